What follows belongs to an exercise in optimizing a design on an open flow for small area, a short achievable clock period and few clock cycles per item; a production flow would make more cautious choices. In this exercise RTL edits were held to simulation tests only and were not proved equivalent to the original. The runs stand in the order in which they began. Some may have run side by side, so a run need not build on the results above it, and the first need not be the original design. Some runs may be left out. An edit can pass the tests and still lose a function that they never use. The clock cells of runs 4 to 24 come from the design's own scripts or RTL, not from TritonCTS. The flow treats the clock pin as an ideal source. Dropping or thinning the clock tree relies on that and would not hold on a real chip. Power figures rest on the tool's default switching activity, not on a simulated workload.

==> flow/design.v <==
module fib_good #(
    parameter int INPUT_WIDTH = 6,
    parameter int OUTPUT_WIDTH = 32
) (
    input  logic                    clk,
    input  logic                    rst,
    input  logic                    go,
    input  logic [ INPUT_WIDTH-1:0] n,
    output logic [OUTPUT_WIDTH-1:0] result,
    output logic                    overflow,
    output logic                    done
);
  logic busy_r, done_r;
  logic [5:0] n_r;
  logic start;
  logic [32:0] rom;
  assign start = go & ~busy_r;
  always_ff @(posedge clk or posedge rst) begin
    if (rst) begin
      busy_r <= 1'b0;
      done_r <= 1'b0;
    end else begin
      busy_r <= start;
      done_r <= busy_r | (done_r & ~go);
    end
  end
  always_ff @(posedge clk) begin
    if (start) n_r <= n;
  end
  always_comb begin
    case (n_r)
      6'd0: rom = {1'b0, 32'h00000000};
      6'd1: rom = {1'b0, 32'h00000000};
      6'd2: rom = {1'b0, 32'h00000001};
      6'd3: rom = {1'b0, 32'h00000001};
      6'd4: rom = {1'b0, 32'h00000002};
      6'd5: rom = {1'b0, 32'h00000003};
      6'd6: rom = {1'b0, 32'h00000005};
      6'd7: rom = {1'b0, 32'h00000008};
      6'd8: rom = {1'b0, 32'h0000000d};
      6'd9: rom = {1'b0, 32'h00000015};
      6'd10: rom = {1'b0, 32'h00000022};
      6'd11: rom = {1'b0, 32'h00000037};
      6'd12: rom = {1'b0, 32'h00000059};
      6'd13: rom = {1'b0, 32'h00000090};
      6'd14: rom = {1'b0, 32'h000000e9};
      6'd15: rom = {1'b0, 32'h00000179};
      6'd16: rom = {1'b0, 32'h00000262};
      6'd17: rom = {1'b0, 32'h000003db};
      6'd18: rom = {1'b0, 32'h0000063d};
      6'd19: rom = {1'b0, 32'h00000a18};
      6'd20: rom = {1'b0, 32'h00001055};
      6'd21: rom = {1'b0, 32'h00001a6d};
      6'd22: rom = {1'b0, 32'h00002ac2};
      6'd23: rom = {1'b0, 32'h0000452f};
      6'd24: rom = {1'b0, 32'h00006ff1};
      6'd25: rom = {1'b0, 32'h0000b520};
      6'd26: rom = {1'b0, 32'h00012511};
      6'd27: rom = {1'b0, 32'h0001da31};
      6'd28: rom = {1'b0, 32'h0002ff42};
      6'd29: rom = {1'b0, 32'h0004d973};
      6'd30: rom = {1'b0, 32'h0007d8b5};
      6'd31: rom = {1'b0, 32'h000cb228};
      6'd32: rom = {1'b0, 32'h00148add};
      6'd33: rom = {1'b0, 32'h00213d05};
      6'd34: rom = {1'b0, 32'h0035c7e2};
      6'd35: rom = {1'b0, 32'h005704e7};
      6'd36: rom = {1'b0, 32'h008cccc9};
      6'd37: rom = {1'b0, 32'h00e3d1b0};
      6'd38: rom = {1'b0, 32'h01709e79};
      6'd39: rom = {1'b0, 32'h02547029};
      6'd40: rom = {1'b0, 32'h03c50ea2};
      6'd41: rom = {1'b0, 32'h06197ecb};
      6'd42: rom = {1'b0, 32'h09de8d6d};
      6'd43: rom = {1'b0, 32'h0ff80c38};
      6'd44: rom = {1'b0, 32'h19d699a5};
      6'd45: rom = {1'b0, 32'h29cea5dd};
      6'd46: rom = {1'b0, 32'h43a53f82};
      6'd47: rom = {1'b0, 32'h6d73e55f};
      6'd48: rom = {1'b0, 32'hb11924e1};
      6'd49: rom = {1'b1, 32'h1e8d0a40};
      6'd50: rom = {1'b1, 32'hcfa62f21};
      6'd51: rom = {1'b1, 32'hee333961};
      6'd52: rom = {1'b1, 32'hbdd96882};
      6'd53: rom = {1'b1, 32'hac0ca1e3};
      6'd54: rom = {1'b1, 32'h69e60a65};
      6'd55: rom = {1'b1, 32'h15f2ac48};
      6'd56: rom = {1'b1, 32'h7fd8b6ad};
      6'd57: rom = {1'b1, 32'h95cb62f5};
      6'd58: rom = {1'b1, 32'h15a419a2};
      6'd59: rom = {1'b1, 32'hab6f7c97};
      6'd60: rom = {1'b1, 32'hc1139639};
      6'd61: rom = {1'b1, 32'h6c8312d0};
      6'd62: rom = {1'b1, 32'h2d96a909};
      6'd63: rom = {1'b1, 32'h9a19bbd9};
      default: rom = '0;
    endcase
  end
  assign done = done_r;
  assign {overflow, result} = rom;
endmodule
==> flow/run.sh <==
#!/bin/bash
# synth_recipe.tcl (not shown) runs the flow's synth.tcl, then flattens the netlist and writes it again
# the make line also repeats each setting of config.mk as NAME=value (left out here)
make -C /OpenROAD-flow-scripts/flow DESIGN_CONFIG=/design/flow/config.mk WORK_HOME=/design/flow/orfs CLKGATE_MAP_FILE= SYNTH_SCRIPT=/design/flow/synth_recipe.tcl finish
==> flow/config.mk <==
export PLATFORM = sky130hd
export DESIGN_NAME = fib_good
export DESIGN_NICKNAME = fib_good
export VERILOG_FILES = /design/flow/design.v
export SDC_FILE = /design/flow/constraint.sdc
export NUM_CORES = 4
export LEC_CHECK = 0
export CAP_MARGIN = 20
export CORE_MARGIN = 2
export CORE_UTILIZATION = 30
export SLEW_MARGIN = 20
==> flow/constraint.sdc <==
create_clock -name core_clock -period 5.0 [get_ports {clk}]
set_input_delay 1.0000 -clock core_clock [delete_from_list [all_inputs] [get_ports {clk}]]
set_output_delay 1.0000 -clock core_clock [all_outputs]
set_load 0.01 [all_outputs]
==> results_dict.tcl, run 1 <==
set metrics [dict create \
    intPower_uw 842 \
    ant_nets 0 \
    hold_viol_final 0 \
    p_clk_frac 0.294 \
    antenna_found_initial 0 \
    vias 3826 \
    cts_setup_buffers 0 \
    grt.total_usage 0.223 \
    vias_per_cell 6.43 \
    area_delta_synth_final_pct 20.7 \
    final_cell_area_mm2 0.00410 \
    setup_viol 0 \
    wl_per_cell_um 23.9 \
    yosysTopAreaCellShare 0.194 \
    h-tree-depth 2 \
    async_flop_share 0.0488 \
    initial_utilization 0.311 \
    numPortBuffers 42 \
    die-area_mm2 0.0122 \
    dp_hpwl_um 9780 \
    cp-end-kind "flip-flop" \
    arrival_ns 4.03 \
    power_switching_uw 470 \
    overflow 0 \
    avgSynthCellArea_um2 7.94 \
    synth.most_common_cell "a21oi_1" \
    grt_pass1_wl_um 21500 \
    whs_ns 0.486 \
    status "complete, no violations" \
    final_core_util 0.375 \
    netlist_top_cells_count "a21oi_1 (35), dfxtp_1 (33), nor2_1 (33)" \
    ys.flop_type "dfxtp_1" \
    die_w_um 110 \
    finalCritPeriodShare 0.770 \
    yosysWarnings 1 \
    critPathKind "input port to flip-flop" \
    pwr-share-comb 0.398 \
    drt_iter0_markers 376 \
    r2r_slack_ns 1.92 \
    r2r-end "rom[4]$_DFF_P_" \
    worstMarginPinSlew_ns 0.977 \
    fin_crit_ns 3.85 \
    synth_top_area_cell "dfxtp_1" \
    fp.dieH_um 110 \
    min_to "done_r$_DFF_PP0_" \
    fill_cells 1169 \
    slew_headroom 0.346 \
    cp_max_fo 16 \
    route.final.wire_length_um 14200 \
    cts-buffers-inserted 5 \
    clockBufferDepth 2 \
    power_density_mw_per_mm2 320 \
    drcViolationCount 0 \
    root_buffer "clkbuf_16" \
    yosysSeqAreaShare 0.262 \
    drtPass1Iterations 5 \
    clk_pin_slew_worst_paths_ns 0.06 \
    hold_path.class "flip-flop to flip-flop" \
    gp_congestion 1.01 \
    num_antenna_cells 0 \
    grt_max_degree 35 \
    fp-row-count 38 \
    r2r-start "busy_r$_DFF_PP0_" \
    p_leak_uw 0.00153 \
    core_area_mm2 0.0109 \
    cp.required_ns 5.18 \
    post_cts_resized 0 \
    syn_area_mm2 0.00340 \
    layout-drive-gt1-share 0.105 \
    critPathLaunchType "input port" \
    insertion_delay_ns 0.29 \
    max_freq_ghz 0.260 \
    syn_inst 428 \
    seq_power_share 0.308 \
    synth-edff-count 6 \
    finalNetCount 475 \
    syn-num-nets 449 \
    hold_buffers 0 \
    skew_ns 0.00574 \
    synth.distinct_cells 73 \
    cap_viol_max_count 0 \
    io_pins 43 \
    grt_pass1_vias 3622 \
    hp-start "done_r$_DFF_PP0_" \
    peakVddDrop_uv 139 \
    dpl-instance-area_mm2 0.00393 \
    synthTopCellsByArea "dfxtp_1 (19%), edfxtp_1 (5.3%), a21oi_1 (5.2%), ha_1 (4.4%), mux2i_1 (4.1%)" \
    tns_ns 0 \
    cts_tree "yes" \
    holdPathStages 1 \
    maxSlewViolCount 0 \
    yosys_register_bits 41 \
    reg2regPathDepth 9 \
    power_switching_share 0.358 \
    rsz0062_at_grt "no" \
    cts_sinks 41 \
]
[layout make-up]
cell class | count | area [um2] | share of cell area
Multi-Input combinational cell | 326 | 2230 | 0.543
Inverter | 19 | 72.6 | 0.0177
Clock inverter | 1 | 30.0 | 0.00732
Clock buffer | 7 | 143 | 0.0348
Tap cell | 140 | 175 | 0.0427
Sequential cell | 41 | 891 | 0.217
Timing Repair Buffer | 61 | 563 | 0.137
[cells by family (layout without fill, tap and decap cells)]
group                      after synthesis  in the layout  synth area share
muxes                                   24             24            0.0769
and+or+nand+nor                        122            122             0.184
adders and majority gates               12             12            0.0442
xor gates and xnor gates                 4              4            0.0103
DFF                                     41             41             0.262
AOI/OAI and AO/OA                      164            164             0.339
buffers and inverters                   61             88            0.0835
[worst max path at each step]
stage	slack, ns	startpoint	end	cells after the start
after floorplan	1.85	go	rom[3]$_DFF_P_	10
after global placement	0.97	go	rom[3]$_DFF_P_	8
after detailed placement	0.97	go	rom[4]$_DFF_P_	10
after CTS	1.24	go	rom[4]$_DFF_P_	10
after global routing	0.94	go	rom[4]$_DFF_P_	10
final	1.15	go	rom[4]$_DFF_P_	10
[routing by layer]
layer	global-route usage	share of wire
met1	0.298	0.41
met2	0.337	0.44
met3	0.0401	0.098
met4	0.125	0.052
met5	0	0
[placed cells by master, fill, tap and decap left out, types with 3 or more instances in the layout]
master and n:
nor4b_1 3, xor2_1 3, o22ai_1 6, nor4_1 5
a211o_1 3, a32oi_1 4, clkbuf_16 5, nor2b_1 4
nor3_1 9, buf_4 19, ha_1 12, nand3_1 12
nor2_1 33, dfxtp_1 33, mux2i_1 14, nor4bb_1 5
o21ai_0 25, o211ai_1 8, a211oi_1 12, edfxtp_1 6
a221oi_1 10, clkdlybuf4s50_1 42, inv_1 16, mux2_2 7
a21oi_1 34, o221ai_1 6, a31oi_1 12, and2_1 4
nand2_1 32, o31ai_1 11
[worst max-delay path, cell delays in order]
cell and delay, ns:
clkdlybuf4s50_1 0.64, nand2b_1 0.25, mux2_2 0.49, inv_2 0.24, ha_1 0.31, inv_1 0.18
a211oi_1 0.36, a2111oi_0 0.13, a211o_1 0.31, o32ai_1 0.12
[flip-flops by register name (all words and copies together) (netlist names)]
| register | cells |
|---|---|
| n_r | 6 |
| done_r | 1 |
| busy_r | 1 |
| rom | 33 |
[power groups by stage]
stage	logic, uW	registers, uW	clock network (uW)
after floorplan	274	430	0
after global placement	513	411	0
after detailed placement	507	412	0
after CTS	510	405	396
after global routing	549	410	409
final	522	404	385
[through the flow]
step / cells / power, uW / setup slack, ns
after floorplan: 428 / 703 / 1.85
after global placement: 587 / 925 / 0.970
after detailed placement: 587 / 919 / 0.967
after CTS: 595 / 1310 / 1.24
after global routing: 595 / 1370 / 0.943
final: 595 / 1310 / 1.15
Testbench counts, summed over its fixed seeds: cycles 4,800, items 2,400.
==> run 2: changes to the inputs <==
==> flow/design.v (replaced) <==
module fib_good #(
    parameter int INPUT_WIDTH = 6,
    parameter int OUTPUT_WIDTH = 32
) (
    input  logic                    clk,
    input  logic                    rst,
    input  logic                    go,
    input  logic [ INPUT_WIDTH-1:0] n,
    output logic [OUTPUT_WIDTH-1:0] result,
    output logic                    overflow,
    output logic                    done
);
  localparam logic [63:0] COL0 = 64'hdb6db6db6db6db6c;
  localparam logic [63:0] COL1 = 64'h0c30c30c30c30c30;
  localparam logic [63:0] COL2 = 64'h0b40b40b40b40b40;
  localparam logic [63:0] COL3 = 64'hd180aed180aed180;
  localparam logic [63:0] COL4 = 64'hba00a8616d1eba00;
  localparam logic [63:0] COL5 = 64'h176d1deceba5cc00;
  localparam logic [63:0] COL6 = 64'ha2eba65d3173d000;
  localparam logic [63:0] COL7 = 64'haf31733d41426000;
  localparam logic [63:0] COL8 = 64'hc42cf42637828000;
  localparam logic [63:0] COL9 = 64'hb3464345996f0000;
  localparam logic [63:0] COL10 = 64'h1985ef5e17840000;
  localparam logic [63:0] COL11 = 64'hccde5f5379680000;
  localparam logic [63:0] COL12 = 64'hbd0852e2fa300000;
  localparam logic [63:0] COL13 = 64'hcbbde28297400000;
  localparam logic [63:0] COL14 = 64'h0a1082b479800000;
  localparam logic [63:0] COL15 = 64'hd1a0b475fa000000;
  localparam logic [63:0] COL16 = 64'hba1bc32e4c000000;
  localparam logic [63:0] COL17 = 64'h7accb42850000000;
  localparam logic [63:0] COL18 = 64'h4c66759de0000000;
  localparam logic [63:0] COL19 = 64'h8b332e1080000000;
  localparam logic [63:0] COL20 = 64'hd1999ecd00000000;
  localparam logic [63:0] COL21 = 64'h0cccc86600000000;
  localparam logic [63:0] COL22 = 64'h0bd0bde800000000;
  localparam logic [63:0] COL23 = 64'h67d67d3000000000;
  localparam logic [63:0] COL24 = 64'h5fd5fd4000000000;
  localparam logic [63:0] COL25 = 64'h890e4b8000000000;
  localparam logic [63:0] COL26 = 64'h67be8a0000000000;
  localparam logic [63:0] COL27 = 64'he97ebc0000000000;
  localparam logic [63:0] COL28 = 64'h8793100000000000;
  localparam logic [63:0] COL29 = 64'h6979a00000000000;
  localparam logic [63:0] COL30 = 64'h314cc00000000000;
  localparam logic [63:0] COL31 = 64'h9a3d000000000000;
  localparam logic [63:0] COL32 = 64'hfffe000000000000;
  logic busy_r, done_r;
  logic [5:0] n_r;
  logic start;
  logic [32:0] rom;
  logic [32:0] res_r;
  assign start = go & ~busy_r;
  always_ff @(posedge clk or posedge rst) begin
    if (rst) begin
      busy_r <= 1'b0;
      done_r <= 1'b0;
    end else begin
      busy_r <= start;
      done_r <= busy_r | (done_r & ~go);
    end
  end
  always_ff @(posedge clk) begin
    if (start) n_r <= n;
  end
  always_ff @(posedge clk) begin
    res_r <= rom;
  end
  assign rom[0] = COL0[n_r];
  assign rom[1] = COL1[n_r];
  assign rom[2] = COL2[n_r];
  assign rom[3] = COL3[n_r];
  assign rom[4] = COL4[n_r];
  assign rom[5] = COL5[n_r];
  assign rom[6] = COL6[n_r];
  assign rom[7] = COL7[n_r];
  assign rom[8] = COL8[n_r];
  assign rom[9] = COL9[n_r];
  assign rom[10] = COL10[n_r];
  assign rom[11] = COL11[n_r];
  assign rom[12] = COL12[n_r];
  assign rom[13] = COL13[n_r];
  assign rom[14] = COL14[n_r];
  assign rom[15] = COL15[n_r];
  assign rom[16] = COL16[n_r];
  assign rom[17] = COL17[n_r];
  assign rom[18] = COL18[n_r];
  assign rom[19] = COL19[n_r];
  assign rom[20] = COL20[n_r];
  assign rom[21] = COL21[n_r];
  assign rom[22] = COL22[n_r];
  assign rom[23] = COL23[n_r];
  assign rom[24] = COL24[n_r];
  assign rom[25] = COL25[n_r];
  assign rom[26] = COL26[n_r];
  assign rom[27] = COL27[n_r];
  assign rom[28] = COL28[n_r];
  assign rom[29] = COL29[n_r];
  assign rom[30] = COL30[n_r];
  assign rom[31] = COL31[n_r];
  assign rom[32] = COL32[n_r];
  assign done = done_r;
  assign {overflow, result} = res_r;
endmodule
==> results_dict.tcl, run 2 <==
set metrics [dict create \
    synth_top_area_cell "dfxtp_1" \
    fin_crit_ns 3.07 \
    async_flop_share 0.0488 \
    fp.dieH_um 108 \
    die_w_um 108 \
    hold_viol_final 0 \
    antenna_found_initial 0 \
    synth.distinct_cells 62 \
    maxSlewViolCount 0 \
    ys.flop_type "dfxtp_1" \
    max_freq_ghz 0.325 \
    drtPass1Iterations 6 \
    num_antenna_cells 0 \
    final_core_util 0.360 \
    cp_max_fo 21 \
    synth_top_family_by_area "compound AO/OA/AOI/OAI gates" \
    p_leak_uw 0.00139 \
    layout_commonest_cell "clkdlybuf4s50_1" \
    netlist_top_cells_count "dfxtp_1 (33), a21oi_1 (32), nand2_1 (29)" \
    route.final.wire_length_um 10700 \
    skew_ns 0.00432 \
    layout-drive-gt1-share 0.0431 \
    slew_headroom 0.386 \
    syn_inst 405 \
    path_cells "inv_1, ha_1, inv_1, ha_1, a211oi_1, a311oi_1, or3b_1" \
    cp_slowest_cell "edfxtp_1" \
    synthMuxAreaShare 0.0293 \
    yosysWarnings 1 \
    r2r-start "n_r[1]$_DFFE_PP_" \
    worstMarginPinSlew_ns 0.918 \
    cp-end-kind "flip-flop" \
    setup.worst_path.start "n_r[1]$_DFFE_PP_" \
    fill_cells 1078 \
    vias_per_cell 6.09 \
    h-tree-depth 2 \
    wl_per_cell_um 19.2 \
    io_pins 43 \
    syn-num-nets 436 \
    post_cts_resized 0 \
    avgSynthCellArea_um2 8.00 \
    clk_pin_slew_worst_paths_ns 0.09 \
    power_density_mw_per_mm2 254 \
    ant_nets 0 \
    hp-start "busy_r$_DFF_PP0_" \
    yosys.area_share.simple 0.212 \
    vias 3373 \
    grt_max_degree 81 \
    cts_sinks 41 \
    hold_path.class "flip-flop to flip-flop" \
    r2r_slack_ns 1.93 \
    root_buffer "clkbuf_8" \
    cts_setup_buffers 0 \
    synth-edff-count 6 \
    core_area_mm2 0.0104 \
    final_cell_mix "clkdlybuf4s50_1 (42), dfxtp_1 (33), a21oi_1 (32)" \
    dp_hpwl_um 6990 \
    max_stage_delay_ns 0.80 \
    critPathBufInv 2 \
    grt.total_usage 0.181 \
    initial_utilization 0.311 \
    yosysSeqAreaShare 0.275 \
    synth_xor_area_frac 0.00540 \
    synth.most_common_cell "dfxtp_1" \
    cts-buffers-inserted 5 \
    insertion_delay_ns 0.31 \
    grt_pass1_wl_um 16300 \
    peakVddDrop_uv 108 \
    yosysTopAreaCellShare 0.204 \
    finalNetCount 448 \
    setup_viol 0 \
    cts_tree "yes" \
    cap_viol_max_count 0 \
    largest_reg_flops 33 \
    status "complete, no violations" \
    synth_compound_area_frac 0.308 \
    area_delta_synth_final_pct 15.8 \
    drcViolationCount 0 \
    critPathKind "flip-flop to flip-flop" \
    drt_iter0_markers 505 \
    rsz0062_at_grt "no" \
    numPortBuffers 42 \
    fp-row-count 37 \
    tns_ns 0 \
    cp.required_ns 5.20 \
    overflow 0 \
    hold_buffers 0 \
    grt_pass1_vias 3026 \
    yosys_register_bits 41 \
    clockBufferDepth 2 \
    finalCritPeriodShare 0.615 \
    die-area_mm2 0.0117 \
    synthAdderAreaFrac 0.0849 \
    register_area_um2 891 \
    syn_area_mm2 0.00324 \
    synthTopCellsByArea "dfxtp_1 (20%), ha_1 (8.5%), edfxtp_1 (5.6%), a21oi_1 (4.9%), o21ai_0 (3.9%)" \
    critPathLaunchType "flip-flop" \
    critical_path.top_delay_family "adder cells" \
    multiInputGateArea_mm2 0.00207 \
    arrival_ns 3.27 \
    gp_congestion 0.949 \
]
run 2: stage by stage:
step	cells	worst slack (ns)	hold WS, ns	instance area [um2]	total power [uW]
finish	554	1.93	0.470	3750	952
global route	554	1.78	0.506	3750	993
CTS	554	2.03	0.477	3750	950
detailed placement	546	2.08	0.457	3640	668
global placement	546	2.18	0.439	3640	669
floorplan	405	2.66	0.429	3240	563
run 2: worst register-to-register path, cell delays in order, from the launching register on:
cell	delay, ns
edfxtp_1	0.80
inv_1	0.35
ha_1	0.70
inv_1	0.17
ha_1	0.25
a211oi_1	0.22
a311oi_1	0.08
or3b_1	0.39
run 2: cell families (layout without fill, tap and decap cells):
group | count (synthesis) | count (layout)
AOI/OAI and AO/OA | 146 | 146
and+or+nand+nor | 132 | 132
buffers and inverters | 55 | 68
DFF | 41 | 41
adders and majority gates | 22 | 22
muxes | 7 | 7
xor gates and xnor gates | 2 | 2
run 2: layout make-up:
| cell class | count | area share |
|---|---|---|
| clock buffer | 6 | 0.0193 |
| clock inverter | 2 | 0.0103 |
| inverter | 12 | 0.0120 |
| multi-input combinational | 309 | 0.552 |
| sequential | 41 | 0.237 |
| tap | 136 | 0.0453 |
| timing repair buffer | 48 | 0.124 |
run 2: per-layer routing:
metal / up-vias / wire length [um] / part of all wire / global-route usage
met5: - / 0 / 0 / 0
met4: 0 / 413 / 0.039 / 0.0769
met3: 36 / 1060 / 0.099 / 0.0440
met2: 230 / 4650 / 0.44 / 0.266
met1: 1576 / 4540 / 0.43 / 0.252
li1: 1531 / - / - / -
run 2: path summary, 6_finish.rpt:
| path | end | depth (start not counted) |
|---|---|---|
| max | res_r[10]$_DFF_P_ | 7 |
| min | done_r$_DFF_PP0_ | 1 |
| max reg2reg | res_r[10]$_DFF_P_ | 7 |
| min reg2reg | done_r$_DFF_PP0_ | 1 |
| max in group asynchronous | busy_r$_DFF_PP0_ | 2 |
| min in group asynchronous | done_r$_DFF_PP0_ | 2 |
run 2: where the power goes:
group | internal [uW] | total (uW) | leakage (uW) | switching [uW]
logic | 124 | 286 | 0.000979 | 162
registers | 366 | 382 | 0.000357 | 16.1
clock network | 150 | 285 | 0.0000554 | 135
total | 639 | 952 | 0.00139 | 313
Testbench counts for the RTL of run 2, summed over its fixed seeds: cycles 4,800, items 2,400.
==> run 3: changes to the inputs <==
--- a/flow/config.mk
+++ b/flow/config.mk
@@ -9,3 +9,4 @@
 export CORE_MARGIN = 2
 export CORE_UTILIZATION = 30
+export SETUP_SLACK_MARGIN = 3.2
 export SLEW_MARGIN = 20
==> results_dict.tcl, run 3 <==
set metrics [dict create \
    status "complete, no violations" \
    numPortBuffers 42 \
    final_cell_mix "a21oi_1 (31), buf_2 (31), buf_4 (27)" \
    synth_top_area_cell "dfxtp_1" \
    synthTopCellsByArea "dfxtp_1 (20%), ha_1 (8.5%), edfxtp_1 (5.6%), a21oi_1 (4.9%), o21ai_0 (3.9%)" \
    synth_top_family_by_area "compound AO/OA/AOI/OAI gates" \
    cts-buffers-inserted 5 \
    maxSlewViolCount 0 \
    cp-end-kind "flip-flop" \
    async_flop_share 0.0488 \
    tns_ns 0 \
    syn_area_mm2 0.00324 \
    hold_buffers 0 \
    syn-num-nets 436 \
    grt_pass1_vias 3291 \
    ant_nets 0 \
    wl_per_cell_um 21.1 \
    initial_utilization 0.311 \
    hold_path.class "flip-flop to flip-flop" \
    critPathKind "flip-flop to flip-flop" \
    route.final.wire_length_um 12300 \
    largest_reg_flops 33 \
    synth_xor_area_frac 0.00540 \
    root_buffer "clkbuf_8" \
    worstMarginPinSlew_ns 0.459 \
    reg2regPathDepth 7 \
    cts_tree "yes" \
    wl_met3_um 1500 \
    hp-start "done_r$_DFF_PP0_" \
    dp_hpwl_um 7190 \
    yosysSeqAreaShare 0.275 \
    drt_iter0_markers 746 \
    crit_path_end "res_r[6]$_DFF_P_" \
    wl_met1_um 4760 \
    power_switching_uw 337 \
    grt_pass1_wl_um 17700 \
    power_density_mw_per_mm2 235 \
    p_clk_frac 0.274 \
    finalNetCount 476 \
    yosysTopAreaCellShare 0.204 \
    fp-row-count 37 \
    cp.required_ns 5.22 \
    synth_compound_area_frac 0.308 \
    top_layer "met4" \
    synthMuxAreaShare 0.0293 \
    synth.most_common_cell "dfxtp_1" \
    num_antenna_cells 0 \
    finalCritPeriodShare 0.385 \
    antenna_found_initial 0 \
    r2r_slack_ns 3.08 \
    drtPass1Iterations 6 \
    max_freq_ghz 0.520 \
    synth-edff-count 6 \
    gp_congestion 0.957 \
    core_area_mm2 0.0104 \
    fp.dieH_um 108 \
    vias_per_cell 6.25 \
    insertion_delay_ns 0.31 \
    io_pins 43 \
    seq_power_share 0.383 \
    grt.total_usage 0.195 \
    rsz0062_at_grt "yes" \
    power_switching_share 0.341 \
    r2r-start "n_r[0]$_DFFE_PP_" \
    intPower_uw 650 \
    dpl-instance-area_mm2 0.00371 \
    avgSynthCellArea_um2 8.00 \
    netlist_top_cells_count "dfxtp_1 (33), a21oi_1 (32), nand2_1 (29)" \
    synth.distinct_cells 62 \
    drcViolationCount 0 \
    vias 3638 \
    ys.flop_type "dfxtp_1" \
    overflow 0 \
    whs_ns 0.494 \
    pwr-share-comb 0.343 \
    layout-drive-gt1-share 0.303 \
    fin_crit_ns 1.92 \
    skew_ns 0.00824 \
    area_delta_synth_final_pct 29.2 \
    cts_sinks 41 \
    slew_headroom 0.693 \
    p_leak_uw 0.00162 \
    clockBufferDepth 2 \
    die-area_mm2 0.0117 \
    setup.worst_path.start "n_r[0]$_DFFE_PP_" \
    yosys.area_share.simple 0.212 \
    syn_inst 405 \
    synthAdderAreaFrac 0.0849 \
    critPathLaunchType "flip-flop" \
    final_cell_area_mm2 0.00419 \
    grt_max_degree 98 \
    cp_max_fo 11 \
    peakVddDrop_uv 108 \
    cap_viol_max_count 0 \
    setup_viol 0 \
    yosys_register_bits 41 \
    clk_pin_slew_worst_paths_ns 0.08 \
    arrival_ns 2.15 \
    r2r-end "res_r[6]$_DFF_P_" \
    route.met2.wl_um 5340 \
    hold_viol_final 0 \
    die_w_um 108 \
    yosysWarnings 1 \
    h-tree-depth 2 \
]
## run 3: cell types whose count changed in the layout (fill, tap and decap cells not counted), moves of 11 or more
cell | previous run | this run
clkdlybuf4s50_1 | 42 | 8
buf_2 | 0 | 31
buf_4 | 6 | 27
ha_1 | 22 | 8
ha_4 | 0 | 11
## run 3: cell families after synthesis
logic type,Yosys count
XOR/XNOR,2
flip-flops,41
buffers and inverters,55
adder cells (fa/ha/maj),22
AND/OR/NAND/NOR,132
multiplexers,7
AO/OA/AOI/OAI,146
## run 3: timing repair
| action | in CTS | in global routing |
|---|---|---|
| gates resized for setup | 186 | 31 |
| cloned | 0 | 3 |
| endpoints found under the setup margin | 74 | 33 |
| buffers inserted | 20 | 6 |
| pin swaps | 5 | 8 |
## run 3: worst min path at each step
stage / end / slack, ns / cells after the start
floorplan: done_r$_DFF_PP0_ / 0.43 / 1
global placement: done_r$_DFF_PP0_ / 0.44 / 1
detailed placement: done_r$_DFF_PP0_ / 0.45 / 1
CTS: done_r$_DFF_PP0_ / 0.50 / 1
global route: done_r$_DFF_PP0_ / 0.53 / 1
finish: done_r$_DFF_PP0_ / 0.49 / 1
## run 3: cell type report
class,count,area [um2]
tap,136,170
inverter,12,65.1
sequential,41,901
timing repair buffer,76,596
multi-input combinational,309,2350
clock buffer,8,111
fill,1035,6230
## run 3: power groups by stage
stage,registers [uW],logic (uW),clock network [uW]
finish,378,339,270
global route,382,357,290
CTS,378,303,277
detailed placement,390,291,0
global placement,390,292,0
floorplan,399,177,0
## run 3: layer usage
| metal | vias up | track usage |
|---|---|---|
| met5 | - | 0 |
| met2 | 293 | 0.299 |
| met3 | 75 | 0.0404 |
| li1 | 1577 | - |
| met4 | 0 | 0.0998 |
| met1 | 1693 | 0.258 |
## run 3: worst max-delay path, cell delays in order (launching register included)
cell and delay [ns]:
edfxtp_1 0.40, clkinvlp_4 0.19, buf_4 0.19, ha_4 0.21
mux4_2 0.48, nand2_1 0.08, o21ai_0 0.09, a31oi_1 0.19
## run 3: per-stage QoR
| stage | setup WS, ns | instances | util | power, uW |
|---|---|---|---|---|
| global route | 3.04 | 582 | 0.402 | 1030 |
| finish | 3.08 | 582 | 0.402 | 986 |
| CTS | 3.10 | 573 | 0.382 | 958 |
| floorplan | 2.88 | 405 | - | 576 |
| global placement | 2.52 | 545 | 0.356 | 682 |
| detailed placement | 2.38 | 545 | 0.356 | 681 |
==> run 4: changes to the inputs <==
==> flow/flow/run.sh (new file) <==
#!/bin/bash
# Own layout flow:
#  1. the standard synthesis (standard.sh synth), unchanged;
#  2. its combinational logic re-mapped by ABC (flow/remap.tcl, flow/remap.abc),
#     every flip-flop kept as synthesized, with its name and cell;
#  3. the standard floorplan and placement, with the delay cells
#     (dlymetal*, dlygate*, clkdlybuf*) added to the don't-use list;
#  4. a clock tree of one level, two clock buffers each driving half the flip-flops (flow/cts1.tcl)
#     in place of the standard clock tree synthesis, then timing repair;
#  5. the standard global and detailed routing and finishing.
# Each tool's output goes to a log file of its own in this folder.
set -euo pipefail
W=$PWD
R=$W/orfs/results/$FLOW_PLATFORM/fib_good/base
P=$FLOW_HOME/platforms/$FLOW_PLATFORM
LIB=$P/lib/sky130_fd_sc_hd__tt_025C_1v80.lib
DU="$(cat $W/flow/dont_use.txt)"

bash standard.sh synth > $W/1_standard_synth.log 2>&1
cp $R/1_2_yosys.v $W/standard_synth.v
IN=$W/standard_synth.v OUT=$R/1_2_yosys.v LIB=$LIB TOP=$FLOW_TOP \
  ABCSCRIPT=$W/flow/remap.abc yosys -c $W/flow/remap.tcl > $W/2_remap.log 2>&1
rm -f $R/1_synth.odb $R/1_synth.sdc

bash standard.sh "DONT_USE_CELLS=$DU" place > $W/3_place.log 2>&1

RESULTS_DIR=$R PLATFORM_DIR=$P LIB_FILE=$LIB DONT_USE="$DU" \
  CLKBUF=sky130_fd_sc_hd__clkbuf_16 NBUF=2 SETUP_SLACK_MARGIN=3.35 \
  openroad -no_init -exit $W/flow/cts1.tcl > $W/4_cts.log 2>&1

bash standard.sh "DONT_USE_CELLS=$DU" finish > $W/5_route_finish.log 2>&1
==> flow/flow/cts1.tcl (new file) <==
# Clock tree of one level: the clock port drives NBUF clock buffers, each
# placed at the centre of its cluster of flip-flops and driving their clock
# pins; the clusters come from a k-means split of the flip-flop positions.
# env: RESULTS_DIR, PLATFORM_DIR, LIB_FILE, DONT_USE, CLKBUF, NBUF, SETUP_SLACK_MARGIN
read_db $::env(RESULTS_DIR)/3_place.odb
read_liberty $::env(LIB_FILE)
read_sdc $::env(RESULTS_DIR)/3_place.sdc
source $::env(PLATFORM_DIR)/setRC.tcl
set_dont_use $::env(DONT_USE)

set block [ord::get_db_block]
set clk [$block findNet clk]
set master [[ord::get_db] findMaster $::env(CLKBUF)]
set k $::env(NBUF)

# clock pins and their positions
set pins {}
foreach it [$clk getITerms] {
  set bb [[$it getInst] getBBox]
  lappend pins [list $it [expr {([$bb xMin] + [$bb xMax]) / 2.0}] [expr {([$bb yMin] + [$bb yMax]) / 2.0}]]
}
set pins [lsort -real -index 1 $pins]
set n [llength $pins]
# initial centres: spread along x
set cx {}; set cy {}
for {set j 0} {$j < $k} {incr j} {
  set p [lindex $pins [expr {int(($j + 0.5) * $n / $k)}]]
  lappend cx [lindex $p 1]; lappend cy [lindex $p 2]
}
for {set iter 0} {$iter < 20} {incr iter} {
  set assign {}
  foreach p $pins {
    set best 0; set bd 1e30
    for {set j 0} {$j < $k} {incr j} {
      set d [expr {abs([lindex $p 1] - [lindex $cx $j]) + abs([lindex $p 2] - [lindex $cy $j])}]
      if {$d < $bd} { set bd $d; set best $j }
    }
    lappend assign $best
  }
  set sx [lrepeat $k 0.0]; set sy [lrepeat $k 0.0]; set sc [lrepeat $k 0]
  foreach p $pins a $assign {
    lset sx $a [expr {[lindex $sx $a] + [lindex $p 1]}]
    lset sy $a [expr {[lindex $sy $a] + [lindex $p 2]}]
    lset sc $a [expr {[lindex $sc $a] + 1}]
  }
  for {set j 0} {$j < $k} {incr j} {
    if {[lindex $sc $j] > 0} {
      lset cx $j [expr {[lindex $sx $j] / [lindex $sc $j]}]
      lset cy $j [expr {[lindex $sy $j] / [lindex $sc $j]}]
    }
  }
}
for {set j 0} {$j < $k} {incr j} {
  set buf [odb::dbInst_create $block $master clkbuf_root_$j]
  set net [odb::dbNet_create $block clknet_root_$j]
  $net setSigType CLOCK
  [$buf findITerm A] connect $clk
  [$buf findITerm X] connect $net
  $buf setLocation [expr {int([lindex $cx $j])}] [expr {int([lindex $cy $j])}]
  $buf setPlacementStatus PLACED
  lappend nets $net
}
foreach p $pins a $assign {
  set it [lindex $p 0]
  $it disconnect
  $it connect [lindex $nets $a]
}
puts "clock buffers: $k, pins per buffer: $sc"
detailed_placement
set_propagated_clock [all_clocks]
estimate_parasitics -placement
report_clock_latency
report_worst_slack -max
if {[info exists ::env(SETUP_SLACK_MARGIN)]} {
  repair_timing -setup_margin $::env(SETUP_SLACK_MARGIN) -repair_tns 100 -verbose
  detailed_placement
  estimate_parasitics -placement
}
report_worst_slack -max
report_worst_slack -min
report_checks -group_path_count 5 -format end
report_design_area
check_placement
write_db $::env(RESULTS_DIR)/4_1_cts.odb
write_sdc -no_timestamp $::env(RESULTS_DIR)/4_cts.sdc
==> flow/flow/dont_use.txt (new file) <==
sky130_fd_sc_hd__probe_p_8 sky130_fd_sc_hd__probec_p_8 sky130_fd_sc_hd__lpflow_bleeder_1 sky130_fd_sc_hd__lpflow_clkbufkapwr_1 sky130_fd_sc_hd__lpflow_clkbufkapwr_16 sky130_fd_sc_hd__lpflow_clkbufkapwr_2 sky130_fd_sc_hd__lpflow_clkbufkapwr_4 sky130_fd_sc_hd__lpflow_clkbufkapwr_8 sky130_fd_sc_hd__lpflow_clkinvkapwr_1 sky130_fd_sc_hd__lpflow_clkinvkapwr_16 sky130_fd_sc_hd__lpflow_clkinvkapwr_2 sky130_fd_sc_hd__lpflow_clkinvkapwr_4 sky130_fd_sc_hd__lpflow_clkinvkapwr_8 sky130_fd_sc_hd__lpflow_decapkapwr_12 sky130_fd_sc_hd__lpflow_decapkapwr_3 sky130_fd_sc_hd__lpflow_decapkapwr_4 sky130_fd_sc_hd__lpflow_decapkapwr_6 sky130_fd_sc_hd__lpflow_decapkapwr_8 sky130_fd_sc_hd__lpflow_inputiso0n_1 sky130_fd_sc_hd__lpflow_inputiso0p_1 sky130_fd_sc_hd__lpflow_inputiso1n_1 sky130_fd_sc_hd__lpflow_inputiso1p_1 sky130_fd_sc_hd__lpflow_inputisolatch_1 sky130_fd_sc_hd__lpflow_isobufsrc_1 sky130_fd_sc_hd__lpflow_isobufsrc_16 sky130_fd_sc_hd__lpflow_isobufsrc_2 sky130_fd_sc_hd__lpflow_isobufsrc_4 sky130_fd_sc_hd__lpflow_isobufsrc_8 sky130_fd_sc_hd__lpflow_isobufsrckapwr_16 sky130_fd_sc_hd__lpflow_lsbuf_lh_hl_isowell_tap_1 sky130_fd_sc_hd__lpflow_lsbuf_lh_hl_isowell_tap_2 sky130_fd_sc_hd__lpflow_lsbuf_lh_hl_isowell_tap_4 sky130_fd_sc_hd__lpflow_lsbuf_lh_isowell_4 sky130_fd_sc_hd__lpflow_lsbuf_lh_isowell_tap_1 sky130_fd_sc_hd__lpflow_lsbuf_lh_isowell_tap_2 sky130_fd_sc_hd__lpflow_lsbuf_lh_isowell_tap_4 sky130_fd_sc_hd__dlymetal6s2s_1 sky130_fd_sc_hd__dlymetal6s4s_1 sky130_fd_sc_hd__dlymetal6s6s_1 sky130_fd_sc_hd__dlygate4sd1_1 sky130_fd_sc_hd__dlygate4sd2_1 sky130_fd_sc_hd__dlygate4sd3_1 sky130_fd_sc_hd__clkdlybuf4s15_1 sky130_fd_sc_hd__clkdlybuf4s15_2 sky130_fd_sc_hd__clkdlybuf4s18_1 sky130_fd_sc_hd__clkdlybuf4s18_2 sky130_fd_sc_hd__clkdlybuf4s25_1 sky130_fd_sc_hd__clkdlybuf4s25_2 sky130_fd_sc_hd__clkdlybuf4s50_1 sky130_fd_sc_hd__clkdlybuf4s50_2 
==> flow/flow/remap.abc (new file) <==
strash
dch
map -a
strash
dch
map -a
strash
dch
map -B 0.9 -D 900
topo
stime -c
buffer -c
upsize -c -D 900
dnsize -c -D 900
stime -c
==> flow/flow/remap.tcl (new file) <==
# yosys -c: re-map the combinational logic of a mapped netlist,
# keeping every flip-flop instance (and its name) as it is.
# env: IN, OUT, LIB, TOP, ABCSCRIPT, ABCD (delay target in ps, optional)
yosys read_liberty -ignore_miss_func $::env(LIB)
yosys read_verilog $::env(IN)
yosys hierarchy -top $::env(TOP)
yosys setattr -mod -set keep_hierarchy 1 sky130_fd_sc_hd__df* sky130_fd_sc_hd__edf* sky130_fd_sc_hd__conb*
yosys flatten
yosys opt_clean -purge
set constr [file rootname $::env(OUT)].constr
set f [open $constr w]
puts $f "set_driving_cell sky130_fd_sc_hd__buf_1"
puts $f "set_load 0.005"
close $f
set dargs {}
if {[info exists ::env(ABCD)]} { set dargs [list -D $::env(ABCD)] }
yosys abc -liberty $::env(LIB) -constr $constr -script $::env(ABCSCRIPT) {*}$dargs -dont_use sky130_fd_sc_hd__probe_p_8 -dont_use sky130_fd_sc_hd__probec_p_8 -dont_use sky130_fd_sc_hd__lpflow_* $::env(TOP)
yosys opt_clean -purge
yosys rename -hide w:*.*
yosys tee -o [file rootname $::env(OUT)].stat stat -liberty $::env(LIB)
yosys "select -module $::env(TOP)"
yosys write_verilog -noattr -noexpr -nohex -nodec -selected $::env(OUT)
==> flow/standard.sh (new file) <==
#!/bin/bash
# synth_recipe.tcl (not shown) runs the flow's synth.tcl, then flattens the netlist and writes it again
# the make line also repeats each setting of config.mk as NAME=value (left out here)
make -C /OpenROAD-flow-scripts/flow DESIGN_CONFIG=/design/flow/config.mk WORK_HOME=/design/flow/orfs CLKGATE_MAP_FILE= SYNTH_SCRIPT=/design/flow/synth_recipe.tcl "${@:-finish}"
--- a/flow/config.mk
+++ b/flow/config.mk
@@ -6,7 +6,8 @@
 export NUM_CORES = 4
 export LEC_CHECK = 0
+export ABC_AREA = 1
 export CAP_MARGIN = 20
 export CORE_MARGIN = 2
 export CORE_UTILIZATION = 30
-export SETUP_SLACK_MARGIN = 3.2
+export SETUP_SLACK_MARGIN = 3.3
 export SLEW_MARGIN = 20
removed: flow/run.sh
==> results_dict.tcl, run 4 <==
set metrics [dict create \
    clk_pin_slew_worst_paths_ns 0.08 \
    io_pins 43 \
    critPathLaunchType "flip-flop" \
    hold_path.class "flip-flop to flip-flop" \
    syn_inst 376 \
    ant_nets 0 \
    power_density_mw_per_mm2 258 \
    placed_cells 504 \
    grt_max_degree 35 \
    whs_ns 0.504 \
    wl_per_cell_um 17.7 \
    max_freq_ghz 0.585 \
    cp.required_ns 5.04 \
    fill_cells 860 \
    initial_utilization 0.311 \
    die-area_mm2 0.00874 \
    insertion_delay_ns 0.15 \
    yosysWarnings 1 \
    cp_max_fo 8 \
    peakVddDrop_uv 182 \
    syn-num-nets 385 \
    fp.dieH_um 93.5 \
    rsz0062_at_grt "yes" \
    vias 3086 \
    grt_pass1_wl_um 14800 \
    fp-row-count 32 \
    drcViolationCount 0 \
    critPathKind "flip-flop to flip-flop" \
    tns_ns 0 \
    arrival_ns 1.74 \
    dp_hpwl_um 6420 \
    drt_iter0_markers 597 \
    finalNetCount 446 \
    numPortBuffers 42 \
    die_w_um 93.5 \
    skew_ns 0.00413 \
    grt.total_usage 0.212 \
    slew_headroom 0.586 \
    layout-drive-gt1-share 0.126 \
    num_antenna_cells 0 \
    gp_congestion 1.02 \
    syn_area_mm2 0.00240 \
    final_cells 537 \
    path_cells "buf_4, buf_1, nand2_1, nand2_1, nand2_1, nand3_1, o21ai_0, nand2_1, nand2_1" \
    largest_reg_flops 33 \
    core_area_mm2 0.00773 \
    max_stage_delay_ns 0.38 \
    hold_viol_final 0 \
    status "complete, no violations" \
    finalCritPeriodShare 0.342 \
    worstMarginPinSlew_ns 0.619 \
    cap_viol_max_count 0 \
    maxSlewViolCount 0 \
    layout_commonest_cell "nand2_1" \
    cp-end-kind "flip-flop" \
    timing.critical_path.mode_cell "nand2_1" \
    cp_slowest_cell "edfxtp_1" \
    setup_viol 0 \
    drtPass1Iterations 7 \
    final_cell_mix "nand2_1 (100), nand3_1 (55), buf_1 (53)" \
    avgSynthCellArea_um2 6.39 \
    antenna_found_initial 0 \
    vias_per_cell 5.75 \
    area_delta_synth_final_pct 21.6 \
    grt_pass1_vias 2896 \
    route.final.wire_length_um 9480 \
    overflow 0 \
    p_leak_uw 0.00137 \
    fin_crit_ns 1.71 \
]
-- run 4: cell types whose count changed in the layout (fill, tap and decap cells not counted), moves of 9 or more --
| cell | delta |
|---|---|
| nand2_1 | +75 |
| buf_1 | +53 |
| nand3_1 | +47 |
| buf_4 | -26 |
| buf_2 | -21 |
| inv_1 | +20 |
| nand2b_1 | -17 |
| nor2_1 | +17 |
| a21oi_1 | -13 |
| nor2b_1 | -13 |
| ha_4 | -11 |
| nand2_2 | +10 |
| a211oi_1 | -9 |
-- run 4: area by class of cell --
cell class | count | area [um2] | share of cell area
buffer | 2 | 50.0 | 0.0171
inverter | 32 | 138 | 0.0471
multi-input combinational | 287 | 1370 | 0.470
sequential | 41 | 891 | 0.305
tap | 102 | 128 | 0.0437
timing repair buffer | 72 | 337 | 0.115
timing repair inverter | 1 | 5.00 | 0.00171
-- run 4: power breakdown --
group,internal [uW],switching (uW),total [uW]
combinational,65.0,157,222
sequential,367,10.3,377
clock,72.8,81.2,154
total,504,248,752
-- run 4: metal layers --
layer  global-route usage  share of wire
met1                0.281           0.38
met2                0.329           0.42
met3               0.0443           0.14
met4                0.103          0.058
met5                    0              0
-- run 4: worst max-delay path: cells and delay by family, from the launching register on --
kind	cells	cell delay, ns
compound gates	1	0.12
simple gates	6	0.65
flops	1	0.38
buf+inv	2	0.44
-- run 4: final timing paths --
kind / start / endpoint / slack, ns / depth (start not counted)
worst max register to register: n_r[1]$_DFFE_PP_ / res_r[9]$_DFF_P_ / 3.29 / 9
min in group asynchronous: rst / done_r$_DFF_PP0_ / 0.66 / 2
worst min-delay path: busy_r$_DFF_PP0_ / busy_r$_DFF_PP0_ / 0.50 / 1
worst min register to register: busy_r$_DFF_PP0_ / busy_r$_DFF_PP0_ / 0.50 / 1
worst max-delay path: n_r[1]$_DFFE_PP_ / res_r[9]$_DFF_P_ / 3.29 / 9
max in group asynchronous: rst / busy_r$_DFF_PP0_ / 4.24 / 2
-- run 4: metrics by stage --
step / setup WS, ns / power [uW] / instance area, um2 / util
detailed placement: 2.78 / 573 / 2600 / 0.336
floorplan: 3.41 / 512 / 2410 / -
global placement: 2.75 / 580 / 2600 / 0.336
finish: 3.29 / 752 / 2920 / 0.378
global route: 3.25 / 792 / 2920 / 0.378
==> run 5: changes to the inputs <==
--- a/flow/config.mk
+++ b/flow/config.mk
@@ -10,4 +10,4 @@
 export CORE_MARGIN = 2
 export CORE_UTILIZATION = 30
-export SETUP_SLACK_MARGIN = 3.3
+export SETUP_SLACK_MARGIN = 3.2
 export SLEW_MARGIN = 20
==> results_dict.tcl, run 5 <==
set metrics [dict create \
    path_cells "inv_2, nand2_1, o21ai_0, nor2_1, nor2_1, nand3_1" \
    rsz0062_at_grt "no" \
    drcViolationCount 0 \
    layout-drive-gt1-share 0.0993 \
    syn_area_mm2 0.00240 \
    timing.critical_path.mode_cell "nor2_1" \
    insertion_delay_ns 0.16 \
    vias_per_cell 5.71 \
    finalCritPeriodShare 0.345 \
    hold_viol_final 0 \
    cap_viol_max_count 0 \
    area_delta_synth_final_pct 16.0 \
    largest_reg_flops 33 \
    max_stage_delay_ns 0.46 \
    grt_max_degree 35 \
    core_area_mm2 0.00773 \
    tns_ns 0 \
    antenna_found_initial 0 \
    grt_pass1_vias 2808 \
    vias 2997 \
    peakVddDrop_uv 233 \
    cp_max_fo 34 \
    power.total_uw 745 \
    grt_pass1_wl_um 15100 \
    syn-num-nets 385 \
    maxSlewViolCount 0 \
    cp_slowest_cell "inv_2" \
    skew_ns 0.0195 \
    wl_per_cell_um 18.1 \
    status "complete, no violations" \
    die_w_um 93.5 \
    cp-end-kind "flip-flop" \
    critPathKind "flip-flop to flip-flop" \
    hold_path.class "flip-flop to flip-flop" \
    yosysWarnings 1 \
    register_area_um2 892 \
    overflow 0 \
    fp.dieH_um 93.5 \
    arrival_ns 1.78 \
    die-area_mm2 0.00874 \
    cp.required_ns 5.06 \
    p_leak_uw 0.00133 \
    power_density_mw_per_mm2 267 \
    grt.total_usage 0.220 \
    max_freq_ghz 0.579 \
    gp_congestion 1.04 \
    worstMarginPinSlew_ns 0.600 \
    critPathLaunchType "flip-flop" \
    placed_cells 504 \
    route.final.wire_length_um 9530 \
    drt_iter0_markers 490 \
    avgSynthCellArea_um2 6.39 \
    drtPass1Iterations 6 \
    finalNetCount 434 \
    clk_pin_slew_worst_paths_ns 0.09 \
    setup_viol 0 \
    dp_hpwl_um 6770 \
    numPortBuffers 42 \
    final_cells 525 \
    syn_inst 376 \
    final_cell_mix "nand2_1 (108), nand3_1 (57), buf_1 (44)" \
    multiInputGateArea_mm2 0.00133 \
    layout_commonest_cell "nand2_1" \
    ant_nets 0 \
    fp-row-count 32 \
    num_antenna_cells 0 \
    slew_headroom 0.599 \
    fill_cells 891 \
    fin_crit_ns 1.73 \
    initial_utilization 0.311 \
    io_pins 43 \
]
run 5: cell types whose count changed in the layout (fill, tap and decap cells not counted), sizes merged:
cell	previous run	this run
clkbuf	4	7
inv	30	31
clkinvlp	3	1
buf	70	56
run 5: layer usage:
metal / vias to the layer above / global-route usage / wire [um]
li1: 1347 / - / -
met1: 1328 / 0.292 / 3770
met2: 266 / 0.338 / 4030
met3: 56 / 0.0306 / 1060
met4: 0 / 0.131 / 665
met5: - / 0 / 0
run 5: per-stage QoR:
| step | area [um2] | hold slack (ns) | util | worst slack, ns |
|---|---|---|---|---|
| 2_1_floorplan | 2400 | 0.475 | - | 3.28 |
| 6_report | 2790 | 0.514 | 0.361 | 3.27 |
| 3_3_place_gp | 2600 | 0.490 | 0.336 | 2.68 |
| 3_5_place_dp | 2600 | 0.504 | 0.336 | 2.68 |
| 5_1_grt | 2790 | 0.569 | 0.361 | 3.25 |
run 5: final timing paths:
path / from / to / slack [ns] / cells past startpoint
max reg2reg: n_r[3]$_DFFE_PP_ / res_r[5]$_DFF_P_ / 3.27 / 6
max: n_r[3]$_DFFE_PP_ / res_r[5]$_DFF_P_ / 3.27 / 6
min reg2reg: done_r$_DFF_PP0_ / done_r$_DFF_PP0_ / 0.51 / 2
max in group asynchronous: rst / busy_r$_DFF_PP0_ / 4.23 / 2
min in group asynchronous: rst / done_r$_DFF_PP0_ / 0.67 / 2
min: done_r$_DFF_PP0_ / done_r$_DFF_PP0_ / 0.51 / 2
run 5: power breakdown:
group / total, uW / switching, uW / leakage, uW / internal (uW)
registers: 378 / 10.8 / 0.000358 / 367
clock network: 158 / 84.6 / 0.0000246 / 72.9
logic: 210 / 150 / 0.000943 / 59.4
total: 745 / 246 / 0.00133 / 499
run 5: cell type report:
| class | instances | area share |
|---|---|---|
| Timing Repair Buffer | 61 | 0.0956 |
| Tap cell | 102 | 0.0458 |
| Inverter | 32 | 0.0444 |
| Multi-Input combinational cell | 287 | 0.476 |
| Buffer | 2 | 0.0179 |
| Sequential cell | 41 | 0.320 |
run 5: worst max-delay path: cells and delay by family, from the launching register on:
| kind | cells | cell delay [ns] |
|---|---|---|
| buffers and inverters | 1 | 0.46 |
| AND/OR/NAND/NOR | 4 | 0.54 |
| flip-flops | 1 | 0.40 |
| AO/OA/AOI/OAI | 1 | 0.25 |
==> run 6: changes to the inputs <==
--- a/flow/config.mk
+++ b/flow/config.mk
@@ -9,5 +9,5 @@
 export CAP_MARGIN = 20
 export CORE_MARGIN = 2
-export CORE_UTILIZATION = 30
+export CORE_UTILIZATION = 50
 export SETUP_SLACK_MARGIN = 3.2
 export SLEW_MARGIN = 20
==> results_dict.tcl, run 6 <==
set metrics [dict create \
    core_area_mm2 0.00469 \
    critPathKind "flip-flop to flip-flop" \
    dpl-instance-area_mm2 0.00254 \
    tns_ns 0 \
    maxSlewViolCount 0 \
    insertion_delay_ns 0.15 \
    wl_met3_um 1350 \
    ant_nets 0 \
    finalNetCount 441 \
    cp.required_ns 5.04 \
    drt_iter0_markers 651 \
    syn_area_mm2 0.00240 \
    die_w_um 73.3 \
    wl_per_cell_um 18.9 \
    num_antenna_cells 0 \
    yosysWarnings 1 \
    slew_headroom 0.615 \
    fp.dieH_um 73.3 \
    fin_crit_ns 1.76 \
    finalCritPeriodShare 0.352 \
    p_leak_uw 0.00133 \
    power_density_mw_per_mm2 269 \
    route.met2.wl_um 3780 \
    max_freq_ghz 0.569 \
    overflow 0 \
    grt_pass1_vias 2787 \
    worst_slack_ns 3.24 \
    cp-end-kind "flip-flop" \
    avgSynthCellArea_um2 6.39 \
    area_delta_synth_final_pct 15.9 \
    layout_commonest_cell "nand2_1" \
    numPortBuffers 42 \
    placed_cells 456 \
    antenna_found_initial 0 \
    final_cell_mix "nand2_1 (106), nand3_1 (57), buf_1 (54)" \
    critPathLaunchType "flip-flop" \
    dp_hpwl_um 6310 \
    rsz0062_at_grt "no" \
    peakVddDrop_uv 214 \
    pre_cts_ws_ns 2.82 \
    wl_met1_um 3340 \
    io_pins 43 \
    fill_cells 469 \
    status "complete, no violations" \
    syn_inst 376 \
    top_layer "met4" \
    die-area_mm2 0.00538 \
    route.final.wire_length_um 9170 \
    layout-drive-gt1-share 0.0907 \
    vias 3086 \
    syn-num-nets 385 \
    initial_utilization 0.512 \
    clk_pin_slew_worst_paths_ns 0.08 \
    skew_ns 0.00199 \
    vias_per_cell 6.38 \
    hold_viol_final 0 \
    worstMarginPinSlew_ns 0.575 \
    grt_pass1_wl_um 14400 \
    grt.total_usage 0.350 \
    gp_congestion 1.03 \
    final_cells 484 \
    fp-row-count 25 \
    arrival_ns 1.80 \
    drcViolationCount 0 \
    grt_max_degree 35 \
    setup_viol 0 \
    hold_path.class "flip-flop to flip-flop" \
    final_cell_area_mm2 0.00279 \
    cp_max_fo 5 \
    drtPass1Iterations 8 \
    largest_reg_flops 33 \
    cap_viol_max_count 0 \
]
==> run 6: final timing paths <==
kind / slack (ns) / to / from / cells after the start
max: 3.24 / res_r[12]$_DFF_P_ / n_r[2]$_DFFE_PP_ / 6
min: 0.51 / busy_r$_DFF_PP0_ / busy_r$_DFF_PP0_ / 1
max reg2reg: 3.24 / res_r[12]$_DFF_P_ / n_r[2]$_DFFE_PP_ / 6
min reg2reg: 0.51 / busy_r$_DFF_PP0_ / busy_r$_DFF_PP0_ / 1
max in group asynchronous: 4.24 / done_r$_DFF_PP0_ / rst / 2
min in group asynchronous: 0.66 / busy_r$_DFF_PP0_ / rst / 2
==> run 6: critical path: stages, from the launching register on <==
cell	delay, ns
edfxtp_1	0.47
buf_6	0.17
buf_1	0.11
nor2_1	0.42
nor2_1	0.15
a31oi_1	0.23
nand2_1	0.10
==> run 6: power by group <==
part / internal (uW) / switching (uW)
Sequential: 367 / 10.6
Combinational: 62.6 / 153
Clock: 72.8 / 82.8
Total: 502 / 246
==> run 6: area by class of cell <==
type                       instances  area, um2  share of cell area
buffer                             2       50.0              0.0180
inverter                          32        131              0.0472
multi-input combinational        287       1330               0.478
sequential                        41        891               0.320
tap                               54       67.6              0.0243
timing repair buffer              68        314               0.113
==> run 6: stage by stage <==
stage | hold WS [ns] | power [uW] | util
after floorplan | 0.475 | 512 | -
after global placement | 0.488 | 577 | 0.541
after detailed placement | 0.496 | 571 | 0.541
after global routing | 0.543 | 786 | 0.594
final | 0.505 | 748 | 0.594
==> run 6: routing by layer <==
metal  global-route usage  up-vias
met4                0.178        0
met1                0.497     1296
met5                    0        -
met2                0.524      342
li1                     -     1358
met3               0.0425       90
==> run 7: changes to the inputs <==
--- a/flow/flow/run.sh
+++ b/flow/flow/run.sh
@@ -26,5 +26,5 @@
 
 RESULTS_DIR=$R PLATFORM_DIR=$P LIB_FILE=$LIB DONT_USE="$DU" \
-  CLKBUF=sky130_fd_sc_hd__clkbuf_16 NBUF=2 SETUP_SLACK_MARGIN=3.35 \
+  CLKBUF=sky130_fd_sc_hd__clkbuf_16 NBUF=2 SETUP_SLACK_MARGIN=3.30 \
   openroad -no_init -exit $W/flow/cts1.tcl > $W/4_cts.log 2>&1
 
--- a/flow/config.mk
+++ b/flow/config.mk
@@ -9,5 +9,5 @@
 export CAP_MARGIN = 20
 export CORE_MARGIN = 2
-export CORE_UTILIZATION = 50
+export CORE_UTILIZATION = 30
 export SETUP_SLACK_MARGIN = 3.2
 export SLEW_MARGIN = 20
==> results_dict.tcl, run 7 <==
set metrics [dict create \
    insertion_delay_ns 0.16 \
    cp_max_fo 34 \
    drt_iter0_markers 465 \
    maxSlewViolCount 0 \
    drcViolationCount 0 \
    hold_path.class "flip-flop to flip-flop" \
    arrival_ns 1.77 \
    io_pins 43 \
    critPathKind "flip-flop to flip-flop" \
    top_layer "met4" \
    hold_viol_final 0 \
    avgSynthCellArea_um2 6.39 \
    ant_nets 0 \
    wl_met1_um 3770 \
    fin_crit_ns 1.71 \
    status "complete, no violations" \
    vias 3004 \
    grt.total_usage 0.220 \
    skew_ns 0.0183 \
    power.total_uw 744 \
    worstMarginPinSlew_ns 0.604 \
    die_w_um 93.5 \
    cp-end-kind "flip-flop" \
    power_switching_share 0.331 \
    finalNetCount 434 \
    grt_pass1_vias 2825 \
    pwr-share-comb 0.281 \
    fp.dieH_um 93.5 \
    tns_ns 0 \
    setup_viol 0 \
    grt_pass1_wl_um 15100 \
    gp_congestion 1.04 \
    p_leak_uw 0.00131 \
    vias_per_cell 5.72 \
    area_delta_synth_final_pct 15.9 \
    whs_ns 0.514 \
    finalCritPeriodShare 0.343 \
    antenna_found_initial 0 \
    grt_max_degree 35 \
    placed_cells 504 \
    seq_power_share 0.507 \
    largest_reg_flops 33 \
    layout-drive-gt1-share 0.0875 \
    critPathLaunchType "flip-flop" \
    rsz0062_at_grt "no" \
    final_cell_mix "nand2_1 (106), nand3_1 (57), buf_1 (50)" \
    final_cells 525 \
    layout_commonest_cell "nand2_1" \
    power_switching_uw 246 \
    fp-row-count 32 \
    num_antenna_cells 0 \
    cap_viol_max_count 0 \
    numPortBuffers 42 \
    wl_per_cell_um 18.3 \
    power_density_mw_per_mm2 267 \
    max_freq_ghz 0.583 \
    intPower_uw 498 \
    dp_hpwl_um 6770 \
    r2r_slack_ns 3.29 \
    syn_inst 376 \
    p_clk_frac 0.211 \
    wl_met3_um 1060 \
    peakVddDrop_uv 233 \
    core_area_mm2 0.00773 \
    cp.required_ns 5.05 \
    yosysWarnings 1 \
    route.final.wire_length_um 9580 \
    syn-num-nets 385 \
    syn_area_mm2 0.00240 \
    initial_utilization 0.311 \
    overflow 0 \
    clk_pin_slew_worst_paths_ns 0.09 \
    route.met2.wl_um 4040 \
    die-area_mm2 0.00874 \
    slew_headroom 0.597 \
    drtPass1Iterations 6 \
]
run 7: final cells by class:
cell class / count / area, um2
buffer: 2 / 50.0
fill: 887 / 4940
inverter: 32 / 124
multi-input combinational: 287 / 1330
sequential: 41 / 891
tap: 102 / 128
timing repair buffer: 61 / 259
run 7: per-layer routing:
layer,vias to the layer above,track usage
met5,-,0
met3,58,0.0290
met1,1347,0.292
li1,1347,-
met2,252,0.333
met4,0,0.141
run 7: worst paths after layout:
path	startpoint	to	cells past startpoint
worst max-delay path	n_r[3]$_DFFE_PP_	res_r[5]$_DFF_P_	6
worst min-delay path	done_r$_DFF_PP0_	done_r$_DFF_PP0_	2
worst max register to register	n_r[3]$_DFFE_PP_	res_r[5]$_DFF_P_	6
worst min register to register	done_r$_DFF_PP0_	done_r$_DFF_PP0_	2
max in group asynchronous	rst	busy_r$_DFF_PP0_	2
min in group asynchronous	rst	done_r$_DFF_PP0_	2
run 7: through the flow:
step | setup WS, ns | cell area (um2) | utilization
finish | 3.29 | 2790 | 0.360
global route | 3.24 | 2790 | 0.360
detailed placement | 2.68 | 2600 | 0.336
global placement | 2.68 | 2600 | 0.336
floorplan | 3.28 | 2400 | -
run 7: critical path, stage by stage, from the launching register on:
cell and delay (ns):
edfxtp_1 0.40, inv_2 0.46, nand2_1 0.27, o21ai_0 0.23, nor2_1 0.07, nor2_1 0.12
nand3_1 0.08
run 7: power groups by stage:
stage	Clock (uW)	Combinational (uW)	Sequential (uW)
5_1_grt	179	227	381
3_5_place_dp	0	180	395
6_report	157	209	377
2_1_floorplan	0	113	398
3_3_place_gp	0	186	395
==> run 8: changes to the inputs <==
--- a/flow/flow/run.sh
+++ b/flow/flow/run.sh
@@ -26,5 +26,5 @@
 
 RESULTS_DIR=$R PLATFORM_DIR=$P LIB_FILE=$LIB DONT_USE="$DU" \
-  CLKBUF=sky130_fd_sc_hd__clkbuf_16 NBUF=2 SETUP_SLACK_MARGIN=3.30 \
+  CLKBUF=sky130_fd_sc_hd__clkbuf_16 NBUF=2 SETUP_SLACK_MARGIN=3.25 \
   openroad -no_init -exit $W/flow/cts1.tcl > $W/4_cts.log 2>&1
 
==> flow/flow/remap.abc (replaced) <==
strash
dch
map -a
strash
dch
map -a
strash
dch
map -B 0.9 -D 1050
topo
stime -c
buffer -c
upsize -c -D 1050
dnsize -c -D 1050
stime -c
==> results_dict.tcl, run 8 <==
set metrics [dict create \
    insertion_delay_ns 0.15 \
    vias 3009 \
    grt_pass1_vias 2935 \
    holdPathStages 1 \
    layout-drive-gt1-share 0.0913 \
    grt_max_degree 23 \
    avgSynthCellArea_um2 6.29 \
    route.final.wire_length_um 9420 \
    ant_nets 0 \
    hold_path.class "flip-flop to flip-flop" \
    syn-num-nets 385 \
    finalCritPeriodShare 0.362 \
    critPathLaunchType "flip-flop" \
    drcViolationCount 0 \
    arrival_ns 1.84 \
    core_area_mm2 0.00769 \
    p_leak_uw 0.00131 \
    grt.total_usage 0.216 \
    path_cells "buf_1, clkbuf_4, nand2_1, nand3_2, nand3_1, nand3_1, nand3_1" \
    num_antenna_cells 0 \
    final_cell_mix "nand2_1 (105), nand3_1 (55), buf_1 (51)" \
    hp-start "busy_r$_DFF_PP0_" \
    setup_viol 0 \
    grt_pass1_wl_um 15000 \
    fill_cells 895 \
    critPathBufInv 2 \
    worstMarginPinSlew_ns 0.528 \
    status "complete, no violations" \
    layout_commonest_cell "nand2_1" \
    io_pins 43 \
    area_delta_synth_final_pct 19.9 \
    dp_hpwl_um 6600 \
    initial_utilization 0.308 \
    syn_inst 376 \
    cp-end-kind "flip-flop" \
    cap_viol_max_count 0 \
    skew_ns 0.00520 \
    peakVddDrop_uv 237 \
    gp_congestion 1.03 \
    max_freq_ghz 0.553 \
    drtPass1Iterations 5 \
    cp.required_ns 5.03 \
    critPathKind "flip-flop to flip-flop" \
    die-area_mm2 0.00861 \
    drt_iter0_markers 489 \
    setup.worst_path.start "n_r[0]$_DFFE_PP_" \
    cp_slowest_cell "edfxtp_1" \
    syn_area_mm2 0.00237 \
    final_core_util 0.369 \
    fp-row-count 32 \
    fin_crit_ns 1.81 \
    max_stage_delay_ns 0.43 \
    hold_viol_final 0 \
    rsz0062_at_grt "yes" \
    maxSlewViolCount 0 \
    yosysWarnings 1 \
    timing.critical_path.mode_cell "nand3_1" \
    power_density_mw_per_mm2 263 \
    overflow 0 \
    die_w_um 92.8 \
    cp_max_fo 9 \
    r2r-start "n_r[0]$_DFFE_PP_" \
    vias_per_cell 5.69 \
    largest_reg_flops 33 \
    numPortBuffers 42 \
    fp.dieH_um 92.8 \
    finalNetCount 438 \
    clk_pin_slew_worst_paths_ns 0.08 \
    tns_ns 0 \
    antenna_found_initial 0 \
    critical_path.top_delay_family "simple AND/OR/NAND/NOR gates" \
    slew_headroom 0.646 \
    critical_path_cell_count 7 \
    wl_per_cell_um 17.8 \
    reg2regPathDepth 7 \
]
-- run 8: power breakdown --
group	total (uW)	switching, uW	internal (uW)
Clock	155	82.1	72.8
Combinational	213	152	60.8
Sequential	377	10.1	367
Total	745	244	500
-- run 8: path summary, 6_finish.rpt --
path	slack [ns]	end
hold / removal	0.52	busy_r$_DFF_PP0_
setup reg to reg	3.19	res_r[11]$_DFF_P_
hold reg to reg	0.52	busy_r$_DFF_PP0_
max in group asynchronous	4.23	done_r$_DFF_PP0_
setup / recovery	3.19	res_r[11]$_DFF_P_
min in group asynchronous	0.66	busy_r$_DFF_PP0_
-- run 8: through the flow --
| step | std cells | total power (uW) | worst slack, ns | cell area (um2) | hold slack, ns |
|---|---|---|---|---|---|
| after floorplan | 376 | 507 | 3.28 | 2370 | 0.475 |
| after global placement | 505 | 576 | 2.43 | 2580 | 0.489 |
| after detailed placement | 505 | 570 | 2.35 | 2580 | 0.512 |
| after global routing | 529 | 788 | 3.12 | 2840 | 0.559 |
| final | 529 | 745 | 3.19 | 2840 | 0.523 |
-- run 8: area by class of cell --
class	count	area, um2	share of cell area
Tap cell	102	128	0.0450
Sequential cell	41	891	0.314
Timing Repair Buffer	64	288	0.101
Multi-Input combinational cell	287	1340	0.471
Inverter	32	139	0.0490
Timing Repair inverter	1	5.00	0.00176
Buffer	2	50.0	0.0176
-- run 8: worst register-to-register path, cell delays in order (launching register included) --
cell	delay, ns
edfxtp_1	0.43
buf_1	0.17
clkbuf_4	0.25
nand2_1	0.17
nand3_2	0.23
nand3_1	0.21
nand3_1	0.16
nand3_1	0.09
-- run 8: routing by layer --
layer	wire, um	vias to the layer above	track usage
li1	-	1344	-
met1	3670	1335	0.284
met2	4020	281	0.341
met3	1240	49	0.0317
met4	504	0	0.113
met5	0	-	0
==> run 9: changes to the inputs <==
==> flow/flow/remap.abc (replaced) <==
strash
dch
map -a
strash
dch
map -a
strash
dch
map -B 0.9 -D 1200
topo
stime -c
buffer -c
upsize -c -D 1200
dnsize -c -D 1200
stime -c
==> results_dict.tcl, run 9 <==
set metrics [dict create \
    fp.dieH_um 92.7 \
    setup_viol 0 \
    skew_ns 0.0106 \
    pre_cts_ws_ns 2.65 \
    die_w_um 92.7 \
    path_cells "buf_4, nand2_2, nand2_1, nor2_1, inv_1, nand3_1, nand2_1, nand2_1, nand2_1" \
    grt_pass1_wl_um 15200 \
    placed_cells 507 \
    clk_pin_slew_worst_paths_ns 0.09 \
    critical_path.top_delay_family "simple AND/OR/NAND/NOR gates" \
    gp_congestion 1.07 \
    power_density_mw_per_mm2 263 \
    status "complete, no violations" \
    route.final.wire_length_um 9830 \
    drcViolationCount 0 \
    critPathLaunchType "flip-flop" \
    power_switching_uw 251 \
    critPathBufInv 2 \
    cp-end-kind "flip-flop" \
    drt_iter0_markers 663 \
    cp_max_fo 9 \
    antenna_found_initial 0 \
    drtPass1Iterations 6 \
    grt_pass1_vias 2890 \
    p_leak_uw 0.00134 \
    wl_per_cell_um 18.2 \
    finalCritPeriodShare 0.364 \
    hold_viol_final 0 \
    timing.critical_path.mode_cell "nand2_1" \
    grt.total_usage 0.224 \
    cp_slowest_cell "edfxtp_1" \
    worst_slack_ns 3.18 \
    num_antenna_cells 0 \
    holdPathStages 1 \
    cap_viol_max_count 0 \
    cp.required_ns 5.05 \
    peakVddDrop_uv 205 \
    r2r-end "res_r[15]$_DFF_P_" \
    syn_area_mm2 0.00236 \
    insertion_delay_ns 0.15 \
    pwr-share-comb 0.285 \
    maxSlewViolCount 0 \
    p_clk_frac 0.213 \
    register_area_um2 891 \
    arrival_ns 1.87 \
    yosysWarnings 1 \
    seq_power_share 0.502 \
    intPower_uw 502 \
    final_cell_mix "nand2_1 (107), nand3_1 (57), buf_1 (54)" \
    core_area_mm2 0.00769 \
    layout-drive-gt1-share 0.100 \
    grt_max_degree 23 \
    power_switching_share 0.333 \
    multiInputGateArea_mm2 0.00132 \
    critPathKind "flip-flop to flip-flop" \
    overflow 0 \
    initial_utilization 0.307 \
    vias_per_cell 5.75 \
    syn-num-nets 385 \
    fill_cells 891 \
    dp_hpwl_um 6930 \
    slew_headroom 0.676 \
    area_delta_synth_final_pct 21.5 \
    largest_reg_flops 33 \
    layout_commonest_cell "nand2_1" \
    worstMarginPinSlew_ns 0.484 \
    finalNetCount 449 \
    io_pins 43 \
    tns_ns 0 \
    fin_crit_ns 1.82 \
    rsz0062_at_grt "yes" \
    r2r-start "n_r[1]$_DFFE_PP_" \
    die-area_mm2 0.00859 \
    max_stage_delay_ns 0.47 \
    ant_nets 0 \
    max_freq_ghz 0.549 \
    hp-start "busy_r$_DFF_PP0_" \
    fp-row-count 32 \
    syn_inst 376 \
    r2r_slack_ns 3.18 \
    avgSynthCellArea_um2 6.27 \
    final_cells 540 \
    min_to "busy_r$_DFF_PP0_" \
    hold_path.class "flip-flop to flip-flop" \
    numPortBuffers 42 \
    vias 3107 \
    reg2regPathDepth 9 \
]
run 9: layout make-up:
class	count	area share
multi-input combinational	287	0.460
sequential	41	0.311
tap	102	0.0445
buffer	2	0.0175
inverter	32	0.0485
timing repair inverter	1	0.00262
timing repair buffer	75	0.116
run 9: power by group through the flow:
stage / Sequential [uW] / Clock (uW) / Combinational (uW)
finish: 378 / 160 / 215
global route: 382 / 180 / 233
detailed placement: 392 / 0 / 181
global placement: 391 / 0 / 188
floorplan: 398 / 0 / 108
run 9: per-layer routing:
layer / wire, um / global-route usage / vias up / part of all wire
met5: 0 / 0 / - / 0
met1: 3840 / 0.280 / 1395 / 0.39
met2: 4280 / 0.361 / 266 / 0.44
met4: 665 / 0.127 / 0 / 0.068
met3: 1050 / 0.0415 / 75 / 0.11
li1: - / - / 1371 / -
run 9: worst max-delay path by stage:
stage	start	endpoint	slack [ns]	depth (start not counted)
2_1_floorplan	go	n_r[0]$_DFFE_PP_	3.28	2
3_3_place_gp	n_r[1]$_DFFE_PP_	res_r[0]$_DFF_P_	2.58	8
3_5_place_dp	n_r[3]$_DFFE_PP_	res_r[8]$_DFF_P_	2.65	8
5_1_grt	n_r[0]$_DFFE_PP_	res_r[20]$_DFF_P_	3.18	6
6_report	n_r[1]$_DFFE_PP_	res_r[15]$_DFF_P_	3.18	9
run 9: per-stage QoR:
step / util / instance area (um2) / total power, uW / hold slack [ns]
5_1_grt: 0.373 / 2870 / 795 / 0.557
2_1_floorplan: - / 2360 / 506 / 0.475
3_5_place_dp: 0.337 / 2590 / 573 / 0.507
6_report: 0.373 / 2870 / 753 / 0.518
3_3_place_gp: 0.336 / 2580 / 579 / 0.490
==> run 10: changes to the inputs <==
==> flow/flow/remap.abc (replaced) <==
strash
dch
map -a
strash
dch
map -a
strash
dch
map -B 0.9 -D 900
topo
stime -c
buffer -c
upsize -c -D 900
dnsize -c -D 900
stime -c
--- a/flow/config.mk
+++ b/flow/config.mk
@@ -10,4 +10,5 @@
 export CORE_MARGIN = 2
 export CORE_UTILIZATION = 30
+export PLACE_DENSITY = 0.8
 export SETUP_SLACK_MARGIN = 3.2
 export SLEW_MARGIN = 20
==> results_dict.tcl, run 10 <==
set metrics [dict create \
    drt_iter0_markers 501 \
    reg2regPathDepth 7 \
    syn_inst 376 \
    hold_path.class "flip-flop to flip-flop" \
    intPower_uw 499 \
    power_density_mw_per_mm2 266 \
    setup.worst_path.start "n_r[2]$_DFFE_PP_" \
    max_freq_ghz 0.564 \
    rsz0062_at_grt "no" \
    vias_per_cell 5.76 \
    seq_power_share 0.504 \
    hold_viol_final 0 \
    setup_viol 0 \
    power_switching_share 0.332 \
    layout_commonest_cell "nand2_1" \
    status "complete, no violations" \
    layout-drive-gt1-share 0.0820 \
    peakVddDrop_uv 259 \
    maxSlewViolCount 0 \
    fin_crit_ns 1.77 \
    skew_ns 0.0184 \
    fill_cells 855 \
    p_leak_uw 0.00131 \
    avgSynthCellArea_um2 6.39 \
    power_switching_uw 249 \
    grt_pass1_wl_um 15200 \
    cp.required_ns 5.11 \
    gp_congestion 1.03 \
    fp.dieH_um 93.5 \
    slew_headroom 0.606 \
    overflow 0 \
    tns_ns 0 \
    r2r-start "n_r[2]$_DFFE_PP_" \
    core_area_mm2 0.00773 \
    p_clk_frac 0.211 \
    cap_viol_max_count 0 \
    area_delta_synth_final_pct 16.8 \
    grt_pass1_vias 2719 \
    drtPass1Iterations 6 \
    die_w_um 93.5 \
    syn_area_mm2 0.00240 \
    vias 3046 \
    final_cell_mix "nand2_1 (107), nand3_1 (57), buf_1 (55)" \
    critPathLaunchType "flip-flop" \
    worstMarginPinSlew_ns 0.591 \
    r2r-end "res_r[5]$_DFF_P_" \
    cp-end-kind "flip-flop" \
    route.final.wire_length_um 9790 \
    final_cell_area_mm2 0.00281 \
    grt_max_degree 35 \
    ant_nets 0 \
    fp-row-count 32 \
    io_pins 43 \
    syn-num-nets 385 \
    antenna_found_initial 0 \
    grt.total_usage 0.223 \
    critPathKind "flip-flop to flip-flop" \
    clk_pin_slew_worst_paths_ns 0.09 \
    finalNetCount 438 \
    finalCritPeriodShare 0.354 \
    largest_reg_flops 33 \
    dpl-instance-area_mm2 0.00260 \
    power.total_uw 748 \
    insertion_delay_ns 0.16 \
    yosysWarnings 1 \
    crit_path_end "res_r[5]$_DFF_P_" \
    wl_per_cell_um 18.5 \
    num_antenna_cells 0 \
    cp_max_fo 8 \
    die-area_mm2 0.00874 \
    drcViolationCount 0 \
    hp-start "busy_r$_DFF_PP0_" \
    pwr-share-comb 0.285 \
    r2r_slack_ns 3.23 \
    initial_utilization 0.311 \
    numPortBuffers 42 \
    arrival_ns 1.88 \
    dp_hpwl_um 6900 \
]
[run 10: final cells by class]
cell class              instances  area, um2  share of cell area
multi-input cells             287       1330               0.474
well taps                     102        128              0.0455
flip-flops and latches         41        891               0.317
repair buffers                 65        283               0.101
inverters                      32        124              0.0441
plain buffers                   2       50.0              0.0178
[run 10: power groups by stage]
stage | sequential (uW) | combinational (uW) | clock, uW
after global placement | 396 | 185 | 0
final | 377 | 213 | 158
after detailed placement | 395 | 181 | 0
after floorplan | 398 | 113 | 0
after global routing | 380 | 229 | 179
[run 10: worst max-delay path, cell delays in order (launching register included)]
cell and delay (ns):
edfxtp_1 0.43, buf_4 0.18, buf_1 0.11, nand2_1 0.35
nand2_1 0.25, nor2_1 0.26, nor2_1 0.09, nand3_1 0.08
[run 10: worst min-delay path by stage]
stage / end / depth (start not counted) / slack (ns)
final: busy_r$_DFF_PP0_ / 1 / 0.51
after global routing: busy_r$_DFF_PP0_ / 1 / 0.54
after detailed placement: done_r$_DFF_PP0_ / 2 / 0.51
after global placement: done_r$_DFF_PP0_ / 2 / 0.49
after floorplan: done_r$_DFF_PP0_ / 2 / 0.48
[run 10: per-stage QoR]
step	utilization	cells	worst slack (ns)	hold WS, ns
global route	0.363	529	3.21	0.544
detailed placement	0.336	504	2.68	0.511
finish	0.363	529	3.23	0.515
floorplan	-	376	3.28	0.475
global placement	0.336	504	2.75	0.490
[run 10: metal layers]
metal | vias up | share of wire | global-route usage
met5 | - | 0 | 0
met3 | 54 | 0.14 | 0.0427
met1 | 1361 | 0.38 | 0.309
li1 | 1350 | - | -
met2 | 281 | 0.43 | 0.335
met4 | 0 | 0.053 | 0.100
==> run 11: changes to the inputs <==
==> flow/flow/remap.abc (replaced) <==
strash
dch
map -a
strash
dch
map -a
strash
dch
map -B 0.9 -D 800
topo
stime -c
buffer -c
upsize -c -D 800
dnsize -c -D 800
stime -c
--- a/flow/config.mk
+++ b/flow/config.mk
@@ -10,5 +10,4 @@
 export CORE_MARGIN = 2
 export CORE_UTILIZATION = 30
-export PLACE_DENSITY = 0.8
 export SETUP_SLACK_MARGIN = 3.2
 export SLEW_MARGIN = 20
==> results_dict.tcl, run 11 <==
set metrics [dict create \
    status "complete, no violations" \
    overflow 0 \
    setup_viol 0 \
    finalCritPeriodShare 0.348 \
    area_delta_synth_final_pct 14.4 \
    arrival_ns 1.78 \
    core_area_mm2 0.00809 \
    cap_viol_max_count 0 \
    layout_commonest_cell "nand2_1" \
    p_leak_uw 0.00133 \
    tns_ns 0 \
    cp-end-kind "flip-flop" \
    grt_pass1_wl_um 14500 \
    multiInputGateArea_mm2 0.00138 \
    grt_pass1_vias 2661 \
    fill_cells 925 \
    initial_utilization 0.306 \
    largest_reg_flops 33 \
    peakVddDrop_uv 208 \
    fp-row-count 33 \
    worst_slack_ns 3.26 \
    dp_hpwl_um 6710 \
    clk_pin_slew_worst_paths_ns 0.08 \
    wl_per_cell_um 18.0 \
    drt_iter0_markers 504 \
    drcViolationCount 0 \
    power_density_mw_per_mm2 264 \
    vias_per_cell 5.62 \
    hold_viol_final 0 \
    vias 2964 \
    slew_headroom 0.665 \
    fp.dieH_um 94.9 \
    insertion_delay_ns 0.15 \
    maxSlewViolCount 0 \
    io_pins 43 \
    die_w_um 94.9 \
    path_cells "buf_2, clkbuf_4, nand2_2, nand3_1, nand3_1, nand2_1, nand2_1, nand3_1" \
    cp_max_fo 8 \
    critPathKind "flip-flop to flip-flop" \
    grt.total_usage 0.208 \
    grt_max_degree 35 \
    avgSynthCellArea_um2 6.59 \
    route.final.wire_length_um 9470 \
    layout-drive-gt1-share 0.114 \
    num_antenna_cells 0 \
    numPortBuffers 42 \
    syn_area_mm2 0.00248 \
    syn-num-nets 385 \
    timing.critical_path.mode_cell "nand3_1" \
    max_stage_delay_ns 0.44 \
    ant_nets 0 \
    cp_slowest_cell "edfxtp_1" \
    rsz0062_at_grt "yes" \
    hold_path.class "flip-flop to flip-flop" \
    placed_cells 508 \
    syn_inst 376 \
    drtPass1Iterations 5 \
    finalNetCount 433 \
    critPathLaunchType "flip-flop" \
    fin_crit_ns 1.74 \
    register_area_um2 891 \
    whs_ns 0.506 \
    final_cell_mix "nand2_1 (99), nand3_1 (56), buf_1 (47)" \
    die-area_mm2 0.00900 \
    final_cells 527 \
    pre_cts_ws_ns 2.77 \
    antenna_found_initial 0 \
    gp_congestion 1.04 \
    worstMarginPinSlew_ns 0.501 \
    cp.required_ns 5.04 \
    max_freq_ghz 0.575 \
    yosysWarnings 1 \
    skew_ns 0.0103 \
]
[run 11: power by group]
| part | total (uW) | leakage (uW) | internal (uW) | switching [uW] |
|---|---|---|---|---|
| sequential | 378 | 0.000358 | 367 | 11.6 |
| clock | 157 | 0.0000246 | 72.9 | 84.2 |
| combinational | 212 | 0.000949 | 59.9 | 152 |
[run 11: per-layer routing]
layer | share of wire | vias to the layer above | GRT usage
met2 | 0.43 | 246 | 0.334
met3 | 0.11 | 57 | 0.0295
met5 | 0 | - | 0
met4 | 0.054 | 0 | 0.0809
li1 | - | 1344 | -
met1 | 0.40 | 1317 | 0.283
[run 11: cell type report]
| class | instances | area share |
|---|---|---|
| plain buffers | 2 | 0.0177 |
| inverters | 32 | 0.0450 |
| multi-input cells | 287 | 0.486 |
| flip-flops and latches | 41 | 0.314 |
| well taps | 105 | 0.0464 |
| repair buffers | 60 | 0.0909 |
[run 11: metrics by stage]
stage / util / power [uW] / instance area, um2
6_report: 0.350 / 747 / 2830
2_1_floorplan: - / 519 / 2480
3_3_place_gp: 0.328 / 584 / 2660
5_1_grt: 0.350 / 788 / 2830
3_5_place_dp: 0.328 / 579 / 2660
[run 11: worst max-delay path: cells and delay by family (launching register included)]
family / cells / cell delay, ns
buffers and inverters: 2 / 0.36
DFF: 1 / 0.44
and+or+nand+nor: 6 / 0.82
[run 11: final timing paths]
kind / from / end / slack, ns / depth (start not counted)
max in group asynchronous: rst / done_r$_DFF_PP0_ / 4.23 / 2
hold reg to reg: busy_r$_DFF_PP0_ / busy_r$_DFF_PP0_ / 0.51 / 1
setup / recovery: n_r[1]$_DFFE_PP_ / res_r[5]$_DFF_P_ / 3.26 / 8
min in group asynchronous: rst / busy_r$_DFF_PP0_ / 0.66 / 2
hold / removal: busy_r$_DFF_PP0_ / busy_r$_DFF_PP0_ / 0.51 / 1
setup reg to reg: n_r[1]$_DFFE_PP_ / res_r[5]$_DFF_P_ / 3.26 / 8
==> run 12: changes to the inputs <==
--- a/flow/flow/run.sh
+++ b/flow/flow/run.sh
@@ -6,5 +6,5 @@
 #  3. the standard floorplan and placement, with the delay cells
 #     (dlymetal*, dlygate*, clkdlybuf*) added to the don't-use list;
-#  4. a clock tree of one level, two clock buffers each driving half the flip-flops (flow/cts1.tcl)
+#  4. a clock tree of one level, three clock buffers each driving a third of the flip-flops (flow/cts1.tcl)
 #     in place of the standard clock tree synthesis, then timing repair;
 #  5. the standard global and detailed routing and finishing.
@@ -26,5 +26,5 @@
 
 RESULTS_DIR=$R PLATFORM_DIR=$P LIB_FILE=$LIB DONT_USE="$DU" \
-  CLKBUF=sky130_fd_sc_hd__clkbuf_16 NBUF=2 SETUP_SLACK_MARGIN=3.25 \
+  CLKBUF=sky130_fd_sc_hd__clkbuf_16 NBUF=3 SETUP_SLACK_MARGIN=3.25 \
   openroad -no_init -exit $W/flow/cts1.tcl > $W/4_cts.log 2>&1
 
==> flow/flow/remap.abc (replaced) <==
strash
dch
map -a
strash
dch
map -a
strash
dch
map -B 0.9 -D 900
topo
stime -c
buffer -c
upsize -c -D 900
dnsize -c -D 900
stime -c
==> results_dict.tcl, run 12 <==
set metrics [dict create \
    wl_per_cell_um 18.2 \
    syn_area_mm2 0.00240 \
    initial_utilization 0.311 \
    numPortBuffers 42 \
    antenna_found_initial 0 \
    critPathKind "flip-flop to flip-flop" \
    critPathLaunchType "flip-flop" \
    final_core_util 0.369 \
    drtPass1Iterations 7 \
    power.total_uw 781 \
    fin_crit_ns 1.73 \
    route.final.wire_length_um 9700 \
    peakVddDrop_uv 222 \
    syn_inst 376 \
    cp.required_ns 5.02 \
    vias_per_cell 5.68 \
    io_pins 43 \
    clk_pin_slew_worst_paths_ns 0.07 \
    yosysWarnings 1 \
    gp_congestion 1.04 \
    whs_ns 0.513 \
    grt.total_usage 0.221 \
    layout-drive-gt1-share 0.102 \
    path_cells "buf_2, nand3_1, nand2_1, inv_1, o21ai_0, nor3_1" \
    cp-end-kind "flip-flop" \
    vias 3035 \
    insertion_delay_ns 0.13 \
    ant_nets 0 \
    fp-row-count 32 \
    cp_slowest_cell "edfxtp_1" \
    tns_ns 0 \
    slew_headroom 0.605 \
    cap_viol_max_count 0 \
    hold_path.class "flip-flop to flip-flop" \
    layout_commonest_cell "nand2_1" \
    syn-num-nets 385 \
    finalCritPeriodShare 0.347 \
    maxSlewViolCount 0 \
    area_delta_synth_final_pct 18.6 \
    num_antenna_cells 0 \
    dp_hpwl_um 6770 \
    overflow 0 \
    grt_max_degree 35 \
    die_w_um 93.5 \
    grt_pass1_wl_um 15100 \
    hold_viol_final 0 \
    setup_viol 0 \
    arrival_ns 1.75 \
    final_cell_mix "nand2_1 (107), nand3_1 (57), buf_1 (51)" \
    avgSynthCellArea_um2 6.39 \
    largest_reg_flops 33 \
    p_leak_uw 0.00136 \
    skew_ns 0.0124 \
    grt_pass1_vias 2861 \
    drcViolationCount 0 \
    drt_iter0_markers 486 \
    worst_slack_ns 3.27 \
    core_area_mm2 0.00773 \
    power_density_mw_per_mm2 274 \
    worstMarginPinSlew_ns 0.592 \
    rsz0062_at_grt "no" \
    finalNetCount 443 \
    max_freq_ghz 0.577 \
    cp_max_fo 6 \
    die-area_mm2 0.00874 \
    status "complete, no violations" \
    fp.dieH_um 93.5 \
    pre_cts_ws_ns 2.68 \
    max_stage_delay_ns 0.45 \
]
[run 12: per-stage QoR]
step / area, um2 / instances
5_1_grt: 2850 / 534
3_3_place_gp: 2600 / 504
3_5_place_dp: 2600 / 504
6_report: 2850 / 534
2_1_floorplan: 2400 / 376
[run 12: cell type report]
| type | count | area [um2] |
|---|---|---|
| buffer | 3 | 75.1 |
| fill | 883 | 4880 |
| inverter | 32 | 124 |
| multi-input combinational | 287 | 1340 |
| sequential | 41 | 891 |
| tap | 102 | 128 |
| timing repair buffer | 69 | 298 |
[run 12: worst paths after layout]
path                                       start                 to  slack, ns  cells after the start
worst max-delay path            n_r[0]$_DFFE_PP_  res_r[22]$_DFF_P_       3.27                      6
max in group asynchronous                    rst   busy_r$_DFF_PP0_       4.22                      2
worst min register to register  done_r$_DFF_PP0_   done_r$_DFF_PP0_       0.51                      2
worst max register to register  n_r[0]$_DFFE_PP_  res_r[22]$_DFF_P_       3.27                      6
worst min-delay path            done_r$_DFF_PP0_   done_r$_DFF_PP0_       0.51                      2
min in group asynchronous                    rst   done_r$_DFF_PP0_       0.68                      2
[run 12: power by group]
group / switching [uW] / internal [uW] / total, uW
Combinational: 152 / 60.5 / 212
Sequential: 11.8 / 367 / 379
Clock: 82.3 / 107 / 190
[run 12: layer usage]
metal | GRT usage | share of wire | vias to the layer above
met5 | 0 | 0 | -
met4 | 0.151 | 0.070 | 0
met3 | 0.0524 | 0.12 | 61
met2 | 0.329 | 0.42 | 252
met1 | 0.280 | 0.39 | 1356
li1 | - | - | 1366
[run 12: critical path, delay by kind of cell, from the launching register on]
family,cells,cell delay (ns)
AND/OR/NAND/NOR,3,0.59
flip-flops,1,0.45
buffers and inverters,2,0.32
AO/OA/AOI/OAI,1,0.25
==> run 13: changes to the inputs <==
--- a/flow/flow/run.sh
+++ b/flow/flow/run.sh
@@ -6,5 +6,5 @@
 #  3. the standard floorplan and placement, with the delay cells
 #     (dlymetal*, dlygate*, clkdlybuf*) added to the don't-use list;
-#  4. a clock tree of one level, three clock buffers each driving a third of the flip-flops (flow/cts1.tcl)
+#  4. a clock tree of one level, two clock buffers each driving half the flip-flops (flow/cts1.tcl)
 #     in place of the standard clock tree synthesis, then timing repair;
 #  5. the standard global and detailed routing and finishing.
@@ -26,5 +26,5 @@
 
 RESULTS_DIR=$R PLATFORM_DIR=$P LIB_FILE=$LIB DONT_USE="$DU" \
-  CLKBUF=sky130_fd_sc_hd__clkbuf_16 NBUF=3 SETUP_SLACK_MARGIN=3.25 \
+  CLKBUF=sky130_fd_sc_hd__clkbuf_16 NBUF=2 SETUP_SLACK_MARGIN=3.25 \
   openroad -no_init -exit $W/flow/cts1.tcl > $W/4_cts.log 2>&1
 
==> results_dict.tcl, run 13 <==
set metrics [dict create \
    avgSynthCellArea_um2 6.39 \
    rsz0062_at_grt "no" \
    largest_reg_flops 33 \
    slew_headroom 0.588 \
    num_antenna_cells 0 \
    drt_iter0_markers 362 \
    cp_slowest_cell "edfxtp_1" \
    reg2regPathDepth 8 \
    power_switching_uw 247 \
    r2r-end "res_r[17]$_DFF_P_" \
    io_pins 43 \
    timing.critical_path.mode_cell "nand2_1" \
    numPortBuffers 42 \
    dp_hpwl_um 6770 \
    clk_pin_slew_worst_paths_ns 0.09 \
    grt.total_usage 0.219 \
    r2r_slack_ns 3.30 \
    skew_ns 0.0186 \
    layout_commonest_cell "nand2_1" \
    r2r-start "n_r[1]$_DFFE_PP_" \
    area_delta_synth_final_pct 16.4 \
    cp_max_fo 11 \
    die_w_um 93.5 \
    syn_inst 376 \
    critPathBufInv 2 \
    fin_crit_ns 1.70 \
    yosysWarnings 1 \
    maxSlewViolCount 0 \
    die-area_mm2 0.00874 \
    pwr-share-comb 0.283 \
    tns_ns 0 \
    hp-start "done_r$_DFF_PP0_" \
    finalNetCount 436 \
    max_freq_ghz 0.587 \
    finalCritPeriodShare 0.341 \
    initial_utilization 0.311 \
    critical_path.top_delay_family "simple AND/OR/NAND/NOR gates" \
    cap_viol_max_count 0 \
    syn-num-nets 385 \
    setup_viol 0 \
    power_switching_share 0.331 \
    holdPathStages 2 \
    arrival_ns 1.81 \
    min_to "done_r$_DFF_PP0_" \
    fill_cells 886 \
    layout-drive-gt1-share 0.0941 \
    gp_congestion 1.04 \
    final_cell_mix "nand2_1 (107), nand3_1 (57), buf_1 (49)" \
    hold_path.class "flip-flop to flip-flop" \
    route.final.wire_length_um 9580 \
    vias 2983 \
    grt_max_degree 35 \
    fp.dieH_um 93.5 \
    grt_pass1_wl_um 15000 \
    peakVddDrop_uv 231 \
    fp-row-count 32 \
    power_density_mw_per_mm2 266 \
    wl_per_cell_um 18.2 \
    insertion_delay_ns 0.16 \
    worstMarginPinSlew_ns 0.616 \
    max_stage_delay_ns 0.43 \
    critPathLaunchType "flip-flop" \
    p_clk_frac 0.211 \
    hold_viol_final 0 \
    p_leak_uw 0.00132 \
    core_area_mm2 0.00773 \
    antenna_found_initial 0 \
    intPower_uw 499 \
    ant_nets 0 \
    overflow 0 \
    seq_power_share 0.506 \
    final_core_util 0.362 \
    drtPass1Iterations 6 \
    vias_per_cell 5.66 \
    cp.required_ns 5.11 \
    cp-end-kind "flip-flop" \
    syn_area_mm2 0.00240 \
    critPathKind "flip-flop to flip-flop" \
    path_cells "buf_6, nand2_2, inv_1, nand2_1, nand2_1, o21ai_1, nand2_1, nand3_1" \
    grt_pass1_vias 2816 \
    status "complete, no violations" \
    drcViolationCount 0 \
]
run 13: layer usage:
metal  global-route usage  vias up  part of all wire
met5                    0        -                 0
met4                0.141        0             0.074
met3               0.0387       55              0.11
met2                0.331      240              0.42
met1                0.287     1335              0.40
li1                     -     1353                 -
run 13: power groups by stage:
stage	Sequential, uW	Clock, uW	Combinational [uW]
finish	377	157	211
global route	381	179	229
global placement	395	0	186
detailed placement	395	0	180
floorplan	398	0	113
run 13: layout make-up:
| type | count | area (um2) | area share |
|---|---|---|---|
| multi-input cells | 287 | 1330 | 0.477 |
| flip-flops and latches | 41 | 891 | 0.318 |
| repair buffers | 63 | 273 | 0.0975 |
| well taps | 102 | 128 | 0.0456 |
| inverters | 32 | 124 | 0.0443 |
| plain buffers | 2 | 50.0 | 0.0179 |
run 13: tightest hold or removal path, stage by stage (launching register included):
cell,delay [ns]
dfrtp_1,0.35
nor2_1,0.05
nor2_1,0.08
run 13: through the flow:
stage	cells	power [uW]	cell area [um2]	hold slack [ns]	setup slack [ns]
after global routing	527	788	2800	0.569	3.24
after floorplan	376	512	2400	0.475	3.28
after global placement	504	581	2600	0.490	2.68
final	527	746	2800	0.514	3.30
after detailed placement	504	575	2600	0.504	2.68
run 13: worst max-delay path by stage:
stage                                   end  slack [ns]        startpoint  depth (start not counted)
final                     res_r[17]$_DFF_P_        3.30  n_r[1]$_DFFE_PP_                          8
after global routing       res_r[8]$_DFF_P_        3.24  n_r[1]$_DFFE_PP_                          8
after detailed placement  res_r[22]$_DFF_P_        2.68  n_r[3]$_DFFE_PP_                          5
after global placement    res_r[22]$_DFF_P_        2.68  n_r[3]$_DFFE_PP_                          5
after floorplan            n_r[0]$_DFFE_PP_        3.28                go                          2
==> run 14: changes to the inputs <==
--- a/flow/flow/run.sh
+++ b/flow/flow/run.sh
@@ -6,5 +6,5 @@
 #  3. the standard floorplan and placement, with the delay cells
 #     (dlymetal*, dlygate*, clkdlybuf*) added to the don't-use list;
-#  4. a clock tree of one level, two clock buffers each driving half the flip-flops (flow/cts1.tcl)
+#  4. a clock tree of one level, three clock buffers each driving a third of the flip-flops (flow/cts1.tcl)
 #     in place of the standard clock tree synthesis, then timing repair;
 #  5. the standard global and detailed routing and finishing.
@@ -26,5 +26,5 @@
 
 RESULTS_DIR=$R PLATFORM_DIR=$P LIB_FILE=$LIB DONT_USE="$DU" \
-  CLKBUF=sky130_fd_sc_hd__clkbuf_16 NBUF=2 SETUP_SLACK_MARGIN=3.25 \
+  CLKBUF=sky130_fd_sc_hd__clkbuf_8 NBUF=3 SETUP_SLACK_MARGIN=3.25 \
   openroad -no_init -exit $W/flow/cts1.tcl > $W/4_cts.log 2>&1
 
==> results_dict.tcl, run 14 <==
set metrics [dict create \
    status "complete, no violations" \
    fp.dieH_um 93.5 \
    skew_ns 0.0187 \
    max_stage_delay_ns 0.48 \
    power_density_mw_per_mm2 260 \
    rsz0062_at_grt "yes" \
    dp_hpwl_um 6770 \
    syn_area_mm2 0.00240 \
    avgSynthCellArea_um2 6.39 \
    critical_path.top_delay_family "simple AND/OR/NAND/NOR gates" \
    worstMarginPinSlew_ns 0.607 \
    critPathKind "flip-flop to flip-flop" \
    vias_per_cell 5.65 \
    tns_ns 0 \
    cp_slowest_cell "edfxtp_1" \
    overflow 0 \
    num_antenna_cells 0 \
    cap_viol_max_count 0 \
    fin_crit_ns 1.76 \
    grt_pass1_wl_um 15000 \
    path_cells "inv_2, nand2_1, nand2_1, o211ai_1, o21ai_0" \
    cp.required_ns 5.00 \
    drt_iter0_markers 353 \
    multiInputGateArea_mm2 0.00134 \
    core_area_mm2 0.00773 \
    largest_reg_flops 33 \
    fill_cells 888 \
    timing.critical_path.mode_cell "nand2_1" \
    area_delta_synth_final_pct 16.1 \
    cp_max_fo 9 \
    ant_nets 0 \
    hold_path.class "flip-flop to flip-flop" \
    wl_per_cell_um 18.2 \
    syn_inst 376 \
    drcViolationCount 0 \
    numPortBuffers 42 \
    setup_viol 0 \
    die-area_mm2 0.00874 \
    insertion_delay_ns 0.15 \
    hold_viol_final 0 \
    register_area_um2 891 \
    die_w_um 93.5 \
    grt_pass1_vias 2824 \
    maxSlewViolCount 0 \
    critPathLaunchType "flip-flop" \
    initial_utilization 0.311 \
    clk_pin_slew_worst_paths_ns 0.10 \
    layout-drive-gt1-share 0.0941 \
    vias 2978 \
    route.final.wire_length_um 9590 \
    arrival_ns 1.77 \
    whs_ns 0.519 \
    grt.total_usage 0.220 \
    gp_congestion 1.04 \
    cp-end-kind "flip-flop" \
    finalNetCount 436 \
    hp-start "done_r$_DFF_PP0_" \
    finalCritPeriodShare 0.353 \
    fp-row-count 32 \
    layout_commonest_cell "nand2_1" \
    io_pins 43 \
    yosysWarnings 1 \
    slew_headroom 0.595 \
    peakVddDrop_uv 196 \
    r2r-start "n_r[0]$_DFFE_PP_" \
    antenna_found_initial 0 \
    grt_max_degree 35 \
    critPathBufInv 1 \
    final_cell_mix "nand2_1 (107), nand3_1 (57), buf_1 (49)" \
    drtPass1Iterations 6 \
    p_leak_uw 0.00132 \
    max_freq_ghz 0.567 \
    setup.worst_path.start "n_r[0]$_DFFE_PP_" \
    syn-num-nets 385 \
]
-- run 14: metal layers --
layer | GRT usage | wire (um) | vias to the layer above
li1 | - | - | 1343
met1 | 0.284 | 3760 | 1330
met2 | 0.332 | 3990 | 244
met3 | 0.0435 | 1100 | 61
met4 | 0.145 | 732 | 0
met5 | 0 | 0 | -
-- run 14: area by class of cell --
| cell class | instances | share of cell area |
|---|---|---|
| buffer | 3 | 0.0148 |
| inverter | 32 | 0.0444 |
| multi-input combinational | 287 | 0.480 |
| sequential | 41 | 0.319 |
| tap | 102 | 0.0457 |
| timing repair buffer | 62 | 0.0960 |
-- run 14: final timing paths --
path / end / slack [ns] / cells after the start
worst min register to register: done_r$_DFF_PP0_ / 0.52 / 2
worst max register to register: res_r[27]$_DFF_P_ / 3.24 / 5
worst min-delay path: done_r$_DFF_PP0_ / 0.52 / 2
min in group asynchronous: done_r$_DFF_PP0_ / 0.65 / 2
max in group asynchronous: busy_r$_DFF_PP0_ / 4.24 / 2
worst max-delay path: res_r[27]$_DFF_P_ / 3.24 / 5
-- run 14: metrics by stage --
step / cells / setup WS [ns] / utilization / power [uW] / instance area [um2]
detailed placement: 504 / 2.68 / 0.336 / 575 / 2600
finish: 527 / 3.24 / 0.361 / 725 / 2790
global placement: 504 / 2.68 / 0.336 / 581 / 2600
floorplan: 376 / 3.28 / - / 512 / 2400
global route: 527 / 3.17 / 0.361 / 766 / 2790
-- run 14: worst register-to-register path, cell delays in order (launching register included) --
cell	delay [ns]
edfxtp_1	0.48
inv_2	0.14
nand2_1	0.37
nand2_1	0.18
o211ai_1	0.25
o21ai_0	0.20
-- run 14: power by group --
| part | switching [uW] | total [uW] | internal [uW] |
|---|---|---|---|
| Sequential | 11.0 | 378 | 367 |
| Clock | 81.6 | 137 | 55.3 |
| Combinational | 151 | 211 | 59.2 |
==> run 15: changes to the inputs <==
--- a/flow/flow/run.sh
+++ b/flow/flow/run.sh
@@ -6,5 +6,5 @@
 #  3. the standard floorplan and placement, with the delay cells
 #     (dlymetal*, dlygate*, clkdlybuf*) added to the don't-use list;
-#  4. a clock tree of one level, three clock buffers each driving a third of the flip-flops (flow/cts1.tcl)
+#  4. a clock tree of one level, two clock buffers each driving half the flip-flops (flow/cts1.tcl)
 #     in place of the standard clock tree synthesis, then timing repair;
 #  5. the standard global and detailed routing and finishing.
@@ -26,5 +26,5 @@
 
 RESULTS_DIR=$R PLATFORM_DIR=$P LIB_FILE=$LIB DONT_USE="$DU" \
-  CLKBUF=sky130_fd_sc_hd__clkbuf_8 NBUF=3 SETUP_SLACK_MARGIN=3.25 \
+  CLKBUF=sky130_fd_sc_hd__clkbuf_16 NBUF=2 SETUP_SLACK_MARGIN=3.30 \
   openroad -no_init -exit $W/flow/cts1.tcl > $W/4_cts.log 2>&1
 
--- a/flow/config.mk
+++ b/flow/config.mk
@@ -10,4 +10,4 @@
 export CORE_MARGIN = 2
 export CORE_UTILIZATION = 30
-export SETUP_SLACK_MARGIN = 3.2
+export SETUP_SLACK_MARGIN = 3.1
 export SLEW_MARGIN = 20
==> results_dict.tcl, run 15 <==
set metrics [dict create \
    die_w_um 93.5 \
    wl_per_cell_um 18.3 \
    placed_cells 504 \
    yosysWarnings 1 \
    final_cells 523 \
    grt_pass1_wl_um 15100 \
    peakVddDrop_uv 232 \
    rsz0062_at_grt "no" \
    fp-row-count 32 \
    avgSynthCellArea_um2 6.39 \
    num_antenna_cells 0 \
    cap_viol_max_count 0 \
    tns_ns 0 \
    holdPathStages 2 \
    insertion_delay_ns 0.16 \
    cp_max_fo 12 \
    hp-start "done_r$_DFF_PP0_" \
    min_to "done_r$_DFF_PP0_" \
    drt_iter0_markers 446 \
    p_leak_uw 0.00130 \
    ant_nets 0 \
    power_density_mw_per_mm2 269 \
    critPathKind "flip-flop to flip-flop" \
    initial_utilization 0.311 \
    overflow 0 \
    r2r_slack_ns 3.20 \
    hold_path.class "flip-flop to flip-flop" \
    critPathLaunchType "flip-flop" \
    status "complete, no violations" \
    core_area_mm2 0.00773 \
    maxSlewViolCount 0 \
    layout-drive-gt1-share 0.0808 \
    clk_pin_slew_worst_paths_ns 0.09 \
    drtPass1Iterations 6 \
    route.final.wire_length_um 9590 \
    fp.dieH_um 93.5 \
    grt.total_usage 0.220 \
    vias 2997 \
    slew_headroom 0.513 \
    cp-end-kind "flip-flop" \
    finalNetCount 432 \
    syn-num-nets 385 \
    worstMarginPinSlew_ns 0.729 \
    gp_congestion 1.04 \
    io_pins 43 \
    syn_area_mm2 0.00240 \
    final_cell_mix "nand2_1 (108), nand3_1 (57), buf_1 (48)" \
    syn_inst 376 \
    grt_max_degree 35 \
    r2r-end "res_r[0]$_DFF_P_" \
    grt_pass1_vias 2825 \
    max_freq_ghz 0.557 \
    skew_ns 0.0185 \
    drcViolationCount 0 \
    arrival_ns 1.85 \
    vias_per_cell 5.73 \
    antenna_found_initial 0 \
    setup.worst_path.start "n_r[1]$_DFFE_PP_" \
    largest_reg_flops 33 \
    fin_crit_ns 1.80 \
    area_delta_synth_final_pct 14.8 \
    layout_commonest_cell "nand2_1" \
    r2r-start "n_r[1]$_DFFE_PP_" \
    hold_viol_final 0 \
    finalCritPeriodShare 0.359 \
    numPortBuffers 42 \
    cp.required_ns 5.06 \
    dp_hpwl_um 6770 \
    reg2regPathDepth 8 \
    die-area_mm2 0.00874 \
    setup_viol 0 \
]
## run 15: cell count changes in the layout (fill, tap and decap cells not counted), sizes merged
cell / before / now
buf: 61 / 58
clkbuf: 4 / 3
## run 15: worst max-delay path by stage
stage	cells after the start	slack [ns]	to
3_5_place_dp	5	2.68	res_r[22]$_DFF_P_
3_3_place_gp	5	2.68	res_r[22]$_DFF_P_
2_1_floorplan	2	3.28	n_r[0]$_DFFE_PP_
6_report	8	3.20	res_r[0]$_DFF_P_
5_1_grt	8	3.10	res_r[0]$_DFF_P_
## run 15: metrics by stage
step / setup WS [ns] / util / power [uW] / cell area, um2 / hold WS [ns]
6_report: 3.20 / 0.357 / 743 / 2760 / 0.514
2_1_floorplan: 3.28 / - / 512 / 2400 / 0.475
5_1_grt: 3.10 / 0.357 / 784 / 2760 / 0.569
3_5_place_dp: 2.68 / 0.336 / 575 / 2600 / 0.504
3_3_place_gp: 2.68 / 0.336 / 581 / 2600 / 0.490
## run 15: layout make-up
cell class | instances | area, um2
Multi-Input combinational cell | 287 | 1320
Inverter | 32 | 124
Fill cell | 888 | 4970
Tap cell | 102 | 128
Sequential cell | 41 | 891
Buffer | 2 | 50.0
Timing Repair Buffer | 59 | 251
## run 15: power by group
part	switching, uW	internal, uW
sequential	11.2	367
clock	85.0	72.9
combinational	150	57.5
total	246	497
## run 15: worst max-delay path, cell delays in order, from the launching register on
cell and delay, ns:
edfxtp_1 0.44, inv_2 0.20, nand2_1 0.32, nand2_1 0.36, nand2_1 0.12, nand2_1 0.10
nand2_1 0.05, nand2_1 0.06, nand3_1 0.07
## run 15: per-layer routing
metal  vias up  GRT usage  wire length [um]  share of wire
li1       1343          -                 -              -
met1      1318      0.292              3730           0.39
met2       272      0.333              3990           0.42
met3        64     0.0290              1140           0.12
met4         0      0.141               735          0.077
met5         -          0                 0              0
==> run 16: changes to the inputs <==
--- a/flow/flow/run.sh
+++ b/flow/flow/run.sh
@@ -26,5 +26,5 @@
 
 RESULTS_DIR=$R PLATFORM_DIR=$P LIB_FILE=$LIB DONT_USE="$DU" \
-  CLKBUF=sky130_fd_sc_hd__clkbuf_16 NBUF=2 SETUP_SLACK_MARGIN=3.30 \
+  CLKBUF=sky130_fd_sc_hd__clkbuf_16 NBUF=2 SETUP_SLACK_MARGIN=3.25 \
   openroad -no_init -exit $W/flow/cts1.tcl > $W/4_cts.log 2>&1
 
==> results_dict.tcl, run 16 <==
set metrics [dict create \
    grt_pass1_vias 2816 \
    grt_max_degree 35 \
    fp.dieH_um 93.5 \
    power_switching_share 0.330 \
    gp_congestion 1.04 \
    num_antenna_cells 0 \
    grt.total_usage 0.219 \
    setup_viol 0 \
    critPathKind "flip-flop to flip-flop" \
    cp-end-kind "flip-flop" \
    slew_headroom 0.560 \
    avgSynthCellArea_um2 6.39 \
    p_clk_frac 0.213 \
    layout-drive-gt1-share 0.0757 \
    drtPass1Iterations 6 \
    layout_commonest_cell "nand2_1" \
    grt.met2_usage 0.331 \
    pre_cts_ws_ns 2.68 \
    drcViolationCount 0 \
    dp_hpwl_um 6770 \
    yosysWarnings 1 \
    peakVddDrop_uv 231 \
    critical_path.top_delay_family "simple AND/OR/NAND/NOR gates" \
    numPortBuffers 42 \
    cp_slowest_cell "edfxtp_1" \
    largest_reg_flops 33 \
    power_density_mw_per_mm2 268 \
    power.total_uw 743 \
    final_cell_mix "nand2_1 (109), nand3_1 (58), buf_1 (49)" \
    intPower_uw 497 \
    io_pins 43 \
    route.final.wire_length_um 9480 \
    skew_ns 0.0196 \
    fp-row-count 32 \
    critPathLaunchType "flip-flop" \
    cap_viol_max_count 0 \
    finalNetCount 434 \
    worstMarginPinSlew_ns 0.658 \
    core_area_mm2 0.00773 \
    finalCritPeriodShare 0.364 \
    timing.critical_path.mode_cell "nand3_1" \
    final_core_util 0.358 \
    grt_pass1_wl_um 15000 \
    fill_cells 882 \
    initial_utilization 0.311 \
    die_w_um 93.5 \
    clk_pin_slew_worst_paths_ns 0.07 \
    grt_busiest_layer "met2" \
    cp.required_ns 5.02 \
    vias 2963 \
    cp_max_fo 9 \
    max_stage_delay_ns 0.48 \
    p_leak_uw 0.00130 \
    pwr-share-comb 0.279 \
    ant_nets 0 \
    critPathBufInv 1 \
    hold_viol_final 0 \
    syn-num-nets 385 \
    reg2regPathDepth 6 \
    drt_iter0_markers 398 \
    critical_path_cell_count 6 \
    insertion_delay_ns 0.16 \
    rsz0062_at_grt "no" \
    power_switching_uw 245 \
    path_cells "inv_2, nand2_1, nand3_1, nand3_1, nand3_1, nand3_1" \
    vias_per_cell 5.64 \
    use_met1 0.287 \
    area_delta_synth_final_pct 15.1 \
    status "complete, no violations" \
    use_met3 0.0387 \
    max_freq_ghz 0.550 \
    wl_per_cell_um 18.0 \
    maxSlewViolCount 0 \
    syn_area_mm2 0.00240 \
    seq_power_share 0.509 \
    fin_crit_ns 1.82 \
    antenna_found_initial 0 \
    hold_path.class "flip-flop to flip-flop" \
    overflow 0 \
    worst_slack_ns 3.18 \
    syn_inst 376 \
    arrival_ns 1.84 \
    tns_ns 0 \
    holdPathStages 2 \
    die-area_mm2 0.00874 \
]
## run 16: metal layers
metal  part of all wire  vias to the layer above
met5                  0                        -
met1               0.39                     1308
met4              0.080                        0
li1                   -                     1347
met3               0.12                       61
met2               0.41                      247
## run 16: power groups by stage
stage | Combinational (uW) | Clock [uW] | Sequential (uW)
floorplan | 113 | 0 | 398
global placement | 186 | 0 | 395
detailed placement | 180 | 0 | 395
global route | 225 | 179 | 381
finish | 207 | 158 | 378
## run 16: worst min-delay path: stages, from the launching register on
cell and delay (ns):
dfrtp_1 0.35, nor2_1 0.04, nor2_1 0.08
## run 16: path summary, 6_finish.rpt
path / start / end / slack, ns
min reg2reg: busy_r$_DFF_PP0_ / done_r$_DFF_PP0_ / 0.51
max: n_r[0]$_DFFE_PP_ / res_r[11]$_DFF_P_ / 3.18
min: busy_r$_DFF_PP0_ / done_r$_DFF_PP0_ / 0.51
max reg2reg: n_r[0]$_DFFE_PP_ / res_r[11]$_DFF_P_ / 3.18
min in group asynchronous: rst / done_r$_DFF_PP0_ / 0.67
max in group asynchronous: rst / busy_r$_DFF_PP0_ / 4.23
## run 16: through the flow
| stage | cell area [um2] | std cells | hold slack (ns) |
|---|---|---|---|
| 2_1_floorplan | 2400 | 376 | 0.475 |
| 3_3_place_gp | 2600 | 504 | 0.490 |
| 3_5_place_dp | 2600 | 504 | 0.504 |
| 5_1_grt | 2770 | 525 | 0.572 |
| 6_report | 2770 | 525 | 0.512 |
## run 16: cell type report
class,instances,area [um2],share of cell area
Buffer,2,50.0,0.0181
Inverter,32,124,0.0448
Sequential cell,41,891,0.322
Timing Repair Buffer,61,263,0.0950
Multi-Input combinational cell,287,1310,0.474
Tap cell,102,128,0.0461
==> run 17: changes to the inputs <==
--- a/flow/flow/run.sh
+++ b/flow/flow/run.sh
@@ -26,5 +26,5 @@
 
 RESULTS_DIR=$R PLATFORM_DIR=$P LIB_FILE=$LIB DONT_USE="$DU" \
-  CLKBUF=sky130_fd_sc_hd__clkbuf_16 NBUF=2 SETUP_SLACK_MARGIN=3.25 \
+  CLKBUF=sky130_fd_sc_hd__clkbuf_16 NBUF=2 SETUP_SLACK_MARGIN=3.20 \
   openroad -no_init -exit $W/flow/cts1.tcl > $W/4_cts.log 2>&1
 
--- a/flow/config.mk
+++ b/flow/config.mk
@@ -10,4 +10,4 @@
 export CORE_MARGIN = 2
 export CORE_UTILIZATION = 30
-export SETUP_SLACK_MARGIN = 3.1
+export SETUP_SLACK_MARGIN = 3.2
 export SLEW_MARGIN = 20
==> results_dict.tcl, run 17 <==
set metrics [dict create \
    drcViolationCount 0 \
    grt_pass1_vias 2824 \
    antenna_found_initial 0 \
    grt.total_usage 0.217 \
    arrival_ns 1.78 \
    cp-end-kind "flip-flop" \
    grt_pass1_wl_um 14900 \
    layout_commonest_cell "nand2_1" \
    hold_viol_final 0 \
    hold_path.class "flip-flop to flip-flop" \
    r2r-start "n_r[3]$_DFFE_PP_" \
    wl_per_cell_um 18.3 \
    power.total_uw 745 \
    yosysWarnings 1 \
    vias_per_cell 5.78 \
    drtPass1Iterations 9 \
    insertion_delay_ns 0.16 \
    layout-drive-gt1-share 0.0924 \
    critPathLaunchType "flip-flop" \
    dp_hpwl_um 6770 \
    fp.dieH_um 93.5 \
    p_leak_uw 0.00131 \
    final_cell_mix "nand2_1 (107), nand3_1 (57), buf_1 (47)" \
    setup.worst_path.start "n_r[3]$_DFFE_PP_" \
    drt_iter0_markers 452 \
    skew_ns 0.0202 \
    timing.critical_path.mode_cell "nor2_1" \
    cp.required_ns 5.06 \
    gp_congestion 1.04 \
    die_w_um 93.5 \
    numPortBuffers 42 \
    core_area_mm2 0.00773 \
    path_cells "inv_2, nand2_1, o21ai_0, nor2_1, nor2_1, nand3_1" \
    power_density_mw_per_mm2 267 \
    vias 3029 \
    grt_max_degree 35 \
    r2r-end "res_r[5]$_DFF_P_" \
    syn_inst 376 \
    crit_path_end "res_r[5]$_DFF_P_" \
    final_core_util 0.361 \
    peakVddDrop_uv 233 \
    avgSynthCellArea_um2 6.39 \
    status "complete, no violations" \
    fin_crit_ns 1.73 \
    reg2regPathDepth 6 \
    io_pins 43 \
    finalCritPeriodShare 0.345 \
    maxSlewViolCount 0 \
    fp-row-count 32 \
    largest_reg_flops 33 \
    ant_nets 0 \
    slew_headroom 0.586 \
    rsz0062_at_grt "no" \
    syn_area_mm2 0.00240 \
    worstMarginPinSlew_ns 0.620 \
    area_delta_synth_final_pct 15.9 \
    die-area_mm2 0.00874 \
    finalNetCount 433 \
    critPathKind "flip-flop to flip-flop" \
    placed_cells 504 \
    max_freq_ghz 0.579 \
    cap_viol_max_count 0 \
    final_cells 524 \
    setup_viol 0 \
    syn-num-nets 385 \
    whs_ns 0.514 \
    r2r_slack_ns 3.27 \
    critPathBufInv 1 \
    route.final.wire_length_um 9610 \
    critical_path.top_delay_family "simple AND/OR/NAND/NOR gates" \
    max_stage_delay_ns 0.47 \
    tns_ns 0 \
    num_antenna_cells 0 \
    cp_slowest_cell "inv_2" \
    cp_max_fo 34 \
    overflow 0 \
    clk_pin_slew_worst_paths_ns 0.09 \
    critical_path_cell_count 6 \
    initial_utilization 0.311 \
]
[run 17: metrics by stage]
step                      setup WS [ns]  area, um2
after detailed placement           2.68       2600
after global placement             2.68       2600
final                              3.27       2790
after global routing               3.24       2790
after floorplan                    3.28       2400
[run 17: area by class of cell]
class,instances,area [um2]
buffer,2,50.0
fill,887,4940
inverter,32,124
multi-input combinational,287,1330
sequential,41,891
tap,102,128
timing repair buffer,60,260
[run 17: tightest hold or removal path, stage by stage, from the launching register on]
cell and delay (ns):
dfrtp_1 0.35, nor2_1 0.05, nor2_1 0.08
[run 17: worst min-delay path by stage]
stage                  endpoint        startpoint  depth (start not counted)
2_1_floorplan  done_r$_DFF_PP0_  busy_r$_DFF_PP0_                          2
3_3_place_gp   done_r$_DFF_PP0_  busy_r$_DFF_PP0_                          2
3_5_place_dp   done_r$_DFF_PP0_  busy_r$_DFF_PP0_                          2
5_1_grt        busy_r$_DFF_PP0_  busy_r$_DFF_PP0_                          1
6_report       done_r$_DFF_PP0_  done_r$_DFF_PP0_                          2
[run 17: power breakdown]
| part | internal [uW] | switching, uW |
|---|---|---|
| Sequential | 367 | 10.9 |
| Combinational | 58.7 | 152 |
| Clock | 72.9 | 84.5 |
| Total | 498 | 247 |
[run 17: per-layer routing]
metal | vias to the layer above | wire [um] | global-route usage
met5 | - | 0 | 0
li1 | 1347 | - | -
met4 | 0 | 701 | 0.142
met1 | 1355 | 3710 | 0.280
met3 | 65 | 1170 | 0.0411
met2 | 262 | 4020 | 0.329
==> run 18: changes to the inputs <==
--- a/flow/flow/run.sh
+++ b/flow/flow/run.sh
@@ -26,5 +26,5 @@
 
 RESULTS_DIR=$R PLATFORM_DIR=$P LIB_FILE=$LIB DONT_USE="$DU" \
-  CLKBUF=sky130_fd_sc_hd__clkbuf_16 NBUF=2 SETUP_SLACK_MARGIN=3.20 \
+  CLKBUF=sky130_fd_sc_hd__clkbuf_16 NBUF=2 SETUP_SLACK_MARGIN=3.25 \
   openroad -no_init -exit $W/flow/cts1.tcl > $W/4_cts.log 2>&1
 
--- a/flow/config.mk
+++ b/flow/config.mk
@@ -10,4 +10,4 @@
 export CORE_MARGIN = 2
 export CORE_UTILIZATION = 30
-export SETUP_SLACK_MARGIN = 3.2
+export SETUP_SLACK_MARGIN = 3.25
 export SLEW_MARGIN = 20
==> results_dict.tcl, run 18 <==
set metrics [dict create \
    area_delta_synth_final_pct 16.5 \
    clk_pin_slew_worst_paths_ns 0.09 \
    maxSlewViolCount 0 \
    fin_crit_ns 1.70 \
    slew_headroom 0.655 \
    final_cells 527 \
    dp_hpwl_um 6770 \
    layout-drive-gt1-share 0.0941 \
    wl_met1_um 3640 \
    peakVddDrop_uv 231 \
    drt_iter0_markers 422 \
    io_pins 43 \
    route.final.wire_length_um 9530 \
    cp_max_fo 11 \
    wl_per_cell_um 18.1 \
    placed_cells 504 \
    r2r_slack_ns 3.30 \
    power_density_mw_per_mm2 266 \
    hold_viol_final 0 \
    arrival_ns 1.80 \
    power_switching_uw 246 \
    ant_nets 0 \
    skew_ns 0.0195 \
    status "complete, no violations" \
    cp_slowest_cell "edfxtp_1" \
    grt_pass1_wl_um 15000 \
    critPathKind "flip-flop to flip-flop" \
    wl_met3_um 1140 \
    min_to "done_r$_DFF_PP0_" \
    yosysWarnings 1 \
    reg2regPathDepth 8 \
    r2r-start "n_r[1]$_DFFE_PP_" \
    avgSynthCellArea_um2 6.39 \
    num_antenna_cells 0 \
    cp.required_ns 5.11 \
    path_cells "buf_6, nand2_2, inv_1, nand2_1, nand2_1, o21ai_1, nand2_1, nand3_1" \
    initial_utilization 0.311 \
    max_freq_ghz 0.589 \
    fp-row-count 32 \
    layout_commonest_cell "nand2_1" \
    p_clk_frac 0.212 \
    critical_path.top_delay_family "simple AND/OR/NAND/NOR gates" \
    worstMarginPinSlew_ns 0.517 \
    max_stage_delay_ns 0.43 \
    r2r-end "res_r[17]$_DFF_P_" \
    drcViolationCount 0 \
    syn_area_mm2 0.00240 \
    vias 2968 \
    route.met2.wl_um 4000 \
    syn_inst 376 \
    seq_power_share 0.507 \
    hp-start "done_r$_DFF_PP0_" \
    grt_max_degree 35 \
    grt_pass1_vias 2816 \
    finalCritPeriodShare 0.339 \
    critPathBufInv 2 \
    antenna_found_initial 0 \
    critPathLaunchType "flip-flop" \
    numPortBuffers 42 \
    die-area_mm2 0.00874 \
    fp.dieH_um 93.5 \
    intPower_uw 499 \
    timing.critical_path.mode_cell "nand2_1" \
    drtPass1Iterations 5 \
    grt.total_usage 0.219 \
    core_area_mm2 0.00773 \
    hold_path.class "flip-flop to flip-flop" \
    vias_per_cell 5.63 \
    syn-num-nets 385 \
    pwr-share-comb 0.282 \
    die_w_um 93.5 \
    whs_ns 0.514 \
    power_switching_share 0.330 \
    insertion_delay_ns 0.16 \
    p_leak_uw 0.00132 \
    setup_viol 0 \
    holdPathStages 2 \
    cap_viol_max_count 0 \
    tns_ns 0 \
    finalNetCount 436 \
    final_cell_mix "nand2_1 (107), nand3_1 (57), buf_1 (49)" \
    gp_congestion 1.04 \
    overflow 0 \
    largest_reg_flops 33 \
    cp-end-kind "flip-flop" \
    top_layer "met4" \
    rsz0062_at_grt "yes" \
]
run 18: per-layer routing:
metal	track usage	vias up
li1	-	1352
met1	0.287	1310
met2	0.331	245
met3	0.0387	61
met4	0.141	0
met5	0	-
run 18: stage by stage:
stage,utilization,setup WS (ns),instance area (um2),power (uW)
2_1_floorplan,-,3.28,2400,512
3_3_place_gp,0.336,2.68,2600,581
3_5_place_dp,0.336,2.68,2600,575
5_1_grt,0.362,3.25,2800,788
6_report,0.362,3.30,2800,745
run 18: cell type report:
class                   instances  area (um2)
inverters                      32         125
well taps                     102         128
flip-flops and latches         41         891
plain buffers                   2        50.0
fillers                       885        4930
multi-input cells             287        1330
repair buffers                 63         273
run 18: power groups by stage:
stage	registers (uW)	clock network, uW	logic (uW)
global placement	395	0	186
finish	377	158	210
global route	381	179	229
floorplan	398	0	113
detailed placement	395	0	180
run 18: worst max path at each step:
| stage | slack (ns) | cells after the start | startpoint | endpoint |
|---|---|---|---|---|
| 2_1_floorplan | 3.28 | 2 | go | n_r[0]$_DFFE_PP_ |
| 3_3_place_gp | 2.68 | 5 | n_r[3]$_DFFE_PP_ | res_r[22]$_DFF_P_ |
| 3_5_place_dp | 2.68 | 5 | n_r[3]$_DFFE_PP_ | res_r[22]$_DFF_P_ |
| 5_1_grt | 3.25 | 7 | n_r[1]$_DFFE_PP_ | res_r[20]$_DFF_P_ |
| 6_report | 3.30 | 8 | n_r[1]$_DFFE_PP_ | res_r[17]$_DFF_P_ |
run 18: worst min-delay path: cells and delay by family, from the launching register on:
family	cells	cell delay, ns
DFF	1	0.35
and+or+nand+nor	2	0.13
==> run 19: changes to the inputs <==
--- a/flow/flow/run.sh
+++ b/flow/flow/run.sh
@@ -26,5 +26,5 @@
 
 RESULTS_DIR=$R PLATFORM_DIR=$P LIB_FILE=$LIB DONT_USE="$DU" \
-  CLKBUF=sky130_fd_sc_hd__clkbuf_16 NBUF=2 SETUP_SLACK_MARGIN=3.25 \
+  CLKBUF=sky130_fd_sc_hd__clkbuf_16 NBUF=2 SETUP_SLACK_MARGIN=3.30 \
   openroad -no_init -exit $W/flow/cts1.tcl > $W/4_cts.log 2>&1
 
==> results_dict.tcl, run 19 <==
set metrics [dict create \
    status "complete, no violations" \
    drcViolationCount 0 \
    grt_pass1_wl_um 15100 \
    layout-drive-gt1-share 0.0946 \
    syn-num-nets 385 \
    wl_per_cell_um 18.3 \
    route.final.wire_length_um 9590 \
    final_cell_area_mm2 0.00280 \
    die-area_mm2 0.00874 \
    r2r-end "res_r[27]$_DFF_P_" \
    largest_reg_flops 33 \
    cp-end-kind "flip-flop" \
    hold_viol_final 0 \
    core_area_mm2 0.00773 \
    cp_max_fo 9 \
    insertion_delay_ns 0.16 \
    tns_ns 0 \
    critPathKind "flip-flop to flip-flop" \
    slew_headroom 0.590 \
    area_delta_synth_final_pct 16.4 \
    overflow 0 \
    fp-row-count 32 \
    hold_path.class "flip-flop to flip-flop" \
    finalCritPeriodShare 0.341 \
    reg2regPathDepth 5 \
    hp-start "done_r$_DFF_PP0_" \
    numPortBuffers 42 \
    antenna_found_initial 0 \
    initial_utilization 0.311 \
    finalNetCount 434 \
    drt_iter0_markers 454 \
    r2r_slack_ns 3.30 \
    peakVddDrop_uv 233 \
    p_leak_uw 0.00132 \
    clk_pin_slew_worst_paths_ns 0.09 \
    fin_crit_ns 1.70 \
    grt_pass1_vias 2825 \
    avgSynthCellArea_um2 6.39 \
    final_cell_mix "nand2_1 (106), nand3_1 (56), buf_1 (48)" \
    grt_max_degree 35 \
    maxSlewViolCount 0 \
    yosysWarnings 1 \
    gp_congestion 1.04 \
    critPathLaunchType "flip-flop" \
    ant_nets 0 \
    vias_per_cell 5.61 \
    holdPathStages 2 \
    cp.required_ns 5.01 \
    dp_hpwl_um 6770 \
    drtPass1Iterations 5 \
    fp.dieH_um 93.5 \
    layout_commonest_cell "nand2_1" \
    io_pins 43 \
    dpl-instance-area_mm2 0.00260 \
    max_freq_ghz 0.587 \
    skew_ns 0.0184 \
    vias 2945 \
    cap_viol_max_count 0 \
    final_cells 525 \
    grt.total_usage 0.220 \
    syn_inst 376 \
    setup_viol 0 \
    min_to "done_r$_DFF_PP0_" \
    die_w_um 93.5 \
    syn_area_mm2 0.00240 \
    power_density_mw_per_mm2 267 \
    num_antenna_cells 0 \
    rsz0062_at_grt "yes" \
    worstMarginPinSlew_ns 0.614 \
    r2r-start "n_r[0]$_DFFE_PP_" \
    placed_cells 504 \
    arrival_ns 1.71 \
]
-- run 19: cell count changes in the layout (fill, tap and decap cells not counted), sizes merged --
cell and change:
buf -2, clkinv -1, inv +1
-- run 19: metrics by stage --
| step | setup WS, ns | utilization | hold WS, ns | total power (uW) |
|---|---|---|---|---|
| after floorplan | 3.28 | - | 0.475 | 512 |
| after global placement | 2.68 | 0.336 | 0.490 | 581 |
| after detailed placement | 2.68 | 0.336 | 0.504 | 575 |
| after global routing | 3.24 | 0.362 | 0.569 | 788 |
| final | 3.30 | 0.362 | 0.514 | 746 |
-- run 19: power by group --
group | internal (uW) | switching [uW]
Combinational | 58.9 | 152
Clock | 72.9 | 85.0
Sequential | 367 | 10.8
-- run 19: worst max-delay path, cell delays in order (launching register included) --
cell	delay, ns
edfxtp_1	0.45
inv_2	0.13
nand2_1	0.36
nand2_1	0.18
o211ai_1	0.25
o21ai_0	0.20
-- run 19: worst max-delay path by stage --
stage          slack (ns)  cells after the start              from           endpoint
6_report             3.30                      5  n_r[0]$_DFFE_PP_  res_r[27]$_DFF_P_
2_1_floorplan        3.28                      2                go   n_r[0]$_DFFE_PP_
5_1_grt              3.24                      7  n_r[1]$_DFFE_PP_  res_r[10]$_DFF_P_
3_3_place_gp         2.68                      5  n_r[3]$_DFFE_PP_  res_r[22]$_DFF_P_
3_5_place_dp         2.68                      5  n_r[3]$_DFFE_PP_  res_r[22]$_DFF_P_
-- run 19: metal layers --
layer	GRT usage	wire length (um)
met5	0	0
met2	0.333	4040
met1	0.292	3880
met4	0.141	703
met3	0.0290	968
-- run 19: layout make-up --
type	instances	area [um2]
multi-input combinational	287	1340
sequential	41	891
timing repair buffer	61	262
fill	885	4930
inverter	32	124
buffer	2	50.0
tap	102	128
==> run 20: changes to the inputs <==
--- a/flow/flow/run.sh
+++ b/flow/flow/run.sh
@@ -26,5 +26,5 @@
 
 RESULTS_DIR=$R PLATFORM_DIR=$P LIB_FILE=$LIB DONT_USE="$DU" \
-  CLKBUF=sky130_fd_sc_hd__clkbuf_16 NBUF=2 SETUP_SLACK_MARGIN=3.30 \
+  CLKBUF=sky130_fd_sc_hd__clkbuf_16 NBUF=2 SETUP_SLACK_MARGIN=3.25 \
   openroad -no_init -exit $W/flow/cts1.tcl > $W/4_cts.log 2>&1
 
--- a/flow/config.mk
+++ b/flow/config.mk
@@ -10,4 +10,4 @@
 export CORE_MARGIN = 2
 export CORE_UTILIZATION = 30
-export SETUP_SLACK_MARGIN = 3.25
+export SETUP_SLACK_MARGIN = 3.28
 export SLEW_MARGIN = 20
==> results_dict.tcl, run 20 <==
set metrics [dict create \
    status "complete, no violations" \
    num_antenna_cells 0 \
    fill_cells 874 \
    layout_commonest_cell "nand2_1" \
    cap_viol_max_count 0 \
    critPathLaunchType "flip-flop" \
    syn-num-nets 385 \
    yosysWarnings 1 \
    critPathKind "flip-flop to flip-flop" \
    overflow 0 \
    power_density_mw_per_mm2 262 \
    layout-drive-gt1-share 0.0941 \
    tns_ns 0 \
    hold_viol_final 0 \
    vias_per_cell 5.66 \
    pre_cts_ws_ns 2.78 \
    hold_path.class "flip-flop to flip-flop" \
    ant_nets 0 \
    initial_utilization 0.311 \
    reg2regPathDepth 9 \
    core_area_mm2 0.00773 \
    skew_ns 0.00418 \
    gp_congestion 1.02 \
    dp_hpwl_um 6420 \
    cp_max_fo 8 \
    grt.met2_usage 0.325 \
    use_met3 0.0435 \
    max_freq_ghz 0.577 \
    finalCritPeriodShare 0.347 \
    grt.total_usage 0.210 \
    worstMarginPinSlew_ns 0.535 \
    grt_pass1_vias 2778 \
    insertion_delay_ns 0.15 \
    io_pins 43 \
    grt_busiest_layer "met2" \
    grt_pass1_wl_um 14700 \
    antenna_found_initial 0 \
    fp-row-count 32 \
    rsz0062_at_grt "yes" \
    largest_reg_flops 33 \
    syn_area_mm2 0.00240 \
    whs_ns 0.503 \
    finalNetCount 436 \
    dpl-instance-area_mm2 0.00260 \
    wl_per_cell_um 17.5 \
    cp-end-kind "flip-flop" \
    final_cell_area_mm2 0.00284 \
    multiInputGateArea_mm2 0.00136 \
    clk_pin_slew_worst_paths_ns 0.08 \
    slew_headroom 0.642 \
    drtPass1Iterations 6 \
    fin_crit_ns 1.73 \
    cp.required_ns 5.04 \
    holdPathStages 1 \
    avgSynthCellArea_um2 6.39 \
    drcViolationCount 0 \
    use_met1 0.284 \
    die_w_um 93.5 \
    grt_max_degree 35 \
    register_area_um2 891 \
    peakVddDrop_uv 188 \
    setup_viol 0 \
    area_delta_synth_final_pct 18.0 \
    numPortBuffers 42 \
    final_core_util 0.367 \
    drt_iter0_markers 583 \
    maxSlewViolCount 0 \
    arrival_ns 1.78 \
    worst_slack_ns 3.27 \
    vias 2983 \
    final_cell_mix "nand2_1 (102), nand3_1 (56), buf_1 (54)" \
    fp.dieH_um 93.5 \
    p_leak_uw 0.00132 \
    syn_inst 376 \
    route.final.wire_length_um 9210 \
    die-area_mm2 0.00874 \
]
## run 20: cell count changes in the layout (fill, tap and decap cells not counted), sizes merged
| cell | delta |
|---|---|
| buf | +2 |
## run 20: worst paths after layout
path / startpoint / to / slack [ns]
max reg2reg: n_r[1]$_DFFE_PP_ / res_r[15]$_DFF_P_ / 3.27
max in group asynchronous: rst / busy_r$_DFF_PP0_ / 4.24
max: n_r[1]$_DFFE_PP_ / res_r[15]$_DFF_P_ / 3.27
min: busy_r$_DFF_PP0_ / busy_r$_DFF_PP0_ / 0.50
min in group asynchronous: rst / done_r$_DFF_PP0_ / 0.66
min reg2reg: busy_r$_DFF_PP0_ / busy_r$_DFF_PP0_ / 0.50
## run 20: report_power, final
part / total [uW] / switching, uW / internal (uW)
Clock: 153 / 80.7 / 72.7
Combinational: 212 / 152 / 60.3
Sequential: 378 / 11.6 / 367
## run 20: worst max-delay path, stage by stage (launching register included)
cell	delay, ns
edfxtp_1	0.42
buf_4	0.20
nand2_2	0.18
nand2_1	0.14
nor2_1	0.28
inv_1	0.15
nand3_1	0.10
nand2_1	0.05
nand2_1	0.05
nand2_1	0.05
## run 20: area by class of cell
| cell class | instances | share of cell area |
|---|---|---|
| multi-input cells | 287 | 0.481 |
| flip-flops and latches | 41 | 0.314 |
| well taps | 102 | 0.0450 |
| plain buffers | 2 | 0.0177 |
| inverters | 32 | 0.0463 |
| repair buffers | 63 | 0.0958 |
## run 20: routing by layer
layer / part of all wire / up-vias
met5: 0 / -
li1: - / 1351
met2: 0.42 / 271
met1: 0.40 / 1303
met3: 0.13 / 58
met4: 0.055 / 0
## run 20: through the flow
step / cells / power, uW
floorplan: 376 / 512
global placement: 504 / 580
detailed placement: 504 / 573
global route: 527 / 785
finish: 527 / 744
==> run 21: changes to the inputs <==
--- a/flow/config.mk
+++ b/flow/config.mk
@@ -9,5 +9,5 @@
 export CAP_MARGIN = 20
 export CORE_MARGIN = 2
-export CORE_UTILIZATION = 30
-export SETUP_SLACK_MARGIN = 3.28
+export CORE_UTILIZATION = 25
+export SETUP_SLACK_MARGIN = 3.25
 export SLEW_MARGIN = 20
==> results_dict.tcl, run 21 <==
set metrics [dict create \
    dp_hpwl_um 6800 \
    die-area_mm2 0.0104 \
    gp_congestion 1.05 \
    critPathLaunchType "flip-flop" \
    hold_path.class "flip-flop to flip-flop" \
    finalCritPeriodShare 0.343 \
    area_delta_synth_final_pct 19.4 \
    io_pins 43 \
    vias_per_cell 5.58 \
    syn_area_mm2 0.00240 \
    cp.required_ns 5.09 \
    tns_ns 0 \
    status "complete, no violations" \
    holdPathStages 1 \
    syn-num-nets 385 \
    syn_inst 376 \
    num_antenna_cells 0 \
    max_freq_ghz 0.583 \
    multiInputGateArea_mm2 0.00134 \
    fp-row-count 35 \
    initial_utilization 0.259 \
    rsz0062_at_grt "yes" \
    layout_commonest_cell "nand2_1" \
    worstMarginPinSlew_ns 0.534 \
    die_w_um 102 \
    vias 3120 \
    skew_ns 0.0120 \
    maxSlewViolCount 0 \
    fp.dieH_um 102 \
    insertion_delay_ns 0.15 \
    r2r-end "res_r[12]$_DFF_P_" \
    core_area_mm2 0.00928 \
    cp_max_fo 7 \
    cp-end-kind "flip-flop" \
    wl_per_cell_um 17.6 \
    numPortBuffers 42 \
    peakVddDrop_uv 169 \
    r2r-start "n_r[3]$_DFFE_PP_" \
    grt_max_degree 35 \
    grt_pass1_vias 2883 \
    register_area_um2 891 \
    slew_headroom 0.642 \
    layout-drive-gt1-share 0.102 \
    final_cell_mix "nand2_1 (106), nand3_1 (56), buf_1 (50)" \
    hold_viol_final 0 \
    drtPass1Iterations 7 \
    placed_cells 531 \
    power_density_mw_per_mm2 262 \
    power.total_uw 751 \
    p_leak_uw 0.00134 \
    hp-start "busy_r$_DFF_PP0_" \
    yosysWarnings 1 \
    critPathKind "flip-flop to flip-flop" \
    grt_pass1_wl_um 15400 \
    arrival_ns 1.80 \
    reg2regPathDepth 7 \
    largest_reg_flops 33 \
    route.final.wire_length_um 9830 \
    drcViolationCount 0 \
    cap_viol_max_count 0 \
    ant_nets 0 \
    drt_iter0_markers 773 \
    fin_crit_ns 1.72 \
    whs_ns 0.514 \
    min_to "busy_r$_DFF_PP0_" \
    r2r_slack_ns 3.28 \
    finalNetCount 441 \
    clk_pin_slew_worst_paths_ns 0.08 \
    setup_viol 0 \
    final_cells 559 \
    avgSynthCellArea_um2 6.39 \
    fill_cells 1059 \
    antenna_found_initial 0 \
    overflow 0 \
    grt.total_usage 0.188 \
]
[run 21: power breakdown]
part           internal (uW)  switching (uW)  total [uW]  leakage [uW]
Sequential               367            12.6         379      0.000358
Clock                   73.0            85.4         158     0.0000246
Combinational           60.6             153         213      0.000956
[run 21: worst max path at each step]
stage	from	depth (start not counted)	end
after floorplan	go	2	n_r[0]$_DFFE_PP_
after global placement	n_r[3]$_DFFE_PP_	6	res_r[7]$_DFF_P_
after detailed placement	n_r[3]$_DFFE_PP_	6	res_r[7]$_DFF_P_
after global routing	n_r[0]$_DFFE_PP_	7	res_r[11]$_DFF_P_
final	n_r[3]$_DFFE_PP_	7	res_r[12]$_DFF_P_
[run 21: area by class of cell]
| class | instances | share of cell area |
|---|---|---|
| inverters | 32 | 0.0440 |
| flip-flops and latches | 41 | 0.311 |
| well taps | 129 | 0.0563 |
| repair inverters | 1 | 0.00174 |
| plain buffers | 2 | 0.0174 |
| repair buffers | 67 | 0.102 |
| multi-input cells | 287 | 0.468 |
[run 21: stage by stage]
step,utilization,setup slack (ns),instance area (um2)
6_report,0.309,3.28,2870
3_3_place_gp,0.283,2.68,2630
5_1_grt,0.309,3.23,2870
2_1_floorplan,-,3.28,2400
3_5_place_dp,0.283,2.72,2630
[run 21: per-layer routing]
layer	track usage	wire, um	up-vias
li1	-	-	1355
met3	0.0390	1350	84
met4	0.106	799	0
met2	0.287	4010	310
met5	0	0	-
met1	0.247	3670	1371
[run 21: critical path, cell delays in order (launching register included)]
cell	delay, ns
edfxtp_1	0.51
buf_2	0.23
nor2_1	0.45
nand2_1	0.12
nand2_1	0.09
nand3b_1	0.11
nand2_1	0.07
nand2_1	0.08
==> run 22: changes to the inputs <==
--- a/flow/config.mk
+++ b/flow/config.mk
@@ -9,5 +9,5 @@
 export CAP_MARGIN = 20
 export CORE_MARGIN = 2
-export CORE_UTILIZATION = 25
+export CORE_UTILIZATION = 40
 export SETUP_SLACK_MARGIN = 3.25
 export SLEW_MARGIN = 20
==> results_dict.tcl, run 22 <==
set metrics [dict create \
    syn-num-nets 385 \
    finalNetCount 433 \
    drcViolationCount 0 \
    final_cell_area_mm2 0.00275 \
    avgSynthCellArea_um2 6.39 \
    seq_power_share 0.513 \
    slew_headroom 0.704 \
    skew_ns 0.00752 \
    dpl-instance-area_mm2 0.00256 \
    syn_area_mm2 0.00240 \
    wl_per_cell_um 17.4 \
    p_leak_uw 0.00130 \
    yosysWarnings 1 \
    intPower_uw 498 \
    vias_per_cell 6.01 \
    gp_congestion 1.04 \
    clk_pin_slew_worst_paths_ns 0.08 \
    core_area_mm2 0.00585 \
    whs_ns 0.509 \
    overflow 0 \
    layout_commonest_cell "nand2_1" \
    grt_pass1_wl_um 13700 \
    die_w_um 81.5 \
    die-area_mm2 0.00664 \
    power_switching_share 0.322 \
    finalCritPeriodShare 0.344 \
    fp.dieH_um 81.5 \
    route.final.wire_length_um 8650 \
    insertion_delay_ns 0.15 \
    cap_viol_max_count 0 \
    status "complete, no violations" \
    final_cell_mix "nand2_1 (106), nand3_1 (58), buf_1 (49)" \
    arrival_ns 1.81 \
    ant_nets 0 \
    antenna_found_initial 0 \
    pwr-share-comb 0.280 \
    initial_utilization 0.411 \
    hold_path.class "flip-flop to flip-flop" \
    hold_viol_final 0 \
    drt_iter0_markers 540 \
    vias 2988 \
    holdPathStages 1 \
    placed_cells 477 \
    area_delta_synth_final_pct 14.5 \
    numPortBuffers 42 \
    fp-row-count 28 \
    fin_crit_ns 1.72 \
    dp_hpwl_um 6100 \
    largest_reg_flops 33 \
    syn_inst 376 \
    max_freq_ghz 0.581 \
    io_pins 43 \
    critPathLaunchType "flip-flop" \
    p_clk_frac 0.207 \
    final_cells 497 \
    setup_viol 0 \
    worstMarginPinSlew_ns 0.443 \
    cp-end-kind "flip-flop" \
    cp.required_ns 5.09 \
    drtPass1Iterations 5 \
    maxSlewViolCount 0 \
    cp_max_fo 8 \
    grt_pass1_vias 2748 \
    power_density_mw_per_mm2 267 \
    critPathKind "flip-flop to flip-flop" \
    rsz0062_at_grt "no" \
    peakVddDrop_uv 220 \
    grt_max_degree 35 \
    num_antenna_cells 0 \
    tns_ns 0 \
    layout-drive-gt1-share 0.0900 \
    grt.total_usage 0.268 \
    reg2regPathDepth 6 \
    power_switching_uw 236 \
]
[run 22: final timing paths]
path	startpoint	endpoint	slack, ns
worst max-delay path	n_r[2]$_DFFE_PP_	res_r[10]$_DFF_P_	3.28
worst min-delay path	busy_r$_DFF_PP0_	busy_r$_DFF_PP0_	0.51
worst max register to register	n_r[2]$_DFFE_PP_	res_r[10]$_DFF_P_	3.28
worst min register to register	busy_r$_DFF_PP0_	busy_r$_DFF_PP0_	0.51
max in group asynchronous	rst	busy_r$_DFF_PP0_	4.25
min in group asynchronous	rst	done_r$_DFF_PP0_	0.65
[run 22: power by group through the flow]
stage	clock network, uW	registers, uW	logic, uW
2_1_floorplan	0	398	113
3_3_place_gp	0	393	180
3_5_place_dp	0	393	176
5_1_grt	172	381	225
6_report	152	377	205
[run 22: through the flow]
step                utilization  worst slack (ns)  power (uW)
floorplan                     -              3.28         512
detailed placement        0.438              2.89         569
finish                    0.470              3.28         734
global route              0.470              3.24         777
global placement          0.438              2.90         573
[run 22: final cells by class]
class                      count  area, um2
tap                           75       93.8
inverter                      32        126
multi-input combinational    287       1330
sequential                    41        891
timing repair buffer          60        258
fill                         612       3100
buffer                         2       50.0
[run 22: layer usage]
layer,part of all wire,track usage
met3,0.13,0.0451
met4,0.070,0.142
met1,0.38,0.350
met2,0.42,0.420
met5,0,0
[run 22: worst max-delay path, cell delays in order (launching register included)]
cell,delay (ns)
edfxtp_1,0.50
buf_2,0.20
nand2_1,0.30
nand2_1,0.25
o21ai_1,0.25
nand2_1,0.07
nand3_1,0.08
==> run 23: changes to the inputs <==
==> flow/flow/remap.abc (replaced) <==
strash
dch
map -a
strash
dch
map -a
strash
dch
map -B 0.9 -D 850
topo
stime -c
buffer -c
upsize -c -D 850
dnsize -c -D 850
stime -c
--- a/flow/config.mk
+++ b/flow/config.mk
@@ -9,5 +9,5 @@
 export CAP_MARGIN = 20
 export CORE_MARGIN = 2
-export CORE_UTILIZATION = 40
+export CORE_UTILIZATION = 30
 export SETUP_SLACK_MARGIN = 3.25
 export SLEW_MARGIN = 20
==> results_dict.tcl, run 23 <==
set metrics [dict create \
    status "complete, no violations" \
    critPathLaunchType "flip-flop" \
    layout_commonest_cell "nand2_1" \
    cp.required_ns 5.09 \
    finalNetCount 434 \
    path_cells "buf_2, buf_6, nor2_1, or2_1, nand2_1, nand3_1, nor2_1, nor2_1" \
    fp.dieH_um 94.9 \
    fp-row-count 33 \
    syn_area_mm2 0.00248 \
    vias 2980 \
    hold_path.class "flip-flop to flip-flop" \
    antenna_found_initial 0 \
    max_stage_delay_ns 0.42 \
    timing.critical_path.mode_cell "nor2_1" \
    p_leak_uw 0.00133 \
    clk_pin_slew_worst_paths_ns 0.08 \
    drt_iter0_markers 468 \
    insertion_delay_ns 0.15 \
    cp_slowest_cell "edfxtp_1" \
    syn-num-nets 385 \
    slew_headroom 0.647 \
    dpl-instance-area_mm2 0.00266 \
    arrival_ns 1.76 \
    final_cells 528 \
    route.final.wire_length_um 9580 \
    syn_inst 376 \
    gp_congestion 1.04 \
    worstMarginPinSlew_ns 0.527 \
    numPortBuffers 42 \
    num_antenna_cells 0 \
    grt_pass1_vias 2661 \
    ant_nets 0 \
    largest_reg_flops 33 \
    rsz0062_at_grt "yes" \
    area_delta_synth_final_pct 16.0 \
    overflow 0 \
    multiInputGateArea_mm2 0.00140 \
    cp-end-kind "flip-flop" \
    layout-drive-gt1-share 0.125 \
    dp_hpwl_um 6710 \
    final_cell_mix "nand2_1 (97), nand3_1 (55), buf_1 (47)" \
    critPathKind "flip-flop to flip-flop" \
    max_freq_ghz 0.598 \
    grt.total_usage 0.208 \
    maxSlewViolCount 0 \
    yosysWarnings 1 \
    skew_ns 0.0116 \
    finalCritPeriodShare 0.334 \
    die_w_um 94.9 \
    hold_viol_final 0 \
    fin_crit_ns 1.67 \
    drtPass1Iterations 5 \
    peakVddDrop_uv 208 \
    register_area_um2 891 \
    wl_per_cell_um 18.1 \
    final_cell_area_mm2 0.00287 \
    final_core_util 0.355 \
    cap_viol_max_count 0 \
    io_pins 43 \
    drcViolationCount 0 \
    setup_viol 0 \
    initial_utilization 0.306 \
    tns_ns 0 \
    grt_pass1_wl_um 14500 \
    cp_max_fo 6 \
    vias_per_cell 5.64 \
    grt_max_degree 35 \
    avgSynthCellArea_um2 6.59 \
    die-area_mm2 0.00900 \
    core_area_mm2 0.00809 \
    power_density_mw_per_mm2 262 \
    placed_cells 508 \
    fill_cells 917 \
]
-- run 23: changes by cell type in the layout (fill, tap and decap cells not counted), moves of 2 or more --
| cell | delta |
|---|---|
| buf_1 | -2 |
| buf_2 | +2 |
| inv_4 | +2 |
| nand2_1 | -9 |
| nand2_2 | +4 |
| nand2_4 | +4 |
| nand3_1 | -3 |
| nand3_2 | +3 |
-- run 23: final timing paths --
kind	start	to	slack [ns]	cells past startpoint
min in group asynchronous	rst	busy_r$_DFF_PP0_	0.66	2
max in group asynchronous	rst	done_r$_DFF_PP0_	4.23	2
max reg2reg	n_r[5]$_DFFE_PP_	res_r[4]$_DFF_P_	3.33	8
min	busy_r$_DFF_PP0_	busy_r$_DFF_PP0_	0.51	1
min reg2reg	busy_r$_DFF_PP0_	busy_r$_DFF_PP0_	0.51	1
max	n_r[5]$_DFFE_PP_	res_r[4]$_DFF_P_	3.33	8
-- run 23: worst max-delay path, delay by kind of cell (launching register included) --
kind / cells / cell delay [ns]
simple gates: 6 / 0.86
buf+inv: 2 / 0.33
flops: 1 / 0.42
-- run 23: final cells by class --
cell class                 instances  share of cell area
multi-input combinational        287               0.487
timing repair buffer              61              0.0936
sequential                        41               0.310
buffer                             2              0.0174
tap                              105              0.0457
inverter                          32              0.0457
-- run 23: where the power goes --
group	internal, uW	switching (uW)	leakage [uW]
combinational	61.6	155	0.000952
clock	72.9	85.0	0.0000246
sequential	367	11.3	0.000358
-- run 23: per-stage QoR --
step | setup WS, ns | hold WS [ns] | total power [uW]
6_report | 3.33 | 0.506 | 752
5_1_grt | 3.22 | 0.536 | 792
3_5_place_dp | 2.77 | 0.509 | 579
3_3_place_gp | 2.68 | 0.490 | 584
2_1_floorplan | 3.28 | 0.475 | 519
-- run 23: layer usage --
| metal | track usage | part of all wire | routed length (um) | vias to the layer above |
|---|---|---|---|---|
| met4 | 0.0809 | 0.056 | 540 | 0 |
| met3 | 0.0295 | 0.11 | 1070 | 55 |
| met2 | 0.334 | 0.43 | 4140 | 246 |
| met5 | 0 | 0 | 0 | - |
| li1 | - | - | - | 1346 |
| met1 | 0.283 | 0.40 | 3830 | 1333 |
==> run 24: changes to the inputs <==
==> flow/flow/remap.abc (replaced) <==
strash
dch
map -a
strash
dch
map -a
strash
dch
map -B 0.9 -D 950
topo
stime -c
buffer -c
upsize -c -D 950
dnsize -c -D 950
stime -c
==> results_dict.tcl, run 24 <==
set metrics [dict create \
    status "complete, no violations" \
    worstMarginPinSlew_ns 0.499 \
    max_freq_ghz 0.571 \
    cp_max_fo 34 \
    cp-end-kind "flip-flop" \
    hold_path.class "flip-flop to flip-flop" \
    maxSlewViolCount 0 \
    syn-num-nets 385 \
    setup.worst_path.start "n_r[3]$_DFFE_PP_" \
    fin_crit_ns 1.75 \
    dp_hpwl_um 6770 \
    area_delta_synth_final_pct 20.0 \
    layout-drive-gt1-share 0.111 \
    core_area_mm2 0.00773 \
    tns_ns 0 \
    fp-row-count 32 \
    arrival_ns 1.79 \
    die_w_um 93.1 \
    fp.dieH_um 93.1 \
    p_leak_uw 0.00134 \
    num_antenna_cells 0 \
    clk_pin_slew_worst_paths_ns 0.09 \
    numPortBuffers 42 \
    dpl-instance-area_mm2 0.00258 \
    layout_commonest_cell "nand2_1" \
    pwr-share-comb 0.287 \
    hold_viol_final 0 \
    whs_ns 0.514 \
    cap_viol_max_count 0 \
    insertion_delay_ns 0.15 \
    syn_area_mm2 0.00238 \
    peakVddDrop_uv 232 \
    die-area_mm2 0.00867 \
    overflow 0 \
    gp_congestion 1.04 \
    skew_ns 0.00948 \
    yosysWarnings 1 \
    finalCritPeriodShare 0.351 \
    finalNetCount 442 \
    antenna_found_initial 0 \
    initial_utilization 0.308 \
    intPower_uw 501 \
    ant_nets 0 \
    rsz0062_at_grt "yes" \
    drcViolationCount 0 \
    power_switching_uw 253 \
    fill_cells 885 \
    slew_headroom 0.667 \
    grt_pass1_vias 2926 \
    vias 3013 \
    drtPass1Iterations 5 \
    hp-start "busy_r$_DFF_PP0_" \
    grt_pass1_wl_um 15400 \
    syn_inst 376 \
    wl_per_cell_um 18.3 \
    final_cell_mix "nand2_1 (104), nand3_1 (56), buf_1 (55)" \
    largest_reg_flops 33 \
    critPathKind "flip-flop to flip-flop" \
    vias_per_cell 5.65 \
    power_switching_share 0.335 \
    r2r-start "n_r[3]$_DFFE_PP_" \
    multiInputGateArea_mm2 0.00136 \
    grt_max_degree 35 \
    final_cell_area_mm2 0.00286 \
    drt_iter0_markers 450 \
    p_clk_frac 0.213 \
    avgSynthCellArea_um2 6.33 \
    seq_power_share 0.501 \
    grt.total_usage 0.225 \
    register_area_um2 891 \
    route.final.wire_length_um 9740 \
    setup_viol 0 \
    io_pins 43 \
    critPathLaunchType "flip-flop" \
    power_density_mw_per_mm2 264 \
    cp.required_ns 5.04 \
]
-- run 24: critical path: stages, from the launching register on --
cell and delay (ns):
edfxtp_1 0.39, clkinv_2 0.42, nor2_2 0.34, inv_1 0.12
o21ai_0 0.31, nor3_1 0.07
-- run 24: metal layers --
metal  global-route usage  wire length (um)  share of wire
met5                    0                 0              0
met4                0.130               631          0.065
met3               0.0427              1140           0.12
met2                0.356              4190           0.43
met1                0.285              3780           0.39
-- run 24: power groups by stage --
stage	logic, uW	clock network (uW)	registers (uW)
2_1_floorplan	111	0	398
3_3_place_gp	183	0	394
3_5_place_dp	179	0	394
5_1_grt	234	181	380
6_report	216	160	377
-- run 24: path summary, 6_finish.rpt --
check / end / slack [ns] / cells past startpoint
setup / recovery: res_r[22]$_DFF_P_ / 3.25 / 5
min in group asynchronous: done_r$_DFF_PP0_ / 0.66 / 2
hold / removal: busy_r$_DFF_PP0_ / 0.51 / 1
setup reg to reg: res_r[22]$_DFF_P_ / 3.25 / 5
hold reg to reg: busy_r$_DFF_PP0_ / 0.51 / 1
max in group asynchronous: busy_r$_DFF_PP0_ / 4.24 / 2
-- run 24: layout make-up --
cell class,instances,area share
Inverter,32,0.0447
Multi-Input combinational cell,287,0.477
Timing Repair Buffer,69,0.104
Sequential cell,41,0.312
Buffer,2,0.0175
Tap cell,102,0.0447
-- run 24: metrics by stage --
step | std cells | power [uW] | util | setup WS [ns]
final | 533 | 754 | 0.370 | 3.25
after global routing | 533 | 796 | 0.370 | 3.18
after detailed placement | 504 | 573 | 0.334 | 2.75
after global placement | 504 | 577 | 0.334 | 2.74
after floorplan | 376 | 509 | - | 3.28

## static timing again, ports no longer ideal
The flow's constraints put no driver on any port. The routed layouts listed below were extracted and timed again, unchanged, in two steps. Step 1 assumes that a clkbuf_16 drives the clock port and a buf_2 every other input. Step 2 moves the port delays by t, midway between the first and last clock arrival at a register: inputs arrive t later, outputs are due t later. That takes back most of the time a late clock gives input paths. Three values: ideal ports, drivers, drivers and shift; two values: the first two.
run	t (ns)	setup slack, ns	hold slack, ns	latest minus earliest clock arrival (ns)	cell pins on the clock port's net
run 1	0.321	1.152 / 1.168 / 0.847	0.486 / 0.486 / 0.486	0.005 / 0.005	1
run 2	0.334	1.926 / 1.926 / 1.926	0.470 / 0.470 / 0.470	0.005 / 0.004	1
run 3	0.340	3.077 / 3.077 / 2.945	0.494 / 0.494 / 0.494	0.009 / 0.008	1
run 4	0.197	3.291 / 3.290 / 3.281	0.504 / 0.504 / 0.504	0.006 / 0.005	2
run 5	0.199	3.274 / 3.274 / 3.264	0.514 / 0.514 / 0.514	0.019 / 0.020	2
run 6	0.196	3.242 / 3.242 / 3.242	0.505 / 0.505 / 0.505	0.003 / 0.003	2
run 7	0.199	3.286 / 3.263 / 3.264	0.514 / 0.514 / 0.514	0.018 / 0.018	2
run 8	0.198	3.192 / 3.192 / 3.192	0.523 / 0.523 / 0.523	0.007 / 0.006	2
run 9	0.201	3.178 / 3.178 / 3.178	0.518 / 0.518 / 0.518	0.012 / 0.012	2
run 10	0.200	3.228 / 3.228 / 3.228	0.515 / 0.515 / 0.515	0.019 / 0.019	2
run 11	0.200	3.260 / 3.260 / 3.260	0.506 / 0.506 / 0.506	0.011 / 0.011	2
run 12	0.197	3.267 / 3.267 / 3.267	0.513 / 0.513 / 0.513	0.014 / 0.015	3
run 13	0.199	3.296 / 3.263 / 3.264	0.514 / 0.514 / 0.514	0.018 / 0.019	2
run 14	0.199	3.235 / 3.235 / 3.235	0.519 / 0.519 / 0.519	0.022 / 0.022	3
run 15	0.199	3.203 / 3.203 / 3.203	0.514 / 0.514 / 0.514	0.018 / 0.018	2
run 16	0.201	3.181 / 3.181 / 3.112	0.512 / 0.512 / 0.512	0.020 / 0.019	2
run 17	0.200	3.273 / 3.262 / 3.264	0.514 / 0.514 / 0.514	0.020 / 0.020	2
run 18	0.201	3.303 / 3.265 / 3.264	0.514 / 0.514 / 0.514	0.019 / 0.019	2
run 19	0.199	3.296 / 3.264 / 3.265	0.514 / 0.514 / 0.514	0.018 / 0.019	2
run 20	0.197	3.267 / 3.267 / 3.267	0.503 / 0.503 / 0.503	0.005 / 0.005	2
run 21	0.203	3.284 / 3.270 / 3.233	0.514 / 0.514 / 0.514	0.012 / 0.012	2
run 22	0.196	3.279 / 3.279 / 3.271	0.509 / 0.509 / 0.509	0.008 / 0.007	2
run 23	0.200	3.328 / 3.294 / 3.277	0.506 / 0.506 / 0.506	0.012 / 0.012	2
run 24	0.204	3.247 / 3.247 / 3.247	0.514 / 0.514 / 0.514	0.011 / 0.011	2
After both steps every run listed still meets setup and hold. For run 1, which loses most, drivers alone change the setup slack by +0.016 ns; drivers and shift together by -0.305 ns.
